Source: an optimization exercise on an open RTL-to-GDS flow (aim: small area). Production flows keep margins and buffers that such runs may drop. At most, simulation tests tie the RTL to the original design; equivalence was not proved. The runs stand in the order in which they began. Some may have run side by side, so a run need not build on the results above it, and the first need not be the original design. The series may have gaps, and a smaller design here may also do less where the tests do not look. Only the layout flow was run in runs 6 to 11 and 14; the RTL was not checked for function there. Power is estimated from default activity; no workload was simulated.

### flow/design.v
  module dot_product_stage_1 (stage1_in_1, stage1_in_2, clk, stage1_out_x, stage1_out_y, stage1_out_z);
  input [56:0] 	stage1_in_1;
  input [56:0] 	stage1_in_2;
  input         clk; 
  output [18:0] stage1_out_x;
  output [18:0] stage1_out_y;
  output [18:0] stage1_out_z;
  reg [18:0] reg_x1; 
  reg [18:0] reg_x2;
  reg [18:0] reg_y1;      
  reg [18:0] reg_y2;      
  reg [18:0] reg_z1;   
  reg [18:0] reg_z2;
  reg [36:0] temp_stage1_out_x;     
  reg [36:0] temp_stage1_out_y;     
  reg [36:0] temp_stage1_out_z;
  reg [18:0] temp_out_x;
  reg [18:0] temp_out_y;       
  reg [18:0] temp_out_z;
  always @ *
    begin: ARITHMETIC_BLOCK
      reg_x1[18:0] = stage1_in_1[56:38];      
      reg_x2[18:0] = stage1_in_2[56:38];
      reg_y1[18:0] = stage1_in_1[37:19];      
      reg_y2[18:0] = stage1_in_2[37:19];
      reg_z1[18:0] = stage1_in_1[18:0];       
      reg_z2[18:0] = stage1_in_2[18:0];
      temp_stage1_out_x[36] = reg_x1[18] ^ reg_x2[18];       
      temp_stage1_out_x[35:0] = reg_x1[17:0] * reg_x2[17:0];   
      temp_stage1_out_y[36] = reg_y1[18] ^ reg_y2[18];       
      temp_stage1_out_y[35:0] = reg_y1[17:0] * reg_y2[17:0];   
      temp_stage1_out_z[36] = reg_z1[18] ^ reg_z2[18];       
      temp_stage1_out_z[35:0] = reg_z1[17:0] * reg_z2[17:0];   
    end
  always @ (posedge clk)
    begin: OVERFLOW_HANDLING_DELAY_BLOCK
      temp_out_x[18:0] <= {|temp_stage1_out_x[35:28]}  ?  { temp_stage1_out_x[36], {18{1'b1}} } : { temp_stage1_out_x[36], temp_stage1_out_x[27:10] };
      temp_out_y[18:0] <= {|temp_stage1_out_y[35:28]}  ?  { temp_stage1_out_y[36], {18{1'b1}} } : { temp_stage1_out_y[36], temp_stage1_out_y[27:10] };
      temp_out_z[18:0] <= {|temp_stage1_out_z[35:28]}  ?  { temp_stage1_out_z[36], {18{1'b1}} } : { temp_stage1_out_z[36], temp_stage1_out_z[27:10] };
    end 
  assign stage1_out_x[18:0] = temp_out_x[18:0];
  assign stage1_out_y[18:0] = temp_out_y[18:0];
  assign stage1_out_z[18:0] = temp_out_z[18:0];
endmodule
module dot_product_stage_2(stage2_in_1, stage2_in_2, stage2_in_3, clk, stage2_out);
  input [18:0] stage2_in_1;
  input [18:0] stage2_in_2;
  input [18:0] stage2_in_3;
  input clk;
  output [18:0] stage2_out;
  localparam ALL_POS = 3'b000;
  localparam Z_NEG   = 3'b001;
  localparam Y_NEG   = 3'b010;
  localparam YZ_NEG  = 3'b011;   
  localparam X_NEG   = 3'b100;
  localparam XZ_NEG  = 3'b101;
  localparam XY_NEG  = 3'b110;
  localparam XYZ_NEG = 3'b111;
  reg [18:0] product_x;   
  reg [18:0] product_y;     
  reg [18:0] product_z; 
  reg [18:0] temp_sum_xy;     
  reg [18:0] temp_sum_yz;     
  reg [18:0] temp_sum_xz;     
  reg [20:0] temp_sum;   
  reg [18:0] temp_out;
  reg [18:0] final_temp_out;
  reg [2:0] concatenated_sign_bits;  
  always @ *
    begin: ADDITION    
      product_x[18:0] = stage2_in_1;
      product_y[18:0] = stage2_in_2;
      product_z[18:0] = stage2_in_3;
      concatenated_sign_bits[2:0] = {product_x[18], product_y[18], product_z[18]};
      temp_sum_xy[18:0] = product_x[17:0] + product_y[17:0]; 
      temp_sum_yz[18:0] = product_y[17:0] + product_z[17:0];    
      temp_sum_xz[18:0] = product_z[17:0] + product_x[17:0];
      case (concatenated_sign_bits[2:0])
        ALL_POS: begin
                   temp_sum[19:0] = product_x[17:0] + product_y[17:0] + product_z[17:0];
                   temp_sum[20] = 1'b0;  
                 end   
        Z_NEG:   begin
                   if(temp_sum_xy[18:0] > product_z[17:0])
                     begin
                       temp_sum[19:0] = temp_sum_xy[18:0] - product_z[17:0];
                       temp_sum[20] = 1'b0;  
                     end
                   else    
                     begin
                       temp_sum[19:0] = product_z[17:0] - temp_sum_xy[18:0];
                       temp_sum[20] = 1'b1;  
                     end
                 end   
        Y_NEG:   begin
                   if(temp_sum_xz[18:0] > product_y[17:0])
                     begin
                       temp_sum[19:0] = temp_sum_xz[18:0] - product_y[17:0];
                       temp_sum[20] = 1'b0;  
                     end 
                   else    
                     begin
                       temp_sum[19:0] = product_y[17:0] - temp_sum_xz[18:0];
                       temp_sum[20] = 1'b1;  
                     end
                 end   
        YZ_NEG:  begin
                   if(temp_sum_yz[18:0] > product_x[17:0])
                     begin
                       temp_sum[19:0] = temp_sum_yz[18:0] - product_x[17:0];
                       temp_sum[20] = 1'b1;  
                     end
                   else   
                     begin
                       temp_sum[19:0] = product_x[17:0] - temp_sum_yz[18:0];
                       temp_sum[20] = 1'b0;  
                     end
                 end   
        X_NEG:   begin
                   if(temp_sum_yz[18:0] > product_x[17:0])
                     begin
                       temp_sum[19:0] = temp_sum_yz[18:0] - product_x[17:0];
                       temp_sum[20] = 1'b0;  
                     end
                   else    
                     begin
                       temp_sum[19:0] = product_x[17:0] - temp_sum_yz[18:0];
                       temp_sum[20] = 1'b1;  
                     end
                 end   
        XZ_NEG:  begin
                   if(temp_sum_xz[18:0] > product_y[17:0])
                     begin
                       temp_sum[19:0] = temp_sum_xz[18:0] - product_y[17:0];
                       temp_sum[20] = 1'b1;  
                     end
                   else   
                     begin
                       temp_sum[19:0] = product_y[17:0] - temp_sum_xz[18:0];
                       temp_sum[20] = 1'b0;  
                     end
                 end   
        XY_NEG:  begin
                   if(temp_sum_xy[18:0] > product_z[17:0])
                     begin
                       temp_sum[19:0] = temp_sum_xy[18:0] - product_z[17:0];
                       temp_sum[20] = 1'b1;  
                     end
                   else   
                     begin
                       temp_sum[19:0] = product_z[17:0] - temp_sum_xy[18:0];
                       temp_sum[20] = 1'b0;  
                     end
                 end   
        XYZ_NEG: begin
                   temp_sum[19:0] = product_x[17:0] + product_y[17:0] + product_z[17:0];
                   temp_sum[20] = 1'b1;  
                 end
      endcase   
      if(|temp_sum[19:18] == 1)                          
        begin
          temp_out[18:0] = {temp_sum[20], {18{1'b1}}}; 
        end
      else                  
        begin
          temp_out[18:0] = {temp_sum[20], temp_sum[17:0]};  
        end
    end  
  always @ (posedge clk)
    begin : STAGE2_TIMING_CONTROL
      final_temp_out[18:0] <= temp_out[18:0];
    end  
  assign stage2_out[18:0] = final_temp_out[18:0];
endmodule 
module dot_product_TOP (in_vector_1, in_vector_2, clk, out_scalar);
  input [56:0] in_vector_1;
  input [56:0] in_vector_2;
  input clk;
  output [18:0] out_scalar; 
  wire [18:0] stage1_out_x;
  wire [18:0] stage1_out_y;
  wire [18:0] stage1_out_z;
  dot_product_stage_1 STAGE1 (  .stage1_in_1    (in_vector_1), 
                                .stage1_in_2    (in_vector_2), 
                                .clk            (clk), 
                                .stage1_out_x   (stage1_out_x), 
                                .stage1_out_y   (stage1_out_y), 
                                .stage1_out_z   (stage1_out_z)
                             );     
  dot_product_stage_2 STAGE2 (  .stage2_in_1    (stage1_out_x),
                                .stage2_in_2    (stage1_out_y),
                                .stage2_in_3    (stage1_out_z),
                                .clk            (clk), 
                                .stage2_out     (out_scalar)
                             );     
endmodule
### flow/run.sh
#!/bin/bash
# synth_recipe.tcl (not shown) runs the flow's synth.tcl, then flattens the netlist and writes it again
# the make line also repeats each setting of config.mk as NAME=value (left out here)
make -C /OpenROAD-flow-scripts/flow DESIGN_CONFIG=/design/flow/config.mk WORK_HOME=/design/flow/orfs CLKGATE_MAP_FILE= SYNTH_SCRIPT=/design/flow/synth_recipe.tcl finish
### flow/config.mk
export PLATFORM = sky130hd
export DESIGN_NAME = dot_product_TOP
export DESIGN_NICKNAME = dot_product_TOP
export VERILOG_FILES = /design/flow/design.v
export SDC_FILE = /design/flow/constraint.sdc
export NUM_CORES = 4
export LEC_CHECK = 0
export CAP_MARGIN = 20
export CORE_MARGIN = 2
export CORE_UTILIZATION = 40
export SLEW_MARGIN = 20
### flow/constraint.sdc
create_clock -name core_clock -period 10.0 [get_ports {clk}]
set_input_delay 2.0000 -clock core_clock [delete_from_list [all_inputs] [get_ports {clk}]]
set_output_delay 2.0000 -clock core_clock [all_outputs]
set_load 0.01 [all_outputs]
==> impl_metrics.tcl, run 1 <==
set metrics [dict create \
    vias 32400 \
    clk_pin_slew_ps 60 \
    r2r_cells 24 \
    fin_tns_setup_ps 0 \
    die-area_um2 107000 \
    multi_input_area_um2 35500 \
    grt_pass1_wl_um 176000 \
    rows 118 \
    nets 6326 \
    detail-route-antenna-nets 0 \
    route.detailed.drc 0 \
    numCtsBuffers 9 \
    syn_inst 4934 \
    cts_sinks 76 \
    synth_edf_count 0 \
    worstPathRequired_ps 10240 \
    holdCritPathClass "flop to flop" \
    grt_usage_pct 20.4 \
    worstSetupEndpointType "flop" \
    die_x_um 327 \
    cts_buffer_depth 2 \
    cp.arrival_ps 9090 \
    antenna_found_initial 0 \
    ff_latch_area_um2 1520 \
    io_pins 134 \
    dp_hpwl_um 90000 \
    period_needed_ps 8850 \
    core_area_um2 103000 \
    cp_max_fo 18 \
    status "finished clean" \
    final_cell_mix "inv_1 (1003), fa_1 (772), nand2_1 (645)" \
    area_growth_pct 7.16 \
    clk_latency_ps 370 \
    ys_ff_latch 76 \
    report.final.slew_viol_count 0 \
    finalSetupViolCount 0 \
    portBuffers 133 \
    viasPerCell 5.12 \
    avgSynthCellArea_um2 8.44 \
    fin_crit_sh_pct 88.5 \
    rsz0062_at_grt "no" \
    yosysSeqAreaShare_pct 3.65 \
    place.gp.congestion 0.899 \
    tightest_slew_ps 940 \
    drt_first_iter_violations 2242 \
    wl_um 107000 \
    async_reset_ff_share_pct 0 \
    crit_top_cell "fa_1" \
    grt_max_degree 30 \
    syn_area_um2 41600 \
    finClkSkew_ps 8.98 \
    grt_pass1_vias 33100 \
    critical_path_class "input port to flop" \
    cts_hold_buf 0 \
    final_hold_viol_count 0 \
    drt-pass1-iter-count 7 \
    synth_ff_type "dfxtp_1" \
    dpl.cell_count 6306 \
    timing.hold.ws_ps 766 \
    layout_commonest_cell "inv_1" \
    hold_depth 1 \
    start_util_pct 40.3 \
    maxCapViolations 0 \
    globalRoute.totalOverflow 0 \
    critical_path.max_stage_delay_ps 860 \
    cts_setup_buffers 0 \
    ys_types 92 \
    yosysWarnings 2 \
    critPathSlowestCell "clkdlybuf4s50_1" \
    htree_levels 3 \
    dieHeight_um 327 \
    cts_tree "built" \
    fmax_mhz 113 \
    fin_cells 6323 \
    startpoint_type "input port" \
    cts_resized 0 \
    fillers 10400 \
    slew_headroom_pct 37.1 \
    cts_root_buf "clkbuf_16" \
    drive_above_1_share_pct 2.57 \
    wl_per_cell_um 16.8 \
]
==> final cells by class <==
cell class,count,area share [%]
clock buffer,10,0.513
antenna,1,0.00561
timing repair buffer,181,3.79
tap,1380,3.87
clock inverter,6,0.306
sequential,76,3.41
multi-input combinational,3664,79.7
inverter,1005,8.45
==> registers in the layout (all words and copies together), names as in the netlist <==
| signal | count |
|---|---|
| STAGE1.temp_out_x | 19 |
| STAGE2.final_temp_out | 19 |
| STAGE1.temp_out_z | 19 |
| STAGE1.temp_out_y | 19 |
==> critical path: cells and delay by family <==
family	cells	cell delay, ps
adders and majority gates	7	3290
AOI/OAI and AO/OA	8	1340
buffers and inverters	6	1310
and+or+nand+nor	4	1130
==> kinds of logic after synthesis <==
group	Yosys count	share of synthesized area, %
adder cells (fa/ha/maj)	1274	52.2
AND/OR/NAND/NOR	1524	18.3
multiplexers	54	1.35
buffers and inverters	1194	11.0
flip-flops	76	3.65
AO/OA/AOI/OAI	671	10.5
XOR/XNOR	141	2.97
==> metrics by stage <==
step                      setup slack (ps)  instance area [µm²]  utilization (%)
after floorplan                       1680                41600                -
after global placement                 845                44300             42.8
after detailed placement               748                44300             42.8
after CTS                             1150                44600             43.2
after global routing                   694                44600             43.2
final                                 1150                44600             43.2
==> cells in the mapped netlist (7+ instances only) <==
master / number / area, µm²
a211oi_1: 22 / 165
a21boi_0: 7 / 52.6
a21o_1: 62 / 465
a21oi_1: 199 / 996
a221oi_1: 8 / 70.1
a22oi_1: 7 / 52.6
a311oi_1: 7 / 61.3
a31oi_1: 15 / 93.8
and2_1: 489 / 3060
and3_1: 14 / 87.6
and4_1: 7 / 61.3
buf_2: 13 / 65.1
buf_6: 7 / 78.8
clkbuf_1: 162 / 608
dfxtp_1: 76 / 1520
fa_1: 772 / 15500
ha_1: 502 / 6280
inv_1: 1003 / 3760
mux2_2: 12 / 135
mux2i_1: 40 / 400
nand2_1: 645 / 2420
nand2b_1: 30 / 188
nand3_1: 39 / 195
nand3b_1: 7 / 52.6
nand4_1: 30 / 188
nor2_1: 129 / 484
nor2b_1: 35 / 219
nor3_1: 48 / 240
nor4_1: 7 / 43.8
o2111ai_1: 10 / 87.6
o211ai_1: 19 / 143
o21a_1: 32 / 240
o21ai_0: 131 / 656
o21ai_1: 12 / 60.1
o21bai_1: 50 / 375
o22ai_1: 14 / 87.6
or3_1: 14 / 87.6
xnor2_1: 87 / 762
xor2_1: 54 / 473
==> metal layers <==
layer	GRT usage (%)	wire, µm
met1	29.6	49900
met2	32.9	48800
met3	2.33	5930
met4	3.82	1800
met5	0	0
==> final timing paths <==
path	from	end	slack, ps
setup / recovery	in_vector_1[28]	STAGE1.temp_out_y[16]$_SDFF_PP1_	1150
hold / removal	STAGE1.temp_out_y[18]$_DFF_P_	STAGE2.final_temp_out[18]$_DFF_P_	770
setup reg to reg	STAGE1.temp_out_y[1]$_SDFF_PP1_	STAGE2.final_temp_out[16]$_SDFF_PP1_	2430
hold reg to reg	STAGE1.temp_out_y[18]$_DFF_P_	STAGE2.final_temp_out[18]$_DFF_P_	770
Power of run 1 is not shown: the default activity estimate is doubtful for this run.
==> inputs of run 2 (changes only) <==
==> flow/design.v (replaced) <==
module dot_product_stage_1 (stage1_in_1, stage1_in_2, stage1_out_x, stage1_out_y, stage1_out_z);
  input [56:0] stage1_in_1;
  input [56:0] stage1_in_2;
  output [18:0] stage1_out_x;
  output [18:0] stage1_out_y;
  output [18:0] stage1_out_z;
  vd_mul MX (.a(stage1_in_1[55:38]), .b(stage1_in_2[55:38]), .t(stage1_out_x[17:0]));
  vd_mul MY (.a(stage1_in_1[36:19]), .b(stage1_in_2[36:19]), .t(stage1_out_y[17:0]));
  vd_mul MZ (.a(stage1_in_1[17:0]),  .b(stage1_in_2[17:0]),  .t(stage1_out_z[17:0]));
  assign stage1_out_x[18] = stage1_in_1[56] ^ stage1_in_2[56];
  assign stage1_out_y[18] = stage1_in_1[37] ^ stage1_in_2[37];
  assign stage1_out_z[18] = stage1_in_1[18] ^ stage1_in_2[18];
endmodule
module vd_mul (a, b, t);
  input [17:0] a;
  input [17:0] b;
  output [17:0] t;
  wire [323:0] pn;
  assign pn[0] = ~(a[0] & b[0]);
  assign pn[1] = ~(a[0] & b[1]);
  assign pn[2] = ~(a[0] & b[2]);
  assign pn[3] = ~(a[0] & b[3]);
  assign pn[4] = ~(a[0] & b[4]);
  assign pn[5] = ~(a[0] & b[5]);
  assign pn[6] = ~(a[0] & b[6]);
  assign pn[7] = ~(a[0] & b[7]);
  assign pn[8] = ~(a[0] & b[8]);
  assign pn[9] = ~(a[0] & b[9]);
  assign pn[10] = ~(a[0] & b[10]);
  assign pn[11] = ~(a[0] & b[11]);
  assign pn[12] = ~(a[0] & b[12]);
  assign pn[13] = ~(a[0] & b[13]);
  assign pn[14] = ~(a[0] & b[14]);
  assign pn[15] = ~(a[0] & b[15]);
  assign pn[16] = ~(a[0] & b[16]);
  assign pn[17] = ~(a[0] & b[17]);
  assign pn[18] = ~(a[1] & b[0]);
  assign pn[19] = ~(a[1] & b[1]);
  assign pn[20] = ~(a[1] & b[2]);
  assign pn[21] = ~(a[1] & b[3]);
  assign pn[22] = ~(a[1] & b[4]);
  assign pn[23] = ~(a[1] & b[5]);
  assign pn[24] = ~(a[1] & b[6]);
  assign pn[25] = ~(a[1] & b[7]);
  assign pn[26] = ~(a[1] & b[8]);
  assign pn[27] = ~(a[1] & b[9]);
  assign pn[28] = ~(a[1] & b[10]);
  assign pn[29] = ~(a[1] & b[11]);
  assign pn[30] = ~(a[1] & b[12]);
  assign pn[31] = ~(a[1] & b[13]);
  assign pn[32] = ~(a[1] & b[14]);
  assign pn[33] = ~(a[1] & b[15]);
  assign pn[34] = ~(a[1] & b[16]);
  assign pn[35] = ~(a[1] & b[17]);
  assign pn[36] = ~(a[2] & b[0]);
  assign pn[37] = ~(a[2] & b[1]);
  assign pn[38] = ~(a[2] & b[2]);
  assign pn[39] = ~(a[2] & b[3]);
  assign pn[40] = ~(a[2] & b[4]);
  assign pn[41] = ~(a[2] & b[5]);
  assign pn[42] = ~(a[2] & b[6]);
  assign pn[43] = ~(a[2] & b[7]);
  assign pn[44] = ~(a[2] & b[8]);
  assign pn[45] = ~(a[2] & b[9]);
  assign pn[46] = ~(a[2] & b[10]);
  assign pn[47] = ~(a[2] & b[11]);
  assign pn[48] = ~(a[2] & b[12]);
  assign pn[49] = ~(a[2] & b[13]);
  assign pn[50] = ~(a[2] & b[14]);
  assign pn[51] = ~(a[2] & b[15]);
  assign pn[52] = ~(a[2] & b[16]);
  assign pn[53] = ~(a[2] & b[17]);
  assign pn[54] = ~(a[3] & b[0]);
  assign pn[55] = ~(a[3] & b[1]);
  assign pn[56] = ~(a[3] & b[2]);
  assign pn[57] = ~(a[3] & b[3]);
  assign pn[58] = ~(a[3] & b[4]);
  assign pn[59] = ~(a[3] & b[5]);
  assign pn[60] = ~(a[3] & b[6]);
  assign pn[61] = ~(a[3] & b[7]);
  assign pn[62] = ~(a[3] & b[8]);
  assign pn[63] = ~(a[3] & b[9]);
  assign pn[64] = ~(a[3] & b[10]);
  assign pn[65] = ~(a[3] & b[11]);
  assign pn[66] = ~(a[3] & b[12]);
  assign pn[67] = ~(a[3] & b[13]);
  assign pn[68] = ~(a[3] & b[14]);
  assign pn[69] = ~(a[3] & b[15]);
  assign pn[70] = ~(a[3] & b[16]);
  assign pn[71] = ~(a[3] & b[17]);
  assign pn[72] = ~(a[4] & b[0]);
  assign pn[73] = ~(a[4] & b[1]);
  assign pn[74] = ~(a[4] & b[2]);
  assign pn[75] = ~(a[4] & b[3]);
  assign pn[76] = ~(a[4] & b[4]);
  assign pn[77] = ~(a[4] & b[5]);
  assign pn[78] = ~(a[4] & b[6]);
  assign pn[79] = ~(a[4] & b[7]);
  assign pn[80] = ~(a[4] & b[8]);
  assign pn[81] = ~(a[4] & b[9]);
  assign pn[82] = ~(a[4] & b[10]);
  assign pn[83] = ~(a[4] & b[11]);
  assign pn[84] = ~(a[4] & b[12]);
  assign pn[85] = ~(a[4] & b[13]);
  assign pn[86] = ~(a[4] & b[14]);
  assign pn[87] = ~(a[4] & b[15]);
  assign pn[88] = ~(a[4] & b[16]);
  assign pn[89] = ~(a[4] & b[17]);
  assign pn[90] = ~(a[5] & b[0]);
  assign pn[91] = ~(a[5] & b[1]);
  assign pn[92] = ~(a[5] & b[2]);
  assign pn[93] = ~(a[5] & b[3]);
  assign pn[94] = ~(a[5] & b[4]);
  assign pn[95] = ~(a[5] & b[5]);
  assign pn[96] = ~(a[5] & b[6]);
  assign pn[97] = ~(a[5] & b[7]);
  assign pn[98] = ~(a[5] & b[8]);
  assign pn[99] = ~(a[5] & b[9]);
  assign pn[100] = ~(a[5] & b[10]);
  assign pn[101] = ~(a[5] & b[11]);
  assign pn[102] = ~(a[5] & b[12]);
  assign pn[103] = ~(a[5] & b[13]);
  assign pn[104] = ~(a[5] & b[14]);
  assign pn[105] = ~(a[5] & b[15]);
  assign pn[106] = ~(a[5] & b[16]);
  assign pn[107] = ~(a[5] & b[17]);
  assign pn[108] = ~(a[6] & b[0]);
  assign pn[109] = ~(a[6] & b[1]);
  assign pn[110] = ~(a[6] & b[2]);
  assign pn[111] = ~(a[6] & b[3]);
  assign pn[112] = ~(a[6] & b[4]);
  assign pn[113] = ~(a[6] & b[5]);
  assign pn[114] = ~(a[6] & b[6]);
  assign pn[115] = ~(a[6] & b[7]);
  assign pn[116] = ~(a[6] & b[8]);
  assign pn[117] = ~(a[6] & b[9]);
  assign pn[118] = ~(a[6] & b[10]);
  assign pn[119] = ~(a[6] & b[11]);
  assign pn[120] = ~(a[6] & b[12]);
  assign pn[121] = ~(a[6] & b[13]);
  assign pn[122] = ~(a[6] & b[14]);
  assign pn[123] = ~(a[6] & b[15]);
  assign pn[124] = ~(a[6] & b[16]);
  assign pn[125] = ~(a[6] & b[17]);
  assign pn[126] = ~(a[7] & b[0]);
  assign pn[127] = ~(a[7] & b[1]);
  assign pn[128] = ~(a[7] & b[2]);
  assign pn[129] = ~(a[7] & b[3]);
  assign pn[130] = ~(a[7] & b[4]);
  assign pn[131] = ~(a[7] & b[5]);
  assign pn[132] = ~(a[7] & b[6]);
  assign pn[133] = ~(a[7] & b[7]);
  assign pn[134] = ~(a[7] & b[8]);
  assign pn[135] = ~(a[7] & b[9]);
  assign pn[136] = ~(a[7] & b[10]);
  assign pn[137] = ~(a[7] & b[11]);
  assign pn[138] = ~(a[7] & b[12]);
  assign pn[139] = ~(a[7] & b[13]);
  assign pn[140] = ~(a[7] & b[14]);
  assign pn[141] = ~(a[7] & b[15]);
  assign pn[142] = ~(a[7] & b[16]);
  assign pn[143] = ~(a[7] & b[17]);
  assign pn[144] = ~(a[8] & b[0]);
  assign pn[145] = ~(a[8] & b[1]);
  assign pn[146] = ~(a[8] & b[2]);
  assign pn[147] = ~(a[8] & b[3]);
  assign pn[148] = ~(a[8] & b[4]);
  assign pn[149] = ~(a[8] & b[5]);
  assign pn[150] = ~(a[8] & b[6]);
  assign pn[151] = ~(a[8] & b[7]);
  assign pn[152] = ~(a[8] & b[8]);
  assign pn[153] = ~(a[8] & b[9]);
  assign pn[154] = ~(a[8] & b[10]);
  assign pn[155] = ~(a[8] & b[11]);
  assign pn[156] = ~(a[8] & b[12]);
  assign pn[157] = ~(a[8] & b[13]);
  assign pn[158] = ~(a[8] & b[14]);
  assign pn[159] = ~(a[8] & b[15]);
  assign pn[160] = ~(a[8] & b[16]);
  assign pn[161] = ~(a[8] & b[17]);
  assign pn[162] = ~(a[9] & b[0]);
  assign pn[163] = ~(a[9] & b[1]);
  assign pn[164] = ~(a[9] & b[2]);
  assign pn[165] = ~(a[9] & b[3]);
  assign pn[166] = ~(a[9] & b[4]);
  assign pn[167] = ~(a[9] & b[5]);
  assign pn[168] = ~(a[9] & b[6]);
  assign pn[169] = ~(a[9] & b[7]);
  assign pn[170] = ~(a[9] & b[8]);
  assign pn[171] = ~(a[9] & b[9]);
  assign pn[172] = ~(a[9] & b[10]);
  assign pn[173] = ~(a[9] & b[11]);
  assign pn[174] = ~(a[9] & b[12]);
  assign pn[175] = ~(a[9] & b[13]);
  assign pn[176] = ~(a[9] & b[14]);
  assign pn[177] = ~(a[9] & b[15]);
  assign pn[178] = ~(a[9] & b[16]);
  assign pn[179] = ~(a[9] & b[17]);
  assign pn[180] = ~(a[10] & b[0]);
  assign pn[181] = ~(a[10] & b[1]);
  assign pn[182] = ~(a[10] & b[2]);
  assign pn[183] = ~(a[10] & b[3]);
  assign pn[184] = ~(a[10] & b[4]);
  assign pn[185] = ~(a[10] & b[5]);
  assign pn[186] = ~(a[10] & b[6]);
  assign pn[187] = ~(a[10] & b[7]);
  assign pn[188] = ~(a[10] & b[8]);
  assign pn[189] = ~(a[10] & b[9]);
  assign pn[190] = ~(a[10] & b[10]);
  assign pn[191] = ~(a[10] & b[11]);
  assign pn[192] = ~(a[10] & b[12]);
  assign pn[193] = ~(a[10] & b[13]);
  assign pn[194] = ~(a[10] & b[14]);
  assign pn[195] = ~(a[10] & b[15]);
  assign pn[196] = ~(a[10] & b[16]);
  assign pn[197] = ~(a[10] & b[17]);
  assign pn[198] = ~(a[11] & b[0]);
  assign pn[199] = ~(a[11] & b[1]);
  assign pn[200] = ~(a[11] & b[2]);
  assign pn[201] = ~(a[11] & b[3]);
  assign pn[202] = ~(a[11] & b[4]);
  assign pn[203] = ~(a[11] & b[5]);
  assign pn[204] = ~(a[11] & b[6]);
  assign pn[205] = ~(a[11] & b[7]);
  assign pn[206] = ~(a[11] & b[8]);
  assign pn[207] = ~(a[11] & b[9]);
  assign pn[208] = ~(a[11] & b[10]);
  assign pn[209] = ~(a[11] & b[11]);
  assign pn[210] = ~(a[11] & b[12]);
  assign pn[211] = ~(a[11] & b[13]);
  assign pn[212] = ~(a[11] & b[14]);
  assign pn[213] = ~(a[11] & b[15]);
  assign pn[214] = ~(a[11] & b[16]);
  assign pn[216] = ~(a[12] & b[0]);
  assign pn[217] = ~(a[12] & b[1]);
  assign pn[218] = ~(a[12] & b[2]);
  assign pn[219] = ~(a[12] & b[3]);
  assign pn[220] = ~(a[12] & b[4]);
  assign pn[221] = ~(a[12] & b[5]);
  assign pn[222] = ~(a[12] & b[6]);
  assign pn[223] = ~(a[12] & b[7]);
  assign pn[224] = ~(a[12] & b[8]);
  assign pn[225] = ~(a[12] & b[9]);
  assign pn[226] = ~(a[12] & b[10]);
  assign pn[227] = ~(a[12] & b[11]);
  assign pn[228] = ~(a[12] & b[12]);
  assign pn[229] = ~(a[12] & b[13]);
  assign pn[230] = ~(a[12] & b[14]);
  assign pn[231] = ~(a[12] & b[15]);
  assign pn[234] = ~(a[13] & b[0]);
  assign pn[235] = ~(a[13] & b[1]);
  assign pn[236] = ~(a[13] & b[2]);
  assign pn[237] = ~(a[13] & b[3]);
  assign pn[238] = ~(a[13] & b[4]);
  assign pn[239] = ~(a[13] & b[5]);
  assign pn[240] = ~(a[13] & b[6]);
  assign pn[241] = ~(a[13] & b[7]);
  assign pn[242] = ~(a[13] & b[8]);
  assign pn[243] = ~(a[13] & b[9]);
  assign pn[244] = ~(a[13] & b[10]);
  assign pn[245] = ~(a[13] & b[11]);
  assign pn[246] = ~(a[13] & b[12]);
  assign pn[247] = ~(a[13] & b[13]);
  assign pn[248] = ~(a[13] & b[14]);
  assign pn[252] = ~(a[14] & b[0]);
  assign pn[253] = ~(a[14] & b[1]);
  assign pn[254] = ~(a[14] & b[2]);
  assign pn[255] = ~(a[14] & b[3]);
  assign pn[256] = ~(a[14] & b[4]);
  assign pn[257] = ~(a[14] & b[5]);
  assign pn[258] = ~(a[14] & b[6]);
  assign pn[259] = ~(a[14] & b[7]);
  assign pn[260] = ~(a[14] & b[8]);
  assign pn[261] = ~(a[14] & b[9]);
  assign pn[262] = ~(a[14] & b[10]);
  assign pn[263] = ~(a[14] & b[11]);
  assign pn[264] = ~(a[14] & b[12]);
  assign pn[265] = ~(a[14] & b[13]);
  assign pn[270] = ~(a[15] & b[0]);
  assign pn[271] = ~(a[15] & b[1]);
  assign pn[272] = ~(a[15] & b[2]);
  assign pn[273] = ~(a[15] & b[3]);
  assign pn[274] = ~(a[15] & b[4]);
  assign pn[275] = ~(a[15] & b[5]);
  assign pn[276] = ~(a[15] & b[6]);
  assign pn[277] = ~(a[15] & b[7]);
  assign pn[278] = ~(a[15] & b[8]);
  assign pn[279] = ~(a[15] & b[9]);
  assign pn[280] = ~(a[15] & b[10]);
  assign pn[281] = ~(a[15] & b[11]);
  assign pn[282] = ~(a[15] & b[12]);
  assign pn[288] = ~(a[16] & b[0]);
  assign pn[289] = ~(a[16] & b[1]);
  assign pn[290] = ~(a[16] & b[2]);
  assign pn[291] = ~(a[16] & b[3]);
  assign pn[292] = ~(a[16] & b[4]);
  assign pn[293] = ~(a[16] & b[5]);
  assign pn[294] = ~(a[16] & b[6]);
  assign pn[295] = ~(a[16] & b[7]);
  assign pn[296] = ~(a[16] & b[8]);
  assign pn[297] = ~(a[16] & b[9]);
  assign pn[298] = ~(a[16] & b[10]);
  assign pn[299] = ~(a[16] & b[11]);
  assign pn[306] = ~(a[17] & b[0]);
  assign pn[307] = ~(a[17] & b[1]);
  assign pn[308] = ~(a[17] & b[2]);
  assign pn[309] = ~(a[17] & b[3]);
  assign pn[310] = ~(a[17] & b[4]);
  assign pn[311] = ~(a[17] & b[5]);
  assign pn[312] = ~(a[17] & b[6]);
  assign pn[313] = ~(a[17] & b[7]);
  assign pn[314] = ~(a[17] & b[8]);
  assign pn[315] = ~(a[17] & b[9]);
  assign pn[316] = ~(a[17] & b[10]);
  wire s1;
  wire c2;
  vd_xnor x2 (.a(pn[13]), .b(pn[30]), .y(s1));
  vd_or o2 (.a(pn[13]), .b(pn[30]), .y(c2));
  wire s3;
  wire c4;
  vd_fa u4 (.a(pn[14]), .b(pn[31]), .ci(pn[48]), .s(s3), .co(c4));
  wire s5;
  wire c6;
  vd_xnor x6 (.a(pn[65]), .b(pn[82]), .y(s5));
  vd_or o6 (.a(pn[65]), .b(pn[82]), .y(c6));
  wire s7;
  wire c8;
  vd_fa u8 (.a(pn[15]), .b(pn[32]), .ci(pn[49]), .s(s7), .co(c8));
  wire s9;
  wire c10;
  vd_fa u10 (.a(pn[66]), .b(pn[83]), .ci(pn[100]), .s(s9), .co(c10));
  wire s11;
  wire c12;
  vd_xnor x12 (.a(pn[117]), .b(pn[134]), .y(s11));
  vd_or o12 (.a(pn[117]), .b(pn[134]), .y(c12));
  wire s13;
  wire c14;
  vd_fa u14 (.a(pn[16]), .b(pn[33]), .ci(pn[50]), .s(s13), .co(c14));
  wire s15;
  wire c16;
  vd_fa u16 (.a(pn[67]), .b(pn[84]), .ci(pn[101]), .s(s15), .co(c16));
  wire s17;
  wire c18;
  vd_fa u18 (.a(pn[118]), .b(pn[135]), .ci(pn[152]), .s(s17), .co(c18));
  wire s19;
  wire c20;
  vd_xnor x20 (.a(pn[169]), .b(pn[186]), .y(s19));
  vd_or o20 (.a(pn[169]), .b(pn[186]), .y(c20));
  wire s21;
  wire c22;
  vd_fa u22 (.a(pn[17]), .b(pn[34]), .ci(pn[51]), .s(s21), .co(c22));
  wire s23;
  wire c24;
  vd_fa u24 (.a(pn[68]), .b(pn[85]), .ci(pn[102]), .s(s23), .co(c24));
  wire s25;
  wire c26;
  vd_fa u26 (.a(pn[119]), .b(pn[136]), .ci(pn[153]), .s(s25), .co(c26));
  wire s27;
  wire c28;
  vd_fa u28 (.a(pn[170]), .b(pn[187]), .ci(pn[204]), .s(s27), .co(c28));
  wire s29;
  wire c30;
  vd_xnor x30 (.a(pn[221]), .b(pn[238]), .y(s29));
  vd_or o30 (.a(pn[221]), .b(pn[238]), .y(c30));
  wire s31;
  wire c32;
  vd_fa u32 (.a(pn[35]), .b(pn[52]), .ci(pn[69]), .s(s31), .co(c32));
  wire s33;
  wire c34;
  vd_fa u34 (.a(pn[86]), .b(pn[103]), .ci(pn[120]), .s(s33), .co(c34));
  wire s35;
  wire c36;
  vd_fa u36 (.a(pn[137]), .b(pn[154]), .ci(pn[171]), .s(s35), .co(c36));
  wire s37;
  wire c38;
  vd_fa u38 (.a(pn[188]), .b(pn[205]), .ci(pn[222]), .s(s37), .co(c38));
  wire s39;
  wire c40;
  vd_xnor x40 (.a(pn[239]), .b(pn[256]), .y(s39));
  vd_or o40 (.a(pn[239]), .b(pn[256]), .y(c40));
  wire s41;
  wire c42;
  vd_fa u42 (.a(pn[53]), .b(pn[70]), .ci(pn[87]), .s(s41), .co(c42));
  wire s43;
  wire c44;
  vd_fa u44 (.a(pn[104]), .b(pn[121]), .ci(pn[138]), .s(s43), .co(c44));
  wire s45;
  wire c46;
  vd_fa u46 (.a(pn[155]), .b(pn[172]), .ci(pn[189]), .s(s45), .co(c46));
  wire s47;
  wire c48;
  vd_fa u48 (.a(pn[206]), .b(pn[223]), .ci(pn[240]), .s(s47), .co(c48));
  wire s49;
  wire c50;
  vd_fa u50 (.a(pn[71]), .b(pn[88]), .ci(pn[105]), .s(s49), .co(c50));
  wire s51;
  wire c52;
  vd_fa u52 (.a(pn[122]), .b(pn[139]), .ci(pn[156]), .s(s51), .co(c52));
  wire s53;
  wire c54;
  vd_fa u54 (.a(pn[173]), .b(pn[190]), .ci(pn[207]), .s(s53), .co(c54));
  wire s55;
  wire c56;
  vd_fa u56 (.a(pn[89]), .b(pn[106]), .ci(pn[123]), .s(s55), .co(c56));
  wire s57;
  wire c58;
  vd_fa u58 (.a(pn[140]), .b(pn[157]), .ci(pn[174]), .s(s57), .co(c58));
  wire s59;
  wire c60;
  vd_fa u60 (.a(pn[107]), .b(pn[124]), .ci(pn[141]), .s(s59), .co(c60));
  wire s61;
  wire c62;
  vd_xnor x62 (.a(pn[9]), .b(pn[26]), .y(s61));
  vd_or o62 (.a(pn[9]), .b(pn[26]), .y(c62));
  wire s63;
  wire c64;
  vd_fa u64 (.a(pn[10]), .b(pn[27]), .ci(pn[44]), .s(s63), .co(c64));
  wire s65;
  wire c66;
  vd_xnor x66 (.a(pn[61]), .b(pn[78]), .y(s65));
  vd_or o66 (.a(pn[61]), .b(pn[78]), .y(c66));
  wire s67;
  wire c68;
  vd_fa u68 (.a(pn[11]), .b(pn[28]), .ci(pn[45]), .s(s67), .co(c68));
  wire s69;
  wire c70;
  vd_fa u70 (.a(pn[62]), .b(pn[79]), .ci(pn[96]), .s(s69), .co(c70));
  wire s71;
  wire c72;
  vd_xnor x72 (.a(pn[113]), .b(pn[130]), .y(s71));
  vd_or o72 (.a(pn[113]), .b(pn[130]), .y(c72));
  wire s73;
  wire c74;
  vd_fa u74 (.a(pn[12]), .b(pn[29]), .ci(pn[46]), .s(s73), .co(c74));
  wire s75;
  wire c76;
  vd_fa u76 (.a(pn[63]), .b(pn[80]), .ci(pn[97]), .s(s75), .co(c76));
  wire s77;
  wire c78;
  vd_fa u78 (.a(pn[114]), .b(pn[131]), .ci(pn[148]), .s(s77), .co(c78));
  wire s79;
  wire c80;
  vd_xnor x80 (.a(pn[165]), .b(pn[182]), .y(s79));
  vd_or o80 (.a(pn[165]), .b(pn[182]), .y(c80));
  wire s81;
  wire c82;
  vd_fa u82 (.a(pn[47]), .b(pn[64]), .ci(pn[81]), .s(s81), .co(c82));
  wire s83;
  wire c84;
  vd_fa u84 (.a(pn[98]), .b(pn[115]), .ci(pn[132]), .s(s83), .co(c84));
  wire s85;
  wire c86;
  vd_fa u86 (.a(pn[149]), .b(pn[166]), .ci(pn[183]), .s(s85), .co(c86));
  wire s87;
  wire c88;
  vd_fa u88 (.a(pn[200]), .b(pn[217]), .ci(pn[234]), .s(s87), .co(c88));
  wire s89;
  wire c90;
  vd_fa u90 (.a(pn[99]), .b(pn[116]), .ci(pn[133]), .s(s89), .co(c90));
  wire s91;
  wire c92;
  vd_fa u92 (.a(pn[150]), .b(pn[167]), .ci(pn[184]), .s(s91), .co(c92));
  wire s93;
  wire c94;
  vd_fa u94 (.a(pn[201]), .b(pn[218]), .ci(pn[235]), .s(s93), .co(c94));
  wire s95;
  wire c96;
  vd_fa u96 (.a(pn[252]), .b(c2), .ci(s5), .s(s95), .co(c96));
  wire s97;
  wire c98;
  vd_fa u98 (.a(pn[151]), .b(pn[168]), .ci(pn[185]), .s(s97), .co(c98));
  wire s99;
  wire c100;
  vd_fa u100 (.a(pn[202]), .b(pn[219]), .ci(pn[236]), .s(s99), .co(c100));
  wire s101;
  wire c102;
  vd_fa u102 (.a(pn[253]), .b(pn[270]), .ci(c6), .s(s101), .co(c102));
  wire s103;
  wire c104;
  vd_fa u104 (.a(s11), .b(c4), .ci(s7), .s(s103), .co(c104));
  wire s105;
  wire c106;
  vd_fa u106 (.a(pn[203]), .b(pn[220]), .ci(pn[237]), .s(s105), .co(c106));
  wire s107;
  wire c108;
  vd_fa u108 (.a(pn[254]), .b(pn[271]), .ci(pn[288]), .s(s107), .co(c108));
  wire s109;
  wire c110;
  vd_fa u110 (.a(c12), .b(s19), .ci(c8), .s(s109), .co(c110));
  wire s111;
  wire c112;
  vd_fa u112 (.a(c10), .b(s13), .ci(s15), .s(s111), .co(c112));
  wire s113;
  wire c114;
  vd_fa u114 (.a(pn[255]), .b(pn[272]), .ci(pn[289]), .s(s113), .co(c114));
  wire s115;
  wire c116;
  vd_fa u116 (.a(pn[306]), .b(c20), .ci(s29), .s(s115), .co(c116));
  wire s117;
  wire c118;
  vd_fa u118 (.a(c14), .b(c16), .ci(c18), .s(s117), .co(c118));
  wire s119;
  wire c120;
  vd_fa u120 (.a(s21), .b(s23), .ci(s25), .s(s119), .co(c120));
  wire s121;
  wire c122;
  vd_fa u122 (.a(pn[273]), .b(pn[290]), .ci(pn[307]), .s(s121), .co(c122));
  wire s123;
  wire c124;
  vd_fa u124 (.a(c30), .b(s39), .ci(c22), .s(s123), .co(c124));
  wire s125;
  wire c126;
  vd_fa u126 (.a(c24), .b(c26), .ci(c28), .s(s125), .co(c126));
  wire s127;
  wire c128;
  vd_fa u128 (.a(s31), .b(s33), .ci(s35), .s(s127), .co(c128));
  wire s129;
  wire c130;
  vd_fa u130 (.a(pn[257]), .b(pn[274]), .ci(pn[291]), .s(s129), .co(c130));
  wire s131;
  wire c132;
  vd_fa u132 (.a(pn[308]), .b(c40), .ci(c32), .s(s131), .co(c132));
  wire s133;
  wire c134;
  vd_fa u134 (.a(c34), .b(c36), .ci(c38), .s(s133), .co(c134));
  wire s135;
  wire c136;
  vd_fa u136 (.a(s41), .b(s43), .ci(s45), .s(s135), .co(c136));
  wire s137;
  wire c138;
  vd_fa u138 (.a(pn[224]), .b(pn[241]), .ci(pn[258]), .s(s137), .co(c138));
  wire s139;
  wire c140;
  vd_fa u140 (.a(pn[275]), .b(pn[292]), .ci(pn[309]), .s(s139), .co(c140));
  wire s141;
  wire c142;
  vd_fa u142 (.a(c42), .b(c44), .ci(c46), .s(s141), .co(c142));
  wire s143;
  wire c144;
  vd_fa u144 (.a(c48), .b(s49), .ci(s51), .s(s143), .co(c144));
  wire s145;
  wire c146;
  vd_fa u146 (.a(pn[191]), .b(pn[208]), .ci(pn[225]), .s(s145), .co(c146));
  wire s147;
  wire c148;
  vd_fa u148 (.a(pn[242]), .b(pn[259]), .ci(pn[276]), .s(s147), .co(c148));
  wire s149;
  wire c150;
  vd_fa u150 (.a(pn[293]), .b(pn[310]), .ci(c50), .s(s149), .co(c150));
  wire s151;
  wire c152;
  vd_fa u152 (.a(c52), .b(c54), .ci(s55), .s(s151), .co(c152));
  wire s153;
  wire c154;
  vd_fa u154 (.a(pn[158]), .b(pn[175]), .ci(pn[192]), .s(s153), .co(c154));
  wire s155;
  wire c156;
  vd_fa u156 (.a(pn[209]), .b(pn[226]), .ci(pn[243]), .s(s155), .co(c156));
  wire s157;
  wire c158;
  vd_fa u158 (.a(pn[260]), .b(pn[277]), .ci(pn[294]), .s(s157), .co(c158));
  wire s159;
  wire c160;
  vd_fa u160 (.a(pn[311]), .b(c56), .ci(c58), .s(s159), .co(c160));
  wire s161;
  wire c162;
  vd_fa u162 (.a(pn[125]), .b(pn[142]), .ci(pn[159]), .s(s161), .co(c162));
  wire s163;
  wire c164;
  vd_fa u164 (.a(pn[176]), .b(pn[193]), .ci(pn[210]), .s(s163), .co(c164));
  wire s165;
  wire c166;
  vd_fa u166 (.a(pn[227]), .b(pn[244]), .ci(pn[261]), .s(s165), .co(c166));
  wire s167;
  wire c168;
  vd_fa u168 (.a(pn[278]), .b(pn[295]), .ci(pn[312]), .s(s167), .co(c168));
  wire s169;
  wire c170;
  vd_fa u170 (.a(pn[143]), .b(pn[160]), .ci(pn[177]), .s(s169), .co(c170));
  wire s171;
  wire c172;
  vd_fa u172 (.a(pn[194]), .b(pn[211]), .ci(pn[228]), .s(s171), .co(c172));
  wire s173;
  wire c174;
  vd_fa u174 (.a(pn[245]), .b(pn[262]), .ci(pn[279]), .s(s173), .co(c174));
  wire s175;
  wire c176;
  vd_fa u176 (.a(pn[161]), .b(pn[178]), .ci(pn[195]), .s(s175), .co(c176));
  wire s177;
  wire c178;
  vd_fa u178 (.a(pn[212]), .b(pn[229]), .ci(pn[246]), .s(s177), .co(c178));
  wire s179;
  wire c180;
  vd_fa u180 (.a(pn[179]), .b(pn[196]), .ci(pn[213]), .s(s179), .co(c180));
  wire s181;
  wire c182;
  vd_xnor x182 (.a(pn[6]), .b(pn[23]), .y(s181));
  vd_or o182 (.a(pn[6]), .b(pn[23]), .y(c182));
  wire s183;
  wire c184;
  vd_fa u184 (.a(pn[7]), .b(pn[24]), .ci(pn[41]), .s(s183), .co(c184));
  wire s185;
  wire c186;
  vd_xnor x186 (.a(pn[58]), .b(pn[75]), .y(s185));
  vd_or o186 (.a(pn[58]), .b(pn[75]), .y(c186));
  wire s187;
  wire c188;
  vd_fa u188 (.a(pn[8]), .b(pn[25]), .ci(pn[42]), .s(s187), .co(c188));
  wire s189;
  wire c190;
  vd_fa u190 (.a(pn[59]), .b(pn[76]), .ci(pn[93]), .s(s189), .co(c190));
  wire s191;
  wire c192;
  vd_xnor x192 (.a(pn[110]), .b(pn[127]), .y(s191));
  vd_or o192 (.a(pn[110]), .b(pn[127]), .y(c192));
  wire s193;
  wire c194;
  vd_fa u194 (.a(pn[43]), .b(pn[60]), .ci(pn[77]), .s(s193), .co(c194));
  wire s195;
  wire c196;
  vd_fa u196 (.a(pn[94]), .b(pn[111]), .ci(pn[128]), .s(s195), .co(c196));
  wire s197;
  wire c198;
  vd_fa u198 (.a(pn[145]), .b(pn[162]), .ci(s61), .s(s197), .co(c198));
  wire s199;
  wire c200;
  vd_fa u200 (.a(pn[95]), .b(pn[112]), .ci(pn[129]), .s(s199), .co(c200));
  wire s201;
  wire c202;
  vd_fa u202 (.a(pn[146]), .b(pn[163]), .ci(pn[180]), .s(s201), .co(c202));
  wire s203;
  wire c204;
  vd_fa u204 (.a(c62), .b(s65), .ci(s63), .s(s203), .co(c204));
  wire s205;
  wire c206;
  vd_fa u206 (.a(pn[147]), .b(pn[164]), .ci(pn[181]), .s(s205), .co(c206));
  wire s207;
  wire c208;
  vd_fa u208 (.a(pn[198]), .b(c66), .ci(s71), .s(s207), .co(c208));
  wire s209;
  wire c210;
  vd_fa u210 (.a(c64), .b(s67), .ci(s69), .s(s209), .co(c210));
  wire s211;
  wire c212;
  vd_fa u212 (.a(pn[199]), .b(pn[216]), .ci(c72), .s(s211), .co(c212));
  wire s213;
  wire c214;
  vd_fa u214 (.a(s79), .b(c68), .ci(c70), .s(s213), .co(c214));
  wire s215;
  wire c216;
  vd_fa u216 (.a(s73), .b(s75), .ci(s77), .s(s215), .co(c216));
  wire s217;
  wire c218;
  vd_fa u218 (.a(c80), .b(s1), .ci(c74), .s(s217), .co(c218));
  wire s219;
  wire c220;
  vd_fa u220 (.a(c76), .b(c78), .ci(s81), .s(s219), .co(c220));
  wire s221;
  wire c222;
  vd_fa u222 (.a(s83), .b(s85), .ci(s87), .s(s221), .co(c222));
  wire s223;
  wire c224;
  vd_fa u224 (.a(c82), .b(c84), .ci(c86), .s(s223), .co(c224));
  wire s225;
  wire c226;
  vd_fa u226 (.a(c88), .b(s89), .ci(s91), .s(s225), .co(c226));
  wire s227;
  wire c228;
  vd_fa u228 (.a(s93), .b(s3), .ci(s95), .s(s227), .co(c228));
  wire s229;
  wire c230;
  vd_fa u230 (.a(c90), .b(c92), .ci(c94), .s(s229), .co(c230));
  wire s231;
  wire c232;
  vd_fa u232 (.a(s97), .b(s99), .ci(s9), .s(s231), .co(c232));
  wire s233;
  wire c234;
  vd_fa u234 (.a(c96), .b(s101), .ci(s103), .s(s233), .co(c234));
  wire s235;
  wire c236;
  vd_fa u236 (.a(c98), .b(c100), .ci(s105), .s(s235), .co(c236));
  wire s237;
  wire c238;
  vd_fa u238 (.a(s107), .b(s17), .ci(c102), .s(s237), .co(c238));
  wire s239;
  wire c240;
  vd_fa u240 (.a(c104), .b(s109), .ci(s111), .s(s239), .co(c240));
  wire s241;
  wire c242;
  vd_fa u242 (.a(c106), .b(c108), .ci(s113), .s(s241), .co(c242));
  wire s243;
  wire c244;
  vd_fa u244 (.a(s27), .b(s115), .ci(c110), .s(s243), .co(c244));
  wire s245;
  wire c246;
  vd_fa u246 (.a(c112), .b(s117), .ci(s119), .s(s245), .co(c246));
  wire s247;
  wire c248;
  vd_fa u248 (.a(c114), .b(s121), .ci(s37), .s(s247), .co(c248));
  wire s249;
  wire c250;
  vd_fa u250 (.a(c116), .b(c118), .ci(s123), .s(s249), .co(c250));
  wire s251;
  wire c252;
  vd_fa u252 (.a(c120), .b(s125), .ci(s127), .s(s251), .co(c252));
  wire s253;
  wire c254;
  vd_fa u254 (.a(c122), .b(s129), .ci(s47), .s(s253), .co(c254));
  wire s255;
  wire c256;
  vd_fa u256 (.a(c124), .b(c126), .ci(s131), .s(s255), .co(c256));
  wire s257;
  wire c258;
  vd_fa u258 (.a(c128), .b(s133), .ci(s135), .s(s257), .co(c258));
  wire s259;
  wire c260;
  vd_fa u260 (.a(c130), .b(s137), .ci(s139), .s(s259), .co(c260));
  wire s261;
  wire c262;
  vd_fa u262 (.a(s53), .b(c132), .ci(c134), .s(s261), .co(c262));
  wire s263;
  wire c264;
  vd_fa u264 (.a(c136), .b(s141), .ci(s143), .s(s263), .co(c264));
  wire s265;
  wire c266;
  vd_fa u266 (.a(c138), .b(c140), .ci(s145), .s(s265), .co(c266));
  wire s267;
  wire c268;
  vd_fa u268 (.a(s147), .b(s57), .ci(c142), .s(s267), .co(c268));
  wire s269;
  wire c270;
  vd_fa u270 (.a(s149), .b(c144), .ci(s151), .s(s269), .co(c270));
  wire s271;
  wire c272;
  vd_fa u272 (.a(c146), .b(c148), .ci(s153), .s(s271), .co(c272));
  wire s273;
  wire c274;
  vd_fa u274 (.a(s155), .b(s157), .ci(s59), .s(s273), .co(c274));
  wire s275;
  wire c276;
  vd_fa u276 (.a(c150), .b(c152), .ci(s159), .s(s275), .co(c276));
  wire s277;
  wire c278;
  vd_fa u278 (.a(c154), .b(c156), .ci(c158), .s(s277), .co(c278));
  wire s279;
  wire c280;
  vd_fa u280 (.a(c60), .b(s161), .ci(s163), .s(s279), .co(c280));
  wire s281;
  wire c282;
  vd_fa u282 (.a(s165), .b(s167), .ci(c160), .s(s281), .co(c282));
  wire s283;
  wire c284;
  vd_fa u284 (.a(pn[296]), .b(pn[313]), .ci(c162), .s(s283), .co(c284));
  wire s285;
  wire c286;
  vd_fa u286 (.a(c164), .b(c166), .ci(c168), .s(s285), .co(c286));
  wire s287;
  wire c288;
  vd_fa u288 (.a(s169), .b(s171), .ci(s173), .s(s287), .co(c288));
  wire s289;
  wire c290;
  vd_fa u290 (.a(pn[263]), .b(pn[280]), .ci(pn[297]), .s(s289), .co(c290));
  wire s291;
  wire c292;
  vd_fa u292 (.a(pn[314]), .b(c170), .ci(c172), .s(s291), .co(c292));
  wire s293;
  wire c294;
  vd_fa u294 (.a(c174), .b(s175), .ci(s177), .s(s293), .co(c294));
  wire s295;
  wire c296;
  vd_fa u296 (.a(pn[230]), .b(pn[247]), .ci(pn[264]), .s(s295), .co(c296));
  wire s297;
  wire c298;
  vd_fa u298 (.a(pn[281]), .b(pn[298]), .ci(pn[315]), .s(s297), .co(c298));
  wire s299;
  wire c300;
  vd_fa u300 (.a(c176), .b(c178), .ci(s179), .s(s299), .co(c300));
  wire s301;
  wire c302;
  vd_fa u302 (.a(pn[197]), .b(pn[214]), .ci(pn[231]), .s(s301), .co(c302));
  wire s303;
  wire c304;
  vd_fa u304 (.a(pn[248]), .b(pn[265]), .ci(pn[282]), .s(s303), .co(c304));
  wire s305;
  wire c306;
  vd_fa u306 (.a(pn[299]), .b(pn[316]), .ci(c180), .s(s305), .co(c306));
  wire s307;
  wire c308;
  vd_xnor x308 (.a(pn[4]), .b(pn[21]), .y(s307));
  vd_or o308 (.a(pn[4]), .b(pn[21]), .y(c308));
  wire s309;
  wire c310;
  vd_fa u310 (.a(pn[5]), .b(pn[22]), .ci(pn[39]), .s(s309), .co(c310));
  wire s311;
  wire c312;
  vd_xnor x312 (.a(pn[56]), .b(pn[73]), .y(s311));
  vd_or o312 (.a(pn[56]), .b(pn[73]), .y(c312));
  wire s313;
  wire c314;
  vd_fa u314 (.a(pn[40]), .b(pn[57]), .ci(pn[74]), .s(s313), .co(c314));
  wire s315;
  wire c316;
  vd_fa u316 (.a(pn[91]), .b(pn[108]), .ci(s181), .s(s315), .co(c316));
  wire s317;
  wire c318;
  vd_fa u318 (.a(pn[92]), .b(pn[109]), .ci(pn[126]), .s(s317), .co(c318));
  wire s319;
  wire c320;
  vd_fa u320 (.a(c182), .b(s185), .ci(s183), .s(s319), .co(c320));
  wire s321;
  wire c322;
  vd_fa u322 (.a(pn[144]), .b(c186), .ci(s191), .s(s321), .co(c322));
  wire s323;
  wire c324;
  vd_fa u324 (.a(c184), .b(s187), .ci(s189), .s(s323), .co(c324));
  wire s325;
  wire c326;
  vd_fa u326 (.a(c192), .b(c188), .ci(c190), .s(s325), .co(c326));
  wire s327;
  wire c328;
  vd_fa u328 (.a(s193), .b(s195), .ci(s197), .s(s327), .co(c328));
  wire s329;
  wire c330;
  vd_fa u330 (.a(c194), .b(c196), .ci(s199), .s(s329), .co(c330));
  wire s331;
  wire c332;
  vd_fa u332 (.a(s201), .b(c198), .ci(s203), .s(s331), .co(c332));
  wire s333;
  wire c334;
  vd_fa u334 (.a(c200), .b(c202), .ci(s205), .s(s333), .co(c334));
  wire s335;
  wire c336;
  vd_fa u336 (.a(s207), .b(c204), .ci(s209), .s(s335), .co(c336));
  wire s337;
  wire c338;
  vd_fa u338 (.a(c206), .b(c208), .ci(s211), .s(s337), .co(c338));
  wire s339;
  wire c340;
  vd_fa u340 (.a(c210), .b(s213), .ci(s215), .s(s339), .co(c340));
  wire s341;
  wire c342;
  vd_fa u342 (.a(c212), .b(c214), .ci(s217), .s(s341), .co(c342));
  wire s343;
  wire c344;
  vd_fa u344 (.a(c216), .b(s219), .ci(s221), .s(s343), .co(c344));
  wire s345;
  wire c346;
  vd_fa u346 (.a(c218), .b(c220), .ci(c222), .s(s345), .co(c346));
  wire s347;
  wire c348;
  vd_fa u348 (.a(s223), .b(s225), .ci(s227), .s(s347), .co(c348));
  wire s349;
  wire c350;
  vd_fa u350 (.a(c224), .b(c226), .ci(s229), .s(s349), .co(c350));
  wire s351;
  wire c352;
  vd_fa u352 (.a(s231), .b(c228), .ci(s233), .s(s351), .co(c352));
  wire s353;
  wire c354;
  vd_fa u354 (.a(c230), .b(c232), .ci(s235), .s(s353), .co(c354));
  wire s355;
  wire c356;
  vd_fa u356 (.a(s237), .b(c234), .ci(s239), .s(s355), .co(c356));
  wire s357;
  wire c358;
  vd_fa u358 (.a(c236), .b(s241), .ci(c238), .s(s357), .co(c358));
  wire s359;
  wire c360;
  vd_fa u360 (.a(s243), .b(c240), .ci(s245), .s(s359), .co(c360));
  wire s361;
  wire c362;
  vd_fa u362 (.a(c242), .b(s247), .ci(c244), .s(s361), .co(c362));
  wire s363;
  wire c364;
  vd_fa u364 (.a(c246), .b(s249), .ci(s251), .s(s363), .co(c364));
  wire s365;
  wire c366;
  vd_fa u366 (.a(c248), .b(s253), .ci(c250), .s(s365), .co(c366));
  wire s367;
  wire c368;
  vd_fa u368 (.a(c252), .b(s255), .ci(s257), .s(s367), .co(c368));
  wire s369;
  wire c370;
  vd_fa u370 (.a(c254), .b(s259), .ci(c256), .s(s369), .co(c370));
  wire s371;
  wire c372;
  vd_fa u372 (.a(s261), .b(c258), .ci(s263), .s(s371), .co(c372));
  wire s373;
  wire c374;
  vd_fa u374 (.a(c260), .b(s265), .ci(c262), .s(s373), .co(c374));
  wire s375;
  wire c376;
  vd_fa u376 (.a(s267), .b(c264), .ci(s269), .s(s375), .co(c376));
  wire s377;
  wire c378;
  vd_fa u378 (.a(c266), .b(s271), .ci(s273), .s(s377), .co(c378));
  wire s379;
  wire c380;
  vd_fa u380 (.a(c268), .b(c270), .ci(s275), .s(s379), .co(c380));
  wire s381;
  wire c382;
  vd_fa u382 (.a(c272), .b(c274), .ci(s277), .s(s381), .co(c382));
  wire s383;
  wire c384;
  vd_fa u384 (.a(s279), .b(c276), .ci(s281), .s(s383), .co(c384));
  wire s385;
  wire c386;
  vd_fa u386 (.a(c278), .b(s283), .ci(c280), .s(s385), .co(c386));
  wire s387;
  wire c388;
  vd_fa u388 (.a(s285), .b(s287), .ci(c282), .s(s387), .co(c388));
  wire s389;
  wire c390;
  vd_fa u390 (.a(s289), .b(c284), .ci(c286), .s(s389), .co(c390));
  wire s391;
  wire c392;
  vd_fa u392 (.a(c288), .b(s291), .ci(s293), .s(s391), .co(c392));
  wire s393;
  wire c394;
  vd_fa u394 (.a(c290), .b(s295), .ci(s297), .s(s393), .co(c394));
  wire s395;
  wire c396;
  vd_fa u396 (.a(c292), .b(c294), .ci(s299), .s(s395), .co(c396));
  wire s397;
  wire c398;
  vd_fa u398 (.a(c296), .b(c298), .ci(s301), .s(s397), .co(c398));
  wire s399;
  wire c400;
  vd_fa u400 (.a(s303), .b(c300), .ci(s305), .s(s399), .co(c400));
  wire s401;
  wire c402;
  vd_xnor x402 (.a(pn[3]), .b(pn[20]), .y(s401));
  vd_or o402 (.a(pn[3]), .b(pn[20]), .y(c402));
  wire s403;
  wire c404;
  vd_fa u404 (.a(pn[38]), .b(pn[55]), .ci(pn[72]), .s(s403), .co(c404));
  wire s405;
  wire c406;
  vd_fa u406 (.a(pn[90]), .b(c308), .ci(s311), .s(s405), .co(c406));
  wire s407;
  wire c408;
  vd_fa u408 (.a(c312), .b(c310), .ci(s313), .s(s407), .co(c408));
  wire s409;
  wire c410;
  vd_fa u410 (.a(c314), .b(s317), .ci(c316), .s(s409), .co(c410));
  wire s411;
  wire c412;
  vd_fa u412 (.a(c318), .b(s321), .ci(c320), .s(s411), .co(c412));
  wire s413;
  wire c414;
  vd_fa u414 (.a(c322), .b(c324), .ci(s325), .s(s413), .co(c414));
  wire s415;
  wire c416;
  vd_fa u416 (.a(c326), .b(s329), .ci(c328), .s(s415), .co(c416));
  wire s417;
  wire c418;
  vd_fa u418 (.a(c330), .b(s333), .ci(c332), .s(s417), .co(c418));
  wire s419;
  wire c420;
  vd_fa u420 (.a(c334), .b(s337), .ci(c336), .s(s419), .co(c420));
  wire s421;
  wire c422;
  vd_fa u422 (.a(c338), .b(c340), .ci(s341), .s(s421), .co(c422));
  wire s423;
  wire c424;
  vd_fa u424 (.a(c342), .b(c344), .ci(s345), .s(s423), .co(c424));
  wire s425;
  wire c426;
  vd_fa u426 (.a(c346), .b(s349), .ci(c348), .s(s425), .co(c426));
  wire s427;
  wire c428;
  vd_fa u428 (.a(c350), .b(s353), .ci(c352), .s(s427), .co(c428));
  wire s429;
  wire c430;
  vd_fa u430 (.a(c354), .b(s357), .ci(c356), .s(s429), .co(c430));
  wire s431;
  wire c432;
  vd_fa u432 (.a(c358), .b(s361), .ci(c360), .s(s431), .co(c432));
  wire s433;
  wire c434;
  vd_fa u434 (.a(c362), .b(s365), .ci(c364), .s(s433), .co(c434));
  wire s435;
  wire c436;
  vd_fa u436 (.a(c366), .b(s369), .ci(c368), .s(s435), .co(c436));
  wire s437;
  wire c438;
  vd_fa u438 (.a(c370), .b(s373), .ci(c372), .s(s437), .co(c438));
  wire s439;
  wire c440;
  vd_fa u440 (.a(s377), .b(c374), .ci(c376), .s(s439), .co(c440));
  wire s441;
  wire c442;
  vd_fa u442 (.a(c378), .b(s381), .ci(c380), .s(s441), .co(c442));
  wire s443;
  wire c444;
  vd_fa u444 (.a(c382), .b(s385), .ci(s387), .s(s443), .co(c444));
  wire s445;
  wire c446;
  vd_fa u446 (.a(c386), .b(s389), .ci(s391), .s(s445), .co(c446));
  wire s447;
  wire c448;
  vd_fa u448 (.a(s393), .b(c390), .ci(c392), .s(s447), .co(c448));
  wire s449;
  wire c450;
  vd_fa u450 (.a(c394), .b(s397), .ci(c396), .s(s449), .co(c450));
  wire s451;
  wire c452;
  vd_xnor x452 (.a(pn[2]), .b(pn[19]), .y(s451));
  vd_or o452 (.a(pn[2]), .b(pn[19]), .y(c452));
  wire s453;
  wire c454;
  vd_fa u454 (.a(pn[37]), .b(pn[54]), .ci(s401), .s(s453), .co(c454));
  wire s455;
  wire c456;
  vd_fa u456 (.a(c402), .b(s307), .ci(s403), .s(s455), .co(c456));
  wire s457;
  wire c458;
  vd_fa u458 (.a(c404), .b(s309), .ci(s405), .s(s457), .co(c458));
  wire s459;
  wire c460;
  vd_fa u460 (.a(c406), .b(s315), .ci(s407), .s(s459), .co(c460));
  wire s461;
  wire c462;
  vd_fa u462 (.a(c408), .b(s319), .ci(s409), .s(s461), .co(c462));
  wire s463;
  wire c464;
  vd_fa u464 (.a(s323), .b(c410), .ci(s411), .s(s463), .co(c464));
  wire s465;
  wire c466;
  vd_fa u466 (.a(s327), .b(c412), .ci(s413), .s(s465), .co(c466));
  wire s467;
  wire c468;
  vd_fa u468 (.a(c414), .b(s331), .ci(s415), .s(s467), .co(c468));
  wire s469;
  wire c470;
  vd_fa u470 (.a(s335), .b(c416), .ci(s417), .s(s469), .co(c470));
  wire s471;
  wire c472;
  vd_fa u472 (.a(s339), .b(c418), .ci(s419), .s(s471), .co(c472));
  wire s473;
  wire c474;
  vd_fa u474 (.a(s343), .b(c420), .ci(s421), .s(s473), .co(c474));
  wire s475;
  wire c476;
  vd_fa u476 (.a(s347), .b(c422), .ci(s423), .s(s475), .co(c476));
  wire s477;
  wire c478;
  vd_fa u478 (.a(c424), .b(s351), .ci(s425), .s(s477), .co(c478));
  wire s479;
  wire c480;
  vd_fa u480 (.a(s355), .b(c426), .ci(s427), .s(s479), .co(c480));
  wire s481;
  wire c482;
  vd_fa u482 (.a(s359), .b(c428), .ci(s429), .s(s481), .co(c482));
  wire s483;
  wire c484;
  vd_fa u484 (.a(s363), .b(c430), .ci(s431), .s(s483), .co(c484));
  wire s485;
  wire c486;
  vd_fa u486 (.a(s367), .b(c432), .ci(s433), .s(s485), .co(c486));
  wire s487;
  wire c488;
  vd_fa u488 (.a(s371), .b(c434), .ci(s435), .s(s487), .co(c488));
  wire s489;
  wire c490;
  vd_fa u490 (.a(s375), .b(c436), .ci(s437), .s(s489), .co(c490));
  wire s491;
  wire c492;
  vd_fa u492 (.a(s379), .b(c438), .ci(s439), .s(s491), .co(c492));
  wire s493;
  wire c494;
  vd_fa u494 (.a(s383), .b(c440), .ci(s441), .s(s493), .co(c494));
  wire s495;
  wire c496;
  vd_fa u496 (.a(c384), .b(s443), .ci(c442), .s(s495), .co(c496));
  wire s497;
  wire c498;
  vd_fa u498 (.a(c388), .b(s445), .ci(c444), .s(s497), .co(c498));
  wire s499;
  wire c500;
  vd_fa u500 (.a(s395), .b(c446), .ci(s447), .s(s499), .co(c500));
  wire s501;
  wire c502;
  vd_fa u502 (.a(s399), .b(c448), .ci(s449), .s(s501), .co(c502));
  wire c503;
  assign c503 = pn[1] | pn[18];
  wire c504;
  assign c504 = (pn[36] & s451) | (pn[36] & c503) | (s451 & c503);
  wire c505;
  assign c505 = (c452 & s453) | (c452 & c504) | (s453 & c504);
  wire c506;
  assign c506 = (c454 & s455) | (c454 & c505) | (s455 & c505);
  wire c507;
  assign c507 = (c456 & s457) | (c456 & c506) | (s457 & c506);
  wire c508;
  assign c508 = (c458 & s459) | (c458 & c507) | (s459 & c507);
  wire c509;
  assign c509 = (c460 & s461) | (c460 & c508) | (s461 & c508);
  wire c510;
  assign c510 = (c462 & s463) | (c462 & c509) | (s463 & c509);
  wire c511;
  assign c511 = (c464 & s465) | (c464 & c510) | (s465 & c510);
  wire s512;
  wire c513;
  vd_fa u513 (.a(c466), .b(s467), .ci(c511), .s(s512), .co(c513));
  wire s514;
  wire c515;
  vd_fa u515 (.a(c468), .b(s469), .ci(c513), .s(s514), .co(c515));
  wire s516;
  wire c517;
  vd_fa u517 (.a(c470), .b(s471), .ci(c515), .s(s516), .co(c517));
  wire s518;
  wire c519;
  vd_fa u519 (.a(c472), .b(s473), .ci(c517), .s(s518), .co(c519));
  wire s520;
  wire c521;
  vd_fa u521 (.a(c474), .b(s475), .ci(c519), .s(s520), .co(c521));
  wire s522;
  wire c523;
  vd_fa u523 (.a(c476), .b(s477), .ci(c521), .s(s522), .co(c523));
  wire s524;
  wire c525;
  vd_fa u525 (.a(c478), .b(s479), .ci(c523), .s(s524), .co(c525));
  wire s526;
  wire c527;
  vd_fa u527 (.a(c480), .b(s481), .ci(c525), .s(s526), .co(c527));
  wire g528;
  wire t529;
  vd_gtn u529 (.an(c482), .bn(s483), .g(g528), .t(t529));
  wire s530;
  assign s530 = (t529 & ~g528) ^ ~c527;
  wire c531;
  assign c531 = g528 | (t529 & ~c527);
  wire g532;
  wire t533;
  vd_gtn u533 (.an(c484), .bn(s485), .g(g532), .t(t533));
  wire s534;
  assign s534 = (t533 & ~g532) ^ c531;
  wire c535;
  assign c535 = g532 | (t533 & c531);
  wire g536;
  wire t537;
  vd_gtn u537 (.an(c486), .bn(s487), .g(g536), .t(t537));
  wire s538;
  assign s538 = (t537 & ~g536) ^ c535;
  wire c539;
  assign c539 = g536 | (t537 & c535);
  wire g540;
  wire t541;
  vd_gtn u541 (.an(c488), .bn(s489), .g(g540), .t(t541));
  wire s542;
  assign s542 = (t541 & ~g540) ^ c539;
  wire c543;
  assign c543 = g540 | (t541 & c539);
  wire g544;
  wire t545;
  vd_gtn u545 (.an(c490), .bn(s491), .g(g544), .t(t545));
  wire s546;
  assign s546 = (t545 & ~g544) ^ c543;
  wire c547;
  assign c547 = g544 | (t545 & c543);
  wire g548;
  wire t549;
  vd_gtn u549 (.an(c492), .bn(s493), .g(g548), .t(t549));
  wire s550;
  assign s550 = (t549 & ~g548) ^ c547;
  wire c551;
  assign c551 = g548 | (t549 & c547);
  wire g552;
  wire t553;
  vd_gtn u553 (.an(c494), .bn(s495), .g(g552), .t(t553));
  wire s554;
  assign s554 = (t553 & ~g552) ^ c551;
  wire c555;
  assign c555 = g552 | (t553 & c551);
  wire g556;
  wire t557;
  vd_gtn u557 (.an(s497), .bn(c496), .g(g556), .t(t557));
  wire s558;
  assign s558 = (t557 & ~g556) ^ c555;
  wire c559;
  assign c559 = g556 | (t557 & c555);
  wire g560;
  wire t561;
  vd_gtn u561 (.an(s499), .bn(c498), .g(g560), .t(t561));
  wire s562;
  assign s562 = (t561 & ~g560) ^ c559;
  wire c563;
  assign c563 = g560 | (t561 & c559);
  wire g564;
  wire t565;
  vd_gtn u565 (.an(c500), .bn(s501), .g(g564), .t(t565));
  wire s566;
  assign s566 = (t565 & ~g564) ^ c563;
  wire c567;
  assign c567 = g564 | (t565 & c563);
  wire hi = (a[11] & (|b[17:17])) | (a[12] & (|b[17:16])) | (a[13] & (|b[17:15])) | (a[14] & (|b[17:14])) | (a[15] & (|b[17:13])) | (a[16] & (|b[17:12])) | (a[17] & (|b[17:11]));
  wire sat = hi | ~c302 | ~c304 | ~c306 | ~c398 | ~c400 | ~c450 | ~c502 | c567;
  assign t[0] = ~s512 | sat;
  assign t[1] = ~s514 | sat;
  assign t[2] = ~s516 | sat;
  assign t[3] = ~s518 | sat;
  assign t[4] = ~s520 | sat;
  assign t[5] = ~s522 | sat;
  assign t[6] = ~s524 | sat;
  assign t[7] = ~s526 | sat;
  assign t[8] = s530 | sat;
  assign t[9] = s534 | sat;
  assign t[10] = s538 | sat;
  assign t[11] = s542 | sat;
  assign t[12] = s546 | sat;
  assign t[13] = s550 | sat;
  assign t[14] = s554 | sat;
  assign t[15] = s558 | sat;
  assign t[16] = s562 | sat;
  assign t[17] = s566 | sat;
endmodule
module vd_fa (a, b, ci, s, co);
  input a, b, ci;
  output s, co;
  assign s = a ^ b ^ ci;
  assign co = (a & b) | (ci & (a ^ b));
endmodule
module vd_gtn (an, bn, g, t);
  input an, bn;
  output g, t;
  assign g = ~(an | bn);
  assign t = ~(an & bn);
endmodule
module vd_xnor (a, b, y);
  input a, b;
  output y;
  assign y = ~(a ^ b);
endmodule
module vd_or (a, b, y);
  input a, b;
  output y;
  assign y = a | b;
endmodule
module vd_gt (a, b, g, t);
  input a, b;
  output g, t;
  assign g = a & b;
  assign t = a | b;
endmodule
module dot_product_stage_2 (stage2_in_1, stage2_in_2, stage2_in_3, stage2_out);
  input [18:0] stage2_in_1;
  input [18:0] stage2_in_2;
  input [18:0] stage2_in_3;
  output [18:0] stage2_out;
  wire sx = stage2_in_1[18];
  wire ey = stage2_in_2[18] ^ sx;
  wire ez = stage2_in_3[18] ^ sx;
  wire [17:0] tx = stage2_in_1[17:0];
  wire [17:0] yy = stage2_in_2[17:0] ^ {18{ey}};
  wire [17:0] zz = stage2_in_3[17:0] ^ {18{ez}};
  wire [19:0] u;
  wire s1;
  wire c2;
  vd_fa u2 (.a(tx[0]), .b(yy[0]), .ci(zz[0]), .s(s1), .co(c2));
  wire s3;
  wire c4;
  vd_fa u4 (.a(tx[1]), .b(yy[1]), .ci(zz[1]), .s(s3), .co(c4));
  wire s5;
  wire c6;
  vd_fa u6 (.a(tx[2]), .b(yy[2]), .ci(zz[2]), .s(s5), .co(c6));
  wire s7;
  wire c8;
  vd_fa u8 (.a(tx[3]), .b(yy[3]), .ci(zz[3]), .s(s7), .co(c8));
  wire s9;
  wire c10;
  vd_fa u10 (.a(tx[4]), .b(yy[4]), .ci(zz[4]), .s(s9), .co(c10));
  wire s11;
  wire c12;
  vd_fa u12 (.a(tx[5]), .b(yy[5]), .ci(zz[5]), .s(s11), .co(c12));
  wire s13;
  wire c14;
  vd_fa u14 (.a(tx[6]), .b(yy[6]), .ci(zz[6]), .s(s13), .co(c14));
  wire s15;
  wire c16;
  vd_fa u16 (.a(tx[7]), .b(yy[7]), .ci(zz[7]), .s(s15), .co(c16));
  wire s17;
  wire c18;
  vd_fa u18 (.a(tx[8]), .b(yy[8]), .ci(zz[8]), .s(s17), .co(c18));
  wire s19;
  wire c20;
  vd_fa u20 (.a(tx[9]), .b(yy[9]), .ci(zz[9]), .s(s19), .co(c20));
  wire s21;
  wire c22;
  vd_fa u22 (.a(tx[10]), .b(yy[10]), .ci(zz[10]), .s(s21), .co(c22));
  wire s23;
  wire c24;
  vd_fa u24 (.a(tx[11]), .b(yy[11]), .ci(zz[11]), .s(s23), .co(c24));
  wire s25;
  wire c26;
  vd_fa u26 (.a(tx[12]), .b(yy[12]), .ci(zz[12]), .s(s25), .co(c26));
  wire s27;
  wire c28;
  vd_fa u28 (.a(tx[13]), .b(yy[13]), .ci(zz[13]), .s(s27), .co(c28));
  wire s29;
  wire c30;
  vd_fa u30 (.a(tx[14]), .b(yy[14]), .ci(zz[14]), .s(s29), .co(c30));
  wire s31;
  wire c32;
  vd_fa u32 (.a(tx[15]), .b(yy[15]), .ci(zz[15]), .s(s31), .co(c32));
  wire s33;
  wire c34;
  vd_fa u34 (.a(tx[16]), .b(yy[16]), .ci(zz[16]), .s(s33), .co(c34));
  wire s35;
  wire c36;
  vd_fa u36 (.a(tx[17]), .b(yy[17]), .ci(zz[17]), .s(s35), .co(c36));
  wire s37;
  wire c38;
  vd_fa u38 (.a(ey), .b(ez), .ci(s1), .s(s37), .co(c38));
  wire s39;
  wire c40;
  vd_fa u40 (.a(c2), .b(s3), .ci(c38), .s(s39), .co(c40));
  wire s41;
  wire c42;
  vd_fa u42 (.a(c4), .b(s5), .ci(c40), .s(s41), .co(c42));
  wire s43;
  wire c44;
  vd_fa u44 (.a(c6), .b(s7), .ci(c42), .s(s43), .co(c44));
  wire s45;
  wire c46;
  vd_fa u46 (.a(c8), .b(s9), .ci(c44), .s(s45), .co(c46));
  wire s47;
  wire c48;
  vd_fa u48 (.a(c10), .b(s11), .ci(c46), .s(s47), .co(c48));
  wire s49;
  wire c50;
  vd_fa u50 (.a(c12), .b(s13), .ci(c48), .s(s49), .co(c50));
  wire s51;
  wire c52;
  vd_fa u52 (.a(c14), .b(s15), .ci(c50), .s(s51), .co(c52));
  wire s53;
  wire c54;
  vd_fa u54 (.a(c16), .b(s17), .ci(c52), .s(s53), .co(c54));
  wire s55;
  wire c56;
  vd_fa u56 (.a(c18), .b(s19), .ci(c54), .s(s55), .co(c56));
  wire s57;
  wire c58;
  vd_fa u58 (.a(c20), .b(s21), .ci(c56), .s(s57), .co(c58));
  wire s59;
  wire c60;
  vd_fa u60 (.a(c22), .b(s23), .ci(c58), .s(s59), .co(c60));
  wire s61;
  wire c62;
  vd_fa u62 (.a(c24), .b(s25), .ci(c60), .s(s61), .co(c62));
  wire s63;
  wire c64;
  vd_fa u64 (.a(c26), .b(s27), .ci(c62), .s(s63), .co(c64));
  wire g65;
  wire t66;
  vd_gt u66 (.a(c28), .b(s29), .g(g65), .t(t66));
  wire s67;
  assign s67 = (t66 & ~g65) ^ c64;
  wire c68;
  assign c68 = g65 | (t66 & c64);
  wire g69;
  wire t70;
  vd_gt u70 (.a(c30), .b(s31), .g(g69), .t(t70));
  wire s71;
  assign s71 = (t70 & ~g69) ^ c68;
  wire c72;
  assign c72 = g69 | (t70 & c68);
  wire g73;
  wire t74;
  vd_gt u74 (.a(c32), .b(s33), .g(g73), .t(t74));
  wire s75;
  assign s75 = (t74 & ~g73) ^ c72;
  wire c76;
  assign c76 = g73 | (t74 & c72);
  wire g77;
  wire t78;
  vd_gt u78 (.a(c34), .b(s35), .g(g77), .t(t78));
  wire s79;
  assign s79 = (t78 & ~g77) ^ c76;
  wire c80;
  assign c80 = g77 | (t78 & c76);
  wire s81;
  wire c82;
  assign s81 = c36 ^ c80;
  assign c82 = c36 & c80;
  assign u[0] = s37;
  assign u[1] = s39;
  assign u[2] = s41;
  assign u[3] = s43;
  assign u[4] = s45;
  assign u[5] = s47;
  assign u[6] = s49;
  assign u[7] = s51;
  assign u[8] = s53;
  assign u[9] = s55;
  assign u[10] = s57;
  assign u[11] = s59;
  assign u[12] = s61;
  assign u[13] = s63;
  assign u[14] = s67;
  assign u[15] = s71;
  assign u[16] = s75;
  assign u[17] = s79;
  assign u[18] = s81;
  assign u[19] = c82;
  wire [17:0] lo = u[17:0];
  wire lo_zero = ~(|lo);
  wire [2:0] hi = {1'b0, u[19:18]} - {2'b00, ey} - {2'b00, ez};
  wire hi_pos  = ~hi[2] & (hi[1:0] != 2'b00);       
  wire hi_zero = (hi == 3'b000);
  wire hi_m1   = (hi == 3'b111);                    
  wire ovf  = hi_pos | (hi[2] & ~hi_m1) | (hi_m1 & lo_zero);
  wire [17:0] below;                                 
  assign below[0] = 1'b0;
  genvar k;
  generate for (k = 1; k < 18; k = k + 1) begin : g_or
    assign below[k] = below[k-1] | lo[k-1];
  end endgenerate
  wire [17:0] mag = (lo ^ ({18{hi_m1}} & below)) | {18{ovf}};
  wire sgn = (hi_zero & lo_zero) ? (sx ^ stage2_in_2[18] ^ stage2_in_3[18]) : (sx ^ hi[2]);
  assign stage2_out = {sgn, mag};
endmodule
module dot_product_TOP (in_vector_1, in_vector_2, clk, out_scalar);
  input [56:0] in_vector_1;
  input [56:0] in_vector_2;
  input clk;
  output [18:0] out_scalar;
  wire [18:0] prod_x, prod_y, prod_z;
  wire [18:0] sum;
  reg [18:0] stage1_x, stage1_y, stage1_z;
  reg [18:0] stage2_out;
  dot_product_stage_1 STAGE1 (.stage1_in_1(in_vector_1), .stage1_in_2(in_vector_2),
                              .stage1_out_x(prod_x), .stage1_out_y(prod_y), .stage1_out_z(prod_z));
  always @(posedge clk) begin
    stage1_x <= prod_x;
    stage1_y <= prod_y;
    stage1_z <= prod_z;
  end
  dot_product_stage_2 STAGE2 (.stage2_in_1(stage1_x), .stage2_in_2(stage1_y),
                              .stage2_in_3(stage1_z), .stage2_out(sum));
  always @(posedge clk)
    stage2_out <= sum;
  assign out_scalar = stage2_out;
endmodule
--- a/flow/config.mk
+++ b/flow/config.mk
@@ -10,2 +10,4 @@
 export CORE_UTILIZATION = 40
 export SLEW_MARGIN = 20
+export SYNTH_HIERARCHICAL = 1
+export SYNTH_MINIMUM_KEEP_SIZE = 0
==> run 2 against run 1 <==
Still clean. Clock skew rose by 2.8 ps. Cell count decreased by 46%. First-iteration DRC count down 42%. Global-route usage up 3.2 points. Non-clock buffer count increased by 54. Wire length down 32%. Final area decreased by 38%. Via count decreased by 42%. Hold slack lost 180 ps. Synthesized cell count shrank 49%. Count of clock-buffer cells in the layout shrank 1. Sequential cell count unchanged. Critical path type is now flop to flop.
==> impl_metrics.tcl, run 2 <==
set metrics [dict create \
    status "finished clean" \
    holdCritPathClass "flop to flop" \
    route.detailed.drc 0 \
    startpoint_type "flop" \
    period_needed_ps 9520 \
    r2r_end "stage2_out[4]$_DFF_P_" \
    drive_above_1_share_pct 5.79 \
    grt_pass1_vias 21300 \
    die-area_um2 64500 \
    finClkSkew_ps 11.8 \
    viasPerCell 5.49 \
    timing.hold.ws_ps 583 \
    drt_first_iter_violations 1296 \
    critical_path.max_stage_delay_ps 490 \
    layout_commonest_cell "nand2_1" \
    synth_area_leaders "fa_1 (61%), nand2_1 (14%), dfxtp_1 (6.1%), xnor2_1 (4.0%), clkbuf_1 (2.6%)" \
    vdd_drop_max_uv 358 \
    htree_levels 3 \
    wl_per_cell_um 21.1 \
    synth_ff_type "dfxtp_1" \
    tightest_slew_ps 869 \
    design_area_um2 27600 \
    rows 91 \
    fmax_mhz 105 \
    area_growth_pct 10.2 \
    synth_edf_count 0 \
    rr_startpoint "stage1_x[18]$_DFF_P_" \
    cts_tree "built" \
    hold_depth 1 \
    maxCapViolations 0 \
    nets 3445 \
    cts_root_buf "clkbuf_16" \
    synth_top_cell_by_area "fa_1" \
    avgSynthCellArea_um2 9.86 \
    ys_ff_latch 76 \
    core_area_um2 61700 \
    p_per_area_nw_per_um2 321 \
    finalSetupViolCount 0 \
    grt_usage_pct 23.6 \
    clk_latency_ps 340 \
    dpl_cell_area_um2 27200 \
    yosysWarnings 7 \
    final_cell_mix "nand2_1 (953), fa_1 (759), clkdlybuf4s50_1 (133)" \
    portBuffers 133 \
    synth_top_area_share_pct 60.8 \
    report.final.slew_viol_count 0 \
    critPathSlowestCell "fa_1" \
    yosysSeqAreaShare_pct 6.09 \
    syn_inst 2536 \
    async_reset_ff_share_pct 0 \
    clk_pin_slew_ps 70 \
    rsz0062_at_grt "no" \
    dieHeight_um 254 \
    final_hold_viol_count 0 \
    grt_pass1_wl_um 117000 \
    slew_headroom_pct 41.9 \
    vias 18700 \
    die_x_um 254 \
    fin_crit_sh_pct 95.2 \
    critical_path_class "flop to flop" \
    yosysMostFrequentCell "nand2_1" \
    cts_buffer_depth 2 \
    numCtsBuffers 9 \
    cp_max_fo 18 \
    wl_um 71900 \
    detail-route-antenna-nets 0 \
    syn_area_um2 25000 \
    ys_top_cells_by_count "nand2_1 (953), fa_1 (759), clkbuf_1 (174)" \
    antenna_found_initial 2 \
    cp.arrival_ps 9740 \
    rrSetupSlack_ps 480 \
    whs_endpoint "stage2_out[18]$_DFF_P_" \
    r2r_cells 31 \
    place.gp.congestion 0.884 \
    worstSetupEndpointType "flop" \
    io_pins 134 \
    start_util_pct 40.5 \
    globalRoute.totalOverflow 0 \
    grt_max_degree 19 \
    cts_sinks 76 \
    worstPathRequired_ps 10220 \
    fin_tns_setup_ps 0 \
    ys_types 60 \
    dp_hpwl_um 58100 \
    hp-start "stage1_x[18]$_DFF_P_" \
    drt-pass1-iter-count 5 \
    crit_top_cell "fa_1" \
    leakage_nw 9.16 \
]
[run 2: critical path, delay by kind of cell, from the launching register on]
kind                       cells  cell delay [ps]
buffers and inverters          4              690
DFF                            1              450
xor gates and xnor gates       2              370
adders and majority gates     17             6610
AOI/OAI and AO/OA              3              710
and+or+nand+nor                5              600
[run 2: what timing repair did]
item	4_1_cts	5_1_grt
gates resized for setup	0	1
buffers inserted	0	5
setup endpoints to repair	0	3
hold buffers	0	0
[run 2: power breakdown]
part	leakage, nW	switching (mW)	internal, mW	total [mW]
combinational	8.40	4.68	3.51	8.19
clock	0.136	0.138	0.174	0.311
sequential	0.619	0.0193	0.333	0.352
total	9.16	4.83	4.02	8.85
[run 2: area by class of cell]
type / instances / area, µm²
antenna: 1 / 2.50
clock buffer: 9 / 225
clock inverter: 7 / 63.8
fill: 5839 / 34200
inverter: 19 / 71.3
multi-input combinational: 2228 / 22500
sequential: 76 / 1520
tap: 837 / 1050
timing repair buffer: 235 / 2100
[run 2: Yosys stat by module (local to each module, per instance), a selection]
module	cells inside	times used	area (µm²)	flops+latches
vd_fa	1	758	20.0	0
dot_product_TOP	76	1	1520	76
vd_gt	2	4	13.8	0
dot_product_stage_1	3	1	26.3	0
vd_mul	459	3	2040	0
dot_product_stage_2	152	1	1110	0
vd_or	1	51	6.26	0
[run 2: cells by family (layout without fill, tap and decap cells)]
logic type | Yosys count | count (layout) | synth area share (%)
and+or+nand+nor | 1156 | 1156 | 19.2
AOI/OAI and AO/OA | 171 | 171 | 5.01
other | 0 | 1 | 0
xor gates and xnor gates | 133 | 133 | 4.72
adders and majority gates | 761 | 761 | 60.9
DFF | 76 | 76 | 6.09
buffers and inverters | 232 | 270 | 3.81
muxes | 7 | 7 | 0.280
[run 2: through the flow]
stage          utilization [%]  std cells  worst slack [ps]  power [mW]
2_1_floorplan                -       2536               284        6.74
5_1_grt                   44.7       3412             0.709        9.97
4_1_cts                   44.6       3406               342        8.93
6_report                  44.7       3412               477        8.85
3_3_place_gp              44.1       3390               520        8.44
3_5_place_dp              44.1       3390               324        8.56
[run 2: layer usage]
| layer | up-vias | part of all wire (%) | track usage [%] |
|---|---|---|---|
| li1 | 7895 | - | - |
| met1 | 9859 | 39 | 31.1 |
| met2 | 813 | 50 | 40.5 |
| met3 | 150 | 7.3 | 3.13 |
| met4 | 2 | 3.0 | 7.03 |
| met5 | - | 0.013 | 0 |
[run 2: worst max path at each step]
stage / start / to / slack, ps / cells past startpoint
6_report: stage1_x[18]$_DFF_P_ / stage2_out[4]$_DFF_P_ / 480 / 31
2_1_floorplan: stage1_x[18]$_DFF_P_ / stage2_out[11]$_DFF_P_ / 280 / 33
3_5_place_dp: in_vector_1[39] / stage1_x[5]$_DFF_P_ / 320 / 23
3_3_place_gp: in_vector_1[38] / stage1_x[12]$_DFF_P_ / 520 / 23
4_1_cts: stage1_x[18]$_DFF_P_ / stage2_out[16]$_DFF_P_ / 340 / 30
5_1_grt: stage1_x[18]$_DFF_P_ / stage2_out[5]$_DFF_P_ / 0.7 / 31
==> inputs of run 3 (changes only) <==
--- a/flow/config.mk
+++ b/flow/config.mk
@@ -8,5 +8,5 @@
 export CAP_MARGIN = 20
 export CORE_MARGIN = 2
-export CORE_UTILIZATION = 40
+export CORE_UTILIZATION = 70
 export SLEW_MARGIN = 20
 export SYNTH_HIERARCHICAL = 1
==> run 3 against run 2 <==
Register-to-register slack worse by 30 ps. Critical path depth down 1. Clock skew down 6.7 ps. Critical path type unchanged. Largest cell class unchanged. Die area down 42%. Wire length down 7.8%. Via count up 2.6%.
==> impl_metrics.tcl, run 3 <==
set metrics [dict create \
    critPathSlowestCell "fa_1" \
    wl_um 66300 \
    rrSetupSlack_ps 450 \
    place.gp.congestion 0.960 \
    yosysSeqAreaShare_pct 6.09 \
    final_hold_viol_count 0 \
    cp_max_fo 18 \
    ys_top_cells_by_count "nand2_1 (953), fa_1 (759), clkbuf_1 (174)" \
    status "finished clean" \
    syn_inst 2536 \
    drive_above_1_share_pct 5.38 \
    grt_max_degree 19 \
    cts_root_buf "clkbuf_16" \
    route.detailed.drc 0 \
    num_antenna_cells 0 \
    whs_endpoint "stage2_out[18]$_DFF_P_" \
    die_x_um 193 \
    p_per_area_nw_per_um2 320 \
    worstSetupEndpointType "flop" \
    rsz0062_at_grt "no" \
    numCtsBuffers 9 \
    cts_hold_buf 0 \
    cp.arrival_ps 9770 \
    synth_top_cell_by_area "fa_1" \
    cts_sinks 76 \
    critical_path_class "flop to flop" \
    synth_edf_count 0 \
    wl_per_cell_um 21.9 \
    grt_usage_pct 38.5 \
    ys_ff_latch 76 \
    cts_tree "built" \
    rr_startpoint "stage1_x[18]$_DFF_P_" \
    grt_pass1_vias 21300 \
    globalRoute.totalOverflow 0 \
    hp-start "stage1_x[18]$_DFF_P_" \
    final_cell_mix "nand2_1 (953), fa_1 (759), clkdlybuf4s50_1 (133)" \
    fmax_mhz 105 \
    finalSetupViolCount 0 \
    design_area_um2 27000 \
    slew_headroom_pct 43.0 \
    holdCritPathClass "flop to flop" \
    antenna_found_initial 0 \
    cts_buffer_depth 2 \
    hold_depth 1 \
    dpl_cell_area_um2 26700 \
    tightest_slew_ps 853 \
    io_pins 134 \
    synth_area_leaders "fa_1 (61%), nand2_1 (14%), dfxtp_1 (6.1%), xnor2_1 (4.0%), clkbuf_1 (2.6%)" \
    grt_pass1_wl_um 109000 \
    fin_crit_sh_pct 95.5 \
    drt-pass1-iter-count 6 \
    clk_latency_ps 330 \
    clk_pin_slew_ps 50 \
    period_needed_ps 9550 \
    area_growth_pct 8.09 \
    vdd_drop_max_uv 431 \
    avgSynthCellArea_um2 9.86 \
    critical_path.max_stage_delay_ps 470 \
    yosysMostFrequentCell "nand2_1" \
    start_util_pct 70.6 \
    layout_commonest_cell "nand2_1" \
    r2r_end "stage2_out[0]$_DFF_P_" \
    htree_levels 3 \
    yosysWarnings 7 \
    leakage_nw 9.13 \
    portBuffers 133 \
    dieHeight_um 193 \
    crit_top_cell "fa_1" \
    vias 19200 \
    synth_top_area_share_pct 60.8 \
    rows 69 \
    report.final.slew_viol_count 0 \
    nets 3438 \
    startpoint_type "flop" \
    detail-route-antenna-nets 0 \
    worstPathRequired_ps 10220 \
    die-area_um2 37200 \
    core_area_um2 35400 \
    dp_hpwl_um 54200 \
    async_reset_ff_share_pct 0 \
    fin_tns_setup_ps 0 \
    finClkSkew_ps 5.12 \
    ys_types 60 \
    synth_ff_type "dfxtp_1" \
    syn_area_um2 25000 \
    drt_first_iter_violations 1563 \
    maxCapViolations 0 \
    timing.hold.ws_ps 586 \
    cts_resized 0 \
    r2r_cells 30 \
    viasPerCell 6.34 \
]
-- run 3: cell counts after synthesis --
Identical to the previous run, type by type.
-- run 3: power by group --
group / internal (mW) / switching, mW
Clock: 0.188 / 0.112
Sequential: 0.333 / 0.00811
Combinational: 3.46 / 4.54
Total: 3.98 / 4.66
-- run 3: worst max-delay path by stage --
stage                               startpoint                      to  depth (start not counted)
after CTS                 stage1_x[18]$_DFF_P_   stage2_out[0]$_DFF_P_                         30
after floorplan           stage1_x[18]$_DFF_P_  stage2_out[11]$_DFF_P_                         33
final                     stage1_x[18]$_DFF_P_   stage2_out[0]$_DFF_P_                         30
after detailed placement       in_vector_1[38]    stage1_x[12]$_DFF_P_                         23
after global placement         in_vector_1[38]    stage1_x[12]$_DFF_P_                         23
after global routing      stage1_x[18]$_DFF_P_   stage2_out[5]$_DFF_P_                         31
-- run 3: final cells by class --
class | count | area [µm²]
Clock inverter | 1 | 5.00
Fill cell | 2511 | 8380
Inverter | 19 | 71.3
Tap cell | 461 | 577
Timing Repair Buffer | 228 | 2040
Multi-Input combinational cell | 2228 | 22500
Clock buffer | 15 | 278
Sequential cell | 76 | 1520
-- run 3: worst max-delay path, delay by kind of cell, from the launching register on --
family	cells	cell delay, ps
XOR/XNOR	2	360
AND/OR/NAND/NOR	5	820
buffers and inverters	3	520
adder cells (fa/ha/maj)	17	6600
flip-flops	1	460
AO/OA/AOI/OAI	3	690
-- run 3: per-module statistics from Yosys, one instance, submodules excluded --
| module | times used | flip-flops and latches |
|---|---|---|
| dot_product_stage_2 | 1 | 0 |
| dot_product_stage_1 | 1 | 0 |
| vd_or | 51 | 0 |
| vd_gtn | 30 | 0 |
| dot_product_TOP | 1 | 76 |
| vd_fa | 758 | 0 |
| vd_xnor | 51 | 0 |
| vd_mul | 3 | 0 |
| vd_gt | 4 | 0 |
-- run 3: metal layers --
metal / routed length [µm] / part of all wire [%] / GRT usage [%]
met1: 23800 / 36 / 50.6
met2: 31700 / 48 / 62.5
met3: 7730 / 12 / 9.63
met4: 3100 / 4.7 / 15.3
met5: 0 / 0 / 0
-- run 3: through the flow --
stage / setup WS (ps) / power (mW) / instances / utilization (%)
floorplan: 284 / 6.74 / 2536 / -
global placement: 535 / 8.07 / 3008 / 75.4
detailed placement: 284 / 8.28 / 3008 / 75.4
CTS: 355 / 8.64 / 3024 / 76.2
global route: 10.4 / 9.71 / 3028 / 76.3
finish: 451 / 8.65 / 3028 / 76.3
-- run 3: cell families after synthesis --
logic type / count (synthesis) / share of synthesized area, %
mux: 7 / 0.280
compound gates: 171 / 5.01
flops: 76 / 6.09
fa+ha+maj: 761 / 60.9
buf+inv: 232 / 3.81
xor+xnor: 133 / 4.72
simple gates: 1156 / 19.2
-- run 3: timing repair --
action	in CTS	in global routing
setup endpoints to repair	0	2
buffers inserted	0	4
hold endpoints to repair	0	0
==> inputs of run 4 (changes only) <==
==> flow/flow/run.sh (new file) <==
#!/bin/bash
# The standard layout, with the port buffers of a chosen cell.
set -euo pipefail
export BUFFER_PORTS_ARGS="-buffer_cell sky130_fd_sc_hd__buf_2"
bash standard.sh > standard.log 2>&1
==> flow/standard.sh (new file) <==
#!/bin/bash
# synth_recipe.tcl (not shown) runs the flow's synth.tcl, then flattens the netlist and writes it again
# the make line also repeats each setting of config.mk as NAME=value (left out here)
make -C /OpenROAD-flow-scripts/flow DESIGN_CONFIG=/design/flow/config.mk WORK_HOME=/design/flow/orfs CLKGATE_MAP_FILE= SYNTH_SCRIPT=/design/flow/synth_recipe.tcl "${@:-finish}"
removed: flow/run.sh
==> run 4 against run 3 <==
Via count is 1.3% lower. Critical endpoint unchanged. Sequential cell count stayed put. Cell count is 1.7% lower. Worst setup slack worse by 3.2 ps. Hold slack better by 40 ps. Critical path depth stayed put. Fmax hardly changed. Area after synthesis stayed put. Sequential share of layout area is 0.22 points higher. Die area stayed put. Non-clock buffer count is 51 lower.
==> impl_metrics.tcl, run 4 <==
set metrics [dict create \
    grt_max_degree 20 \
    route.detailed.drc 0 \
    status "finished clean" \
    nets 3387 \
    viasPerCell 6.37 \
    htree_levels 3 \
    globalRoute.totalOverflow 0 \
    holdCritPathClass "flop to flop" \
    syn_inst 2536 \
    hold_depth 1 \
    ys_top_cells_by_count "nand2_1 (953), fa_1 (759), clkbuf_1 (174)" \
    vias 19000 \
    grt_pass1_vias 20600 \
    antenna_found_initial 1 \
    num_antenna_cells 0 \
    synth_top_cell_by_area "fa_1" \
    async_reset_ff_share_pct 0 \
    fmax_mhz 105 \
    numCtsBuffers 9 \
    critical_path_class "flop to flop" \
    worstSetupEndpointType "flop" \
    clk_latency_ps 340 \
    crit_top_cell "fa_1" \
    cts_tree "built" \
    start_util_pct 70.6 \
    hp-start "stage1_x[18]$_DFF_P_" \
    drt_first_iter_violations 1708 \
    cts_root_buf "clkbuf_16" \
    r2r_end "stage2_out[0]$_DFF_P_" \
    worstPathRequired_ps 10230 \
    slew_headroom_pct 31.7 \
    io_pins 134 \
    dieHeight_um 193 \
    cp_max_fo 8 \
    wl_per_cell_um 21.7 \
    die-area_um2 37200 \
    critPathSlowestCell "fa_1" \
    ys_types 60 \
    report.final.slew_viol_count 0 \
    final_util_pct 73.5 \
    final_hold_viol_count 0 \
    synth_top_area_share_pct 60.8 \
    die_x_um 193 \
    startpoint_type "flop" \
    avgSynthCellArea_um2 9.86 \
    maxCapViolations 0 \
    rrSetupSlack_ps 450 \
    finClkSkew_ps 4.69 \
    area_growth_pct 4.05 \
    rr_startpoint "stage1_x[18]$_DFF_P_" \
    syn_area_um2 25000 \
    grt_pass1_wl_um 106000 \
    yosysWarnings 7 \
    cp.arrival_ps 9780 \
    cts_resized 0 \
    yosysSeqAreaShare_pct 6.09 \
    rows 69 \
    drt-pass1-iter-count 7 \
    rsz0062_at_grt "no" \
    period_needed_ps 9550 \
    drive_above_1_share_pct 8.86 \
    clk_pin_slew_ps 60 \
    synth_edf_count 0 \
    finalSetupViolCount 0 \
    r2r_cells 30 \
    layout_commonest_cell "nand2_1" \
    detail-route-antenna-nets 0 \
    whs_endpoint "stage2_out[18]$_DFF_P_" \
    cts_buffer_depth 2 \
    fin_tns_setup_ps 0 \
    grt_usage_pct 37.6 \
    synth_ff_type "dfxtp_1" \
    yosysMostFrequentCell "nand2_1" \
    critical_path.max_stage_delay_ps 470 \
    portBuffers 133 \
    fin_cells 2977 \
    ys_ff_latch 76 \
    final_cell_mix "nand2_1 (953), fa_1 (759), buf_2 (133)" \
    wl_um 64700 \
    dp_hpwl_um 51400 \
    fin_crit_sh_pct 95.5 \
    synth_area_leaders "fa_1 (61%), nand2_1 (14%), dfxtp_1 (6.1%), xnor2_1 (4.0%), clkbuf_1 (2.6%)" \
    place.gp.congestion 0.987 \
    cts_sinks 76 \
    dpl.cell_count 2956 \
    tightest_slew_ps 1010 \
    core_area_um2 35400 \
]
[run 4: cell counts after synthesis]
Identical to the previous run, type by type.
[run 4: Yosys stat by module (local to each module, per instance)]
module / area (µm²) / times used
vd_gtn: 7.51 / 30
vd_mul: 2040 / 3
dot_product_TOP: 1520 / 1
dot_product_stage_2: 1110 / 1
vd_gt: 13.8 / 4
vd_or: 6.26 / 51
vd_fa: 20.0 / 758
vd_xnor: 8.76 / 51
dot_product_stage_1: 26.3 / 1
[run 4: what timing repair did]
action                                  4_1_cts  5_1_grt
endpoints found under the setup margin        0        1
setup buffers                                 0        5
hold buffers                                  0        0
[run 4: routing by layer]
metal	up-vias	GRT usage [%]	wire length (µm)
met3	254	9.99	8070
li1	7770	-	-
met2	1247	59.3	30500
met4	2	14.2	2760
met1	9683	50.9	23300
met5	-	0	18
[run 4: cell families (layout without fill, tap and decap cells)]
kind of cell	Yosys count	in the layout	share of synthesized area, %
buf+inv	232	212	3.81
flops	76	76	6.09
fa+ha+maj	761	761	60.9
xor+xnor	133	133	4.72
compound gates	171	171	5.01
mux	7	7	0.280
simple gates	1156	1156	19.2
[run 4: metrics by stage]
step	hold WS, ps	cell area [µm²]	setup WS [ps]
2_1_floorplan	720	25000	284
3_3_place_gp	594	25600	639
3_5_place_dp	603	25600	415
4_1_cts	627	26000	380
5_1_grt	649	26000	13.5
6_report	626	26000	447
[run 4: area by class of cell]
| type | count | area, µm² |
|---|---|---|
| inverters | 19 | 71.3 |
| clock inverters | 7 | 97.6 |
| clock buffers | 9 | 225 |
| flip-flops and latches | 76 | 1520 |
| well taps | 461 | 577 |
| multi-input cells | 2228 | 22500 |
| fillers | 2603 | 9390 |
| repair buffers | 177 | 996 |
[run 4: worst max path at each step]
stage / startpoint / cells after the start / slack [ps] / endpoint
floorplan: stage1_x[18]$_DFF_P_ / 33 / 280 / stage2_out[11]$_DFF_P_
global placement: stage1_x[18]$_DFF_P_ / 30 / 640 / stage2_out[0]$_DFF_P_
detailed placement: stage1_x[18]$_DFF_P_ / 30 / 410 / stage2_out[0]$_DFF_P_
CTS: stage1_x[18]$_DFF_P_ / 30 / 380 / stage2_out[0]$_DFF_P_
global route: stage1_x[18]$_DFF_P_ / 30 / 10 / stage2_out[0]$_DFF_P_
finish: stage1_x[18]$_DFF_P_ / 30 / 450 / stage2_out[0]$_DFF_P_
[run 4: worst max-delay path: cells and delay by family, from the launching register on]
kind | cells | cell delay [ps]
XOR/XNOR | 2 | 330
buffers and inverters | 2 | 210
AND/OR/NAND/NOR | 5 | 790
flip-flops | 1 | 450
AO/OA/AOI/OAI | 3 | 730
adder cells (fa/ha/maj) | 18 | 6960
Power of run 4 is not shown: the default activity estimate is doubtful for this run.
==> inputs of run 5 (changes only) <==
==> flow/flow/run.sh (replaced) <==
#!/bin/bash
# The standard layout, with the port buffers of a chosen cell.
set -euo pipefail
export BUFFER_PORTS_ARGS="-buffer_cell sky130_fd_sc_hd__buf_4"
bash standard.sh > standard.log 2>&1
==> run 5 against run 4 <==
Clock skew is 1.9 ps lower. Critical path depth stayed put. Sequential cell count stayed put. Final area is 0.28% higher. First-iteration DRC count is 26% lower. Still clean on timing, DRC and antenna. Global-route usage is 1.4 points lower. Cell count is 1.2% lower. Worst setup slack worse by 32 ps. Utilization is 0.20 points higher. Critical endpoint unchanged. Area after synthesis stayed put. Fmax is 0.33% lower. Non-clock buffer count is 35 lower.
==> impl_metrics.tcl, run 5 <==
set metrics [dict create \
    pwr-share-seq_pct 4.0 \
    synth_area_leaders "fa_1 (61%), nand2_1 (14%), dfxtp_1 (6.1%), xnor2_1 (4.0%), clkbuf_1 (2.6%)" \
    hp-start "stage1_x[18]$_DFF_P_" \
    ys_ff_latch 76 \
    start_util_pct 70.6 \
    whs_endpoint "stage2_out[18]$_DFF_P_" \
    design_area_um2 26100 \
    r2r_end "stage2_out[0]$_DFF_P_" \
    synth_ff_type "dfxtp_1" \
    area_growth_pct 4.34 \
    synth_top_cell_by_area "fa_1" \
    timing.hold.ws_ps 605 \
    period_needed_ps 9580 \
    drt-pass1-iter-count 7 \
    finalSetupViolCount 0 \
    tightest_slew_ps 827 \
    syn_inst 2536 \
    die-area_um2 37200 \
    fin_crit_sh_pct 95.8 \
    critical_path.max_stage_delay_ps 500 \
    cp.arrival_ps 9810 \
    clk_pin_slew_ps 60 \
    p_clk_share_pct 4.1 \
    ys_types 60 \
    report.final.slew_viol_count 0 \
    p_switching_mw 4.59 \
    synth_top_area_share_pct 60.8 \
    cts_sinks 76 \
    fin_tns_setup_ps 0 \
    startpoint "stage1_x[18]$_DFF_P_" \
    rrSetupSlack_ps 420 \
    vias 18700 \
    critical_path_class "flop to flop" \
    grt_max_degree 20 \
    hold_depth 1 \
    finClkSkew_ps 2.78 \
    grt_usage_pct 36.2 \
    final_hold_viol_count 0 \
    maxCapViolations 0 \
    rr_startpoint "stage1_x[18]$_DFF_P_" \
    ys_top_cells_by_count "nand2_1 (953), fa_1 (759), clkbuf_1 (174)" \
    startpoint_type "flop" \
    htree_levels 3 \
    vdd_drop_max_uv 417 \
    final_util_pct 73.7 \
    slew_headroom_pct 44.4 \
    numCtsBuffers 9 \
    cts_root_buf "clkbuf_16" \
    globalRoute.totalOverflow 0 \
    io_pins 134 \
    p_sw_share_pct 53.6 \
    dp_hpwl_um 48700 \
    yosysSeqAreaShare_pct 6.09 \
    grt_pass1_wl_um 104000 \
    grt_pass1_vias 20300 \
    rsz0062_at_grt "no" \
    cts_buffer_depth 2 \
    clk_latency_ps 340 \
    yosysMostFrequentCell "nand2_1" \
    drt_first_iter_violations 1272 \
    core_area_um2 35400 \
    r2r_cells 30 \
    yosysWarnings 7 \
    combPwrFrac_pct 91.9 \
    worstSetupEndpointType "flop" \
    nets 3352 \
    cts_resized 0 \
    antenna_found_initial 0 \
    intPower_mw 3.97 \
    layout_commonest_cell "nand2_1" \
    worstPathRequired_ps 10230 \
    crit_top_cell "fa_1" \
    p_total_mw 8.55 \
    p_per_area_nw_per_um2 328 \
    syn_area_um2 25000 \
    place.gp.congestion 0.907 \
    critPathSlowestCell "fa_1" \
    portBuffers 133 \
    detail-route-antenna-nets 0 \
    cts_tree "built" \
    avgSynthCellArea_um2 9.86 \
    dpl_cell_area_um2 25700 \
    status "finished clean" \
    leakage_nw 8.83 \
    dieHeight_um 193 \
    wl_um 62600 \
    route.detailed.drc 0 \
    die_x_um 193 \
    final_cell_mix "nand2_1 (953), fa_1 (759), buf_4 (142)" \
    fmax_mhz 104 \
    rows 69 \
    async_reset_ff_share_pct 0 \
    cp_max_fo 18 \
    num_antenna_cells 0 \
    wl_per_cell_um 21.3 \
    drive_above_1_share_pct 7.58 \
    viasPerCell 6.37 \
    synth_edf_count 0 \
    holdCritPathClass "flop to flop" \
]
[run 5: timing repair]
action / in CTS / in global routing
buffers inserted: 0 / 4
hold buffers: 0 / 0
endpoints found under the setup margin: 0 / 1
[run 5: worst max-delay path, delay by kind of cell, from the launching register on]
kind	cells	cell delay [ps]
AO/OA/AOI/OAI	3	710
adder cells (fa/ha/maj)	17	6640
flip-flops	1	440
buffers and inverters	3	510
XOR/XNOR	2	380
AND/OR/NAND/NOR	5	800
[run 5: power by group through the flow]
stage	sequential [mW]	combinational [mW]	clock, mW
2_1_floorplan	0.356	6.38	0
3_3_place_gp	0.348	7.65	0
3_5_place_dp	0.348	7.83	0
4_1_cts	0.342	7.88	0.353
5_1_grt	0.344	8.96	0.366
6_report	0.341	7.86	0.349
[run 5: worst max-delay path by stage]
| stage | endpoint | slack, ps | cells after the start |
|---|---|---|---|
| after CTS | stage2_out[0]$_DFF_P_ | 330 | 30 |
| after detailed placement | stage2_out[0]$_DFF_P_ | 360 | 30 |
| final | stage2_out[0]$_DFF_P_ | 420 | 30 |
| after global routing | stage2_out[2]$_DFF_P_ | 20 | 31 |
| after floorplan | stage2_out[11]$_DFF_P_ | 280 | 33 |
| after global placement | stage2_out[0]$_DFF_P_ | 640 | 30 |
[run 5: cell type report]
| class | instances | area, µm² |
|---|---|---|
| clock buffers | 10 | 239 |
| clock inverters | 6 | 86.3 |
| fillers | 2553 | 9310 |
| inverters | 19 | 71.3 |
| multi-input cells | 2228 | 22500 |
| flip-flops and latches | 76 | 1520 |
| well taps | 461 | 577 |
| repair buffers | 142 | 1070 |
[run 5: Yosys stat by module, one instance, submodules excluded]
module	times used	flip-flops and latches	cells inside
vd_mul	3	0	459
dot_product_TOP	1	76	76
dot_product_stage_2	1	0	152
dot_product_stage_1	1	0	3
vd_fa	758	0	1
vd_gt	4	0	2
vd_xnor	51	0	1
vd_gtn	30	0	2
vd_or	51	0	1
[run 5: metal layers]
layer,vias up,wire [µm],GRT usage [%]
met1,9668,23200,50.3
met3,199,6660,7.06
li1,7702,-,-
met2,1161,30600,58.6
met5,-,0,0
met4,0,2160,11.5
[run 5: kinds of logic (layout without fill, tap and decap cells)]
logic type | after synthesis | in the layout | synth area share [%]
AOI/OAI and AO/OA | 171 | 171 | 5.01
xor gates and xnor gates | 133 | 133 | 4.72
adders and majority gates | 761 | 761 | 60.9
buffers and inverters | 232 | 177 | 3.81
DFF | 76 | 76 | 6.09
muxes | 7 | 7 | 0.280
and+or+nand+nor | 1156 | 1156 | 19.2
[run 5: per-stage QoR]
| step | worst slack, ps | instances |
|---|---|---|
| detailed placement | 360 | 2922 |
| floorplan | 284 | 2536 |
| global route | 20.5 | 2942 |
| finish | 415 | 2942 |
| CTS | 326 | 2938 |
| global placement | 640 | 2922 |
==> inputs of run 6 (changes only) <==
--- a/flow/design.v
+++ b/flow/design.v
@@ -1084,5 +1084,5 @@
   vd_fa u502 (.a(s399), .b(c448), .ci(s449), .s(s501), .co(c502));
   wire c503;
-  assign c503 = pn[1] | pn[18];
+  vd_or o503 (.a(pn[1]), .b(pn[18]), .y(c503));
   wire c504;
   assign c504 = (pn[36] & s451) | (pn[36] & c503) | (s451 & c503);
==> flow/flow/run.sh (replaced) <==
#!/bin/bash
# The standard layout, with the port buffers of a chosen cell.
set -euo pipefail
export BUFFER_PORTS_ARGS="-buffer_cell sky130_fd_sc_hd__buf_2"
bash standard.sh > standard.log 2>&1
--- a/flow/config.mk
+++ b/flow/config.mk
@@ -6,8 +6,8 @@
 export NUM_CORES = 4
 export LEC_CHECK = 0
-export CAP_MARGIN = 20
+export CAP_MARGIN = 0
 export CORE_MARGIN = 2
 export CORE_UTILIZATION = 70
-export SLEW_MARGIN = 20
+export SLEW_MARGIN = 0
 export SYNTH_HIERARCHICAL = 1
 export SYNTH_MINIMUM_KEEP_SIZE = 0
==> run 6 against run 5 <==
Largest cell class unchanged. Highest routed layer is now met5. Area after synthesis fell by 1.3%. Total power fell by 9.3%. Utilization rose by 1.2 points. Sequential cell count did not move. Critical path type unchanged. Critical endpoint unchanged. Non-clock buffer count rose by 67. Critical path depth did not move. Register-to-register slack improved by 40 ps.
==> impl_metrics.tcl, run 6 <==
set metrics [dict create \
    yosysMostFrequentCell "nand2_1" \
    ys_top_cells_by_count "nand2_1 (995), fa_1 (759), clkbuf_1 (189)" \
    die_x_um 192 \
    nets 3398 \
    report.final.slew_viol_count 0 \
    finalSetupViolCount 0 \
    dp_slack_ps 289 \
    area_growth_pct 5.08 \
    cts_buffer_depth 2 \
    place.gp.congestion 0.930 \
    start_util_pct 71.2 \
    drive_above_1_share_pct 9.74 \
    cts_hold_buf 0 \
    fin_cells 2981 \
    num_antenna_cells 0 \
    status "finished clean" \
    cts_sinks 76 \
    dpl.cell_count 2962 \
    crit_top_cell "fa_1" \
    maxCapViolations 0 \
    core_area_um2 34600 \
    timing.final.ws_setup_ps 459 \
    critical_path_class "flop to flop" \
    globalRoute.totalOverflow 0 \
    final_hold_viol_count 0 \
    cts_root_buf "clkbuf_16" \
    critical_path.max_stage_delay_ps 470 \
    syn_inst 2506 \
    synth_top_area_share_pct 61.6 \
    synth_top_cell_by_area "fa_1" \
    antenna_found_initial 3 \
    clk_latency_ps 340 \
    cts_tree "built" \
    drt_first_iter_violations 1582 \
    viasPerCell 6.21 \
    route.detailed.drc 0 \
    final_cell_mix "nand2_1 (995), fa_1 (759), buf_2 (133)" \
    synth_area_leaders "fa_1 (62%), nand2_1 (15%), dfxtp_1 (6.2%), xnor2_1 (3.9%), clkbuf_1 (2.9%)" \
    ys_types 63 \
    clk_pin_slew_ps 50 \
    fin_crit_sh_pct 95.4 \
    holdCritPathClass "flop to flop" \
    async_reset_ff_share_pct 0 \
    cp_max_fo 9 \
    leakage_nw 8.95 \
    cp.arrival_ps 9770 \
    yosysWarnings 7 \
    finClkSkew_ps 4.25 \
    drt-pass1-iter-count 6 \
    timing.hold.ws_ps 602 \
    critPathSlowestCell "fa_1" \
    wl_um 64300 \
    vdd_drop_max_uv 340 \
    detail-route-antenna-nets 0 \
    grt_pass1_wl_um 107000 \
    grt_usage_pct 38.1 \
    startpoint_type "flop" \
    vias 18500 \
    layout_commonest_cell "nand2_1" \
    portBuffers 133 \
    grt_max_degree 19 \
    fmax_mhz 105 \
    worstPathRequired_ps 10230 \
    rows 68 \
    numCtsBuffers 9 \
    slew_headroom_pct 62.3 \
    synth_edf_count 0 \
    worstSetupEndpointType "flop" \
    ys_ff_latch 76 \
    avgSynthCellArea_um2 9.84 \
    period_needed_ps 9540 \
    wl_per_cell_um 21.6 \
    grt_pass1_vias 20500 \
    io_pins 134 \
    htree_levels 3 \
    dieHeight_um 192 \
    fillers 2532 \
    die-area_um2 36800 \
    rsz0062_at_grt "no" \
    syn_area_um2 24700 \
    synth_ff_type "dfxtp_1" \
    p_per_area_nw_per_um2 299 \
    yosysSeqAreaShare_pct 6.17 \
    fin_tns_setup_ps 0 \
    tightest_slew_ps 562 \
    final_util_pct 74.8 \
    dp_hpwl_um 52000 \
]
[run 6: cell count changes after synthesis, moves of 9 or more]
cell	change
o21ai_0	+12
nor4_1	-12
o31ai_1	-9
a21oi_1	-15
clkbuf_1	+15
nand2_1	+42
buf_1	-12
o211ai_1	-48
nand2b_1	-9
[run 6: repair_timing]
action	CTS	global route
resized for setup	0	1
endpoints found under the setup margin	0	11
buffers inserted	0	4
[run 6: metal layers]
| layer | global-route usage (%) | share of wire [%] | up-vias |
|---|---|---|---|
| met5 | 0 | 0.062 | - |
| li1 | - | - | 7667 |
| met2 | 60.6 | 48 | 1146 |
| met3 | 8.55 | 11 | 203 |
| met1 | 53.2 | 37 | 9496 |
| met4 | 11.7 | 3.3 | 6 |
[run 6: final timing paths]
kind | from | end | slack [ps] | depth (start not counted)
setup reg to reg | stage1_x[18]$_DFF_P_ | stage2_out[0]$_DFF_P_ | 460 | 30
hold reg to reg | stage1_x[18]$_DFF_P_ | stage2_out[18]$_DFF_P_ | 600 | 1
setup / recovery | stage1_x[18]$_DFF_P_ | stage2_out[0]$_DFF_P_ | 460 | 30
hold / removal | stage1_x[18]$_DFF_P_ | stage2_out[18]$_DFF_P_ | 600 | 1
[run 6: cell families (layout without fill, tap and decap cells)]
family | count (synthesis) | count (layout) | share of synthesized area [%]
simple gates | 1195 | 1195 | 20.1
mux | 1 | 1 | 0.0406
flops | 76 | 76 | 6.17
buf+inv | 223 | 243 | 3.56
fa+ha+maj | 767 | 767 | 61.9
compound gates | 114 | 114 | 3.51
xor+xnor | 130 | 130 | 4.68
[run 6: final cells by class]
cell class | instances | area (µm²) | area share, %
clock buffers | 12 | 236 | 0.912
repair buffers | 209 | 1240 | 4.77
multi-input cells | 2207 | 22300 | 85.9
well taps | 455 | 569 | 2.20
flip-flops and latches | 76 | 1520 | 5.87
inverters | 19 | 71.3 | 0.275
clock inverters | 3 | 15.0 | 0.0579
[run 6: where the power goes]
group / internal (mW) / leakage [nW] / switching [mW] / total, mW
sequential: 0.332 / 0.619 / 0.00795 / 0.340
clock: 0.165 / 0.126 / 0.115 / 0.280
combinational: 3.25 / 8.20 / 3.89 / 7.14
[run 6: Yosys stat by module (local to each module, per instance)]
module / cell area, µm² / cells inside / copies in the design
vd_fa: 20.0 / 1 / 758
vd_or: 6.26 / 1 / 54
vd_gt: 13.8 / 2 / 4
dot_product_stage_2: 1110 / 152 / 1
vd_mul: 1920 / 448 / 3
vd_xnor: 8.76 / 1 / 51
dot_product_stage_1: 26.3 / 3 / 1
dot_product_TOP: 1520 / 76 / 1
vd_gtn: 7.51 / 2 / 30
[run 6: worst max-delay path, delay by kind of cell, from the launching register on]
kind,cells,cell delay (ps)
adder cells (fa/ha/maj),18,6910
buffers and inverters,2,170
flip-flops,1,450
AND/OR/NAND/NOR,5,810
XOR/XNOR,2,340
AO/OA/AOI/OAI,3,750
[run 6: stage by stage]
step / power, mW / cell area (µm²)
floorplan: 5.86 / 24700
global route: 8.84 / 25900
CTS: 7.78 / 25900
global placement: 7.25 / 25600
detailed placement: 7.46 / 25600
finish: 7.76 / 25900
==> inputs of run 7 (changes only) <==
--- a/flow/design.v
+++ b/flow/design.v
@@ -1,14 +1,25 @@
-module dot_product_stage_1 (stage1_in_1, stage1_in_2, stage1_out_x, stage1_out_y, stage1_out_z);
+module dot_product_stage_1 (stage1_in_1, stage1_in_2, stage1_out);
   input [56:0] stage1_in_1;
   input [56:0] stage1_in_2;
-  output [18:0] stage1_out_x;
-  output [18:0] stage1_out_y;
-  output [18:0] stage1_out_z;
-  vd_mul MX (.a(stage1_in_1[55:38]), .b(stage1_in_2[55:38]), .t(stage1_out_x[17:0]));
-  vd_mul MY (.a(stage1_in_1[36:19]), .b(stage1_in_2[36:19]), .t(stage1_out_y[17:0]));
-  vd_mul MZ (.a(stage1_in_1[17:0]),  .b(stage1_in_2[17:0]),  .t(stage1_out_z[17:0]));
-  assign stage1_out_x[18] = stage1_in_1[56] ^ stage1_in_2[56];
-  assign stage1_out_y[18] = stage1_in_1[37] ^ stage1_in_2[37];
-  assign stage1_out_z[18] = stage1_in_1[18] ^ stage1_in_2[18];
+  output [39:0] stage1_out;
+  wire [17:0] tx, ty, tz;
+  vd_mul MX (.a(stage1_in_1[55:38]), .b(stage1_in_2[55:38]), .t(tx));
+  vd_mul MY (.a(stage1_in_1[36:19]), .b(stage1_in_2[36:19]), .t(ty));
+  vd_mul MZ (.a(stage1_in_1[17:0]),  .b(stage1_in_2[17:0]),  .t(tz));
+  wire sx = stage1_in_1[56] ^ stage1_in_2[56];
+  wire sy = stage1_in_1[37] ^ stage1_in_2[37];
+  wire sz = stage1_in_1[18] ^ stage1_in_2[18];
+  wire ey = sy ^ sx;
+  wire ez = sz ^ sx;
+  wire [17:0] yy, zz;
+  wire [17:0] sum;
+  wire [18:1] carry;
+  genvar k;
+  generate for (k = 0; k < 18; k = k + 1) begin : g_csa
+    vd_xor uy (.a(ty[k]), .b(ey), .y(yy[k]));
+    vd_xor uz (.a(tz[k]), .b(ez), .y(zz[k]));
+    vd_fa u (.a(tx[k]), .b(yy[k]), .ci(zz[k]), .s(sum[k]), .co(carry[k+1]));
+  end endgenerate
+  assign stage1_out = {sx ^ sy ^ sz, sx, ez, ey, carry, sum};
 endmodule
 module vd_mul (a, b, t);
@@ -1119,20 +1130,21 @@
   wire c523;
   vd_fa u523 (.a(c476), .b(s477), .ci(c521), .s(s522), .co(c523));
-  wire s524;
-  wire c525;
-  vd_fa u525 (.a(c478), .b(s479), .ci(c523), .s(s524), .co(c525));
+  wire g524;
+  wire t525;
+  vd_gtn u525 (.an(c478), .bn(s479), .g(g524), .t(t525));
   wire s526;
+  assign s526 = (t525 & ~g524) ^ ~c523;
   wire c527;
-  vd_fa u527 (.a(c480), .b(s481), .ci(c525), .s(s526), .co(c527));
+  assign c527 = g524 | (t525 & ~c523);
   wire g528;
   wire t529;
-  vd_gtn u529 (.an(c482), .bn(s483), .g(g528), .t(t529));
+  vd_gtn u529 (.an(c480), .bn(s481), .g(g528), .t(t529));
   wire s530;
-  assign s530 = (t529 & ~g528) ^ ~c527;
+  assign s530 = (t529 & ~g528) ^ c527;
   wire c531;
-  assign c531 = g528 | (t529 & ~c527);
+  assign c531 = g528 | (t529 & c527);
   wire g532;
   wire t533;
-  vd_gtn u533 (.an(c484), .bn(s485), .g(g532), .t(t533));
+  vd_gtn u533 (.an(c482), .bn(s483), .g(g532), .t(t533));
   wire s534;
   assign s534 = (t533 & ~g532) ^ c531;
@@ -1141,5 +1153,5 @@
   wire g536;
   wire t537;
-  vd_gtn u537 (.an(c486), .bn(s487), .g(g536), .t(t537));
+  vd_gtn u537 (.an(c484), .bn(s485), .g(g536), .t(t537));
   wire s538;
   assign s538 = (t537 & ~g536) ^ c535;
@@ -1148,5 +1160,5 @@
   wire g540;
   wire t541;
-  vd_gtn u541 (.an(c488), .bn(s489), .g(g540), .t(t541));
+  vd_gtn u541 (.an(c486), .bn(s487), .g(g540), .t(t541));
   wire s542;
   assign s542 = (t541 & ~g540) ^ c539;
@@ -1155,5 +1167,5 @@
   wire g544;
   wire t545;
-  vd_gtn u545 (.an(c490), .bn(s491), .g(g544), .t(t545));
+  vd_gtn u545 (.an(c488), .bn(s489), .g(g544), .t(t545));
   wire s546;
   assign s546 = (t545 & ~g544) ^ c543;
@@ -1162,5 +1174,5 @@
   wire g548;
   wire t549;
-  vd_gtn u549 (.an(c492), .bn(s493), .g(g548), .t(t549));
+  vd_gtn u549 (.an(c490), .bn(s491), .g(g548), .t(t549));
   wire s550;
   assign s550 = (t549 & ~g548) ^ c547;
@@ -1169,5 +1181,5 @@
   wire g552;
   wire t553;
-  vd_gtn u553 (.an(c494), .bn(s495), .g(g552), .t(t553));
+  vd_gtn u553 (.an(c492), .bn(s493), .g(g552), .t(t553));
   wire s554;
   assign s554 = (t553 & ~g552) ^ c551;
@@ -1176,5 +1188,5 @@
   wire g556;
   wire t557;
-  vd_gtn u557 (.an(s497), .bn(c496), .g(g556), .t(t557));
+  vd_gtn u557 (.an(c494), .bn(s495), .g(g556), .t(t557));
   wire s558;
   assign s558 = (t557 & ~g556) ^ c555;
@@ -1183,5 +1195,5 @@
   wire g560;
   wire t561;
-  vd_gtn u561 (.an(s499), .bn(c498), .g(g560), .t(t561));
+  vd_gtn u561 (.an(s497), .bn(c496), .g(g560), .t(t561));
   wire s562;
   assign s562 = (t561 & ~g560) ^ c559;
@@ -1190,11 +1202,18 @@
   wire g564;
   wire t565;
-  vd_gtn u565 (.an(c500), .bn(s501), .g(g564), .t(t565));
+  vd_gtn u565 (.an(s499), .bn(c498), .g(g564), .t(t565));
   wire s566;
   assign s566 = (t565 & ~g564) ^ c563;
   wire c567;
   assign c567 = g564 | (t565 & c563);
+  wire g568;
+  wire t569;
+  vd_gtn u569 (.an(c500), .bn(s501), .g(g568), .t(t569));
+  wire s570;
+  assign s570 = (t569 & ~g568) ^ c567;
+  wire c571;
+  assign c571 = g568 | (t569 & c567);
   wire hi = (a[11] & (|b[17:17])) | (a[12] & (|b[17:16])) | (a[13] & (|b[17:15])) | (a[14] & (|b[17:14])) | (a[15] & (|b[17:13])) | (a[16] & (|b[17:12])) | (a[17] & (|b[17:11]));
-  wire sat = hi | ~c302 | ~c304 | ~c306 | ~c398 | ~c400 | ~c450 | ~c502 | c567;
+  wire sat = hi | ~c302 | ~c304 | ~c306 | ~c398 | ~c400 | ~c450 | ~c502 | c571;
   assign t[0] = ~s512 | sat;
   assign t[1] = ~s514 | sat;
@@ -1203,16 +1222,16 @@
   assign t[4] = ~s520 | sat;
   assign t[5] = ~s522 | sat;
-  assign t[6] = ~s524 | sat;
-  assign t[7] = ~s526 | sat;
-  assign t[8] = s530 | sat;
-  assign t[9] = s534 | sat;
-  assign t[10] = s538 | sat;
-  assign t[11] = s542 | sat;
-  assign t[12] = s546 | sat;
-  assign t[13] = s550 | sat;
-  assign t[14] = s554 | sat;
-  assign t[15] = s558 | sat;
-  assign t[16] = s562 | sat;
-  assign t[17] = s566 | sat;
+  assign t[6] = s526 | sat;
+  assign t[7] = s530 | sat;
+  assign t[8] = s534 | sat;
+  assign t[9] = s538 | sat;
+  assign t[10] = s542 | sat;
+  assign t[11] = s546 | sat;
+  assign t[12] = s550 | sat;
+  assign t[13] = s554 | sat;
+  assign t[14] = s558 | sat;
+  assign t[15] = s562 | sat;
+  assign t[16] = s566 | sat;
+  assign t[17] = s570 | sat;
 endmodule
 module vd_fa (a, b, ci, s, co);
@@ -1233,4 +1252,9 @@
   assign y = ~(a ^ b);
 endmodule
+module vd_xor (a, b, y);
+  input a, b;
+  output y;
+  assign y = a ^ b;
+endmodule
 module vd_or (a, b, y);
   input a, b;
@@ -1244,164 +1268,116 @@
   assign t = a | b;
 endmodule
-module dot_product_stage_2 (stage2_in_1, stage2_in_2, stage2_in_3, stage2_out);
-  input [18:0] stage2_in_1;
-  input [18:0] stage2_in_2;
-  input [18:0] stage2_in_3;
+module dot_product_stage_2 (stage2_in, stage2_out);
+  input [39:0] stage2_in;
   output [18:0] stage2_out;
-  wire sx = stage2_in_1[18];
-  wire ey = stage2_in_2[18] ^ sx;
-  wire ez = stage2_in_3[18] ^ sx;
-  wire [17:0] tx = stage2_in_1[17:0];
-  wire [17:0] yy = stage2_in_2[17:0] ^ {18{ey}};
-  wire [17:0] zz = stage2_in_3[17:0] ^ {18{ez}};
+  wire [17:0] s  = stage2_in[17:0];
+  wire [18:1] cy = stage2_in[35:18];
+  wire ey = stage2_in[36];
+  wire ez = stage2_in[37];
+  wire sx = stage2_in[38];
+  wire zero_sign = stage2_in[39];
   wire [19:0] u;
   wire s1;
   wire c2;
-  vd_fa u2 (.a(tx[0]), .b(yy[0]), .ci(zz[0]), .s(s1), .co(c2));
+  vd_fa u2 (.a(s[0]), .b(ey), .ci(ez), .s(s1), .co(c2));
   wire s3;
   wire c4;
-  vd_fa u4 (.a(tx[1]), .b(yy[1]), .ci(zz[1]), .s(s3), .co(c4));
+  vd_fa u4 (.a(cy[1]), .b(s[1]), .ci(c2), .s(s3), .co(c4));
   wire s5;
   wire c6;
-  vd_fa u6 (.a(tx[2]), .b(yy[2]), .ci(zz[2]), .s(s5), .co(c6));
+  vd_fa u6 (.a(cy[2]), .b(s[2]), .ci(c4), .s(s5), .co(c6));
   wire s7;
   wire c8;
-  vd_fa u8 (.a(tx[3]), .b(yy[3]), .ci(zz[3]), .s(s7), .co(c8));
+  vd_fa u8 (.a(cy[3]), .b(s[3]), .ci(c6), .s(s7), .co(c8));
   wire s9;
   wire c10;
-  vd_fa u10 (.a(tx[4]), .b(yy[4]), .ci(zz[4]), .s(s9), .co(c10));
+  vd_fa u10 (.a(cy[4]), .b(s[4]), .ci(c8), .s(s9), .co(c10));
   wire s11;
   wire c12;
-  vd_fa u12 (.a(tx[5]), .b(yy[5]), .ci(zz[5]), .s(s11), .co(c12));
+  vd_fa u12 (.a(cy[5]), .b(s[5]), .ci(c10), .s(s11), .co(c12));
   wire s13;
   wire c14;
-  vd_fa u14 (.a(tx[6]), .b(yy[6]), .ci(zz[6]), .s(s13), .co(c14));
+  vd_fa u14 (.a(cy[6]), .b(s[6]), .ci(c12), .s(s13), .co(c14));
   wire s15;
   wire c16;
-  vd_fa u16 (.a(tx[7]), .b(yy[7]), .ci(zz[7]), .s(s15), .co(c16));
+  vd_fa u16 (.a(cy[7]), .b(s[7]), .ci(c14), .s(s15), .co(c16));
   wire s17;
   wire c18;
-  vd_fa u18 (.a(tx[8]), .b(yy[8]), .ci(zz[8]), .s(s17), .co(c18));
+  vd_fa u18 (.a(cy[8]), .b(s[8]), .ci(c16), .s(s17), .co(c18));
   wire s19;
   wire c20;
-  vd_fa u20 (.a(tx[9]), .b(yy[9]), .ci(zz[9]), .s(s19), .co(c20));
+  vd_fa u20 (.a(cy[9]), .b(s[9]), .ci(c18), .s(s19), .co(c20));
   wire s21;
   wire c22;
-  vd_fa u22 (.a(tx[10]), .b(yy[10]), .ci(zz[10]), .s(s21), .co(c22));
+  vd_fa u22 (.a(cy[10]), .b(s[10]), .ci(c20), .s(s21), .co(c22));
   wire s23;
   wire c24;
-  vd_fa u24 (.a(tx[11]), .b(yy[11]), .ci(zz[11]), .s(s23), .co(c24));
-  wire s25;
-  wire c26;
-  vd_fa u26 (.a(tx[12]), .b(yy[12]), .ci(zz[12]), .s(s25), .co(c26));
+  vd_fa u24 (.a(cy[11]), .b(s[11]), .ci(c22), .s(s23), .co(c24));
+  wire g25;
+  wire t26;
+  vd_gt u26 (.a(cy[12]), .b(s[12]), .g(g25), .t(t26));
   wire s27;
+  assign s27 = (t26 & ~g25) ^ c24;
   wire c28;
-  vd_fa u28 (.a(tx[13]), .b(yy[13]), .ci(zz[13]), .s(s27), .co(c28));
-  wire s29;
-  wire c30;
-  vd_fa u30 (.a(tx[14]), .b(yy[14]), .ci(zz[14]), .s(s29), .co(c30));
+  assign c28 = g25 | (t26 & c24);
+  wire g29;
+  wire t30;
+  vd_gt u30 (.a(cy[13]), .b(s[13]), .g(g29), .t(t30));
   wire s31;
+  assign s31 = (t30 & ~g29) ^ c28;
   wire c32;
-  vd_fa u32 (.a(tx[15]), .b(yy[15]), .ci(zz[15]), .s(s31), .co(c32));
-  wire s33;
-  wire c34;
-  vd_fa u34 (.a(tx[16]), .b(yy[16]), .ci(zz[16]), .s(s33), .co(c34));
+  assign c32 = g29 | (t30 & c28);
+  wire g33;
+  wire t34;
+  vd_gt u34 (.a(cy[14]), .b(s[14]), .g(g33), .t(t34));
   wire s35;
+  assign s35 = (t34 & ~g33) ^ c32;
   wire c36;
-  vd_fa u36 (.a(tx[17]), .b(yy[17]), .ci(zz[17]), .s(s35), .co(c36));
-  wire s37;
-  wire c38;
-  vd_fa u38 (.a(ey), .b(ez), .ci(s1), .s(s37), .co(c38));
+  assign c36 = g33 | (t34 & c32);
+  wire g37;
+  wire t38;
+  vd_gt u38 (.a(cy[15]), .b(s[15]), .g(g37), .t(t38));
   wire s39;
+  assign s39 = (t38 & ~g37) ^ c36;
   wire c40;
-  vd_fa u40 (.a(c2), .b(s3), .ci(c38), .s(s39), .co(c40));
-  wire s41;
-  wire c42;
-  vd_fa u42 (.a(c4), .b(s5), .ci(c40), .s(s41), .co(c42));
+  assign c40 = g37 | (t38 & c36);
+  wire g41;
+  wire t42;
+  vd_gt u42 (.a(cy[16]), .b(s[16]), .g(g41), .t(t42));
   wire s43;
+  assign s43 = (t42 & ~g41) ^ c40;
   wire c44;
-  vd_fa u44 (.a(c6), .b(s7), .ci(c42), .s(s43), .co(c44));
-  wire s45;
-  wire c46;
-  vd_fa u46 (.a(c8), .b(s9), .ci(c44), .s(s45), .co(c46));
+  assign c44 = g41 | (t42 & c40);
+  wire g45;
+  wire t46;
+  vd_gt u46 (.a(cy[17]), .b(s[17]), .g(g45), .t(t46));
   wire s47;
+  assign s47 = (t46 & ~g45) ^ c44;
   wire c48;
-  vd_fa u48 (.a(c10), .b(s11), .ci(c46), .s(s47), .co(c48));
+  assign c48 = g45 | (t46 & c44);
   wire s49;
   wire c50;
-  vd_fa u50 (.a(c12), .b(s13), .ci(c48), .s(s49), .co(c50));
-  wire s51;
-  wire c52;
-  vd_fa u52 (.a(c14), .b(s15), .ci(c50), .s(s51), .co(c52));
-  wire s53;
-  wire c54;
-  vd_fa u54 (.a(c16), .b(s17), .ci(c52), .s(s53), .co(c54));
-  wire s55;
-  wire c56;
-  vd_fa u56 (.a(c18), .b(s19), .ci(c54), .s(s55), .co(c56));
-  wire s57;
-  wire c58;
-  vd_fa u58 (.a(c20), .b(s21), .ci(c56), .s(s57), .co(c58));
-  wire s59;
-  wire c60;
-  vd_fa u60 (.a(c22), .b(s23), .ci(c58), .s(s59), .co(c60));
-  wire s61;
-  wire c62;
-  vd_fa u62 (.a(c24), .b(s25), .ci(c60), .s(s61), .co(c62));
-  wire s63;
-  wire c64;
-  vd_fa u64 (.a(c26), .b(s27), .ci(c62), .s(s63), .co(c64));
-  wire g65;
-  wire t66;
-  vd_gt u66 (.a(c28), .b(s29), .g(g65), .t(t66));
-  wire s67;
-  assign s67 = (t66 & ~g65) ^ c64;
-  wire c68;
-  assign c68 = g65 | (t66 & c64);
-  wire g69;
-  wire t70;
-  vd_gt u70 (.a(c30), .b(s31), .g(g69), .t(t70));
-  wire s71;
-  assign s71 = (t70 & ~g69) ^ c68;
-  wire c72;
-  assign c72 = g69 | (t70 & c68);
-  wire g73;
-  wire t74;
-  vd_gt u74 (.a(c32), .b(s33), .g(g73), .t(t74));
-  wire s75;
-  assign s75 = (t74 & ~g73) ^ c72;
-  wire c76;
-  assign c76 = g73 | (t74 & c72);
-  wire g77;
-  wire t78;
-  vd_gt u78 (.a(c34), .b(s35), .g(g77), .t(t78));
-  wire s79;
-  assign s79 = (t78 & ~g77) ^ c76;
-  wire c80;
-  assign c80 = g77 | (t78 & c76);
-  wire s81;
-  wire c82;
-  assign s81 = c36 ^ c80;
-  assign c82 = c36 & c80;
-  assign u[0] = s37;
-  assign u[1] = s39;
-  assign u[2] = s41;
-  assign u[3] = s43;
-  assign u[4] = s45;
-  assign u[5] = s47;
-  assign u[6] = s49;
-  assign u[7] = s51;
-  assign u[8] = s53;
-  assign u[9] = s55;
-  assign u[10] = s57;
-  assign u[11] = s59;
-  assign u[12] = s61;
-  assign u[13] = s63;
-  assign u[14] = s67;
-  assign u[15] = s71;
-  assign u[16] = s75;
-  assign u[17] = s79;
-  assign u[18] = s81;
-  assign u[19] = c82;
+  assign s49 = cy[18] ^ c48;
+  assign c50 = cy[18] & c48;
+  assign u[0] = s1;
+  assign u[1] = s3;
+  assign u[2] = s5;
+  assign u[3] = s7;
+  assign u[4] = s9;
+  assign u[5] = s11;
+  assign u[6] = s13;
+  assign u[7] = s15;
+  assign u[8] = s17;
+  assign u[9] = s19;
+  assign u[10] = s21;
+  assign u[11] = s23;
+  assign u[12] = s27;
+  assign u[13] = s31;
+  assign u[14] = s35;
+  assign u[15] = s39;
+  assign u[16] = s43;
+  assign u[17] = s47;
+  assign u[18] = s49;
+  assign u[19] = c50;
   wire [17:0] lo = u[17:0];
   wire lo_zero = ~(|lo);
@@ -1418,5 +1394,5 @@
   end endgenerate
   wire [17:0] mag = (lo ^ ({18{hi_m1}} & below)) | {18{ovf}};
-  wire sgn = (hi_zero & lo_zero) ? (sx ^ stage2_in_2[18] ^ stage2_in_3[18]) : (sx ^ hi[2]);
+  wire sgn = (hi_zero & lo_zero) ? zero_sign : (sx ^ hi[2]);
   assign stage2_out = {sgn, mag};
 endmodule
@@ -1426,17 +1402,12 @@
   input clk;
   output [18:0] out_scalar;
-  wire [18:0] prod_x, prod_y, prod_z;
+  wire [39:0] part;
   wire [18:0] sum;
-  reg [18:0] stage1_x, stage1_y, stage1_z;
+  reg [39:0] stage1_part;
   reg [18:0] stage2_out;
-  dot_product_stage_1 STAGE1 (.stage1_in_1(in_vector_1), .stage1_in_2(in_vector_2),
-                              .stage1_out_x(prod_x), .stage1_out_y(prod_y), .stage1_out_z(prod_z));
-  always @(posedge clk) begin
-    stage1_x <= prod_x;
-    stage1_y <= prod_y;
-    stage1_z <= prod_z;
-  end
-  dot_product_stage_2 STAGE2 (.stage2_in_1(stage1_x), .stage2_in_2(stage1_y),
-                              .stage2_in_3(stage1_z), .stage2_out(sum));
+  dot_product_stage_1 STAGE1 (.stage1_in_1(in_vector_1), .stage1_in_2(in_vector_2), .stage1_out(part));
+  always @(posedge clk)
+    stage1_part <= part;
+  dot_product_stage_2 STAGE2 (.stage2_in(stage1_part), .stage2_out(sum));
   always @(posedge clk)
     stage2_out <= sum;
==> run 7 against run 6 <==
Final area decreased by 0.42%. Utilization decreased by 0.13 points. Area after synthesis decreased by 0.38%. Worst setup slack improved by 95 ps. Critical path type is now input port to flop. Highest routed layer unchanged.
==> impl_metrics.tcl, run 7 <==
set metrics [dict create \
    status "finished clean" \
    area_growth_pct 5.03 \
    antenna_found_initial 1 \
    critical_path.max_stage_delay_ps 530 \
    finalSetupViolCount 0 \
    start_util_pct 71.1 \
    grt_pass1_wl_um 107000 \
    report.final.slew_viol_count 0 \
    clk_latency_ps 330 \
    final_cell_mix "nand2_1 (990), fa_1 (751), buf_2 (133)" \
    r2r_cells 25 \
    rr_startpoint "stage1_part[36]$_DFF_P_" \
    maxCapViolations 0 \
    fin_tns_setup_ps 0 \
    wl_um 64700 \
    globalRoute.totalOverflow 0 \
    htree_levels 3 \
    r2r_end "stage2_out[14]$_DFF_P_" \
    synth_ff_type "dfxtp_1" \
    core_area_um2 34500 \
    grt_pass1_vias 20700 \
    dieHeight_um 191 \
    grt_max_degree 20 \
    yosysSeqAreaShare_pct 4.81 \
    p_total_mw 8.58 \
    largest_reg_flops 40 \
    detail-route-antenna-nets 0 \
    critPathTopFamily "adder cells" \
    startpoint "in_vector_1[19]" \
    leakage_nw 8.96 \
    p_per_area_nw_per_um2 332 \
    cp_num_buf_inv 1 \
    crit_top_cell "fa_1" \
    startpoint_type "input port" \
    rows 68 \
    timing.final.ws_setup_ps 554 \
    fin_crit_sh_pct 94.5 \
    reg_top3 "stage1_part: 40 flops, stage2_out: 19 flops" \
    tightest_slew_ps 725 \
    die_x_um 191 \
    drt_first_iter_violations 1647 \
    nets 3418 \
    cts_hold_buf 0 \
    synth_edf_count 0 \
    num_antenna_cells 0 \
    io_pins 134 \
    fmax_mhz 106 \
    cp_max_fo 17 \
    rsz0062_at_grt "no" \
    cts_tree "built" \
    cts_root_buf "clkbuf_16" \
    dp_slack_ps 257 \
    async_reset_ff_share_pct 0 \
    yosysMostFrequentCell "nand2_1" \
    yosysWarnings 7 \
    finClkSkew_ps 5.51 \
    ys_ff_latch 59 \
    route.detailed.drc 0 \
    slew_headroom_pct 51.7 \
    die-area_um2 36600 \
    grt_usage_pct 38.1 \
    synth_top_cell_by_area "fa_1" \
    syn_inst 2549 \
    viasPerCell 6.29 \
    final_hold_viol_count 0 \
    critPathSlowestCell "fa_1" \
    ys_top_cells_by_count "nand2_1 (990), fa_1 (751), clkbuf_1 (173)" \
    cts_buffer_depth 2 \
    layout_commonest_cell "nand2_1" \
    cts_resized 0 \
    regMostFlops "stage1_part" \
    place.gp.congestion 0.958 \
    timing.hold.ws_ps 480 \
    avgSynthCellArea_um2 9.64 \
    rrSetupSlack_ps 990 \
    critical_path_class "input port to flop" \
    worstSetupEndpointType "flop" \
    drive_above_1_share_pct 9.43 \
    vias 18900 \
    ys_types 65 \
    fin_cells 3010 \
    cts_setup_buffers 0 \
    dpl.cell_count 2994 \
    endpoint "stage1_part[0]$_DFF_P_" \
    synth_area_leaders "fa_1 (61%), nand2_1 (15%), dfxtp_1 (4.8%), xnor2_1 (2.9%), clkbuf_1 (2.6%)" \
    crit_cells 26 \
    worstPathRequired_ps 10200 \
    cts_sinks 59 \
    drt-pass1-iter-count 6 \
    numCtsBuffers 9 \
    period_needed_ps 9450 \
    synth_top_area_share_pct 61.2 \
    portBuffers 133 \
    cp.arrival_ps 9650 \
    wl_per_cell_um 21.5 \
    clk_pin_slew_ps 50 \
    holdCritPathClass "flop to flop" \
    vdd_drop_max_uv 419 \
    dp_hpwl_um 52700 \
    syn_area_um2 24600 \
]
[run 7: cell types whose count changed after synthesis, sizes merged, moves of 9 or more]
cell	before	now
xnor2	113	80
a21oi	10	29
xor2	17	48
nor2	45	59
buf	15	30
dfxtp	76	59
and3	3	13
o21a	3	12
clkbuf	189	173
nand2b	14	26
[run 7: how the worst min path moves through the flow]
stage / startpoint / end / slack, ps / cells past startpoint
after global routing: stage1_part[39]$_DFF_P_ / stage2_out[18]$_DFF_P_ / 500 / 1
after CTS: stage1_part[39]$_DFF_P_ / stage2_out[18]$_DFF_P_ / 480 / 1
final: stage1_part[39]$_DFF_P_ / stage2_out[18]$_DFF_P_ / 480 / 1
after global placement: stage1_part[39]$_DFF_P_ / stage2_out[18]$_DFF_P_ / 430 / 1
after floorplan: stage1_part[39]$_DFF_P_ / stage2_out[18]$_DFF_P_ / 500 / 2
after detailed placement: stage1_part[39]$_DFF_P_ / stage2_out[18]$_DFF_P_ / 450 / 1
[run 7: logic make-up after synthesis]
group / synth area share [%]
XOR/XNOR: 4.69
AND/OR/NAND/NOR: 20.9
adder cells (fa/ha/maj): 61.5
multiplexers: 0.0866
AO/OA/AOI/OAI: 4.39
buffers and inverters: 3.65
flip-flops: 4.81
[run 7: Yosys stat by module (local to each module, per instance), a selection]
| module | cells | flip-flops and latches |
|---|---|---|
| dot_product_stage_1 | 9 | 0 |
| vd_xor | 1 | 0 |
| vd_mul | 463 | 0 |
| vd_gt | 2 | 0 |
| vd_or | 1 | 0 |
| dot_product_TOP | 59 | 59 |
[run 7: area by class of cell]
class,instances,area (µm²)
fillers,2499,8730
flip-flops and latches,59,1180
well taps,455,569
inverters,22,82.6
clock buffers,10,239
repair buffers,193,1120
clock inverters,6,111
multi-input cells,2265,22500
[run 7: power by group]
group	internal [mW]	total, mW	switching [mW]
Sequential	0.321	0.357	0.0362
Combinational	3.43	7.86	4.43
Clock	0.250	0.361	0.111
[run 7: metal layers]
| metal | track usage, % | wire length [µm] | vias to the layer above |
|---|---|---|---|
| met1 | 53.0 | 24000 | 9691 |
| met3 | 8.76 | 7460 | 219 |
| met4 | 10.4 | 2030 | 4 |
| met2 | 61.2 | 31000 | 1215 |
| met5 | 2.34 | 129 | - |
| li1 | - | - | 7808 |
[run 7: stage by stage]
stage          instance area, µm²  utilization, %
2_1_floorplan               24600               -
3_3_place_gp                25500            73.7
3_5_place_dp                25500            73.7
4_1_cts                     25800            74.7
5_1_grt                     25800            74.7
6_report                    25800            74.7
[run 7: worst reg2reg max path: cells and delay by family, from the launching register on]
kind	cells	cell delay [ps]
AOI/OAI and AO/OA	6	1880
DFF	1	350
and+or+nand+nor	3	860
adders and majority gates	15	5710
buffers and inverters	1	50
==> inputs of run 8 (changes only) <==
==> flow/flow/run.sh (replaced) <==
#!/bin/bash
# The standard layout, with buf_2 port buffers and a clock tree of small
# buffers without dummy loads.
set -euo pipefail
export BUFFER_PORTS_ARGS="-buffer_cell sky130_fd_sc_hd__buf_2"
export CTS_ARGS="-sink_clustering_enable -repair_clock_nets -dont_use_dummy_load -buf_list sky130_fd_sc_hd__clkbuf_4"
bash standard.sh > standard.log 2>&1
==> run 8 against run 7 <==
Largest power group unchanged. Critical path type unchanged. Clock power down 68%. Synthesized cell count unchanged. Utilization down 0.81 points. Total power down 3.3%.
==> impl_metrics.tcl, run 8 <==
set metrics [dict create \
    status "finished clean" \
    viasPerCell 6.27 \
    report.final.slew_viol_count 0 \
    synth_area_leaders "fa_1 (61%), nand2_1 (15%), dfxtp_1 (4.8%), xnor2_1 (2.9%), clkbuf_1 (2.6%)" \
    die-area_um2 36600 \
    critical_path_class "input port to flop" \
    cts_root_buf "clkbuf_4" \
    period_needed_ps 9330 \
    cts_setup_buffers 0 \
    final_cell_mix "nand2_1 (990), fa_1 (751), buf_2 (133)" \
    cp.arrival_ps 9600 \
    area_growth_pct 3.89 \
    wl_per_cell_um 21.4 \
    syn_inst 2549 \
    avgSynthCellArea_um2 9.64 \
    p_switching_mw 4.51 \
    ys_types 65 \
    fin_cells 3004 \
    vias 18800 \
    clk_latency_ps 410 \
    portBuffers 133 \
    antenna_found_initial 1 \
    vdd_drop_max_uv 412 \
    holdCritPathClass "flop to flop" \
    cp_max_fo 18 \
    ys_top_cells_by_count "nand2_1 (990), fa_1 (751), clkbuf_1 (173)" \
    yosysWarnings 7 \
    ys_ff_latch 59 \
    layout_commonest_cell "nand2_1" \
    dieHeight_um 191 \
    yosysMostFrequentCell "nand2_1" \
    grt_max_degree 20 \
    globalRoute.totalOverflow 0 \
    startpoint_type "input port" \
    numCtsBuffers 9 \
    wl_um 64200 \
    fin_tns_setup_ps 0 \
    core_area_um2 34500 \
    cts_buffer_depth 2 \
    maxCapViolations 0 \
    route.detailed.drc 0 \
    combPwrFrac_pct 94.3 \
    finalSetupViolCount 0 \
    pwr-share-seq_pct 4.3 \
    drt_first_iter_violations 1591 \
    reg_top3 "stage1_part: 40 flops, stage2_out: 19 flops" \
    clk_pin_slew_ps 110 \
    drive_above_1_share_pct 9.18 \
    io_pins 134 \
    r2r_cells 25 \
    async_reset_ff_share_pct 0 \
    final_hold_viol_count 0 \
    hold_depth 1 \
    fmax_mhz 107 \
    rows 68 \
    cts_tree "built" \
    grt_usage_pct 37.8 \
    start_util_pct 71.1 \
    regMostFlops "stage1_part" \
    rsz0062_at_grt "no" \
    finClkSkew_ps 40.4 \
    syn_area_um2 24600 \
    grt_pass1_vias 20600 \
    synth_top_cell_by_area "fa_1" \
    dp_slack_ps 257 \
    cts_hold_buf 0 \
    detail-route-antenna-nets 0 \
    slew_headroom_pct 53.1 \
    drt-pass1-iter-count 6 \
    p_sw_share_pct 54.3 \
    synth_ff_type "dfxtp_1" \
    htree_levels 3 \
    grt_pass1_wl_um 106000 \
    synth_edf_count 0 \
    dp_hpwl_um 52700 \
    leakage_nw 8.83 \
    largest_reg_flops 40 \
    fin_crit_sh_pct 93.3 \
    dpl.cell_count 2994 \
    p_total_mw 8.29 \
    die_x_um 191 \
    nets 3418 \
    p_per_area_nw_per_um2 325 \
    tightest_slew_ps 704 \
    intPower_mw 3.79 \
    cts_resized 0 \
    yosysSeqAreaShare_pct 4.81 \
    cts_sinks 59 \
    final_util_pct 73.9 \
    fillers 2547 \
    p_clk_share_pct 1.4 \
    timing.final.ws_setup_ps 670 \
    worstPathRequired_ps 10270 \
    place.gp.congestion 0.958 \
    worstSetupEndpointType "flop" \
    synth_top_area_share_pct 61.2 \
]
run 8: cell types whose count changed in the layout (fill, tap and decap cells not counted), sizes merged:
cell      change
clkinvlp      -1
bufinv        -3
diode         +1
clkinv        -1
inv           -1
clkbuf        -1
run 8: path summary, 6_finish.rpt:
kind	slack, ps	endpoint	start
setup / recovery	670	stage1_part[15]$_DFF_P_	in_vector_1[1]
hold reg to reg	450	stage2_out[18]$_DFF_P_	stage1_part[39]$_DFF_P_
setup reg to reg	1030	stage2_out[14]$_DFF_P_	stage1_part[36]$_DFF_P_
hold / removal	450	stage2_out[18]$_DFF_P_	stage1_part[39]$_DFF_P_
run 8: final cells by class:
cell class	instances	area, µm²	share of cell area [%]
multi-input combinational	2265	22500	88.2
sequential	59	1180	4.63
timing repair buffer	193	1120	4.37
tap	455	569	2.23
inverter	22	82.6	0.323
clock buffer	9	67.6	0.265
antenna	1	2.50	0.00980
run 8: logic make-up after synthesis:
| logic type | Yosys count | share of synthesized area (%) |
|---|---|---|
| fa+ha+maj | 759 | 61.5 |
| mux | 2 | 0.0866 |
| buf+inv | 225 | 3.65 |
| xor+xnor | 129 | 4.69 |
| flops | 59 | 4.81 |
| simple gates | 1223 | 20.9 |
| compound gates | 152 | 4.39 |
run 8: through the flow:
step / area [µm²] / hold WS [ps]
2_1_floorplan: 24600 / 501
3_3_place_gp: 25500 / 428
3_5_place_dp: 25500 / 452
4_1_cts: 25500 / 461
5_1_grt: 25500 / 464
6_report: 25500 / 448
run 8: per-module statistics from Yosys, one instance, submodules excluded, a selection:
module,flops+latches,cells inside
vd_gt,0,2
vd_gtn,0,2
vd_mul,0,463
dot_product_stage_2,0,117
dot_product_TOP,59,59
vd_fa,0,1
run 8: per-layer routing:
layer / vias up / share of wire (%) / global-route usage [%] / routed length, µm
li1: 7803 / - / - / -
met1: 9641 / 37 / 52.8 / 23800
met2: 1173 / 48 / 60.2 / 30700
met3: 205 / 12 / 9.12 / 7710
met4: 2 / 3.0 / 10.4 / 1930
met5: - / 0.020 / 0 / 13
run 8: worst max-delay path: stages:
cell      delay, ps
buf_2           310
nand2_1         130
or2_1           260
fa_1            520
fa_1            450
a222oi_1        360
inv_1            80
o221ai_1        160
nand3_1         100
maj3_1          360
maj3_1          410
fa_1            400
fa_1            390
fa_1            420
fa_1            400
fa_1            390
fa_1            420
nor2b_1         200
o31ai_1         130
a21o_1          220
a211oi_1        400
o22ai_4         250
o21ai_0         180
xor2_1          210
fa_1            440
run 8: power by group through the flow:
stage          Clock [mW]  Sequential [mW]  Combinational, mW
2_1_floorplan           0            0.365               5.95
3_3_place_gp            0            0.359               7.71
3_5_place_dp            0            0.362               7.85
4_1_cts             0.118            0.356               7.87
5_1_grt             0.128            0.364               8.83
6_report            0.116            0.355               7.82
==> inputs of run 9 (changes only) <==
==> flow/flow/run.sh (replaced) <==
#!/bin/bash
# The standard layout, with buf_2 port buffers, synthesis buffers removed at
# floorplan and placement that is not timing driven.
set -euo pipefail
export BUFFER_PORTS_ARGS="-buffer_cell sky130_fd_sc_hd__buf_2"
export REMOVE_ABC_BUFFERS=1
bash standard.sh > standard.log 2>&1
--- a/flow/config.mk
+++ b/flow/config.mk
@@ -9,4 +9,5 @@
 export CORE_MARGIN = 2
 export CORE_UTILIZATION = 70
+export GPL_TIMING_DRIVEN = 0
 export SLEW_MARGIN = 0
 export SYNTH_HIERARCHICAL = 1
==> run 9 against run 8 <==
Via count decreased by 0.81%. Clock skew decreased by 34 ps. Sequential cell count unchanged. Largest power group unchanged. Highest routed layer is now met4.
==> impl_metrics.tcl, run 9 <==
set metrics [dict create \
    wl_per_cell_um 21.2 \
    startpoint_type "input port" \
    dp_slack_ps 9.25 \
    synth_top_area_share_pct 61.2 \
    critical_path.max_stage_delay_ps 520 \
    wl_um 62400 \
    critical_path_class "input port to flop" \
    fin_cells 2952 \
    p_total_mw 8.06 \
    cp_max_fo 18 \
    nets 3360 \
    detail-route-antenna-nets 0 \
    yosysSeqAreaShare_pct 4.81 \
    synth_ff_type "dfxtp_1" \
    reg_top3 "stage1_part: 40 flops, stage2_out: 19 flops" \
    cp.arrival_ps 9820 \
    dp_hpwl_um 47800 \
    clk_pin_slew_ps 50 \
    final_cell_mix "nand2_1 (990), fa_1 (751), buf_2 (133)" \
    pwr-share-seq_pct 4.4 \
    synth_area_leaders "fa_1 (61%), nand2_1 (15%), dfxtp_1 (4.8%), xnor2_1 (2.9%), clkbuf_1 (2.6%)" \
    p_sw_share_pct 52.1 \
    drive_above_1_share_pct 7.41 \
    dpl_cell_area_um2 25000 \
    combPwrFrac_pct 91.8 \
    worstSetupEndpointType "flop" \
    start_util_pct 71.1 \
    critPathTopFamily "adder cells" \
    die_x_um 191 \
    dpl.cell_count 2936 \
    num_antenna_cells 0 \
    status "finished clean" \
    timing.final.ws_setup_ps 391 \
    vdd_drop_max_uv 377 \
    grt_max_degree 20 \
    grt_pass1_wl_um 104000 \
    portBuffers 133 \
    grt_pass1_vias 20500 \
    period_needed_ps 9610 \
    p_per_area_nw_per_um2 318 \
    syn_area_um2 24600 \
    fin_crit_sh_pct 96.1 \
    vias 18700 \
    async_reset_ff_share_pct 0 \
    core_area_um2 34500 \
    rows 68 \
    holdCritPathClass "flop to flop" \
    yosysMostFrequentCell "nand2_1" \
    fmax_mhz 104 \
    viasPerCell 6.32 \
    crit_top_cell "fa_1" \
    grt_usage_pct 37.0 \
    final_util_pct 73.4 \
    place.gp.congestion 0.891 \
    rrSetupSlack_ps 1060 \
    antenna_found_initial 0 \
    syn_inst 2549 \
    maxCapViolations 0 \
    drt_first_iter_violations 1625 \
    ys_ff_latch 59 \
    area_growth_pct 3.17 \
    cp_num_buf_inv 2 \
    critPathSlowestCell "fa_1" \
    dieHeight_um 191 \
    fin_tns_setup_ps 0 \
    largest_reg_flops 40 \
    tightest_slew_ps 689 \
    regMostFlops "stage1_part" \
    rsz0062_at_grt "no" \
    numCtsBuffers 9 \
    design_area_um2 25400 \
    p_switching_mw 4.20 \
    fillers 2562 \
    finClkSkew_ps 6.52 \
    cts_sinks 59 \
    die-area_um2 36600 \
    route.detailed.drc 0 \
    ys_types 65 \
    htree_levels 3 \
    finalSetupViolCount 0 \
    ys_top_cells_by_count "nand2_1 (990), fa_1 (751), clkbuf_1 (173)" \
    timing.hold.ws_ps 442 \
    p_clk_share_pct 3.8 \
    avgSynthCellArea_um2 9.64 \
    worstPathRequired_ps 10210 \
    slew_headroom_pct 53.7 \
    leakage_nw 8.66 \
    layout_commonest_cell "nand2_1" \
    io_pins 134 \
    synth_edf_count 0 \
    cts_root_buf "clkbuf_16" \
    report.final.slew_viol_count 0 \
    synth_top_cell_by_area "fa_1" \
    clk_latency_ps 330 \
    cts_buffer_depth 2 \
    final_hold_viol_count 0 \
    cts_tree "built" \
    globalRoute.totalOverflow 0 \
    yosysWarnings 7 \
    intPower_mw 3.86 \
    drt-pass1-iter-count 6 \
]
==> run 9: cell counts after synthesis <==
No cell type changed its count.
==> run 9: cell families after synthesis <==
kind of cell               count (synthesis)  share of synthesized area, %
xor gates and xnor gates                 129                          4.69
DFF                                       59                          4.81
buffers and inverters                    225                          3.65
and+or+nand+nor                         1223                          20.9
AOI/OAI and AO/OA                        152                          4.39
muxes                                      2                        0.0866
adders and majority gates                759                          61.5
==> run 9: Yosys stat by module, one instance, submodules excluded, excerpt <==
| module | cells inside | flops+latches | area (µm²) |
|---|---|---|---|
| vd_xnor | 1 | 0 | 8.76 |
| vd_fa | 1 | 0 | 20.0 |
| vd_or | 1 | 0 | 6.26 |
| dot_product_stage_1 | 9 | 0 | 97.6 |
| vd_gtn | 2 | 0 | 7.51 |
| vd_xor | 1 | 0 | 8.76 |
==> run 9: cell type report <==
| class | instances | area (µm²) | share of cell area [%] |
|---|---|---|---|
| Clock buffer | 10 | 239 | 0.943 |
| Clock inverter | 6 | 63.8 | 0.252 |
| Inverter | 22 | 82.6 | 0.326 |
| Multi-Input combinational cell | 2265 | 22500 | 88.8 |
| Sequential cell | 59 | 1180 | 4.66 |
| Tap cell | 455 | 569 | 2.25 |
| Timing Repair Buffer | 135 | 696 | 2.74 |
==> run 9: metal layers <==
layer,wire (µm),vias up,GRT usage [%]
li1,-,7695,-
met1,22700,9639,50.0
met2,31000,1155,61.0
met3,6680,182,7.09
met4,2040,0,12.4
met5,0,-,0
==> run 9: path summary, 6_finish.rpt <==
path         cells past startpoint                      to                    start
min reg2reg                      1  stage2_out[18]$_DFF_P_  stage1_part[39]$_DFF_P_
max reg2reg                     25  stage2_out[14]$_DFF_P_   stage1_part[0]$_DFF_P_
max                             25  stage1_part[3]$_DFF_P_           in_vector_2[3]
min                              1  stage2_out[18]$_DFF_P_  stage1_part[39]$_DFF_P_
==> run 9: power groups by stage <==
stage               Clock, mW  Sequential, mW  Combinational (mW)
floorplan                   0           0.365                5.84
global placement            0           0.359                7.12
detailed placement          0           0.362                7.35
CTS                     0.311           0.358                7.39
global route            0.323           0.365                8.46
finish                  0.306           0.357                7.40
==> run 9: timing repair <==
action,4_1_cts,5_1_grt
hold buffers,0,0
hold endpoints to repair,0,0
buffers inserted,0,0
endpoints found under the setup margin,0,10
gates resized for setup,0,2
==> inputs of run 10 (changes only) <==
==> flow/flow/run.sh (replaced) <==
#!/bin/bash
# The standard layout with: buf_1 port buffers, synthesis buffers removed at
# floorplan (placement is not timing driven), and a clock tree of clkbuf_4
# without dummy loads.
set -euo pipefail
export BUFFER_PORTS_ARGS="-buffer_cell sky130_fd_sc_hd__buf_1"
export REMOVE_ABC_BUFFERS=1
export CTS_ARGS="-sink_clustering_enable -repair_clock_nets -dont_use_dummy_load -buf_list sky130_fd_sc_hd__clkbuf_4"
bash standard.sh > standard.log 2>&1
==> run 10 against run 9 <==
Register-to-register slack got worse by 50 ps. Worst setup slack got worse by 52 ps. Clock skew increased by 31 ps. Sequential power about the same. Clock power decreased by 62%. Cell count decreased by 0.24%.
==> impl_metrics.tcl, run 10 <==
set metrics [dict create \
    startpoint_type "input port" \
    drive_above_1_share_pct 3.65 \
    leakage_nw 8.36 \
    cts_root_buf "clkbuf_4" \
    syn_area_um2 24600 \
    die-area_um2 36600 \
    grt_usage_pct 37.0 \
    fmax_mhz 104 \
    synth_ff_type "dfxtp_1" \
    synth_xor_area_share_pct 4.69 \
    ys_ff_latch 59 \
    yosys.area_share.adder_pct 61.5 \
    num_antenna_cells 0 \
    critical_path_class "input port to flop" \
    rsz0062_at_grt "no" \
    synth_edf_count 0 \
    async_reset_ff_share_pct 0 \
    vdd_drop_max_uv 373 \
    fin_tns_setup_ps 0 \
    numCtsBuffers 9 \
    cp.arrival_ps 9920 \
    ys_types 65 \
    timing.hold.ws_ps 444 \
    synthMuxAreaShare_pct 0.0866 \
    reg_top3 "stage1_part: 40 flops, stage2_out: 19 flops" \
    drt-pass1-iter-count 6 \
    avgSynthCellArea_um2 9.64 \
    drt_first_iter_violations 1337 \
    synth_top_area_share_pct 61.2 \
    cts_hold_buf 0 \
    slew_headroom_pct 13.2 \
    vias 18500 \
    final_cell_mix "nand2_1 (990), fa_1 (751), buf_1 (84)" \
    period_needed_ps 9660 \
    maxCapViolations 0 \
    final_util_pct 72.5 \
    rows 68 \
    yosysMostFrequentCell "nand2_1" \
    io_pins 134 \
    finalSetupViolCount 0 \
    nets 3360 \
    synth_top_family_by_area "adder cells" \
    dp_hpwl_um 48000 \
    fin_crit_sh_pct 96.6 \
    syn_inst 2549 \
    p_per_area_nw_per_um2 313 \
    cts_sinks 59 \
    synthSimpleGateAreaFrac_pct 20.9 \
    viasPerCell 6.29 \
    cts_buffer_depth 2 \
    synth_top_cell_by_area "fa_1" \
    ys_top_cells_by_count "nand2_1 (990), fa_1 (751), clkbuf_1 (173)" \
    fillers 2640 \
    final_hold_viol_count 0 \
    layout_commonest_cell "nand2_1" \
    grt_pass1_wl_um 104000 \
    report.final.slew_viol_count 0 \
    tightest_slew_ps 1300 \
    largest_reg_flops 40 \
    htree_levels 3 \
    cts_setup_buffers 0 \
    finClkSkew_ps 37.3 \
    grt_pass1_vias 20500 \
    die_x_um 191 \
    detail-route-antenna-nets 0 \
    ff_latch_area_um2 1180 \
    grt_max_degree 20 \
    place.gp.congestion 0.900 \
    yosysWarnings 7 \
    worstSetupEndpointType "flop" \
    synth_area_leaders "fa_1 (61%), nand2_1 (15%), dfxtp_1 (4.8%), xnor2_1 (2.9%), clkbuf_1 (2.6%)" \
    core_area_um2 34500 \
    portBuffers 133 \
    p_total_mw 7.83 \
    globalRoute.totalOverflow 0 \
    multi_input_area_um2 22500 \
    wl_um 62600 \
    start_util_pct 71.1 \
    clk_pin_slew_ps 100 \
    area_growth_pct 1.89 \
    dieHeight_um 191 \
    regMostFlops "stage1_part" \
    yosysSeqAreaShare_pct 4.81 \
    wl_per_cell_um 21.3 \
    holdCritPathClass "flop to flop" \
    clk_latency_ps 420 \
    antenna_found_initial 0 \
    cts_tree "built" \
    route.detailed.drc 0 \
    cp_max_fo 18 \
    status "finished clean" \
    synth_compound_area_share_pct 4.39 \
    worstPathRequired_ps 10260 \
    cts_resized 29 \
]
run 10: cell counts after synthesis:
Identical to the previous run, type by type.
run 10: worst paths after layout:
kind	from	to	slack [ps]	cells after the start
max	in_vector_1[45]	stage1_part[11]$_DFF_P_	340	24
min	stage1_part[39]$_DFF_P_	stage2_out[18]$_DFF_P_	440	1
max reg2reg	stage1_part[0]$_DFF_P_	stage2_out[14]$_DFF_P_	1010	25
min reg2reg	stage1_part[39]$_DFF_P_	stage2_out[18]$_DFF_P_	440	1
run 10: report_power, final:
part           internal [mW]  total, mW  switching (mW)
clock network         0.0416      0.116          0.0749
logic                   3.33       7.35            4.02
registers              0.320      0.358          0.0381
total                   3.69       7.83            4.14
run 10: kinds of logic after synthesis:
family	Yosys count
fa+ha+maj	759
buf+inv	225
compound gates	152
simple gates	1223
flops	59
mux	2
xor+xnor	129
run 10: area by class of cell:
cell class / instances / area share (%)
multi-input cells: 2265 / 89.9
flip-flops and latches: 59 / 4.72
repair buffers: 135 / 2.46
well taps: 455 / 2.27
inverters: 22 / 0.330
clock buffers: 9 / 0.270
run 10: layer usage:
metal | up-vias | global-route usage (%) | share of wire, %
li1 | 7685 | - | -
met2 | 1072 | 61.8 | 50
met1 | 9581 | 49.4 | 36
met3 | 194 | 6.68 | 10
met5 | - | 0 | 0.081
met4 | 2 | 12.7 | 3.3
run 10: through the flow:
| step | cells | worst slack (ps) | instance area, µm² |
|---|---|---|---|
| 6_report | 2945 | 339 | 25000 |
| 5_1_grt | 2945 | 5.67 | 25000 |
| 4_1_cts | 2945 | 0.480 | 25100 |
| 3_5_place_dp | 2936 | -594 | 24900 |
| 3_3_place_gp | 2934 | -440 | 24800 |
| 2_1_floorplan | 2346 | 1190 | 23800 |
run 10: per-module statistics from Yosys (local to each module, per instance):
module               area [µm²]  times used  cells
vd_xor                     8.76          36      1
vd_fa                      20.0         750      1
vd_gt                      13.8           6      2
vd_gtn                     7.51          36      2
vd_or                      6.26          54      1
dot_product_stage_2         830           1    117
dot_product_TOP            1180           1     59
vd_mul                     2000           3    463
dot_product_stage_1        97.6           1      9
vd_xnor                    8.76          51      1
run 10: critical path, cell delays in order:
cell and delay, ps:
clkdlybuf4s15_1 800, nand2_1 160, fa_1 500, fa_1 540, fa_1 460, o22ai_1 190
nor2_1 50, o221ai_1 70, nand3_1 140, maj3_1 370, maj3_1 380, fa_1 400
fa_1 390, fa_1 390, fa_1 390, fa_1 390, fa_1 420, nor2b_1 240
o31ai_1 140, a21o_1 230, a211oi_1 390, o22ai_4 250, o21ai_0 210, fa_1 440
==> inputs of run 11 (changes only) <==
==> flow/flow/run.sh (replaced) <==
#!/bin/bash
# The standard layout with: buf_2 port buffers, synthesis buffers removed at
# floorplan (placement is not timing driven), and a clock tree of clkbuf_4
# without dummy loads.
set -euo pipefail
export BUFFER_PORTS_ARGS="-buffer_cell sky130_fd_sc_hd__buf_2"
export REMOVE_ABC_BUFFERS=1
export CTS_ARGS="-sink_clustering_enable -repair_clock_nets -dont_use_dummy_load -buf_list sky130_fd_sc_hd__clkbuf_4"
bash standard.sh > standard.log 2>&1
==> run 11 against run 10 <==
Sequential power about the same. Non-clock buffer count did not move. Area after synthesis unchanged. Hold slack lost 5.5 ps. Sequential share of layout area about the same. Global-route usage decreased by 0.35 points. Via count increased by 0.46%. Utilization is 0.21 points higher. Combinational power about the same. Count of clock-buffer cells in the layout unchanged. Critical path type unchanged. Critical endpoint is now stage1_part[0]$_DFF_P_.
==> impl_metrics.tcl, run 11 <==
set metrics [dict create \
    status "finished clean" \
    synth_area_leaders "fa_1 (61%), nand2_1 (15%), dfxtp_1 (4.8%), xnor2_1 (2.9%), clkbuf_1 (2.6%)" \
    dp_hpwl_um 47800 \
    dp_slack_ps 9.25 \
    report.final.slew_viol_count 0 \
    yosysWarnings 7 \
    antenna_found_initial 0 \
    viasPerCell 6.32 \
    regMostFlops "stage1_part" \
    portBuffers 133 \
    globalRoute.totalOverflow 0 \
    fin_crit_sh_pct 95.4 \
    final_hold_viol_count 0 \
    finClkSkew_ps 46.1 \
    ys_types 65 \
    start_util_pct 71.1 \
    synth_edf_count 0 \
    ys_ff_latch 59 \
    cts_buffer_depth 2 \
    p_per_area_nw_per_um2 312 \
    clk_pin_slew_ps 110 \
    yosysMostFrequentCell "nand2_1" \
    timing.final.ws_setup_ps 457 \
    cts_root_buf "clkbuf_4" \
    yosysSeqAreaShare_pct 4.81 \
    ys_top_cells_by_count "nand2_1 (990), fa_1 (751), clkbuf_1 (173)" \
    slew_headroom_pct 52.4 \
    htree_levels 3 \
    holdCritPathClass "flop to flop" \
    worstSetupEndpointType "flop" \
    cp_max_fo 18 \
    worstPathRequired_ps 10270 \
    async_reset_ff_share_pct 0 \
    maxCapViolations 0 \
    num_antenna_cells 0 \
    grt_usage_pct 36.6 \
    vdd_drop_max_uv 358 \
    leakage_nw 8.56 \
    wl_um 62000 \
    fin_tns_setup_ps 0 \
    io_pins 134 \
    synth_top_cell_by_area "fa_1" \
    core_area_um2 34500 \
    finalSetupViolCount 0 \
    area_growth_pct 2.19 \
    startpoint_type "input port" \
    cts_hold_buf 0 \
    wl_per_cell_um 21.0 \
    rsz0062_at_grt "no" \
    cts_setup_buffers 0 \
    layout_commonest_cell "nand2_1" \
    drive_above_1_share_pct 7.11 \
    nets 3360 \
    synth_ff_type "dfxtp_1" \
    fmax_mhz 105 \
    avgSynthCellArea_um2 9.64 \
    tightest_slew_ps 709 \
    cts_tree "built" \
    dieHeight_um 191 \
    final_cell_mix "nand2_1 (990), fa_1 (751), buf_2 (133)" \
    cts_sinks 59 \
    grt_pass1_vias 20400 \
    fillers 2596 \
    numCtsBuffers 9 \
    period_needed_ps 9540 \
    rows 68 \
    syn_area_um2 24600 \
    synth_top_area_share_pct 61.2 \
    reg_top3 "stage1_part: 40 flops, stage2_out: 19 flops" \
    timing.hold.ws_ps 438 \
    critical_path_class "input port to flop" \
    die-area_um2 36600 \
    vias 18600 \
    place.gp.congestion 0.891 \
    final_util_pct 72.7 \
    detail-route-antenna-nets 0 \
    clk_latency_ps 400 \
    drt_first_iter_violations 1628 \
    drt-pass1-iter-count 5 \
    cp.arrival_ps 9820 \
    route.detailed.drc 0 \
    largest_reg_flops 40 \
    grt_max_degree 20 \
    grt_pass1_wl_um 104000 \
    syn_inst 2549 \
    die_x_um 191 \
]
run 11: cell counts after synthesis:
No cell type changed its count.
run 11: cells by family after synthesis:
logic type	count (synthesis)	share of synthesized area, %
simple gates	1223	20.9
fa+ha+maj	759	61.5
buf+inv	225	3.65
compound gates	152	4.39
xor+xnor	129	4.69
flops	59	4.81
mux	2	0.0866
run 11: metal layers:
layer / vias to the layer above / wire, µm / global-route usage (%)
met3: 175 / 6740 / 6.76
li1: 7693 / - / -
met1: 9595 / 22600 / 49.9
met4: 0 / 1910 / 11.5
met5: - / 0 / 0
met2: 1157 / 30700 / 60.5
run 11: stage by stage:
stage / power [mW] / cell area [µm²] / std cells
global placement: 7.48 / 25000 / 2934
global route: 8.92 / 25100 / 2945
detailed placement: 7.71 / 25000 / 2936
finish: 7.84 / 25100 / 2945
CTS: 7.84 / 25100 / 2945
floorplan: 6.21 / 23800 / 2346
run 11: worst max-delay path, cell delays in order:
cell and delay, ps:
buf_2 360, nand2_1 150, xnor2_1 180, fa_1 400, fa_1 520, fa_1 460
o22ai_1 190, nor2_1 60, o221ai_1 70, nand3_1 140, maj3_1 390, maj3_1 380
fa_1 390, fa_1 390, fa_1 380, fa_1 380, fa_1 380, fa_1 410
nor2b_1 220, o31ai_1 140, a21o_1 240, a211oi_1 380, o22ai_4 240, nand2_1 150
xor2_1 320, fa_1 470
run 11: cell type report:
cell class                 count  area, µm²  area share (%)
tap                          455        569            2.27
timing repair buffer         135        696            2.77
sequential                    59       1180            4.70
multi-input combinational   2265      22500            89.7
clock buffer                   9       67.6           0.269
inverter                      22       82.6           0.329
run 11: worst paths after layout:
kind	from	endpoint	slack (ps)	cells past startpoint
max	in_vector_2[25]	stage1_part[0]$_DFF_P_	460	26
min	stage1_part[39]$_DFF_P_	stage2_out[18]$_DFF_P_	440	1
max reg2reg	stage1_part[0]$_DFF_P_	stage2_out[14]$_DFF_P_	1090	25
min reg2reg	stage1_part[39]$_DFF_P_	stage2_out[18]$_DFF_P_	440	1
run 11: what timing repair did:
item / in CTS / in global routing
resized for setup: 0 / 1
setup endpoints to repair: 0 / 4
endpoints found under the hold margin: 0 / 0
run 11: per-module statistics from Yosys, one instance, submodules excluded, excerpt:
module               flops+latches  cells  times used
vd_xnor                          0      1          51
vd_gtn                           0      2          36
dot_product_TOP                 59     59           1
vd_xor                           0      1          36
vd_gt                            0      2           6
vd_or                            0      1          54
dot_product_stage_1              0      9           1
vd_mul                           0    463           3
run 11: power by group:
part	internal (mW)	switching (mW)	total, mW
clock	0.0416	0.0693	0.111
combinational	3.34	4.04	7.37
sequential	0.320	0.0349	0.355
total	3.70	4.14	7.84
==> inputs of run 12 (changes only) <==
--- a/flow/design.v
+++ b/flow/design.v
@@ -1314,50 +1314,26 @@
   wire c24;
   vd_fa u24 (.a(cy[11]), .b(s[11]), .ci(c22), .s(s23), .co(c24));
-  wire g25;
-  wire t26;
-  vd_gt u26 (.a(cy[12]), .b(s[12]), .g(g25), .t(t26));
+  wire s25;
+  wire c26;
+  vd_fa u26 (.a(cy[12]), .b(s[12]), .ci(c24), .s(s25), .co(c26));
   wire s27;
-  assign s27 = (t26 & ~g25) ^ c24;
   wire c28;
-  assign c28 = g25 | (t26 & c24);
-  wire g29;
-  wire t30;
-  vd_gt u30 (.a(cy[13]), .b(s[13]), .g(g29), .t(t30));
+  vd_fa u28 (.a(cy[13]), .b(s[13]), .ci(c26), .s(s27), .co(c28));
+  wire s29;
+  wire c30;
+  vd_fa u30 (.a(cy[14]), .b(s[14]), .ci(c28), .s(s29), .co(c30));
   wire s31;
-  assign s31 = (t30 & ~g29) ^ c28;
   wire c32;
-  assign c32 = g29 | (t30 & c28);
-  wire g33;
-  wire t34;
-  vd_gt u34 (.a(cy[14]), .b(s[14]), .g(g33), .t(t34));
+  vd_fa u32 (.a(cy[15]), .b(s[15]), .ci(c30), .s(s31), .co(c32));
+  wire s33;
+  wire c34;
+  vd_fa u34 (.a(cy[16]), .b(s[16]), .ci(c32), .s(s33), .co(c34));
   wire s35;
-  assign s35 = (t34 & ~g33) ^ c32;
   wire c36;
-  assign c36 = g33 | (t34 & c32);
-  wire g37;
-  wire t38;
-  vd_gt u38 (.a(cy[15]), .b(s[15]), .g(g37), .t(t38));
-  wire s39;
-  assign s39 = (t38 & ~g37) ^ c36;
-  wire c40;
-  assign c40 = g37 | (t38 & c36);
-  wire g41;
-  wire t42;
-  vd_gt u42 (.a(cy[16]), .b(s[16]), .g(g41), .t(t42));
-  wire s43;
-  assign s43 = (t42 & ~g41) ^ c40;
-  wire c44;
-  assign c44 = g41 | (t42 & c40);
-  wire g45;
-  wire t46;
-  vd_gt u46 (.a(cy[17]), .b(s[17]), .g(g45), .t(t46));
-  wire s47;
-  assign s47 = (t46 & ~g45) ^ c44;
-  wire c48;
-  assign c48 = g45 | (t46 & c44);
-  wire s49;
-  wire c50;
-  assign s49 = cy[18] ^ c48;
-  assign c50 = cy[18] & c48;
+  vd_fa u36 (.a(cy[17]), .b(s[17]), .ci(c34), .s(s35), .co(c36));
+  wire c37;
+  assign c37 = cy[18] & c36;
+  wire s38;
+  assign s38 = cy[18] ^ c36;
   assign u[0] = s1;
   assign u[1] = s3;
@@ -1372,12 +1348,12 @@
   assign u[10] = s21;
   assign u[11] = s23;
-  assign u[12] = s27;
-  assign u[13] = s31;
-  assign u[14] = s35;
-  assign u[15] = s39;
-  assign u[16] = s43;
-  assign u[17] = s47;
-  assign u[18] = s49;
-  assign u[19] = c50;
+  assign u[12] = s25;
+  assign u[13] = s27;
+  assign u[14] = s29;
+  assign u[15] = s31;
+  assign u[16] = s33;
+  assign u[17] = s35;
+  assign u[18] = s38;
+  assign u[19] = c37;
   wire [17:0] lo = u[17:0];
   wire lo_zero = ~(|lo);
==> flow/flow/run.sh (replaced) <==
#!/bin/bash
# The standard layout with: buf_1 port buffers, synthesis buffers removed at
# floorplan (placement is not timing driven), and a clock tree of clkbuf_4
# without dummy loads.
set -euo pipefail
export BUFFER_PORTS_ARGS="-buffer_cell sky130_fd_sc_hd__buf_1"
export REMOVE_ABC_BUFFERS=1
export CTS_ARGS="-sink_clustering_enable -repair_clock_nets -dont_use_dummy_load -buf_list sky130_fd_sc_hd__clkbuf_4"
bash standard.sh > standard.log 2>&1
==> run 12 against run 11 <==
Final area is 1.1% lower. Die area is 0.91% lower. Cell count is 1.2% lower. Critical endpoint is now stage2_out[18]$_DFF_P_. Largest power group unchanged.
==> impl_metrics.tcl, run 12 <==
set metrics [dict create \
    status "finished clean" \
    dpl.cell_count 2900 \
    syn_inst 2511 \
    fmax_mhz 103 \
    p_per_area_nw_per_um2 313 \
    rows 68 \
    drive_above_1_share_pct 3.30 \
    htree_levels 3 \
    detail-route-antenna-nets 0 \
    cts_sinks 59 \
    cts_tree "built" \
    cts_root_buf "clkbuf_4" \
    period_needed_ps 9710 \
    startpoint_type "flop" \
    slew_headroom_pct 15.6 \
    hp-start "stage1_part[39]$_DFF_P_" \
    regMostFlops "stage1_part" \
    multi_input_area_um2 22300 \
    numCtsBuffers 9 \
    maxCapViolations 0 \
    yosysWarnings 7 \
    synth_top_area_share_pct 62.3 \
    timing.hold.ws_ps 451 \
    p_sw_share_pct 52.7 \
    core_area_um2 34400 \
    avgSynthCellArea_um2 9.70 \
    grt_pass1_vias 20300 \
    antenna_found_initial 0 \
    cts_buffer_depth 2 \
    intPower_mw 3.67 \
    startpoint "stage1_part[36]$_DFF_P_" \
    syn_area_um2 24300 \
    critical_path_class "flop to flop" \
    dpl_cell_area_um2 24700 \
    finalSetupViolCount 0 \
    async_reset_ff_share_pct 0 \
    viasPerCell 6.30 \
    yosysSeqAreaShare_pct 4.85 \
    holdCritPathClass "flop to flop" \
    die_x_um 190 \
    finClkSkew_ps 28.1 \
    start_util_pct 70.8 \
    clk_pin_slew_ps 80 \
    nets 3332 \
    grt_max_degree 19 \
    synth_ff_type "dfxtp_1" \
    largest_reg_flops 40 \
    place.gp.congestion 0.883 \
    final_hold_viol_count 0 \
    synth_top_cell_by_area "fa_1" \
    vias 18300 \
    die-area_um2 36300 \
    cp.arrival_ps 9990 \
    io_pins 134 \
    synth_edf_count 0 \
    yosysMostFrequentCell "nand2_1" \
    dp_hpwl_um 46500 \
    clk_latency_ps 400 \
    reg_top3 "stage1_part: 40 flops, stage2_out: 19 flops" \
    area_growth_pct 1.97 \
    worstPathRequired_ps 10280 \
    ff_latch_area_um2 1180 \
    layout_commonest_cell "nand2_1" \
    design_area_um2 24800 \
    fin_cells 2911 \
    p_switching_mw 4.09 \
    ys_ff_latch 59 \
    fillers 2644 \
    globalRoute.totalOverflow 0 \
    dieHeight_um 190 \
    cp_max_fo 9 \
    route.detailed.drc 0 \
    p_clk_share_pct 1.4 \
    num_antenna_cells 0 \
    drt-pass1-iter-count 6 \
    vdd_drop_max_uv 354 \
    wl_per_cell_um 21.0 \
    leakage_nw 8.27 \
    grt_pass1_wl_um 102000 \
    rsz0062_at_grt "no" \
    final_cell_mix "nand2_1 (984), fa_1 (757), buf_1 (88)" \
    final_util_pct 72.2 \
    synth_area_leaders "fa_1 (62%), nand2_1 (15%), dfxtp_1 (4.9%), clkbuf_1 (2.7%), xnor2_1 (2.6%)" \
    drt_first_iter_violations 1350 \
    worstSetupEndpointType "flop" \
    grt_usage_pct 36.7 \
    rr_startpoint "stage1_part[36]$_DFF_P_" \
    combPwrFrac_pct 94.0 \
    pwr-share-seq_pct 4.6 \
    report.final.slew_viol_count 0 \
    fin_crit_sh_pct 97.1 \
    tightest_slew_ps 1270 \
    cts_hold_buf 0 \
    ys_types 58 \
    ys_top_cells_by_count "nand2_1 (984), fa_1 (757), clkbuf_1 (172)" \
    wl_um 61100 \
    fin_tns_setup_ps 0 \
    portBuffers 133 \
]
==> run 12: cell count changes after synthesis, moves of 3 or more <==
| cell | change |
|---|---|
| xnor2_1 | -7 |
| and2_2 | -6 |
| fa_1 | +6 |
| nand2_1 | -6 |
| nand4_1 | -5 |
| or2_1 | -4 |
| a21oi_1 | +3 |
| nand2b_1 | -3 |
==> run 12: power by group through the flow <==
| stage | logic (mW) | clock network [mW] | registers [mW] |
|---|---|---|---|
| 2_1_floorplan | 5.78 | 0 | 0.363 |
| 3_3_place_gp | 7.05 | 0 | 0.359 |
| 3_5_place_dp | 7.27 | 0 | 0.361 |
| 4_1_cts | 7.30 | 0.115 | 0.356 |
| 5_1_grt | 8.33 | 0.124 | 0.362 |
| 6_report | 7.30 | 0.111 | 0.354 |
==> run 12: final cells by class <==
class | count | share of cell area (%)
Clock buffer | 9 | 0.272
Inverter | 23 | 0.348
Sequential cell | 59 | 4.76
Multi-Input combinational cell | 2228 | 89.9
Tap cell | 455 | 2.29
Timing Repair Buffer | 137 | 2.46
==> run 12: path summary, 6_finish.rpt <==
path / endpoint / slack [ps] / cells past startpoint
setup / recovery: stage2_out[18]$_DFF_P_ / 290 / 25
setup reg to reg: stage2_out[18]$_DFF_P_ / 290 / 25
hold / removal: stage2_out[18]$_DFF_P_ / 450 / 1
hold reg to reg: stage2_out[18]$_DFF_P_ / 450 / 1
==> run 12: worst max-delay path, stage by stage, from the launching register on <==
cell and delay, ps:
dfxtp_1 370, fa_1 440, fa_1 400, fa_1 400, fa_1 400, fa_1 390
fa_1 380, fa_1 390, fa_1 400, fa_1 390, fa_1 380, fa_1 400
fa_1 410, fa_1 390, fa_1 380, fa_1 390, fa_1 390, fa_1 400
fa_1 440, ha_1 300, inv_1 50, fa_1 360, ha_1 370, nand3b_1 310
nor3_1 330, mux2_1 350
==> run 12: kinds of logic after synthesis <==
| group | after synthesis | share of synthesized area, % |
|---|---|---|
| XOR/XNOR | 121 | 4.45 |
| multiplexers | 1 | 0.0463 |
| buffers and inverters | 224 | 3.64 |
| adder cells (fa/ha/maj) | 765 | 62.6 |
| flip-flops | 59 | 4.85 |
| AO/OA/AOI/OAI | 147 | 4.14 |
| AND/OR/NAND/NOR | 1194 | 20.3 |
==> run 12: modules after synthesis (local to each module, per instance) <==
module               copies in the design  cells inside  area [µm²]
vd_mul                                  3           463        2000
dot_product_TOP                         1            59        1180
dot_product_stage_2                     1            85         563
dot_product_stage_1                     1             9        97.6
vd_fa                                 756             1        20.0
vd_xnor                                51             1        8.76
vd_xor                                 36             1        8.76
vd_gtn                                 36             2        7.51
vd_or                                  54             1        6.26
==> run 12: metrics by stage <==
stage,total power [mW],worst slack [ps]
2_1_floorplan,6.15,155
3_3_place_gp,7.41,-622
3_5_place_dp,7.63,-491
4_1_cts,7.77,2.55
5_1_grt,8.81,6.88
6_report,7.76,291
==> run 12: layer usage <==
metal | GRT usage [%] | up-vias | wire length (µm)
li1 | - | 7560 | -
met1 | 49.1 | 9491 | 22100
met2 | 61.6 | 1120 | 31000
met3 | 6.13 | 163 | 6180
met4 | 12.9 | 0 | 1870
met5 | 0 | - | 0
==> run 12: what timing repair did <==
item | in CTS | in global routing
cloned | 0 | 0
gates resized for setup | 12 | 89
pin swaps | 1 | 0
endpoints found under the hold margin | 0 | 0
setup buffers | 2 | 0
setup endpoints to repair | 21 | 36
==> inputs of run 13 (changes only) <==
--- a/flow/config.mk
+++ b/flow/config.mk
@@ -8,5 +8,5 @@
 export CAP_MARGIN = 0
 export CORE_MARGIN = 2
-export CORE_UTILIZATION = 70
+export CORE_UTILIZATION = 85
 export GPL_TIMING_DRIVEN = 0
 export SLEW_MARGIN = 0
==> run 13 against run 12 <==
First-iteration DRC count is 80% higher. Critical path depth did not move. Worst setup slack worse by 89 ps. Clock power is 4% higher. Register-to-register slack worse by 30 ps. Combinational power increased by 6.2%. Hold slack better by 3.8 ps. Count of clock-buffer cells in the layout unchanged.
==> impl_metrics.tcl, run 13 <==
set metrics [dict create \
    nets 3332 \
    cts_root_buf "clkbuf_4" \
    largest_reg_flops 40 \
    start_util_pct 86.9 \
    synth_xor_area_share_pct 4.45 \
    slew_headroom_pct 15.2 \
    grt_pass1_vias 22800 \
    multi_input_area_um2 22300 \
    fin_cells 2834 \
    final_util_pct 88.4 \
    globalRoute.totalOverflow 0 \
    drive_above_1_share_pct 3.54 \
    grt_pass1_wl_um 112000 \
    crit_top_cell "fa_1" \
    holdCritPathClass "flop to flop" \
    worstSetupEndpointType "flop" \
    startpoint_type "input port" \
    dp_hpwl_um 49900 \
    cts_buffer_depth 2 \
    synth_compound_area_share_pct 4.14 \
    numCtsBuffers 9 \
    tightest_slew_ps 1270 \
    hp-start "stage1_part[39]$_DFF_P_" \
    p_total_mw 8.23 \
    wl_um 67000 \
    cp.arrival_ps 10080 \
    status "finished clean" \
    finClkSkew_ps 20.5 \
    synth_top_family_by_area "adder cells" \
    final_hold_viol_count 0 \
    r2r_cells 26 \
    rr_startpoint "stage1_part[36]$_DFF_P_" \
    portBuffers 133 \
    critPathSlowestCell "fa_1" \
    dpl.cell_count 2823 \
    cts_tree "built" \
    core_area_um2 28000 \
    period_needed_ps 9800 \
    wirelength_met1_um 19900 \
    io_pins 134 \
    drt-pass1-iter-count 9 \
    timing.final.ws_setup_ps 203 \
    startpoint "in_vector_2[23]" \
    antenna_found_initial 0 \
    grt_usage_pct 48.2 \
    cts_sinks 59 \
    ff_latch_area_um2 1180 \
    maxCapViolations 0 \
    syn_inst 2511 \
    worstPathRequired_ps 10280 \
    vias 19600 \
    critical_path.max_stage_delay_ps 570 \
    critical_path_class "input port to flop" \
    synth_edf_count 0 \
    regMostFlops "stage1_part" \
    finalSetupViolCount 0 \
    syn_area_um2 24300 \
    num_antenna_cells 0 \
    fmax_mhz 102 \
    reg_top3 "stage1_part: 40 flops, stage2_out: 19 flops" \
    route.detailed.drc 0 \
    synth_ff_type "dfxtp_1" \
    wl_met2_um 32400 \
    synth_top_cell_by_area "fa_1" \
    final_cell_mix "nand2_1 (984), fa_1 (757), buf_1 (85)" \
    fillers 1388 \
    yosysSeqAreaShare_pct 4.85 \
    grt_max_degree 19 \
    dieHeight_um 173 \
    fin_crit_sh_pct 98.0 \
    async_reset_ff_share_pct 0 \
    die-area_um2 30000 \
    htree_levels 3 \
    cts_hold_buf 0 \
    clk_pin_slew_ps 90 \
    hold_depth 1 \
    yosys.area_share.adder_pct 62.6 \
    rows 61 \
    place.gp.congestion 0.934 \
    vdd_drop_max_uv 386 \
    synth_area_leaders "fa_1 (62%), nand2_1 (15%), dfxtp_1 (4.9%), clkbuf_1 (2.7%), xnor2_1 (2.6%)" \
    drt_first_iter_violations 2424 \
    leakage_nw 8.28 \
    ys_types 58 \
    viasPerCell 6.93 \
    ys_ff_latch 59 \
    dp_slack_ps -618 \
    yosysWarnings 7 \
    wl_met3_um 9490 \
    area_growth_pct 1.69 \
    wl_per_cell_um 23.6 \
    layout_commonest_cell "nand2_1" \
    synth_top_area_share_pct 62.3 \
    die_x_um 173 \
    top_layer_used "met4" \
    cp_max_fo 18 \
    ys_top_cells_by_count "nand2_1 (984), fa_1 (757), clkbuf_1 (172)" \
    report.final.slew_viol_count 0 \
    yosysMostFrequentCell "nand2_1" \
    detail-route-antenna-nets 0 \
    clk_latency_ps 400 \
    p_per_area_nw_per_um2 332 \
    synthMuxAreaShare_pct 0.0463 \
    avgSynthCellArea_um2 9.70 \
    synthSimpleGateAreaFrac_pct 20.3 \
]
run 13: cell types whose count changed in the layout (fill, tap and decap cells not counted), sizes merged:
cell           delta
clkbuf            -5
clkdlybuf4s18     +3
buf               +1
clkdlybuf4s15     +1
run 13: repair_timing:
action / 4_1_cts / 5_1_grt
gates cloned: 0 / 0
pin swaps: 1 / 0
gates resized for setup: 30 / 86
setup endpoints to repair: 21 / 35
buffers inserted: 2 / 0
run 13: area by class of cell:
cell class	instances	share of cell area [%]
sequential	59	4.77
multi-input combinational	2228	90.1
inverter	23	0.349
clock buffer	9	0.273
tap	378	1.91
timing repair buffer	137	2.56
run 13: through the flow:
step / hold WS, ps / setup TNS [ps] / area (µm²)
floorplan: 417 / 0 / 23500
global placement: 433 / -14200 / 24500
detailed placement: 440 / -13370 / 24600
CTS: 461 / 0 / 24800
global route: 479 / -0.917 / 24800
finish: 455 / 0 / 24800
run 13: power by group:
| part | leakage [nW] | internal (mW) | switching, mW |
|---|---|---|---|
| Sequential | 0.493 | 0.317 | 0.0414 |
| Combinational | 7.74 | 3.38 | 4.38 |
| Clock | 0.0414 | 0.0417 | 0.0738 |
| Total | 8.28 | 3.74 | 4.49 |
run 13: path summary, 6_finish.rpt:
kind	end	slack, ps
max	stage1_part[4]$_DFF_P_	200
min	stage2_out[18]$_DFF_P_	450
max reg2reg	stage2_out[8]$_DFF_P_	260
min reg2reg	stage2_out[18]$_DFF_P_	450
run 13: routing by layer:
metal / vias to the layer above / track usage, %
met5: - / 0
met4: 0 / 27.3
met3: 647 / 13.9
met2: 1848 / 78.5
met1: 9578 / 58.6
li1: 7576 / -
run 13: critical path, delay by kind of cell:
| family | cells | cell delay [ps] |
|---|---|---|
| simple gates | 5 | 990 |
| xor+xnor | 1 | 320 |
| fa+ha+maj | 11 | 4670 |
| compound gates | 6 | 1610 |
| buf+inv | 2 | 480 |
run 13: kinds of logic (layout without fill, tap and decap cells):
kind of cell    count (synthesis)  count (layout)
fa+ha+maj                     765             765
buf+inv                       224             169
mux                             1               1
compound gates                147             147
simple gates                 1194            1194
xor+xnor                      121             121
flops                          59              59
run 13: modules after synthesis, one instance, submodules excluded:
module	flip-flops and latches	cells	copies in the design
dot_product_TOP	59	59	1
dot_product_stage_1	0	9	1
dot_product_stage_2	0	85	1
vd_fa	0	1	756
vd_gtn	0	2	36
vd_mul	0	463	3
vd_or	0	1	54
vd_xnor	0	1	51
vd_xor	0	1	36
==> inputs of run 14 (changes only) <==
--- a/flow/design.v
+++ b/flow/design.v
@@ -1130,90 +1130,86 @@
   wire c523;
   vd_fa u523 (.a(c476), .b(s477), .ci(c521), .s(s522), .co(c523));
-  wire g524;
-  wire t525;
-  vd_gtn u525 (.an(c478), .bn(s479), .g(g524), .t(t525));
-  wire s526;
-  assign s526 = (t525 & ~g524) ^ ~c523;
-  wire c527;
-  assign c527 = g524 | (t525 & ~c523);
-  wire g528;
-  wire t529;
-  vd_gtn u529 (.an(c480), .bn(s481), .g(g528), .t(t529));
-  wire s530;
-  assign s530 = (t529 & ~g528) ^ c527;
-  wire c531;
-  assign c531 = g528 | (t529 & c527);
-  wire g532;
-  wire t533;
-  vd_gtn u533 (.an(c482), .bn(s483), .g(g532), .t(t533));
-  wire s534;
-  assign s534 = (t533 & ~g532) ^ c531;
-  wire c535;
-  assign c535 = g532 | (t533 & c531);
-  wire g536;
-  wire t537;
-  vd_gtn u537 (.an(c484), .bn(s485), .g(g536), .t(t537));
-  wire s538;
-  assign s538 = (t537 & ~g536) ^ c535;
-  wire c539;
-  assign c539 = g536 | (t537 & c535);
-  wire g540;
-  wire t541;
-  vd_gtn u541 (.an(c486), .bn(s487), .g(g540), .t(t541));
-  wire s542;
-  assign s542 = (t541 & ~g540) ^ c539;
-  wire c543;
-  assign c543 = g540 | (t541 & c539);
-  wire g544;
-  wire t545;
-  vd_gtn u545 (.an(c488), .bn(s489), .g(g544), .t(t545));
-  wire s546;
-  assign s546 = (t545 & ~g544) ^ c543;
-  wire c547;
-  assign c547 = g544 | (t545 & c543);
-  wire g548;
-  wire t549;
-  vd_gtn u549 (.an(c490), .bn(s491), .g(g548), .t(t549));
-  wire s550;
-  assign s550 = (t549 & ~g548) ^ c547;
-  wire c551;
-  assign c551 = g548 | (t549 & c547);
-  wire g552;
-  wire t553;
-  vd_gtn u553 (.an(c492), .bn(s493), .g(g552), .t(t553));
-  wire s554;
-  assign s554 = (t553 & ~g552) ^ c551;
-  wire c555;
-  assign c555 = g552 | (t553 & c551);
-  wire g556;
-  wire t557;
-  vd_gtn u557 (.an(c494), .bn(s495), .g(g556), .t(t557));
-  wire s558;
-  assign s558 = (t557 & ~g556) ^ c555;
-  wire c559;
-  assign c559 = g556 | (t557 & c555);
-  wire g560;
-  wire t561;
-  vd_gtn u561 (.an(s497), .bn(c496), .g(g560), .t(t561));
-  wire s562;
-  assign s562 = (t561 & ~g560) ^ c559;
-  wire c563;
-  assign c563 = g560 | (t561 & c559);
-  wire g564;
-  wire t565;
-  vd_gtn u565 (.an(s499), .bn(c498), .g(g564), .t(t565));
-  wire s566;
-  assign s566 = (t565 & ~g564) ^ c563;
-  wire c567;
-  assign c567 = g564 | (t565 & c563);
-  wire g568;
-  wire t569;
-  vd_gtn u569 (.an(c500), .bn(s501), .g(g568), .t(t569));
-  wire s570;
-  assign s570 = (t569 & ~g568) ^ c567;
-  wire c571;
-  assign c571 = g568 | (t569 & c567);
+  wire s524;
+  wire c525;
+  vd_fa u525 (.a(c478), .b(s479), .ci(c523), .s(s524), .co(c525));
+  wire g526;
+  wire t527;
+  vd_gtn u527 (.an(c480), .bn(s481), .g(g526), .t(t527));
+  wire s528;
+  assign s528 = (t527 & ~g526) ^ ~c525;
+  wire c529;
+  assign c529 = g526 | (t527 & ~c525);
+  wire g530;
+  wire t531;
+  vd_gtn u531 (.an(c482), .bn(s483), .g(g530), .t(t531));
+  wire s532;
+  assign s532 = (t531 & ~g530) ^ c529;
+  wire c533;
+  assign c533 = g530 | (t531 & c529);
+  wire g534;
+  wire t535;
+  vd_gtn u535 (.an(c484), .bn(s485), .g(g534), .t(t535));
+  wire s536;
+  assign s536 = (t535 & ~g534) ^ c533;
+  wire c537;
+  assign c537 = g534 | (t535 & c533);
+  wire g538;
+  wire t539;
+  vd_gtn u539 (.an(c486), .bn(s487), .g(g538), .t(t539));
+  wire s540;
+  assign s540 = (t539 & ~g538) ^ c537;
+  wire c541;
+  assign c541 = g538 | (t539 & c537);
+  wire g542;
+  wire t543;
+  vd_gtn u543 (.an(c488), .bn(s489), .g(g542), .t(t543));
+  wire s544;
+  assign s544 = (t543 & ~g542) ^ c541;
+  wire c545;
+  assign c545 = g542 | (t543 & c541);
+  wire g546;
+  wire t547;
+  vd_gtn u547 (.an(c490), .bn(s491), .g(g546), .t(t547));
+  wire s548;
+  assign s548 = (t547 & ~g546) ^ c545;
+  wire c549;
+  assign c549 = g546 | (t547 & c545);
+  wire g550;
+  wire t551;
+  vd_gtn u551 (.an(c492), .bn(s493), .g(g550), .t(t551));
+  wire s552;
+  assign s552 = (t551 & ~g550) ^ c549;
+  wire c553;
+  assign c553 = g550 | (t551 & c549);
+  wire g554;
+  wire t555;
+  vd_gtn u555 (.an(c494), .bn(s495), .g(g554), .t(t555));
+  wire s556;
+  assign s556 = (t555 & ~g554) ^ c553;
+  wire c557;
+  assign c557 = g554 | (t555 & c553);
+  wire g558;
+  wire t559;
+  vd_gtn u559 (.an(s497), .bn(c496), .g(g558), .t(t559));
+  wire s560;
+  assign s560 = (t559 & ~g558) ^ c557;
+  wire c561;
+  assign c561 = g558 | (t559 & c557);
+  wire g562;
+  wire t563;
+  vd_gtn u563 (.an(s499), .bn(c498), .g(g562), .t(t563));
+  wire s564;
+  assign s564 = (t563 & ~g562) ^ c561;
+  wire c565;
+  assign c565 = g562 | (t563 & c561);
+  wire g566;
+  wire t567;
+  vd_gtn u567 (.an(c500), .bn(s501), .g(g566), .t(t567));
+  wire s568;
+  assign s568 = (t567 & ~g566) ^ c565;
+  wire c569;
+  assign c569 = g566 | (t567 & c565);
   wire hi = (a[11] & (|b[17:17])) | (a[12] & (|b[17:16])) | (a[13] & (|b[17:15])) | (a[14] & (|b[17:14])) | (a[15] & (|b[17:13])) | (a[16] & (|b[17:12])) | (a[17] & (|b[17:11]));
-  wire sat = hi | ~c302 | ~c304 | ~c306 | ~c398 | ~c400 | ~c450 | ~c502 | c571;
+  wire sat = hi | ~c302 | ~c304 | ~c306 | ~c398 | ~c400 | ~c450 | ~c502 | c569;
   assign t[0] = ~s512 | sat;
   assign t[1] = ~s514 | sat;
@@ -1222,16 +1218,16 @@
   assign t[4] = ~s520 | sat;
   assign t[5] = ~s522 | sat;
-  assign t[6] = s526 | sat;
-  assign t[7] = s530 | sat;
-  assign t[8] = s534 | sat;
-  assign t[9] = s538 | sat;
-  assign t[10] = s542 | sat;
-  assign t[11] = s546 | sat;
-  assign t[12] = s550 | sat;
-  assign t[13] = s554 | sat;
-  assign t[14] = s558 | sat;
-  assign t[15] = s562 | sat;
-  assign t[16] = s566 | sat;
-  assign t[17] = s570 | sat;
+  assign t[6] = ~s524 | sat;
+  assign t[7] = s528 | sat;
+  assign t[8] = s532 | sat;
+  assign t[9] = s536 | sat;
+  assign t[10] = s540 | sat;
+  assign t[11] = s544 | sat;
+  assign t[12] = s548 | sat;
+  assign t[13] = s552 | sat;
+  assign t[14] = s556 | sat;
+  assign t[15] = s560 | sat;
+  assign t[16] = s564 | sat;
+  assign t[17] = s568 | sat;
 endmodule
 module vd_fa (a, b, ci, s, co);
--- a/flow/config.mk
+++ b/flow/config.mk
@@ -8,5 +8,5 @@
 export CAP_MARGIN = 0
 export CORE_MARGIN = 2
-export CORE_UTILIZATION = 85
+export CORE_UTILIZATION = 70
 export GPL_TIMING_DRIVEN = 0
 export SLEW_MARGIN = 0
==> run 14 against run 13 <==
Still clean on timing, DRC and antenna. Sequential share of layout area hardly changed. Worst setup slack better by 110 ps. Wire length is 8.2% lower. Largest cell class unchanged. Non-clock buffer count stayed put. Clock power hardly changed. Sequential cell count stayed put. Global-route usage is 12 points lower. Critical path type unchanged. Cell count is 1.2% higher.
==> impl_metrics.tcl, run 14 <==
set metrics [dict create \
    holdCritPathClass "flop to flop" \
    async_reset_ff_share_pct 0 \
    synth_area_leaders "fa_1 (63%), nand2_1 (15%), dfxtp_1 (4.9%), xnor2_1 (3.1%), clkbuf_1 (2.6%)" \
    avgSynthCellArea_um2 9.82 \
    wl_um 61500 \
    synth_top_cell_by_area "fa_1" \
    cts_buffer_depth 2 \
    synth_edf_count 0 \
    synth_ff_type "dfxtp_1" \
    yosysWarnings 7 \
    period_needed_ps 9690 \
    critical_path_class "input port to flop" \
    grt_pass1_vias 20200 \
    p_total_mw 8.11 \
    largest_reg_flops 40 \
    yosysSeqAreaShare_pct 4.86 \
    fin_crit_sh_pct 96.9 \
    leakage_nw 8.26 \
    cp_num_buf_inv 1 \
    cts_tree "built" \
    finClkSkew_ps 15.7 \
    ys_ff_latch 59 \
    num_antenna_cells 0 \
    ys_types 58 \
    vias 18100 \
    yosysMostFrequentCell "nand2_1" \
    clk_pin_slew_ps 80 \
    critical_path.max_stage_delay_ps 590 \
    synth_top_area_share_pct 62.6 \
    vdd_drop_max_uv 372 \
    die_x_um 190 \
    yosys.area_share.adder_pct 63.1 \
    fmax_mhz 103 \
    synth_top_family_by_area "adder cells" \
    grt_pass1_wl_um 102000 \
    worstSetupEndpointType "flop" \
    rsz0062_at_grt "no" \
    report.final.slew_viol_count 0 \
    synthMuxAreaShare_pct 0.0463 \
    viasPerCell 6.32 \
    start_util_pct 70.7 \
    wl_per_cell_um 21.4 \
    status "finished clean" \
    fin_tns_setup_ps 0 \
    critPathTopFamily "adder cells" \
    numCtsBuffers 9 \
    maxCapViolations 0 \
    drt_first_iter_violations 1256 \
    htree_levels 3 \
    startpoint_type "input port" \
    route.detailed.drc 0 \
    grt_usage_pct 36.5 \
    globalRoute.totalOverflow 0 \
    io_pins 134 \
    dieHeight_um 190 \
    cts_hold_buf 0 \
    reg_top3 "stage1_part: 40 flops, stage2_out: 19 flops" \
    antenna_found_initial 0 \
    core_area_um2 34400 \
    clk_latency_ps 390 \
    area_growth_pct 2.40 \
    critPathSlowestCell "fa_1" \
    syn_inst 2475 \
    die-area_um2 36200 \
    worstPathRequired_ps 10260 \
    cts_sinks 59 \
    portBuffers 133 \
    regMostFlops "stage1_part" \
    synth_compound_area_share_pct 3.14 \
    syn_area_um2 24300 \
    drt-pass1-iter-count 5 \
    place.gp.congestion 0.892 \
    synthSimpleGateAreaFrac_pct 20.3 \
    detail-route-antenna-nets 0 \
    ys_top_cells_by_count "nand2_1 (951), fa_1 (760), clkbuf_1 (169)" \
    nets 3293 \
    finalSetupViolCount 0 \
    crit_top_cell "fa_1" \
    cp_max_fo 18 \
    p_per_area_nw_per_um2 326 \
    tightest_slew_ps 1240 \
    cts_root_buf "clkbuf_4" \
    cp.arrival_ps 9950 \
    final_cell_mix "nand2_1 (951), fa_1 (760), xnor2_1 (83)" \
    grt_max_degree 19 \
    synth_xor_area_share_pct 4.89 \
    drive_above_1_share_pct 4.18 \
    final_hold_viol_count 0 \
    rows 68 \
    fillers 2575 \
    dp_hpwl_um 47000 \
    slew_headroom_pct 17.2 \
    layout_commonest_cell "nand2_1" \
]
-- run 14: cell count changes in the layout (fill, tap and decap cells not counted), sizes merged, moves of 12 or more --
cell and change:
a21oi -18, and3 -12, inv -15, nand2 -33, nand3 +51, nor2b +12, o21ai -18, xnor2 +12
-- run 14: per-layer routing --
layer,track usage (%),share of wire (%)
met3,6.11,9.2
met5,0,0
met4,13.1,3.3
met1,48.5,36
met2,61.6,51
-- run 14: worst paths after layout --
check | cells past startpoint | slack (ps) | start | end
worst max-delay path | 26 | 310 | in_vector_2[26] | stage1_part[12]$_DFF_P_
worst min-delay path | 1 | 460 | stage1_part[39]$_DFF_P_ | stage2_out[18]$_DFF_P_
worst max register to register | 27 | 400 | stage1_part[36]$_DFF_P_ | stage2_out[11]$_DFF_P_
worst min register to register | 1 | 460 | stage1_part[39]$_DFF_P_ | stage2_out[18]$_DFF_P_
-- run 14: cells by family (layout without fill, tap and decap cells) --
kind of cell / after synthesis / in the layout
adder cells (fa/ha/maj): 771 / 771
XOR/XNOR: 133 / 133
multiplexers: 1 / 1
buffers and inverters: 215 / 154
flip-flops: 59 / 59
AO/OA/AOI/OAI: 102 / 102
AND/OR/NAND/NOR: 1194 / 1194
-- run 14: report_power, final --
group | total [mW] | switching, mW | leakage (nW) | internal [mW]
clock | 0.112 | 0.0700 | 0.0414 | 0.0417
sequential | 0.352 | 0.0367 | 0.493 | 0.316
combinational | 7.65 | 4.14 | 7.72 | 3.51
-- run 14: through the flow --
stage | cells | setup slack (ps) | hold slack [ps] | area, µm² | util [%]
final | 2869 | 315 | 458 | 24900 | 72.4
after global routing | 2869 | 0.0275 | 477 | 24900 | 72.4
after CTS | 2869 | 1.90 | 463 | 24900 | 72.5
after detailed placement | 2858 | -744 | 443 | 24600 | 71.5
after global placement | 2856 | -614 | 437 | 24500 | 71.3
after floorplan | 2268 | 155 | 417 | 23500 | -
-- run 14: cell type report --
| cell class | count | area [µm²] | share of cell area, % |
|---|---|---|---|
| multi-input cells | 2201 | 22300 | 89.8 |
| well taps | 455 | 569 | 2.29 |
| flip-flops and latches | 59 | 1180 | 4.75 |
| clock buffers | 9 | 67.6 | 0.271 |
| inverters | 8 | 30.0 | 0.121 |
| repair buffers | 137 | 696 | 2.80 |
-- run 14: what timing repair did --
item                       4_1_cts  5_1_grt
pin swaps                        1        2
setup buffers                    2        0
setup endpoints to repair       45       36
resized for setup               68      148
-- run 14: per-module statistics from Yosys (local to each module, per instance) --
module	cells	times used	area [µm²]	flip-flops and latches
dot_product_stage_1	9	1	97.6	0
vd_mul	452	3	1970	0
dot_product_stage_2	85	1	563	0
vd_xnor	1	51	8.76	0
vd_or	1	54	6.26	0
vd_xor	1	36	8.76	0
vd_gtn	2	33	7.51	0
dot_product_TOP	59	1	1180	59
vd_fa	1	759	20.0	0
==> inputs of run 15 (changes only) <==
==> flow/design.v: back to that of run 12 <==
--- a/flow/config.mk
+++ b/flow/config.mk
@@ -8,5 +8,5 @@
 export CAP_MARGIN = 0
 export CORE_MARGIN = 2
-export CORE_UTILIZATION = 70
+export CORE_UTILIZATION = 55
 export GPL_TIMING_DRIVEN = 0
 export SLEW_MARGIN = 0
==> run 15 against run 14 <==
Still clean on timing, DRC and antenna. Final area rose by 0.84%. Wire length rose by 4.5%. Combinational power fell by 3.9%. Largest cell class unchanged. Highest routed layer unchanged.
==> impl_metrics.tcl, run 15 <==
set metrics [dict create \
    status "finished clean" \
    critical_path_class "flop to flop" \
    grt_usage_pct 29.8 \
    period_needed_ps 9660 \
    avgSynthCellArea_um2 9.70 \
    drive_above_1_share_pct 3.82 \
    worstPathRequired_ps 10250 \
    grt_max_degree 19 \
    portBuffers 133 \
    r2r_end "stage2_out[16]$_DFF_P_" \
    vdd_drop_max_uv 308 \
    clk_latency_ps 400 \
    ys_ff_latch 59 \
    fmax_mhz 103 \
    fin_crit_sh_pct 96.6 \
    finClkSkew_ps 28.3 \
    final_cell_mix "nand2_1 (984), fa_1 (757), buf_1 (85)" \
    startpoint_type "flop" \
    ys_top_cells_by_count "nand2_1 (984), fa_1 (757), clkbuf_1 (172)" \
    dieHeight_um 214 \
    synth_edf_count 0 \
    drt_first_iter_violations 1279 \
    cp_max_fo 5 \
    place.gp.congestion 0.861 \
    tightest_slew_ps 1290 \
    synth_area_leaders "fa_1 (62%), nand2_1 (15%), dfxtp_1 (4.9%), clkbuf_1 (2.7%), xnor2_1 (2.6%)" \
    largest_reg_flops 40 \
    nets 3336 \
    core_area_um2 43900 \
    critical_path.max_stage_delay_ps 460 \
    route.detailed.drc 0 \
    reg_top3 "stage1_part: 40 flops, stage2_out: 19 flops" \
    whs_endpoint "stage2_out[18]$_DFF_P_" \
    viasPerCell 5.90 \
    grt_pass1_wl_um 107000 \
    async_reset_ff_share_pct 0 \
    hold_depth 1 \
    cts_buffer_depth 2 \
    r2r_cells 28 \
    ys_types 58 \
    syn_area_um2 24300 \
    critPathSlowestCell "fa_1" \
    detail-route-antenna-nets 0 \
    grt_pass1_vias 19900 \
    maxCapViolations 0 \
    globalRoute.totalOverflow 0 \
    syn_inst 2511 \
    io_pins 134 \
    vias 18000 \
    wl_um 64300 \
    crit_top_cell "fa_1" \
    synth_top_area_share_pct 62.3 \
    cts_tree "built" \
    synth_top_cell_by_area "fa_1" \
    dpl_cell_area_um2 24800 \
    htree_levels 3 \
    hp-start "stage1_part[39]$_DFF_P_" \
    die-area_um2 46000 \
    numCtsBuffers 9 \
    dp_hpwl_um 48700 \
    final_hold_viol_count 0 \
    rr_startpoint "stage1_part[0]$_DFF_P_" \
    cp.arrival_ps 9910 \
    slew_headroom_pct 14.1 \
    timing.hold.ws_ps 501 \
    drt-pass1-iter-count 5 \
    layout_commonest_cell "nand2_1" \
    design_area_um2 25100 \
    fillers 3988 \
    holdCritPathClass "flop to flop" \
    report.final.slew_viol_count 0 \
    leakage_nw 8.31 \
    synth_ff_type "dfxtp_1" \
    yosysWarnings 7 \
    yosysSeqAreaShare_pct 4.85 \
    wl_per_cell_um 21.1 \
    finalSetupViolCount 0 \
    yosysMostFrequentCell "nand2_1" \
    start_util_pct 55.4 \
    cts_root_buf "clkbuf_4" \
    die_x_um 214 \
    area_growth_pct 3.09 \
    antenna_found_initial 1 \
    clk_pin_slew_ps 100 \
    rows 77 \
    p_per_area_nw_per_um2 311 \
    cts_sinks 59 \
    regMostFlops "stage1_part" \
    rrSetupSlack_ps 340 \
    worstSetupEndpointType "flop" \
]
run 15: worst max-delay path: cells and delay by family, from the launching register on:
| family | cells | cell delay [ps] |
|---|---|---|
| AND/OR/NAND/NOR | 3 | 650 |
| flip-flops | 1 | 330 |
| buffers and inverters | 2 | 200 |
| adder cells (fa/ha/maj) | 21 | 8080 |
| AO/OA/AOI/OAI | 2 | 230 |
run 15: routing by layer:
layer | share of wire, % | up-vias | track usage, % | wire (µm)
li1 | - | 7575 | - | -
met1 | 39 | 9446 | 40.6 | 25400
met2 | 49 | 840 | 49.5 | 31700
met3 | 8.1 | 147 | 4.70 | 5190
met4 | 3.2 | 0 | 9.68 | 2040
met5 | 0 | - | 0 | 0
run 15: power by group:
part | leakage, nW | switching (mW) | total [mW] | internal [mW]
combinational | 7.78 | 4.01 | 7.35 | 3.34
sequential | 0.493 | 0.0364 | 0.353 | 0.317
clock | 0.0414 | 0.0712 | 0.113 | 0.0417
total | 8.31 | 4.12 | 7.82 | 3.70
run 15: modules after synthesis (local to each module, per instance), a selection:
module               cell area (µm²)  flops+latches
vd_xnor                         8.76              0
dot_product_stage_1             97.6              0
dot_product_stage_2              563              0
vd_fa                           20.0              0
dot_product_TOP                 1180             59
vd_or                           6.26              0
run 15: timing repair:
action,in CTS,in global routing
setup endpoints to repair,28,53
pin swaps,0,1
hold buffers,0,0
buffers inserted,0,6
gates resized for setup,41,87
run 15: metrics by stage:
stage / setup slack (ps) / std cells / util, % / total power [mW] / setup TNS, ps
global placement: -637 / 3035 / 56.4 / 7.56 / -21920
detailed placement: -709 / 3037 / 56.5 / 7.70 / -15980
finish: 337 / 3053 / 57.1 / 7.82 / 0
floorplan: 155 / 2310 / - / 6.15 / 0
global route: -0.936 / 3053 / 57.1 / 8.95 / -1.01
CTS: 1.20 / 3046 / 57.1 / 7.85 / 0
run 15: logic make-up (layout without fill, tap and decap cells):
kind of cell               after synthesis  count (layout)  synth area share [%]
other                                    0               1                     0
muxes                                    1               1                0.0463
AOI/OAI and AO/OA                      147             147                  4.14
xor gates and xnor gates               121             121                  4.45
buffers and inverters                  224             173                  3.64
adders and majority gates              765             765                  62.6
and+or+nand+nor                       1194            1194                  20.3
DFF                                     59              59                  4.85
run 15: layout make-up:
| class | count | area, µm² | share of cell area, % |
|---|---|---|---|
| Antenna cell | 1 | 2.50 | 0.00997 |
| Timing Repair Buffer | 141 | 679 | 2.71 |
| Multi-Input combinational cell | 2228 | 22300 | 89.0 |
| Sequential cell | 59 | 1180 | 4.71 |
| Inverter | 23 | 86.3 | 0.344 |
| Tap cell | 592 | 741 | 2.95 |
| Clock buffer | 9 | 67.6 | 0.269 |
run 15: worst max-delay path by stage:
| stage | from | end | cells after the start |
|---|---|---|---|
| finish | stage1_part[0]$_DFF_P_ | stage2_out[16]$_DFF_P_ | 28 |
| global route | in_vector_1[3] | stage1_part[3]$_DFF_P_ | 25 |
| CTS | in_vector_2[21] | stage1_part[3]$_DFF_P_ | 25 |
| detailed placement | in_vector_2[6] | stage1_part[0]$_DFF_P_ | 26 |
| global placement | stage1_part[36]$_DFF_P_ | stage2_out[16]$_DFF_P_ | 27 |
| floorplan | stage1_part[36]$_DFF_P_ | stage2_out[16]$_DFF_P_ | 27 |

==> re-timing with driven ports <==
The flow's constraints put no driver on any port. The routed layouts listed below were extracted and timed again, unchanged, in two steps.
Step 1, drivers: a clkbuf_16 drives clk and a buf_2 each remaining input, both assumed.
Step 2 adds t to the input delays and takes it off the output delays; t is the mean of the earliest and latest rising clock arrival at the registers after step 1. Input paths then give back, and output paths get back, about the clock's delay inside the block.
a / b / c = ideal ports / drivers / drivers and shift; a / b = the first two.
run	t, ns	slack for setup (ns)	clock arrival spread, ns	cell pins on the clock port's net
run 1	0.423	1.145 / 1.148 / 0.724	0.009 / 0.009	1
run 2	0.375	0.477 / 0.477 / 0.313	0.012 / 0.012	1
run 3	0.364	0.451 / 0.451 / 0.258	0.006 / 0.006	1
run 4	0.377	0.447 / 0.447 / 0.447	0.006 / 0.006	1
run 5	0.373	0.415 / 0.415 / 0.415	0.004 / 0.004	1
run 6	0.376	0.459 / 0.459 / 0.236	0.004 / 0.004	1
run 7	0.362	0.554 / 0.565 / 0.202	0.006 / 0.005	1
run 8	0.421	0.670 / 0.680 / 0.259	0.040 / 0.040	1
run 9	0.361	0.391 / 0.405 / 0.043	0.007 / 0.007	1
run 10	0.425	0.339 / 0.336 / -0.089	0.037 / 0.038	1
run 11	0.403	0.457 / 0.459 / 0.056	0.046 / 0.046	1
run 12	0.417	0.291 / 0.291 / -0.084	0.028 / 0.028	1
run 13	0.421	0.203 / 0.192 / -0.229	0.020 / 0.021	1
run 14	0.412	0.315 / 0.292 / -0.120	0.016 / 0.016	1
run 15	0.412	0.337 / 0.337 / -0.034	0.028 / 0.028	1
Met with ideal ports but missed after step 2: setup timing in 5 of these runs. For run 14, which loses most, drivers alone change the setup slack by -0.023 ns; drivers and shift together by -0.435 ns.
